Source: an optimization exercise on an open RTL-to-GDS flow (aim: small area and a short achievable clock period). Production flows keep margins and buffers that such runs may drop. At most, simulation tests tie the RTL to the original design; equivalence was not proved. The runs stand in the order in which they began. Some may have run side by side, so a run need not build on the results above it, and the first need not be the original design. Not every run is shown, and edits may drop behaviour that the tests do not exercise. No functional check of the RTL was part of run 2.

[design/flow/run.sh]
#!/bin/bash
# synth_recipe.tcl (not shown) runs the flow's synth.tcl, then flattens the netlist and writes it again
# the make line also repeats each setting of config.mk as NAME=value (left out here)
make -C /OpenROAD-flow-scripts/flow DESIGN_CONFIG=/design/flow/config.mk WORK_HOME=/design/flow/orfs CLKGATE_MAP_FILE= SYNTH_SCRIPT=/design/flow/synth_recipe.tcl finish
[design/flow/config.mk]
export PLATFORM = sky130hd
export DESIGN_NAME = mcdf
export DESIGN_NICKNAME = mcdf
export VERILOG_FILES = /design/flow/design.v
export SDC_FILE = /design/flow/constraint.sdc
export NUM_CORES = 8
export LEC_CHECK = 0
export CAP_MARGIN = 20
export CORE_MARGIN = 2
export CORE_UTILIZATION = 40
export SLEW_MARGIN = 20
[design/flow/constraint.sdc]
create_clock -name core_clock -period 8.0 [get_ports {clk_i}]
set_input_delay 1.6000 -clock core_clock [delete_from_list [all_inputs] [get_ports {clk_i}]]
set_output_delay 1.6000 -clock core_clock [all_outputs]
set_load 0.01 [all_outputs]
[design/flow/design.v]
   module ctrl_regs(	clk_i,
						rstn_i,
						cmd_i,
						cmd_addr_i,
						cmd_data_i,
						cmd_data_o,
			      slv0_pkglen_o,
						slv1_pkglen_o,
						slv2_pkglen_o,
			      slv0_prio_o,
						slv1_prio_o,
						slv2_prio_o,		
						slv0_margin_i,
						slv1_margin_i,
						slv2_margin_i,
					 	slv0_en_o,
						slv1_en_o,
						slv2_en_o);
input clk_i;
input rstn_i;
input [1:0] cmd_i;
input [8-1:0]  cmd_addr_i; 
input [32-1:0]  cmd_data_i;
input [8-1:0] slv0_margin_i;
input [8-1:0] slv1_margin_i;
input [8-1:0] slv2_margin_i;
reg [32-1:0] mem_slv0_rw;
reg [32-1:0] mem_slv1_rw;
reg [32-1:0] mem_slv2_rw;
reg [32-1:0] mem_slv0_r;
reg [32-1:0] mem_slv1_r;
reg [32-1:0] mem_slv2_r;
reg [32-1:0] cmd_data_reg;
output  [32-1:0] cmd_data_o;
output  [3-1:0]  slv0_pkglen_o;
output  [3-1:0]  slv1_pkglen_o;
output  [3-1:0]  slv2_pkglen_o;
output  [2-1:0]  slv0_prio_o;
output  [2-1:0]  slv1_prio_o;
output  [2-1:0]  slv2_prio_o;
output   slv0_en_o;
output   slv1_en_o;
output   slv2_en_o;
always @ (posedge clk_i or negedge rstn_i)  
begin 
  if (!rstn_i)
    begin
      mem_slv0_r <= 32'h00000020;    
      mem_slv1_r <= 32'h00000020;
      mem_slv2_r <= 32'h00000020;
    end
    else 
    begin
      mem_slv0_r <= {24'b0,slv0_margin_i};
      mem_slv1_r <= {24'b0,slv1_margin_i};
      mem_slv2_r <= {24'b0,slv2_margin_i};
    end
end
always @ (posedge clk_i or negedge rstn_i)  
begin
	if (!rstn_i)
  begin 
    mem_slv0_rw <= 32'h00000007;
    mem_slv1_rw <= 32'h00000007;
    mem_slv2_rw <= 32'h00000007;
  end
 else if (cmd_i== 2'b10) begin
				case(cmd_addr_i)
				8'h00: mem_slv0_rw<= {26'b0,cmd_data_i[5:0]};				
				8'h04: mem_slv1_rw<= {26'b0,cmd_data_i[5:0]};			
				8'h08: mem_slv2_rw<= {26'b0,cmd_data_i[5:0]};   
				endcase 
			end	
end 
always@ (posedge clk_i or negedge rstn_i)  
  if(!rstn_i)
  	  cmd_data_reg <= 32'b0;
		else if(cmd_i == 2'b01)
      begin       
				case(cmd_addr_i)
				8'h00:		cmd_data_reg  <= mem_slv0_rw;
				8'h04:		cmd_data_reg  <= mem_slv1_rw;
				8'h08:	  cmd_data_reg  <= mem_slv2_rw;					
				8'h10: 		cmd_data_reg  <= mem_slv0_r;
				8'h14: 		cmd_data_reg  <= mem_slv1_r;
				8'h18: 		cmd_data_reg  <= mem_slv2_r;
				endcase
     end
assign  cmd_data_o  = cmd_data_reg;
assign  slv0_pkglen_o  = mem_slv0_rw[5:3];
assign  slv1_pkglen_o  = mem_slv1_rw[5:3];
assign  slv2_pkglen_o  = mem_slv2_rw[5:3];
assign  slv0_prio_o  = mem_slv0_rw[2:1];
assign  slv1_prio_o  = mem_slv1_rw[2:1];
assign  slv2_prio_o  = mem_slv2_rw[2:1];
assign  slv0_en_o = mem_slv0_rw[0];
assign  slv1_en_o = mem_slv1_rw[0];
assign  slv2_en_o = mem_slv2_rw[0];
endmodule
module slave_fifo (
input                       clk_i,                   
input                       rstn_i,                  
input [31:0]                chx_data_i,              
input                       a2sx_ack_i,              
input                       slvx_en_i,               
input                       chx_valid_i,             
output reg [31:0]           slvx_data_o,             
output [5:0]                margin_o,                
output reg                  chx_ready_o,             
output reg                  slvx_val_o,              
output reg                  slvx_req_o 
);     
reg [5:0] wr_pointer_r;
reg [5:0] rd_pointer_r;
reg [31:0] mem [0:31];  
wire full_s, empty_s, rd_en_s ;
wire [5:0] data_cnt_s;
assign full_s = ({~wr_pointer_r[5],wr_pointer_r[4:0]}==rd_pointer_r);
assign empty_s = (wr_pointer_r == rd_pointer_r);
assign data_cnt_s = (6'd32 - (wr_pointer_r - rd_pointer_r));
assign margin_o = data_cnt_s;
assign rd_en_s = a2sx_ack_i;
always @ (*)  
begin
if (!full_s && slvx_en_i) chx_ready_o = 1'b1; 
else chx_ready_o = 1'b0;
end
always @ (*)  
begin 
  if (!rstn_i) slvx_req_o = 1'b0;
  else if (!empty_s) slvx_req_o = 1'b1;
  else slvx_req_o = 1'b0;
end 
always @ (posedge clk_i or negedge rstn_i)
begin : WRITE_POINTER
  if (!rstn_i) begin
    wr_pointer_r <= 6'b0000;
  end else 
  if (chx_valid_i && chx_ready_o) begin
    wr_pointer_r <= wr_pointer_r + 6'b0001;
  end
end
always @ (posedge clk_i or negedge rstn_i)
begin : READ_POINTER
  if (!rstn_i) begin
    rd_pointer_r <= 6'b0000;
  end else 
  if (rd_en_s && (!empty_s)) begin
    rd_pointer_r <= rd_pointer_r + 6'b0001;
  end
end
always @ (posedge clk_i or negedge rstn_i)
begin
  if (!rstn_i) slvx_val_o <= 1'b0;
  else if (rd_en_s && (!empty_s))
    slvx_val_o <= 1'b1;
    else slvx_val_o <= 1'b0;
end 
always  @ (posedge clk_i )
begin : READ_DATA 
  if (rstn_i && rd_en_s && (!empty_s)) begin
    slvx_data_o <= mem[rd_pointer_r[4:0]];
  end
end
always @ (posedge clk_i)
begin : MEM_WRITE
	if (rstn_i && chx_valid_i && chx_ready_o && slvx_en_i) begin
	  mem[wr_pointer_r[4:0]] <= chx_data_i;
	 end
end
endmodule 
module arbiter(
input                    clk_i,
input                    rstn_i,
input  [1:0]             slv0_prio_i,
input  [1:0]             slv1_prio_i,
input  [1:0]             slv2_prio_i,
input [2:0] 				 slv0_pkglen_i,
input [2:0]					 slv1_pkglen_i,
input [2:0]					 slv2_pkglen_i,
input  [31:0]            slv0_data_i,
input  [31:0]            slv1_data_i,
input  [31:0]            slv2_data_i,
input                    slv0_req_i,
input                    slv1_req_i,
input                    slv2_req_i,
input                    slv0_val_i,
input                    slv1_val_i,
input                    slv2_val_i,
output                   a2s0_ack_o,
output                   a2s1_ack_o,
output                   a2s2_ack_o,
input                    f2a_id_req_i,
input                    f2a_ack_i,
output                   a2f_val_o,
output [1:0]             a2f_id_o,
output [31:0]            a2f_data_o,
output [2:0] 				 a2f_pkglen_sel_o
);
reg                   a2f_val_r;
reg [1:0]             a2f_id_r;
reg [31:0]            a2f_data_r;
reg [1:0]             id_sel_r;
reg [2:0] 				 a2f_pkglen_sel_r;
always @ (posedge clk_i or negedge rstn_i)
begin : CHANEL_SELECT
  if (!rstn_i) begin
    id_sel_r  <= 2'b11;
    a2f_pkglen_sel_r <= 3'b111;    
  end
  else if (f2a_id_req_i)
         case ({slv2_req_i,slv1_req_i,slv0_req_i})  
				3'b001: 	begin 
							id_sel_r <= 2'b00;
							a2f_pkglen_sel_r <= slv0_pkglen_i;
							end 
				3'b010: 	begin
							id_sel_r <= 2'b01;
							a2f_pkglen_sel_r <= slv1_pkglen_i;
							end 
				3'b011: 	begin
							if(slv1_prio_i >= slv0_prio_i) 
								begin
									id_sel_r <= 2'b00;
									a2f_pkglen_sel_r <= slv0_pkglen_i;
								end 
							else 
								begin
									id_sel_r <= 2'b01;
									a2f_pkglen_sel_r <= slv1_pkglen_i;
								end 
							end 
				3'b100: 	begin
								id_sel_r <= 2'b10;
								a2f_pkglen_sel_r <= slv2_pkglen_i;
							end 
				3'b101: 	begin
							if(slv2_prio_i >= slv0_prio_i) 
								begin
									id_sel_r <= 2'b00;
									a2f_pkglen_sel_r <= slv0_pkglen_i;
								end 
							else 
								begin
									id_sel_r <= 2'b10;
									a2f_pkglen_sel_r <= slv2_pkglen_i;
								end 
							end
		     3'b110: 	begin
							if(slv2_prio_i >= slv1_prio_i) 
								begin
									id_sel_r <= 2'b01;
									a2f_pkglen_sel_r <= slv1_pkglen_i;
								end 
							else 
								begin
									id_sel_r <= 2'b10;
									a2f_pkglen_sel_r <= slv2_pkglen_i;
								end 
							end
		     3'b111: 	begin
							      if(slv2_prio_i >= slv0_prio_i && slv1_prio_i >= slv0_prio_i)  
										begin 
											id_sel_r <= 2'b00;
											a2f_pkglen_sel_r <= slv0_pkglen_i;
										end  																														 
							      if(slv2_prio_i >= slv0_prio_i && slv1_prio_i < slv0_prio_i)   
										begin
											id_sel_r <= 2'b01;              																				 
											a2f_pkglen_sel_r <= slv1_pkglen_i;
										end 
							      if(slv2_prio_i < slv0_prio_i && slv2_prio_i >= slv1_prio_i)   
										begin
											id_sel_r <= 2'b01; 																								 
											a2f_pkglen_sel_r <= slv1_pkglen_i;
										end 	
							      if(slv2_prio_i < slv0_prio_i && slv2_prio_i < slv1_prio_i)    
										begin 
											id_sel_r <= 2'b10; 																								 
											a2f_pkglen_sel_r <= slv2_pkglen_i;
										end 
							    end
		     default: 	begin 
								id_sel_r <= 2'b11;
								a2f_pkglen_sel_r <= 3'b111;
							end 
		     endcase 
       else 
			begin
				id_sel_r <= id_sel_r;
				a2f_pkglen_sel_r <= a2f_pkglen_sel_r;
			end 
end 
always@( id_sel_r or slv0_data_i or slv1_data_i or slv2_data_i or
        slv0_val_i or slv1_val_i or slv2_val_i) begin
  case ( id_sel_r)
    2'b00: begin
      a2f_id_r = 2'b00;
      a2f_data_r = slv0_data_i;
      a2f_val_r = slv0_val_i;
    end
    2'b01: begin
      a2f_id_r = 2'b01;
      a2f_data_r = slv1_data_i;
      a2f_val_r = slv1_val_i;
    end
    2'b10: begin
      a2f_id_r = 2'b10;
      a2f_data_r = slv2_data_i;
      a2f_val_r = slv2_val_i;
    end
    default :begin
      a2f_id_r = 2'b11;               
      a2f_data_r = 32'hffff_ffff; 
      a2f_val_r = 1'b0;
    end
  endcase
end
assign a2s0_ack_o = ( id_sel_r == 2'b00)?f2a_ack_i:1'b0;
assign a2s1_ack_o = ( id_sel_r == 2'b01)?f2a_ack_i:1'b0;
assign a2s2_ack_o = ( id_sel_r == 2'b10)?f2a_ack_i:1'b0;
assign  a2f_val_o = a2f_val_r;
assign  a2f_id_o = a2f_id_r;
assign  a2f_data_o = a2f_data_r;
assign  a2f_pkglen_sel_o = a2f_pkglen_sel_r;
endmodule
module formater(
                 input                      clk_i,
                 input                      rstn_i,
				         output                     f2a_ack_o,
                 output                     fmt_id_req_o,
                 input                      a2f_val_i,
                 input    [1:0]             a2f_id_i,
                 input    [31:0]            a2f_data_i,
					       input 	  [2:0] 				  pkglen_sel_i,
				        input                      fmt_grant_i,
                output   [1:0]             fmt_chid_o,                  
                output   [5:0]             fmt_length_o,                  
                output                     fmt_req_o,
                output   [31:0]            fmt_data_o,
                output                     fmt_start_o,
                output                     fmt_end_o
               );
reg [5:0]     length_r;
reg [31:0]    fmt_fifo [0:31];
reg [5:0]     cnt_rec_r;
reg [5:0]     cnt_sen_r;
reg [31:0]    slv0_buffer_r;
reg [31:0]    slv1_buffer_r;
reg [31:0]    slv2_buffer_r;
reg [31:0]    fmt_data_r;
reg [2:0]     c_state, n_state;
reg buffer0_val_r;
reg buffer1_val_r;
reg buffer2_val_r;
reg fmt_end_r;
reg fmt_start_r;
reg fmt_req_r;
reg fmt_ack_r;
reg fmt_send_r;
reg fmt_id_req_r;
always @ (*)   						
begin
  if (!rstn_i) length_r = 6'd32;
  else 
  case (pkglen_sel_i) 
    3'd0 : length_r = 6'd4;
    3'd1 : length_r = 6'd8;
    3'd2 : length_r = 6'd16;
    3'd3 : length_r = 6'd32;
    default : length_r = 6'd32;
  endcase
end 
always @ (posedge clk_i or negedge rstn_i)
begin
  if (!rstn_i) cnt_rec_r <= 1'b0;
  else if (fmt_id_req_r) cnt_rec_r <= 1'b0;
  else 
  case (a2f_id_i)
    2'b00 : if ((a2f_val_i | buffer0_val_r) && fmt_ack_r) cnt_rec_r <= cnt_rec_r + 1'b1;
    2'b01 : if ((a2f_val_i | buffer1_val_r) && fmt_ack_r) cnt_rec_r <= cnt_rec_r + 1'b1;
    2'b10 : if ((a2f_val_i | buffer2_val_r) && fmt_ack_r) cnt_rec_r <= cnt_rec_r + 1'b1;
    default : cnt_rec_r <= cnt_rec_r;
  endcase 
end 
always @ (posedge clk_i)
begin
  if (rstn_i && fmt_ack_r)
        case (a2f_id_i)
              2'b00 : if (buffer0_val_r) fmt_fifo[cnt_rec_r] <= slv0_buffer_r;
              else if (a2f_val_i) fmt_fifo[cnt_rec_r] <= a2f_data_i;
              2'b01 : if (buffer1_val_r) fmt_fifo[cnt_rec_r] <= slv1_buffer_r;
              else if (a2f_val_i) fmt_fifo[cnt_rec_r] <= a2f_data_i;
              2'b10 : if (buffer2_val_r) fmt_fifo[cnt_rec_r] <= slv2_buffer_r;
              else if (a2f_val_i) fmt_fifo[cnt_rec_r] <= a2f_data_i;
              default : ;
        endcase
end
always @ (posedge clk_i or negedge rstn_i)
begin
  if (!rstn_i) begin
                      slv0_buffer_r <= 32'hffff_ffff; 
					            buffer0_val_r <= 1'b0;
                      slv1_buffer_r <= 32'hffff_ffff;
					            buffer1_val_r <= 1'b0;
                      slv2_buffer_r <= 32'hffff_ffff;
					            buffer2_val_r <= 1'b0;
                end 
  else if (fmt_ack_r) 
        case (a2f_id_i)
              2'b00 : if (buffer0_val_r) buffer0_val_r <= 1'b0;
              2'b01 : if (buffer1_val_r) buffer1_val_r <= 1'b0;
              2'b10 : if (buffer2_val_r) buffer2_val_r <= 1'b0;
              default : ;
        endcase
    else 
      case (a2f_id_i)
            2'b00 : if (a2f_val_i) begin slv0_buffer_r <= a2f_data_i; buffer0_val_r <= 1'b1; end
            2'b01 : if (a2f_val_i) begin slv1_buffer_r <= a2f_data_i; buffer1_val_r <= 1'b1; end
            2'b10 : if (a2f_val_i) begin slv2_buffer_r <= a2f_data_i; buffer2_val_r <= 1'b1; end 
            default : ;
      endcase 
end 
always @ (posedge clk_i or negedge rstn_i)
begin 
  if (!rstn_i) cnt_sen_r <= 1'b0;
  else if (fmt_id_req_r) cnt_sen_r <= 1'b0;
  else if (fmt_send_r) cnt_sen_r <= cnt_sen_r + 1'b1;
end 
always @ (*)
begin
	if (!rstn_i) fmt_data_r <= 32'hffff_ffff;
	else if (fmt_send_r) fmt_data_r <= fmt_fifo[cnt_sen_r];
	else fmt_data_r <= 32'hffff_ffff;
end 
parameter FMT_REQ = 3'b000;
parameter FMT_WAIT_GRANT = 3'b001;
parameter FMT_START = 3'b011;
parameter FMT_SEND = 3'b010;
parameter FMT_END = 3'b110;
parameter FMT_IDLE = 3'b111;
always @ (posedge clk_i or negedge rstn_i)
if (!rstn_i) c_state <= FMT_IDLE;
else c_state <= n_state;
always @ (*)                       
begin
	if (!rstn_i) 
	n_state = FMT_IDLE;
	else case (c_state)
	FMT_IDLE : 	begin
						if (cnt_rec_r == length_r - 2'd1)  
							n_state = FMT_REQ;       
						else 
							n_state = FMT_IDLE;
					end 
	FMT_REQ : if(cnt_rec_r >= length_r)	n_state = FMT_WAIT_GRANT;
            else n_state = FMT_REQ;
	FMT_WAIT_GRANT : 	begin
								if(fmt_grant_i) n_state = FMT_START;
								else n_state = FMT_WAIT_GRANT;
							end 
	FMT_START :  n_state = FMT_SEND ;
	FMT_SEND  : 	begin
							if (cnt_sen_r == length_r - 2'd2) n_state = FMT_END;
							else n_state = FMT_SEND;
						end 
	FMT_END : n_state = FMT_IDLE;	
	default : n_state = FMT_IDLE;
	endcase 
end 
always @ (*)
begin
  if (!rstn_i)begin
                fmt_end_r = 1'b0;
                fmt_start_r = 1'b0;
                fmt_req_r = 1'b0;
                fmt_ack_r = 1'b0;
                fmt_send_r = 1'b0;
                fmt_id_req_r = 1'b1;
              end
  else case (c_state)
    FMT_IDLE : begin
      if (a2f_id_i != 2'b11) fmt_ack_r = 1'b1;
      else fmt_ack_r = 1'b0;
      if (a2f_id_i == 2'b11) fmt_id_req_r = 1'b1;
      else fmt_id_req_r = 1'b0;
      fmt_end_r = 1'b0;
      fmt_start_r = 1'b0;
      fmt_req_r = 1'b0;
      fmt_send_r = 1'b0;
    end 
    FMT_REQ : begin
      if (cnt_rec_r >= length_r)  fmt_ack_r = 1'b0;
      else fmt_ack_r = 1'b1;
      fmt_req_r = 1'b1;
      fmt_end_r = 1'b0;
      fmt_start_r = 1'b0;
      fmt_send_r = 1'b0;
      fmt_id_req_r = 1'b0;
    end
    FMT_WAIT_GRANT : begin
      fmt_req_r = 1'b1;
      fmt_ack_r = 1'b0;
      fmt_start_r = 1'b0;
      fmt_end_r = 1'b0;
      fmt_send_r = 1'b0;
      fmt_id_req_r = 1'b0;
    end
    FMT_START : begin
      fmt_req_r = 1'b0;
      fmt_ack_r = 1'b0;
      fmt_start_r = 1'b1;
      fmt_end_r = 1'b0;
      fmt_send_r = 1'b1;
      fmt_id_req_r = 1'b0;
    end
    FMT_SEND : begin
      fmt_req_r = 1'b0;
      fmt_ack_r = 1'b0;
      fmt_start_r = 1'b0;
      fmt_end_r = 1'b0;
      fmt_send_r = 1'b1;
      fmt_id_req_r = 1'b0;
    end
    FMT_END : begin 
      fmt_req_r = 1'b0;
      fmt_ack_r = 1'b0;
      fmt_start_r = 1'b0;
      fmt_end_r = 1'b1;
      fmt_send_r = 1'b1;
      fmt_id_req_r = 1'b1;
    end
    default : begin   
      fmt_req_r = 1'b0;
      fmt_ack_r = 1'b0;
      fmt_start_r = 1'b0;
      fmt_end_r = 1'b0;
      fmt_send_r = 1'b0;
      fmt_id_req_r = 1'b0;
    end
  endcase 
end  
assign fmt_id_req_o = fmt_id_req_r;
assign fmt_chid_o = a2f_id_i;
assign fmt_length_o = length_r;
assign fmt_req_o = fmt_req_r;
assign fmt_start_o = fmt_start_r;
assign fmt_end_o = fmt_end_r; 
assign f2a_ack_o = fmt_ack_r;
assign fmt_data_o = fmt_data_r;
endmodule 
module mcdf(
  input clk_i,
  input rstn_i,
  input [1:0]  cmd_i,
  input [8-1:0] cmd_addr_i,
  input [32-1:0] cmd_data_i,
  output[32-1:0] cmd_data_o,
  input [31:0] ch0_data_i,
  input  ch0_vld_i,
  input [31:0] ch1_data_i,
  input  ch1_vld_i,
  input [31:0] ch2_data_i,
  input  ch2_vld_i,
  output  ch0_ready_o,
  output  ch1_ready_o,
  output  ch2_ready_o,
  input  fmt_grant_i,
  output [1:0] fmt_chid_o,
  output fmt_req_o,
  output [5:0]  fmt_length_o,
  output [31:0] fmt_data_o,
  output fmt_start_o,
  output fmt_end_o );
wire  slv0_en_s;
wire  slv1_en_s;
wire  slv2_en_s;
wire [5:0] slv0_margin_s;
wire [5:0] slv1_margin_s;
wire [5:0] slv2_margin_s;
wire [2-1:0] slv0_prio_s;
wire [2-1:0] slv1_prio_s;
wire [2-1:0] slv2_prio_s;
wire  [3-1:0]  slv0_pkglen_s;
wire  [3-1:0]  slv1_pkglen_s;
wire  [3-1:0]  slv2_pkglen_s;
wire [31:0]  slv0_data_s;
wire [31:0]  slv1_data_s;
wire [31:0]  slv2_data_s;
wire slv0_req_s;
wire slv1_req_s;
wire slv2_req_s;
wire slv0_val_s;
wire slv1_val_s;
wire slv2_val_s;
wire a2s0_ack_s;
wire a2s1_ack_s;
wire a2s2_ack_s;
wire   			f2a_ack_s;
wire    			a2f_val_s;
wire    			f2a_id_req_s;
wire[31:0] 		a2f_data_s;
wire[1:0]   	a2f_id_s;
wire[2:0] 		pkglen_sel_s;
ctrl_regs ctrl_regs_inst(
	.clk_i(clk_i),   
	.rstn_i(rstn_i),
	.cmd_i(cmd_i),
	.cmd_addr_i(cmd_addr_i),
	.cmd_data_i(cmd_data_i),
	.cmd_data_o(cmd_data_o),
	.slv0_pkglen_o(slv0_pkglen_s),
	.slv1_pkglen_o(slv1_pkglen_s),
	.slv2_pkglen_o(slv2_pkglen_s),
	.slv0_prio_o(slv0_prio_s),
	.slv1_prio_o(slv1_prio_s),
	.slv2_prio_o(slv2_prio_s),		
	.slv0_margin_i({2'b0, slv0_margin_s}),
	.slv1_margin_i({2'b0, slv1_margin_s}),
	.slv2_margin_i({2'b0, slv2_margin_s}),
	.slv0_en_o(slv0_en_s),
	.slv1_en_o(slv1_en_s),
	.slv2_en_o(slv2_en_s));
 slave_fifo slv0_inst(
         .clk_i(clk_i),
         .rstn_i(rstn_i),
         .chx_data_i(ch0_data_i),
         .chx_valid_i(ch0_vld_i),
         .chx_ready_o(ch0_ready_o),
         .slvx_en_i(slv0_en_s),
         .margin_o(slv0_margin_s),
         .a2sx_ack_i(a2s0_ack_s),
         .slvx_req_o(slv0_req_s),
         .slvx_val_o(slv0_val_s),
         .slvx_data_o(slv0_data_s)
          );
 slave_fifo slv1_inst(
         .clk_i(clk_i),
         .rstn_i(rstn_i),
         .chx_data_i(ch1_data_i),
         .chx_valid_i(ch1_vld_i),
         .chx_ready_o(ch1_ready_o),
         .slvx_en_i(slv1_en_s),
         .margin_o(slv1_margin_s),
         .slvx_req_o(slv1_req_s),
         .a2sx_ack_i(a2s1_ack_s),
         .slvx_val_o(slv1_val_s),
         .slvx_data_o(slv1_data_s)
          );
 slave_fifo slv2_inst(
         .clk_i(clk_i),
         .rstn_i(rstn_i),
         .chx_data_i(ch2_data_i),
         .chx_valid_i(ch2_vld_i),
         .chx_ready_o(ch2_ready_o),
         .slvx_en_i(slv2_en_s),
         .margin_o(slv2_margin_s),
         .slvx_req_o(slv2_req_s),
         .a2sx_ack_i(a2s2_ack_s),
         .slvx_val_o(slv2_val_s),
         .slvx_data_o(slv2_data_s)
          );
arbiter arbiter_inst(
  .clk_i(clk_i),
  .rstn_i(rstn_i),
  .slv0_prio_i(slv0_prio_s),
  .slv1_prio_i(slv1_prio_s),
  .slv2_prio_i(slv2_prio_s),
  .slv0_data_i(slv0_data_s),
  .slv1_data_i(slv1_data_s),
  .slv2_data_i(slv2_data_s),
  .slv0_req_i(slv0_req_s),
  .slv1_req_i(slv1_req_s),
  .slv2_req_i(slv2_req_s),
  .slv0_val_i(slv0_val_s),
  .slv1_val_i(slv1_val_s),
  .slv2_val_i(slv2_val_s),
  .slv0_pkglen_i(slv0_pkglen_s),
  .slv1_pkglen_i(slv1_pkglen_s),
  .slv2_pkglen_i(slv2_pkglen_s),  
  .a2s0_ack_o(a2s0_ack_s),
  .a2s1_ack_o(a2s1_ack_s),
  .a2s2_ack_o(a2s2_ack_s),
  .a2f_pkglen_sel_o(pkglen_sel_s),
  .f2a_ack_i(f2a_ack_s),
  .f2a_id_req_i(f2a_id_req_s),
  .a2f_val_o(a2f_val_s),
  .a2f_id_o(a2f_id_s),
  .a2f_data_o(a2f_data_s)
);
formater formater_inst(
                 .clk_i(clk_i),
                 .rstn_i(rstn_i),
                 .a2f_val_i(a2f_val_s),
					       .pkglen_sel_i(pkglen_sel_s),
                 .a2f_id_i(a2f_id_s),
                 .a2f_data_i(a2f_data_s),                          
                 .f2a_ack_o(f2a_ack_s),
                 .fmt_id_req_o(f2a_id_req_s),
                 .fmt_chid_o(fmt_chid_o),                  
                 .fmt_length_o(fmt_length_o),                  
                 .fmt_req_o(fmt_req_o),
                 .fmt_grant_i(fmt_grant_i),
                 .fmt_data_o(fmt_data_o),
                 .fmt_start_o(fmt_start_o),
                 .fmt_end_o(fmt_end_o)
                  );
endmodule
==> impl_metrics.json, run 1 <==
{
  "setup_viol": 0,
  "synth_warnings": 4,
  "track_usage_pct": 19.1,
  "cts_hold_buf": 0,
  "overflow": 0,
  "final_common_cell": "edfxtp_1",
  "nFillCells": 34800,
  "hold_viol_final": 0,
  "worst_setup_path_end_kind": "output pin",
  "synth_top_area_share_pct": 74.1,
  "vias": 78200,
  "status": "no timing/DRC/antenna violations",
  "die_y_um": 656,
  "cp_data_arrival_time_ps": 4970,
  "wl_per_cell_um": 30.3,
  "pin_count": 222,
  "syn_area_sq_um": 170000,
  "cp.required_ps": 6400,
  "crit_type": "reg2out",
  "post-dp-hpwl_um": 234000,
  "htree_levels": 5,
  "antenna_found_initial": 62,
  "yosys_register_bits": 4392,
  "worst_pin_slew_ps": 1110,
  "avgSynthCellArea_sq_um": 23.3,
  "drt_iter0_markers": 8784,
  "post_cts_buffers": 0,
  "nets": 7947,
  "critPathMaxFanout": 70,
  "crit_top_cell": "mux4_2",
  "first_pass_iters": 25,
  "fin_crit_sh_pct": 82.1,
  "gp_congestion": 0.846,
  "hold_class": "reg2reg",
  "remaining_drc_errors": 0,
  "slew_headroom_pct": 25.7,
  "crit_chain": "buf_12 > mux4_2 > mux4_2 > mux2i_1 > nand2_1 > clkdlybuf4s50_1",
  "drive_above_1_share_pct": 31.7,
  "max_stage_delay_ps": 1000,
  "slowest_stage": "dfrtp_4",
  "grt_pass1_wl_um": 596000,
  "synth_edf_count": 4192,
  "top_layer": "met5",
  "grt_max_degree": 144,
  "clockBufferDepth": 4,
  "layout_min_cycle_time_ps": 6570,
  "async_reset_ff_share_pct": 4.55,
  "cts_root_buf": "clkbuf_16",
  "yosysSeqAreaShare_pct": 77.1,
  "wirelength_um": 418000,
  "synthToLayoutAreaGrowth_pct": 13.9,
  "timing.critical_path.max_delay_family": "multiplexers",
  "cts_num_sinks": 4392,
  "fin_worst_skew_ps": 48.4,
  "critical_path_buf_inv_count": 2,
  "met1Wirelength_um": 171000,
  "rsz0062_at_grt": "false",
  "grt_pass1_vias": 80300,
  "clkTransAtPathRegs_ps": 60,
  "postRouteAntennaNets": 0,
  "die_area_sq_um": 430000,
  "synthCells": 7303,
  "maxSlewViolCount": 0,
  "die_x_um": 656,
  "setup_tns_ps": 0,
  "met3_length_um": 26000,
  "port_buffers": 167,
  "start_util_pct": 40.1,
  "clock_latency_ps": 990,
  "core_sq_um": 423000,
  "routed-wl-met2_um": 207000,
  "rows": 239,
  "fmax_ghz": 0.152,
  "yosysTopAreaCell": "edfxtp_1",
  "cts_tree": "built",
  "synthFlopType": "edfxtp_1",
  "cts_resized": 0,
  "cts_buffers": 439,
  "startpoint_type": "flip-flop",
  "ys_types": 79,
  "synthTopCellsByArea": "edfxtp_1 74%, mux4_2 17%, dfstp_2 1.8%",
  "maxCapViolCount": 0,
  "viasPerCell": 5.67,
  "layout_common_cells": "4,192 x edfxtp_1, 1,280 x mux4_2, 443 x clkbuf_16"
}
-- worst min-delay path, cell delays in order (launching register included) --
cell,delay (ps)
dfstp_2,360
nand2_1,40
o21ai_0,60
-- layout make-up --
| class | instances | area, sq um | area share, % |
|---|---|---|---|
| Sequential cell | 4392 | 131000 | 67.7 |
| Multi-Input combinational cell | 2465 | 37900 | 19.5 |
| Clock buffer | 539 | 11500 | 5.93 |
| Tap cell | 5663 | 7090 | 3.66 |
| Timing Repair Buffer | 377 | 3460 | 1.79 |
| Clock inverter | 279 | 2390 | 1.24 |
| Inverter | 60 | 225 | 0.116 |
| Antenna cell | 17 | 42.5 | 0.0220 |
-- final timing paths --
kind	start	cells after the start	end	slack, ps
worst max-delay path	formater_inst.cnt_sen_r[0]$_DFFE_PN0P_	6	fmt_data_o[9]	1430
worst min-delay path	formater_inst.slv2_buffer_r[19]$_DFFE_PN1P_	2	formater_inst.slv2_buffer_r[19]$_DFFE_PN1P_	480
min in group asynchronous	rstn_i	1	ctrl_regs_inst.mem_slv1_r[2]$_DFF_PN0_	540
worst min register to register	formater_inst.slv2_buffer_r[19]$_DFFE_PN1P_	2	formater_inst.slv2_buffer_r[19]$_DFFE_PN1P_	480
worst max register to register	arbiter_inst.id_sel_r[0]$_DFFE_PN1P_	9	formater_inst.fmt_fifo[23][19]$_DFFE_PP_	2270
max in group asynchronous	rstn_i	3	formater_inst.cnt_sen_r[2]$_DFFE_PN0P_	5690
-- Yosys cell counts (9+ instances only) --
cell	count
a211oi_1	33
a21o_1	10
a21oi_1	99
a221o_1	24
a221oi_1	9
a22o_1	31
buf_1	38
buf_2	59
buf_4	94
buf_6	14
clkbuf_1	207
dfrtp_1	84
dfstp_2	116
edfxtp_1	4192
ha_1	65
inv_1	59
mux2_2	109
mux2i_1	39
mux4_2	1280
nand2_1	151
nand2b_1	9
nand3_1	47
nand4_1	17
nor2_1	229
nor3_1	12
o21ai_0	65
o2bb2ai_1	25
or3_1	9
xnor2_1	46
xor2_1	11
-- stage by stage --
stage	cell area, sq um	hold WS, ps	setup slack [ps]	utilization, %	instances
after CTS	194000	465	1240	45.7	13800
after floorplan	170000	461	1990	-	7330
after detailed placement	180000	472	1230	42.5	13000
after global placement	180000	467	1200	42.4	12900
final	194000	479	1430	45.7	13800
after global routing	194000	496	1150	45.7	13800
-- layer usage --
layer,GRT usage (%),vias to the layer above
li1,-,31900
met4,6.11,18
met5,0,-
met1,26.2,42800
met3,2.91,654
met2,31.5,2791
-- cells by family (layout without fill, tap and decap cells) --
kind of cell / Yosys count / after routing / share of synthesized area [%]
other cells: 1 / 45 / 0.00221
mux: 1432 / 1432 / 17.9
compound gates: 357 / 357 / 1.44
fa+ha+maj: 68 / 68 / 0.514
buf+inv: 473 / 1255 / 1.36
flops: 4392 / 4392 / 77.1
xor+xnor: 57 / 57 / 0.294
simple gates: 523 / 523 / 1.37
Power of run 1 is not shown: the default activity estimate is doubtful for this run.
==> inputs of run 2 (changes only) <==
==> design/flow/design.v (replaced) <==
module mcdf_chan (
  input             clk_i,
  input             rstn_i,
  input      [31:0] data_i,
  input             vld_i,
  input             en_next_i,    
  input             pop_req_i,    
  output reg        ready_o,
  output     [5:0]  free_o,       
  output            empty_o,
  output reg        val_o,        
  output     [31:0] rdata_o       
);
reg [31:0] mem [0:31];
reg [4:0]  wr_r;       
reg [4:0]  lp_r;       
reg [5:0]  free_r;     
wire push = vld_i & ready_o;
wire pop  = pop_req_i & ~free_r[5];
reg [5:0] free_nx;
always @(*) begin
  case ({push, pop})
    2'b10:   free_nx = free_r - 6'd1;
    2'b01:   free_nx = free_r + 6'd1;
    default: free_nx = free_r;
  endcase
end
always @(posedge clk_i or negedge rstn_i) begin
  if (!rstn_i) begin
    wr_r    <= 5'd0;
    lp_r    <= 5'd31;
    free_r  <= 6'd32;
    ready_o <= 1'b1;
    val_o   <= 1'b0;
  end else begin
    if (push) wr_r <= wr_r + 5'd1;
    if (pop)  lp_r <= lp_r + 5'd1;
    free_r  <= free_nx;
    ready_o <= en_next_i & (free_nx != 6'd0);
    val_o   <= pop;
  end
end
always @(posedge clk_i) begin
  if (ready_o) mem[wr_r] <= data_i;
end
assign rdata_o = mem[lp_r];
assign free_o  = free_r;
assign empty_o = free_r[5];
endmodule
module mcdf(
  input clk_i,
  input rstn_i,
  input [1:0]  cmd_i,
  input [8-1:0] cmd_addr_i,
  input [32-1:0] cmd_data_i,
  output[32-1:0] cmd_data_o,
  input [31:0] ch0_data_i,
  input  ch0_vld_i,
  input [31:0] ch1_data_i,
  input  ch1_vld_i,
  input [31:0] ch2_data_i,
  input  ch2_vld_i,
  output  ch0_ready_o,
  output  ch1_ready_o,
  output  ch2_ready_o,
  input  fmt_grant_i,
  output [1:0] fmt_chid_o,
  output fmt_req_o,
  output [5:0]  fmt_length_o,
  output [31:0] fmt_data_o,
  output fmt_start_o,
  output fmt_end_o );
reg [5:0] cfg0_r, cfg1_r, cfg2_r;      
reg [5:0] mar0_r, mar1_r, mar2_r;      
reg [5:0] rdata_r;                     
wire wr_cmd = (cmd_i == 2'b10);
wire rd_cmd = (cmd_i == 2'b01);
wire wr0 = wr_cmd & (cmd_addr_i == 8'h00);
wire wr1 = wr_cmd & (cmd_addr_i == 8'h04);
wire wr2 = wr_cmd & (cmd_addr_i == 8'h08);
wire [5:0] cfg0_nx = wr0 ? cmd_data_i[5:0] : cfg0_r;
wire [5:0] cfg1_nx = wr1 ? cmd_data_i[5:0] : cfg1_r;
wire [5:0] cfg2_nx = wr2 ? cmd_data_i[5:0] : cfg2_r;
wire [5:0] free0, free1, free2;
always @(posedge clk_i or negedge rstn_i) begin
  if (!rstn_i) begin
    cfg0_r <= 6'h07; cfg1_r <= 6'h07; cfg2_r <= 6'h07;
    mar0_r <= 6'd32; mar1_r <= 6'd32; mar2_r <= 6'd32;
    rdata_r <= 6'd0;
  end else begin
    cfg0_r <= cfg0_nx; cfg1_r <= cfg1_nx; cfg2_r <= cfg2_nx;
    mar0_r <= free0; mar1_r <= free1; mar2_r <= free2;
    if (rd_cmd)
      case (cmd_addr_i)
        8'h00: rdata_r <= cfg0_r;
        8'h04: rdata_r <= cfg1_r;
        8'h08: rdata_r <= cfg2_r;
        8'h10:  rdata_r <= mar0_r;
        8'h14:  rdata_r <= mar1_r;
        8'h18:  rdata_r <= mar2_r;
        default: ;
      endcase
  end
end
assign cmd_data_o = {26'b0, rdata_r};
reg  [1:0] id_r;                  
reg  [3:0] len_r;                 
reg  s_idle, s_req, s_wait, s_start, s_send, s_end;
reg  [5:0] cnt_rec_r, cnt_sen_r;
reg  [2:0] bval_r;
reg  [31:0] buf0_r, buf1_r, buf2_r;
wire id_none = (id_r == 2'b11);
wire id_req  = (s_idle & id_none) | s_end;
wire ge_len  = len_r[0] ? (cnt_rec_r >= 6'd4)  :
               len_r[1] ? (cnt_rec_r >= 6'd8)  :
               len_r[2] ? (cnt_rec_r >= 6'd16) : (cnt_rec_r >= 6'd32);
wire ack     = (s_idle & ~id_none) | (s_req & ~ge_len);
wire send    = s_start | s_send | s_end;
wire empty0, empty1, empty2;
wire val0, val1, val2;
wire [31:0] rd0, rd1, rd2;
mcdf_chan chan0 (.clk_i(clk_i), .rstn_i(rstn_i), .data_i(ch0_data_i), .vld_i(ch0_vld_i),
  .en_next_i(cfg0_nx[0]), .pop_req_i(ack & (id_r == 2'b00)), .ready_o(ch0_ready_o),
  .free_o(free0), .empty_o(empty0), .val_o(val0), .rdata_o(rd0));
mcdf_chan chan1 (.clk_i(clk_i), .rstn_i(rstn_i), .data_i(ch1_data_i), .vld_i(ch1_vld_i),
  .en_next_i(cfg1_nx[0]), .pop_req_i(ack & (id_r == 2'b01)), .ready_o(ch1_ready_o),
  .free_o(free1), .empty_o(empty1), .val_o(val1), .rdata_o(rd1));
mcdf_chan chan2 (.clk_i(clk_i), .rstn_i(rstn_i), .data_i(ch2_data_i), .vld_i(ch2_vld_i),
  .en_next_i(cfg2_nx[0]), .pop_req_i(ack & (id_r == 2'b10)), .ready_o(ch2_ready_o),
  .free_o(free2), .empty_o(empty2), .val_o(val2), .rdata_o(rd2));
wire [1:0] p0 = cfg0_r[2:1], p1 = cfg1_r[2:1], p2 = cfg2_r[2:1];
reg  [1:0] id_nx;
always @(*) begin
  case ({~empty2, ~empty1, ~empty0})
    3'b001:  id_nx = 2'b00;
    3'b010:  id_nx = 2'b01;
    3'b011:  id_nx = (p1 >= p0) ? 2'b00 : 2'b01;
    3'b100:  id_nx = 2'b10;
    3'b101:  id_nx = (p2 >= p0) ? 2'b00 : 2'b10;
    3'b110:  id_nx = (p2 >= p1) ? 2'b01 : 2'b10;
    3'b111:  id_nx = (p2 >= p0 && p1 >= p0) ? 2'b00 :
                     (p2 >= p1 || p1 < p0 && p2 >= p0) ? 2'b01 : 2'b10;
    default: id_nx = 2'b11;
  endcase
end
function [3:0] len_dec(input [2:0] code);
  case (code)
    3'd0:    len_dec = 4'b0001;
    3'd1:    len_dec = 4'b0010;
    3'd2:    len_dec = 4'b0100;
    default: len_dec = 4'b1000;
  endcase
endfunction
reg [3:0] len_nx;
always @(*) begin
  case (id_nx)
    2'b00:   len_nx = len_dec(cfg0_r[5:3]);
    2'b01:   len_nx = len_dec(cfg1_r[5:3]);
    2'b10:   len_nx = len_dec(cfg2_r[5:3]);
    default: len_nx = 4'b1000;
  endcase
end
reg        a2f_val;
reg        bval_sel;
reg [31:0] a2f_data;
reg [31:0] buf_sel;
always @(*) begin
  case (id_r)
    2'b00:   begin a2f_val = val0; a2f_data = rd0; bval_sel = bval_r[0]; buf_sel = buf0_r; end
    2'b01:   begin a2f_val = val1; a2f_data = rd1; bval_sel = bval_r[1]; buf_sel = buf1_r; end
    2'b10:   begin a2f_val = val2; a2f_data = rd2; bval_sel = bval_r[2]; buf_sel = buf2_r; end
    default: begin a2f_val = 1'b0; a2f_data = 32'hffff_ffff; bval_sel = 1'b0; buf_sel = 32'hffff_ffff; end
  endcase
end
wire        take   = ack & (a2f_val | bval_sel);    
wire [31:0] din    = bval_sel ? buf_sel : a2f_data;
wire eq_last = len_r[0] ? (cnt_rec_r == 6'd3)  :
               len_r[1] ? (cnt_rec_r == 6'd7)  :
               len_r[2] ? (cnt_rec_r == 6'd15) : (cnt_rec_r == 6'd31);
wire eq_send = len_r[0] ? (cnt_sen_r == 6'd2)  :
               len_r[1] ? (cnt_sen_r == 6'd6)  :
               len_r[2] ? (cnt_sen_r == 6'd14) : (cnt_sen_r == 6'd30);
always @(posedge clk_i or negedge rstn_i) begin
  if (!rstn_i) begin
    id_r <= 2'b11;
    len_r <= 4'b1000;
    s_idle <= 1'b1; s_req <= 1'b0; s_wait <= 1'b0;
    s_start <= 1'b0; s_send <= 1'b0; s_end <= 1'b0;
    cnt_rec_r <= 6'd0;
    cnt_sen_r <= 6'd0;
    bval_r <= 3'b000;
  end else begin
    if (id_req) begin
      id_r  <= id_nx;
      len_r <= len_nx;
    end
    s_idle  <= (s_idle & ~eq_last) | s_end;
    s_req   <= (s_idle & eq_last) | (s_req & ~ge_len);
    s_wait  <= (s_req & ge_len) | (s_wait & ~fmt_grant_i);
    s_start <= s_wait & fmt_grant_i;
    s_send  <= s_start | (s_send & ~eq_send);
    s_end   <= s_send & eq_send;
    if (id_req)    cnt_rec_r <= 6'd0;
    else if (take) cnt_rec_r <= cnt_rec_r + 6'd1;
    if (id_req)    cnt_sen_r <= 6'd0;
    else if (send) cnt_sen_r <= cnt_sen_r + 6'd1;
    if (ack) begin
      if (id_r == 2'b00 && bval_r[0]) bval_r[0] <= 1'b0;
      if (id_r == 2'b01 && bval_r[1]) bval_r[1] <= 1'b0;
      if (id_r == 2'b10 && bval_r[2]) bval_r[2] <= 1'b0;
    end else begin
      if (id_r == 2'b00 && val0) bval_r[0] <= 1'b1;
      if (id_r == 2'b01 && val1) bval_r[1] <= 1'b1;
      if (id_r == 2'b10 && val2) bval_r[2] <= 1'b1;
    end
  end
end
always @(posedge clk_i) begin
  if (!ack && id_r == 2'b00 && val0) buf0_r <= rd0;
  if (!ack && id_r == 2'b01 && val1) buf1_r <= rd1;
  if (!ack && id_r == 2'b10 && val2) buf2_r <= rd2;
end
reg [31:0] pk [0:31];
wire shift = take | send;
integer i;
always @(posedge clk_i) begin
  if (shift) begin
    for (i = 0; i < 31; i = i + 1)
      pk[i] <= pk[i+1];
    pk[31] <= din;
    if (len_r[0]) pk[3]  <= din;
    if (len_r[1]) pk[7]  <= din;
    if (len_r[2]) pk[15] <= din;
  end
end
assign fmt_data_o   = send ? pk[0] : 32'hffff_ffff;
assign fmt_chid_o   = id_r;
assign fmt_length_o = {len_r, 2'b00};
assign fmt_req_o    = s_req | s_wait;
assign fmt_start_o  = s_start;
assign fmt_end_o    = s_end;
endmodule
==> run 2 against run 1 <==
Synthesized area down 5.3%. Worst hold slack worse by 120 ps. Die area down 5.2%. Clock skew up 56 ps. Count of clock-buffer cells in the layout down 1. Global-route usage down 1.1 points. Routed wire length down 11%. Still clean on timing, DRC and antenna. Highest routed layer unchanged.
==> impl_metrics.json, run 2 <==
{
  "crit_type": "reg2reg",
  "cts_num_sinks": 4315,
  "fin_crit_sh_pct": 66.7,
  "track_usage_pct": 18.0,
  "yosys_register_bits": 4315,
  "nets": 8343,
  "maxCapViolCount": 0,
  "antenna_found_initial": 30,
  "cp_data_arrival_time_ps": 5870,
  "crit_chain": "inv_2 > buf_4 > nor2_4 > buf_4 > a21oi_1 > a21o_1 > nand2_8 > buf_4 > buf_12",
  "avgSynthCellArea_sq_um": 20.8,
  "fmax_ghz": 0.187,
  "worst_setup_path_end_kind": "flip-flop",
  "layout_min_cycle_time_ps": 5330,
  "synthCells": 7723,
  "cts_hold_buf": 0,
  "cts_tree": "built",
  "place_area_sq_um": 170000,
  "hold_viol_final": 0,
  "die_area_sq_um": 408000,
  "setup_tns_ps": 0,
  "rows": 232,
  "rsz0062_at_grt": "false",
  "postRouteAntennaNets": 0,
  "grt_pass1_wl_um": 537000,
  "clkTransAtPathRegs_ps": 60,
  "worst_slack_ps": 2670,
  "die_x_um": 638,
  "final_cell_area_sq_um": 184000,
  "overflow": 0,
  "yosysSeqAreaShare_pct": 80.1,
  "clock_latency_ps": 1000,
  "grt_pass1_vias": 77000,
  "final_common_cell": "edfxtp_1",
  "ys_types": 71,
  "cts_root_buf": "clkbuf_16",
  "remaining_drc_errors": 0,
  "clockBufferDepth": 4,
  "synth_top_area_share_pct": 78.2,
  "drive_above_1_share_pct": 21.9,
  "gp_congestion": 0.803,
  "multi_input_area_sq_um": 30900,
  "startpoint_type": "flip-flop",
  "die_y_um": 638,
  "yosysTopAreaCell": "edfxtp_1",
  "syn_area_sq_um": 161000,
  "synthToLayoutAreaGrowth_pct": 14.1,
  "max_stage_delay_ps": 730,
  "maxSlewViolCount": 0,
  "fin_worst_skew_ps": 105,
  "cp.required_ps": 8530,
  "cts_buffers": 425,
  "post_cts_buffers": 0,
  "grt_max_degree": 199,
  "async_reset_ff_share_pct": 2.85,
  "wl_per_cell_um": 27.1,
  "htree_levels": 5,
  "reg2reg_slack_ps": 2670,
  "worst_pin_slew_ps": 1240,
  "port_buffers": 167,
  "layout_common_cells": "4,192 x edfxtp_1, 556 x mux4_2, 447 x mux2i_1",
  "wirelength_um": 373000,
  "place_inst": 13000,
  "synth_common_cells": "4,192 x edfxtp_1, 556 x mux4_2, 447 x mux2i_1, 282 x nor2_1, 227 x nand2_1",
  "post-dp-hpwl_um": 209000,
  "core_sq_um": 400000,
  "crit_top_cell": "buf_4",
  "drt_iter0_markers": 8228,
  "slew_headroom_pct": 16.8,
  "layout.cells.non_filler": 13800,
  "pin_count": 222,
  "synth_warnings": 3,
  "synthFlopType": "edfxtp_1",
  "nFillCells": 33000,
  "pre_cts_ws_ps": 2820,
  "regArea_sq_um": 129000,
  "yosysMostFrequentCell": "edfxtp_1",
  "start_util_pct": 40.3,
  "first_pass_iters": 6,
  "hold_class": "reg2reg",
  "status": "no timing/DRC/antenna violations",
  "synth_edf_count": 4192,
  "viasPerCell": 5.55,
  "setup_viol": 0,
  "critPathMaxFanout": 198,
  "vias": 76500,
  "synthTopCellsByArea": "edfxtp_1 78%, mux4_2 7.8%, mux2i_1 2.8%",
  "cts_resized": 0,
  "slowest_stage": "dfstp_2"
}
==> run 2: worst paths after layout <==
| check | startpoint | end | depth (start not counted) |
|---|---|---|---|
| worst max-delay path | id_r[1]$_DFFE_PN1N_ | pk[26][18]$_DFFE_PP_ | 9 |
| worst min-delay path | pk[7][7]$_DFFE_PP_ | pk[6][7]$_DFFE_PP_ | 0 |
| worst max register to register | id_r[1]$_DFFE_PN1N_ | pk[26][18]$_DFFE_PP_ | 9 |
| worst min register to register | pk[7][7]$_DFFE_PP_ | pk[6][7]$_DFFE_PP_ | 0 |
| max in group asynchronous | rstn_i | len_r[2]$_DFFE_PN0N_ | 3 |
| min in group asynchronous | rstn_i | chan2.free_r[4]$_DFF_PN0_ | 1 |
==> run 2: kinds of logic after synthesis <==
family	share of synthesized area, %
muxes	12.0
AOI/OAI and AO/OA	3.98
DFF	80.1
and+or+nand+nor	1.89
other	0.00233
xor gates and xnor gates	0.277
adders and majority gates	0.348
buffers and inverters	1.38
==> run 2: critical path, delay by kind of cell, from the launching register on <==
| kind | cells | cell delay, ps |
|---|---|---|
| compound gates | 2 | 520 |
| simple gates | 2 | 750 |
| flops | 1 | 730 |
| buf+inv | 5 | 2530 |
==> run 2: per-layer routing <==
layer | up-vias | global-route usage (%) | part of all wire [%]
met2 | 2646 | 29.2 | 48
met3 | 561 | 2.98 | 7.0
met5 | - | 0 | 0.021
li1 | 32500 | - | -
met4 | 12 | 5.13 | 2.8
met1 | 40700 | 25.0 | 42
==> run 2: per-stage QoR <==
stage / hold WS, ps / util (%)
after floorplan: 353 / -
after global placement: 397 / 42.6
after detailed placement: 396 / 42.6
after CTS: 360 / 46.0
after global routing: 367 / 45.9
final: 363 / 45.9
==> run 2: area by class of cell <==
type | instances | area share, %
antenna | 12 | 0.0163
clock buffer | 538 | 6.08
clock inverter | 241 | 1.35
inverter | 79 | 0.161
multi-input combinational | 2939 | 16.8
sequential | 4315 | 70.3
tap | 5265 | 3.59
timing repair buffer | 396 | 1.72
Power of run 2 is not shown: the default activity estimate is doubtful for this run.
==> inputs of run 3 (changes only) <==
--- a/design/flow/design.v
+++ b/design/flow/design.v
@@ -5,6 +5,7 @@
   input             vld_i,
   input             en_next_i,    
   input             pop_req_i,    
+  input             sel_i,        
   output reg        ready_o,
   output     [5:0]  free_o,       
   output            empty_o,
@@ -17,14 +18,12 @@
 reg [5:0]  free_r;     
 wire push = vld_i & ready_o;
 wire pop  = pop_req_i & ~free_r[5];
-reg [5:0] free_nx;
-always @(*) begin
-  case ({push, pop})
-    2'b10:   free_nx = free_r - 6'd1;
-    2'b01:   free_nx = free_r + 6'd1;
-    default: free_nx = free_r;
-  endcase
-end
+wire       f0 = (free_r == 6'd0);
+wire       f1 = (free_r == 6'd1);
+wire       full_nx = ~pop & (f0 | (push & f1));
+wire [5:0] free_m1 = free_r - 6'd1;
+wire [5:0] free_p1 = free_r + 6'd1;
+wire [5:0] free_nx = (push & ~pop) ? free_m1 : (pop & ~push) ? free_p1 : free_r;
 always @(posedge clk_i or negedge rstn_i) begin
   if (!rstn_i) begin
     wr_r    <= 5'd0;
@@ -36,14 +35,22 @@
     if (push) wr_r <= wr_r + 5'd1;
     if (pop)  lp_r <= lp_r + 5'd1;
     free_r  <= free_nx;
-    ready_o <= en_next_i & (free_nx != 6'd0);
+    ready_o <= en_next_i & ~full_nx;
     val_o   <= pop;
   end
 end
 always @(posedge clk_i) begin
   if (ready_o) mem[wr_r] <= data_i;
 end
-assign rdata_o = mem[lp_r];
+wire [31:0] rsel = sel_i ? (32'd1 << lp_r) : 32'd0;
+reg  [31:0] rd;
+integer k;
+always @(*) begin
+  rd = 32'd0;
+  for (k = 0; k < 32; k = k + 1)
+    rd = rd | (mem[k] & {32{rsel[k]}});
+end
+assign rdata_o = rd;
 assign free_o  = free_r;
 assign empty_o = free_r[5];
 endmodule
@@ -115,18 +122,20 @@
                len_r[1] ? (cnt_rec_r >= 6'd8)  :
                len_r[2] ? (cnt_rec_r >= 6'd16) : (cnt_rec_r >= 6'd32);
 wire ack     = (s_idle & ~id_none) | (s_req & ~ge_len);
-wire send    = s_start | s_send | s_end;
+reg  send_r;                      
+reg  req_r;                       
+wire send    = send_r;
 wire empty0, empty1, empty2;
 wire val0, val1, val2;
 wire [31:0] rd0, rd1, rd2;
 mcdf_chan chan0 (.clk_i(clk_i), .rstn_i(rstn_i), .data_i(ch0_data_i), .vld_i(ch0_vld_i),
-  .en_next_i(cfg0_nx[0]), .pop_req_i(ack & (id_r == 2'b00)), .ready_o(ch0_ready_o),
+  .en_next_i(cfg0_nx[0]), .pop_req_i(ack & (id_r == 2'b00)), .sel_i(id_r == 2'b00), .ready_o(ch0_ready_o),
   .free_o(free0), .empty_o(empty0), .val_o(val0), .rdata_o(rd0));
 mcdf_chan chan1 (.clk_i(clk_i), .rstn_i(rstn_i), .data_i(ch1_data_i), .vld_i(ch1_vld_i),
-  .en_next_i(cfg1_nx[0]), .pop_req_i(ack & (id_r == 2'b01)), .ready_o(ch1_ready_o),
+  .en_next_i(cfg1_nx[0]), .pop_req_i(ack & (id_r == 2'b01)), .sel_i(id_r == 2'b01), .ready_o(ch1_ready_o),
   .free_o(free1), .empty_o(empty1), .val_o(val1), .rdata_o(rd1));
 mcdf_chan chan2 (.clk_i(clk_i), .rstn_i(rstn_i), .data_i(ch2_data_i), .vld_i(ch2_vld_i),
-  .en_next_i(cfg2_nx[0]), .pop_req_i(ack & (id_r == 2'b10)), .ready_o(ch2_ready_o),
+  .en_next_i(cfg2_nx[0]), .pop_req_i(ack & (id_r == 2'b10)), .sel_i(id_r == 2'b10), .ready_o(ch2_ready_o),
   .free_o(free2), .empty_o(empty2), .val_o(val2), .rdata_o(rd2));
 wire [1:0] p0 = cfg0_r[2:1], p1 = cfg1_r[2:1], p2 = cfg2_r[2:1];
 reg  [1:0] id_nx;
@@ -165,11 +174,12 @@
 reg [31:0] a2f_data;
 reg [31:0] buf_sel;
 always @(*) begin
+  a2f_data = rd0 | rd1 | rd2;    
   case (id_r)
-    2'b00:   begin a2f_val = val0; a2f_data = rd0; bval_sel = bval_r[0]; buf_sel = buf0_r; end
-    2'b01:   begin a2f_val = val1; a2f_data = rd1; bval_sel = bval_r[1]; buf_sel = buf1_r; end
-    2'b10:   begin a2f_val = val2; a2f_data = rd2; bval_sel = bval_r[2]; buf_sel = buf2_r; end
-    default: begin a2f_val = 1'b0; a2f_data = 32'hffff_ffff; bval_sel = 1'b0; buf_sel = 32'hffff_ffff; end
+    2'b00:   begin a2f_val = val0; bval_sel = bval_r[0]; buf_sel = buf0_r; end
+    2'b01:   begin a2f_val = val1; bval_sel = bval_r[1]; buf_sel = buf1_r; end
+    2'b10:   begin a2f_val = val2; bval_sel = bval_r[2]; buf_sel = buf2_r; end
+    default: begin a2f_val = 1'b0; bval_sel = 1'b0; buf_sel = 32'hffff_ffff; end
   endcase
 end
 wire        take   = ack & (a2f_val | bval_sel);    
@@ -189,7 +199,11 @@
     cnt_rec_r <= 6'd0;
     cnt_sen_r <= 6'd0;
     bval_r <= 3'b000;
+    send_r <= 1'b0;
+    req_r <= 1'b0;
   end else begin
+    send_r  <= (s_wait & fmt_grant_i) | s_start | s_send;
+    req_r   <= (s_idle & eq_last) | s_req | (s_wait & ~fmt_grant_i);
     if (id_req) begin
       id_r  <= id_nx;
       len_r <= len_nx;
@@ -216,27 +230,34 @@
   end
 end
 always @(posedge clk_i) begin
-  if (!ack && id_r == 2'b00 && val0) buf0_r <= rd0;
-  if (!ack && id_r == 2'b01 && val1) buf1_r <= rd1;
-  if (!ack && id_r == 2'b10 && val2) buf2_r <= rd2;
+  if (!ack && id_r == 2'b00 && val0) buf0_r <= a2f_data;
+  if (!ack && id_r == 2'b01 && val1) buf1_r <= a2f_data;
+  if (!ack && id_r == 2'b10 && val2) buf2_r <= a2f_data;
 end
 reg [31:0] pk [0:31];
-wire shift = take | send;
+reg [31:0] pk_in_r;
+reg        pk_we_r;
+always @(posedge clk_i or negedge rstn_i) begin
+  if (!rstn_i) pk_we_r <= 1'b0;
+  else         pk_we_r <= take;
+end
+always @(posedge clk_i) pk_in_r <= din;
+wire shift = pk_we_r | send_r;
 integer i;
 always @(posedge clk_i) begin
   if (shift) begin
     for (i = 0; i < 31; i = i + 1)
       pk[i] <= pk[i+1];
-    pk[31] <= din;
-    if (len_r[0]) pk[3]  <= din;
-    if (len_r[1]) pk[7]  <= din;
-    if (len_r[2]) pk[15] <= din;
+    pk[31] <= pk_in_r;
+    if (len_r[0]) pk[3]  <= pk_in_r;
+    if (len_r[1]) pk[7]  <= pk_in_r;
+    if (len_r[2]) pk[15] <= pk_in_r;
   end
 end
 assign fmt_data_o   = send ? pk[0] : 32'hffff_ffff;
 assign fmt_chid_o   = id_r;
 assign fmt_length_o = {len_r, 2'b00};
-assign fmt_req_o    = s_req | s_wait;
+assign fmt_req_o    = req_r;
 assign fmt_start_o  = s_start;
 assign fmt_end_o    = s_end;
 endmodule
==> run 3 against run 2 <==
Still clean on timing, DRC and antenna. Fmax shrank 17%. Flip-flop and latch count grew 35. Setup slack lost 1100 ps. Synthesized area shrank 3.0%. Count of clock-buffer cells in the layout shrank 21. Synthesized cell count grew 8.3%. Sequential share of layout area grew 1.7 points. Utilization grew 0.46 points. Critical endpoint is now pk_in_r[2]$_DFF_P_.
==> impl_metrics.json, run 3 <==
{
  "status": "no timing/DRC/antenna violations",
  "gp_congestion": 0.938,
  "worst_setup_path_end_kind": "flip-flop",
  "drive_above_1_share_pct": 15.6,
  "wl_per_cell_um": 42.1,
  "start_util_pct": 40.2,
  "cts_hold_buf": 0,
  "first_pass_iters": 8,
  "die_y_um": 629,
  "cp.required_ps": 8800,
  "grt_pass1_vias": 88900,
  "core_sq_um": 389000,
  "vias": 97900,
  "cts_num_sinks": 4350,
  "regToRegEndpoint": "pk_in_r[2]$_DFF_P_",
  "post-dp-hpwl_um": 343000,
  "setup_viol": 0,
  "hold_viol_final": 0,
  "yosysMostFrequentCell": "edfxtp_1",
  "yosysTopAreaCell": "edfxtp_1",
  "clkTransAtPathRegs_ps": 60,
  "cts_root_buf": "clkbuf_16",
  "fin_crit_sh_pct": 80.4,
  "fin_util_pct": 46.4,
  "layout_min_cycle_time_ps": 6430,
  "cts_resized": 0,
  "nFillCells": 32400,
  "avgSynthCellArea_sq_um": 18.7,
  "synth_warnings": 3,
  "use_met1_pct": 37.4,
  "startpoint_type": "flip-flop",
  "worst_pin_slew_ps": 1350,
  "track_usage_pct": 30.1,
  "nets": 9152,
  "fin_worst_skew_ps": 97.2,
  "clock_latency_ps": 980,
  "grt_pass1_wl_um": 801000,
  "wirelength_um": 613000,
  "pre_cts_ws_ps": 2220,
  "rows": 229,
  "busiest_layer": "met2",
  "ys_types": 80,
  "worstRegToRegCells": 8,
  "pin_count": 222,
  "fmax_ghz": 0.155,
  "synth_top_area_share_pct": 80.6,
  "whs_endpoint": "pk[18][28]$_DFFE_PP_",
  "final_common_cell": "edfxtp_1",
  "synth-simple-area-share_pct": 6.26,
  "cts_tree": "built",
  "crit_type": "reg2reg",
  "synthAdderAreaFrac_pct": 0.441,
  "post_cts_buffers": 0,
  "grt.met3_usage_pct": 12.2,
  "drt_iter0_markers": 20200,
  "cp_data_arrival_time_ps": 7230,
  "antenna_found_initial": 76,
  "maxCapViolCount": 0,
  "min_from": "pk[19][28]$_DFFE_PP_",
  "syn_area_sq_um": 156000,
  "hold_class": "reg2reg",
  "hold_depth": 0,
  "reg2reg_slack_ps": 1570,
  "clockBufferDepth": 4,
  "rsz0062_at_grt": "false",
  "yosys_register_bits": 4350,
  "die_x_um": 629,
  "postRouteAntennaNets": 0,
  "r2r_start": "id_r[1]$_DFFE_PN1N_",
  "cts_buffers": 410,
  "synth_compound_area_share_pct": 7.16,
  "critPathMaxFanout": 51,
  "layout_common_cells": "4,192 x edfxtp_1, 878 x a22oi_1, 439 x and3_1",
  "synth_top_family_by_area": "compound AO/OA/AOI/OAI gates",
  "synth-xor-area-share_pct": 0.280,
  "synthFlopType": "edfxtp_1",
  "slew_headroom_pct": 9.53,
  "synth_common_cells": "4,192 x edfxtp_1, 878 x a22oi_1, 442 x and3_1, 335 x clkbuf_1, 274 x nand2_1",
  "synthToLayoutAreaGrowth_pct": 15.4,
  "synthMuxAreaShare_pct": 1.43,
  "synthCells": 8367,
  "yosysSeqAreaShare_pct": 83.0,
  "overflow": 0,
  "port_buffers": 167,
  "async_reset_ff_share_pct": 2.90,
  "remaining_drc_errors": 0,
  "use_met2_pct": 41.7,
  "setup_tns_ps": 0,
  "synthTopCellsByArea": "edfxtp_1 81%, a22oi_1 4.2%, and3_1 1.8%",
  "worst_slack_ps": 1570,
  "viasPerCell": 6.72,
  "maxSlewViolCount": 0,
  "die_area_sq_um": 396000,
  "grt_max_degree": 199,
  "synth_edf_count": 4192,
  "htree_levels": 5,
  "whs_ps": 401
}
[run 3: layer usage]
| metal | up-vias | routed length (um) |
|---|---|---|
| met5 | - | 701 |
| met4 | 26 | 59700 |
| met3 | 2719 | 106000 |
| met2 | 10500 | 248000 |
| met1 | 49200 | 199000 |
| li1 | 35500 | - |
[run 3: final cells by class]
| class | count | area, sq um | area share, % |
|---|---|---|---|
| Timing Repair Buffer | 606 | 5010 | 2.78 |
| Clock inverter | 232 | 2090 | 1.16 |
| Clock buffer | 517 | 10800 | 5.99 |
| Multi-Input combinational cell | 3539 | 25800 | 14.3 |
| Sequential cell | 4350 | 130000 | 71.9 |
| Tap cell | 5197 | 6500 | 3.61 |
| Antenna cell | 82 | 205 | 0.114 |
| Inverter | 46 | 173 | 0.0958 |
[run 3: cells by family after synthesis]
kind of cell | after synthesis
compound gates | 1446
xor+xnor | 50
fa+ha+maj | 55
buf+inv | 505
flops | 4350
mux | 203
other cells | 1
simple gates | 1757
[run 3: metrics by stage]
step	instance area, sq um	instances
after detailed placement	167000	13700
after floorplan	156000	8394
after global placement	167000	13700
final	180000	14600
after CTS	180000	14500
after global routing	180000	14500
[run 3: how the worst max path moves through the flow]
stage	from	to	slack, ps	cells past startpoint
floorplan	send_r$_DFF_PN0_	pk[0][0]$_DFFE_PP_	-530	3
finish	id_r[1]$_DFFE_PN1N_	pk_in_r[2]$_DFF_P_	1570	8
global route	id_r[1]$_DFFE_PN1N_	pk_in_r[2]$_DFF_P_	1840	8
global placement	id_r[1]$_DFFE_PN1N_	pk_in_r[2]$_DFF_P_	2140	8
CTS	id_r[1]$_DFFE_PN1N_	pk_in_r[29]$_DFF_P_	2220	9
detailed placement	id_r[1]$_DFFE_PN1N_	pk_in_r[29]$_DFF_P_	2220	9
[run 3: worst max-delay path: stages (launching register included)]
cell and delay (ps):
dfstp_4 1130, or3_1 850, nor2_4 270, buf_4 410, a222oi_1 1090, nand3_1 140, nor4_1 910, nand3_1 890
mux2_2 560
Power of run 3 is not shown: the default activity estimate is doubtful for this run.
==> inputs of run 4 (changes only) <==
==> design/flow/design.v (replaced) <==
module mcdf_chan (
  input             clk_i,
  input             rstn_i,
  input      [31:0] data_i,
  input             vld_i,
  input             en_next_i,    
  input             pop_req_i,    
  input             sel_next_i,   
  output reg        ready_o,
  output     [5:0]  free_o,       
  output            empty_o,
  output reg        val_o,        
  output reg [31:0] rdata_o       
);
reg [31:0] mem [0:31];
reg [3:0]  wlo_r;      
reg [7:0]  whi_r;
reg [3:0]  rlo_r;      
reg [7:0]  rhi_r;
reg [7:0]  rhs_r;      
reg [5:0]  lag_r;      
reg        push_r;     
reg        pop_r;
reg        full_r;
reg        empty_r;
wire push = vld_i & ready_o;
wire pop  = pop_req_i & ~empty_r;
wire [5:0] free = lag_r - {5'd0, push_r} + {5'd0, pop_r};
wire       f1 = (free == 6'd1);
wire       e1 = (free == 6'd31);
wire       full_nx  = ~pop & (full_r | (push & f1));
wire       empty_nx = ~push & (empty_r | (pop & e1));
wire [3:0] rlo_nx = pop ? {rlo_r[2:0], rlo_r[3]} : rlo_r;
wire [7:0] rhi_nx = (pop & rlo_r[3]) ? {rhi_r[6:0], rhi_r[7]} : rhi_r;
always @(posedge clk_i or negedge rstn_i) begin
  if (!rstn_i) begin
    wlo_r   <= 4'b0001;
    whi_r   <= 8'b0000_0001;
    rlo_r   <= 4'b0001;
    rhi_r   <= 8'b0000_0001;
    rhs_r   <= 8'b0000_0000;
    lag_r   <= 6'd32;
    push_r  <= 1'b0;
    pop_r   <= 1'b0;
    full_r  <= 1'b0;
    empty_r <= 1'b1;
    ready_o <= 1'b1;
    val_o   <= 1'b0;
  end else begin
    if (push) begin
      wlo_r <= {wlo_r[2:0], wlo_r[3]};
      if (wlo_r[3]) whi_r <= {whi_r[6:0], whi_r[7]};
    end
    rlo_r   <= rlo_nx;
    rhi_r   <= rhi_nx;
    rhs_r   <= rhi_nx & {8{sel_next_i}};
    lag_r   <= free;
    push_r  <= push;
    pop_r   <= pop;
    full_r  <= full_nx;
    empty_r <= empty_nx;
    ready_o <= en_next_i & ~full_nx;
    val_o   <= pop;
  end
end
integer k;
always @(posedge clk_i) begin
  for (k = 0; k < 32; k = k + 1)
    if (~full_r & wlo_r[k % 4] & whi_r[k / 4]) mem[k] <= data_i;
end
reg [31:0] rd;
always @(*) begin
  rd = 32'd0;
  for (k = 0; k < 32; k = k + 1)
    rd = rd | (mem[k] & {32{rlo_r[k % 4] & rhs_r[k / 4]}});
end
always @(posedge clk_i) rdata_o <= rd;
assign free_o  = free;
assign empty_o = empty_r;
endmodule
module mcdf(
  input clk_i,
  input rstn_i,
  input [1:0]  cmd_i,
  input [8-1:0] cmd_addr_i,
  input [32-1:0] cmd_data_i,
  output[32-1:0] cmd_data_o,
  input [31:0] ch0_data_i,
  input  ch0_vld_i,
  input [31:0] ch1_data_i,
  input  ch1_vld_i,
  input [31:0] ch2_data_i,
  input  ch2_vld_i,
  output  ch0_ready_o,
  output  ch1_ready_o,
  output  ch2_ready_o,
  input  fmt_grant_i,
  output [1:0] fmt_chid_o,
  output fmt_req_o,
  output [5:0]  fmt_length_o,
  output [31:0] fmt_data_o,
  output fmt_start_o,
  output fmt_end_o );
reg [5:0] cfg0_r, cfg1_r, cfg2_r;      
reg [5:0] mar0_r, mar1_r, mar2_r;      
reg [5:0] rdata_r;                     
wire wr_cmd = (cmd_i == 2'b10);
wire rd_cmd = (cmd_i == 2'b01);
wire wr0 = wr_cmd & (cmd_addr_i == 8'h00);
wire wr1 = wr_cmd & (cmd_addr_i == 8'h04);
wire wr2 = wr_cmd & (cmd_addr_i == 8'h08);
wire [5:0] cfg0_nx = wr0 ? cmd_data_i[5:0] : cfg0_r;
wire [5:0] cfg1_nx = wr1 ? cmd_data_i[5:0] : cfg1_r;
wire [5:0] cfg2_nx = wr2 ? cmd_data_i[5:0] : cfg2_r;
wire [5:0] free0, free1, free2;
always @(posedge clk_i or negedge rstn_i) begin
  if (!rstn_i) begin
    cfg0_r <= 6'h07; cfg1_r <= 6'h07; cfg2_r <= 6'h07;
    mar0_r <= 6'd32; mar1_r <= 6'd32; mar2_r <= 6'd32;
    rdata_r <= 6'd0;
  end else begin
    cfg0_r <= cfg0_nx; cfg1_r <= cfg1_nx; cfg2_r <= cfg2_nx;
    mar0_r <= free0; mar1_r <= free1; mar2_r <= free2;
    if (rd_cmd)
      case (cmd_addr_i)
        8'h00: rdata_r <= cfg0_r;
        8'h04: rdata_r <= cfg1_r;
        8'h08: rdata_r <= cfg2_r;
        8'h10:  rdata_r <= mar0_r;
        8'h14:  rdata_r <= mar1_r;
        8'h18:  rdata_r <= mar2_r;
        default: ;
      endcase
  end
end
assign cmd_data_o = {26'b0, rdata_r};
reg  [1:0] id_r;                  
reg  [2:0] sel_r;                 
reg  [3:0] len_r;                 
reg  s_idle, s_req, s_wait, s_start, s_send, s_end;
reg  send_r;                      
reg  req_r;                       
reg  [5:0] cnt_rec_r, cnt_sen_r;
reg  ge_len_r;                    
reg  eq_last_r;                   
reg  [2:0] bval_r;
reg  [31:0] buf0_r, buf1_r, buf2_r;
wire any_sel = |sel_r;
wire id_req  = (s_idle & ~any_sel) | s_end;
wire ack     = (s_idle & any_sel) | (s_req & ~ge_len_r);
wire [1:0] id_nx;
wire [2:0] sel_nx = id_req ? {id_nx == 2'b10, id_nx == 2'b01, id_nx == 2'b00} : sel_r;
wire empty0, empty1, empty2;
wire val0, val1, val2;
wire [31:0] rd0, rd1, rd2;
mcdf_chan chan0 (.clk_i(clk_i), .rstn_i(rstn_i), .data_i(ch0_data_i), .vld_i(ch0_vld_i),
  .en_next_i(cfg0_nx[0]), .pop_req_i(ack & sel_r[0]), .sel_next_i(sel_nx[0]), .ready_o(ch0_ready_o),
  .free_o(free0), .empty_o(empty0), .val_o(val0), .rdata_o(rd0));
mcdf_chan chan1 (.clk_i(clk_i), .rstn_i(rstn_i), .data_i(ch1_data_i), .vld_i(ch1_vld_i),
  .en_next_i(cfg1_nx[0]), .pop_req_i(ack & sel_r[1]), .sel_next_i(sel_nx[1]), .ready_o(ch1_ready_o),
  .free_o(free1), .empty_o(empty1), .val_o(val1), .rdata_o(rd1));
mcdf_chan chan2 (.clk_i(clk_i), .rstn_i(rstn_i), .data_i(ch2_data_i), .vld_i(ch2_vld_i),
  .en_next_i(cfg2_nx[0]), .pop_req_i(ack & sel_r[2]), .sel_next_i(sel_nx[2]), .ready_o(ch2_ready_o),
  .free_o(free2), .empty_o(empty2), .val_o(val2), .rdata_o(rd2));
wire [1:0] p0 = cfg0_r[2:1], p1 = cfg1_r[2:1], p2 = cfg2_r[2:1];
reg  [1:0] id_sel;
assign id_nx = id_sel;
always @(*) begin
  case ({~empty2, ~empty1, ~empty0})
    3'b001:  id_sel = 2'b00;
    3'b010:  id_sel = 2'b01;
    3'b011:  id_sel = (p1 >= p0) ? 2'b00 : 2'b01;
    3'b100:  id_sel = 2'b10;
    3'b101:  id_sel = (p2 >= p0) ? 2'b00 : 2'b10;
    3'b110:  id_sel = (p2 >= p1) ? 2'b01 : 2'b10;
    3'b111:  id_sel = (p2 >= p0 && p1 >= p0) ? 2'b00 :
                     (p2 >= p1 || p1 < p0 && p2 >= p0) ? 2'b01 : 2'b10;
    default: id_sel = 2'b11;
  endcase
end
function [3:0] len_dec(input [2:0] code);
  case (code)
    3'd0:    len_dec = 4'b0001;
    3'd1:    len_dec = 4'b0010;
    3'd2:    len_dec = 4'b0100;
    default: len_dec = 4'b1000;
  endcase
endfunction
reg [3:0] len_nx;
always @(*) begin
  case (id_nx)
    2'b00:   len_nx = len_dec(cfg0_r[5:3]);
    2'b01:   len_nx = len_dec(cfg1_r[5:3]);
    2'b10:   len_nx = len_dec(cfg2_r[5:3]);
    default: len_nx = 4'b1000;
  endcase
end
wire        a2f_val  = |(sel_r & {val2, val1, val0});
wire        bval_sel = |(sel_r & bval_r);
wire [31:0] a2f_data = rd0 | rd1 | rd2;    
wire [31:0] buf_sel  = (buf0_r & {32{sel_r[0]}}) | (buf1_r & {32{sel_r[1]}}) |
                       (buf2_r & {32{sel_r[2]}});
wire        take = ack & (a2f_val | bval_sel);    
wire [31:0] din  = bval_sel ? buf_sel : a2f_data;
wire eq_m2   = len_r[0] ? (cnt_rec_r == 6'd2)  :
               len_r[1] ? (cnt_rec_r == 6'd6)  :
               len_r[2] ? (cnt_rec_r == 6'd14) : (cnt_rec_r == 6'd30);
wire eq_send = len_r[0] ? (cnt_sen_r == 6'd2)  :
               len_r[1] ? (cnt_sen_r == 6'd6)  :
               len_r[2] ? (cnt_sen_r == 6'd14) : (cnt_sen_r == 6'd30);
always @(posedge clk_i or negedge rstn_i) begin
  if (!rstn_i) begin
    id_r <= 2'b11;
    sel_r <= 3'b000;
    len_r <= 4'b1000;
    s_idle <= 1'b1; s_req <= 1'b0; s_wait <= 1'b0;
    s_start <= 1'b0; s_send <= 1'b0; s_end <= 1'b0;
    send_r <= 1'b0;
    req_r <= 1'b0;
    cnt_rec_r <= 6'd0;
    cnt_sen_r <= 6'd0;
    ge_len_r <= 1'b0;
    eq_last_r <= 1'b0;
    bval_r <= 3'b000;
  end else begin
    sel_r <= sel_nx;
    if (id_req) begin
      id_r  <= id_nx;
      len_r <= len_nx;
    end
    s_idle  <= (s_idle & ~eq_last_r) | s_end;
    s_req   <= (s_idle & eq_last_r) | (s_req & ~ge_len_r);
    s_wait  <= (s_req & ge_len_r) | (s_wait & ~fmt_grant_i);
    s_start <= s_wait & fmt_grant_i;
    s_send  <= s_start | (s_send & ~eq_send);
    s_end   <= s_send & eq_send;
    send_r  <= (s_wait & fmt_grant_i) | s_start | s_send;
    req_r   <= (s_idle & eq_last_r) | s_req | (s_wait & ~fmt_grant_i);
    if (id_req) begin
      cnt_rec_r <= 6'd0;
      ge_len_r  <= 1'b0;
      eq_last_r <= 1'b0;
    end else if (take) begin
      cnt_rec_r <= cnt_rec_r + 6'd1;
      ge_len_r  <= ge_len_r | eq_last_r;
      eq_last_r <= eq_m2;
    end
    if (id_req)      cnt_sen_r <= 6'd0;
    else if (send_r) cnt_sen_r <= cnt_sen_r + 6'd1;
    if (ack) bval_r <= bval_r & ~sel_r;
    else     bval_r <= bval_r | (sel_r & {val2, val1, val0});
  end
end
always @(posedge clk_i) begin
  if (!ack && sel_r[0] && val0) buf0_r <= a2f_data;
  if (!ack && sel_r[1] && val1) buf1_r <= a2f_data;
  if (!ack && sel_r[2] && val2) buf2_r <= a2f_data;
end
reg [31:0] pk [0:31];
reg [31:0] pk_in_r;
reg        pk_we_r;
reg  [2:0] pk_ld_r;               
always @(posedge clk_i or negedge rstn_i) begin
  if (!rstn_i) begin
    pk_we_r <= 1'b0;
    pk_ld_r <= 3'b000;
  end else begin
    pk_we_r <= take;
    pk_ld_r <= {3{take}} & len_r[2:0];
  end
end
always @(posedge clk_i) pk_in_r <= din;
wire shift = pk_we_r | send_r;
integer i;
always @(posedge clk_i) begin
  if (shift) begin
    for (i = 0; i < 31; i = i + 1)
      pk[i] <= pk[i+1];
    pk[31] <= pk_in_r;
    if (pk_ld_r[0]) pk[3]  <= pk_in_r;
    if (pk_ld_r[1]) pk[7]  <= pk_in_r;
    if (pk_ld_r[2]) pk[15] <= pk_in_r;
  end
end
wire send_nx = (s_wait & fmt_grant_i) | s_start | s_send;
reg [31:0] dout_r;
always @(posedge clk_i or negedge rstn_i) begin
  if (!rstn_i) dout_r <= 32'hffff_ffff;
  else         dout_r <= send_nx ? (send_r ? pk[1] : pk[0]) : 32'hffff_ffff;
end
assign fmt_data_o   = dout_r;
assign fmt_chid_o   = id_r;
assign fmt_length_o = {len_r, 2'b00};
assign fmt_req_o    = req_r;
assign fmt_start_o  = s_start;
assign fmt_end_o    = s_end;
endmodule
--- a/design/flow/config.mk
+++ b/design/flow/config.mk
@@ -8,4 +8,7 @@
 export CAP_MARGIN = 20
 export CORE_MARGIN = 2
 export CORE_UTILIZATION = 40
+export CTS_CLUSTER_DIAMETER = 100
+export CTS_CLUSTER_SIZE = 20
+export SETUP_SLACK_MARGIN = 4.8
 export SLEW_MARGIN = 20
==> run 4 against run 3 <==
Die area rose by 2.2%. Critical path depth fell by 7. Critical path type is now reg2out. Synthesized area rose by 2.2%. Global-route usage fell by 8.6 points. Non-clock buffer count fell by 248. Register-to-register slack improved by 3200 ps.
==> impl_metrics.json, run 4 <==
{
  "htree_levels": 5,
  "core_sq_um": 397000,
  "synth-xor-area-share_pct": 0.148,
  "status": "no timing/DRC/antenna violations",
  "die_x_um": 636,
  "hold_viol_final": 0,
  "pin_count": 222,
  "ys_types": 86,
  "port_buffers": 167,
  "synth_common_cells": "4,192 x edfxtp_1, 678 x a22oi_1, 338 x a222oi_1, 331 x clkbuf_1, 258 x a22o_1",
  "critPathMaxFanout": 2,
  "drt_iter0_markers": 14800,
  "startpoint_type": "flip-flop",
  "clock_latency_ps": 930,
  "postRouteAntennaNets": 0,
  "crit_chain": "buf_6",
  "yosysSeqAreaShare_pct": 84.0,
  "hold_class": "reg2reg",
  "antenna_found_initial": 78,
  "start_util_pct": 40.2,
  "cts_buffers": 267,
  "grt_pass1_vias": 81300,
  "remaining_drc_errors": 0,
  "timing.critical_path.max_delay_family": "flip-flops",
  "max_stage_delay_ps": 760,
  "cts_num_sinks": 4543,
  "async_reset_ff_share_pct": 4.91,
  "synthCells": 8289,
  "final_common_cell": "edfxtp_1",
  "viasPerCell": 6.16,
  "grt_max_degree": 206,
  "synth_top_family_by_area": "compound AO/OA/AOI/OAI gates",
  "rsz0062_at_grt": "true",
  "layout_min_cycle_time_ps": 3450,
  "track_usage_pct": 21.5,
  "synthAdderAreaFrac_pct": 0.257,
  "overflow": 0,
  "die_area_sq_um": 404000,
  "synth_top_area_share_pct": 78.9,
  "grt_pass1_wl_um": 624000,
  "clockBufferDepth": 4,
  "wl_per_cell_um": 32.6,
  "synthMuxAreaShare_pct": 1.28,
  "first_pass_iters": 7,
  "fin_crit_sh_pct": 43.1,
  "maxSlewViolCount": 0,
  "yosysMostFrequentCell": "edfxtp_1",
  "post-dp-hpwl_um": 233000,
  "vias": 85500,
  "yosysTopAreaCell": "edfxtp_1",
  "synth_compound_area_share_pct": 9.76,
  "gp_congestion": 0.805,
  "rows": 231,
  "worst_setup_path_end_kind": "output pin",
  "drive_above_1_share_pct": 10.8,
  "clkTransAtPathRegs_ps": 80,
  "maxCapViolCount": 0,
  "synthToLayoutAreaGrowth_pct": 10.1,
  "die_y_um": 636,
  "layout_common_cells": "4,192 x edfxtp_1, 678 x a22oi_1, 338 x a222oi_1",
  "synthTopCellsByArea": "edfxtp_1 79%, a22oi_1 3.2%, dfrtp_1 2.5%",
  "avgSynthCellArea_sq_um": 19.3,
  "cts_root_buf": "clkbuf_16",
  "fmax_ghz": 0.290,
  "synth_warnings": 4,
  "worst_pin_slew_ps": 1170,
  "synth_edf_count": 4192,
  "nets": 8625,
  "synth-simple-area-share_pct": 3.08,
  "slew_headroom_pct": 21.6,
  "cts_tree": "built",
  "crit_type": "reg2out",
  "synthFlopType": "edfxtp_1",
  "fin_worst_skew_ps": 66.1,
  "setup_viol": 0,
  "whs_ps": 377,
  "syn_area_sq_um": 160000,
  "cp.required_ps": 6400,
  "slowest_stage": "dfstp_4",
  "nFillCells": 33500,
  "cp_data_arrival_time_ps": 1850,
  "critical_path_buf_inv_count": 1,
  "yosys_register_bits": 4543,
  "wirelength_um": 453000
}
## run 4: cell count changes in the layout (fill, tap and decap cells not counted), moves of 115 or more
| cell | change |
|---|---|
| a21oi_1 | +178 |
| a222oi_1 | +305 |
| a22o_1 | +150 |
| a22oi_1 | -200 |
| and3_1 | -430 |
| buf_4 | -260 |
| clkbuf_16 | -142 |
| nand3_1 | -115 |
| nand4_1 | -149 |
| nor2_4 | -120 |
## run 4: kinds of logic (layout without fill, tap and decap cells)
logic type,count (synthesis),in the layout
DFF,4543,4543
adders and majority gates,31,31
AOI/OAI and AO/OA,1986,1986
and+or+nand+nor,942,942
xor gates and xnor gates,27,27
other,1,63
muxes,185,185
buffers and inverters,574,869
## run 4: through the flow
stage / setup slack, ps / setup TNS [ps] / cell area (sq um) / instances / util [%]
finish: 4550 / 0 / 176000 / 13900 / 44.3
global placement: 3670 / 0 / 168000 / 13400 / 42.3
global route: 4520 / 0 / 176000 / 13900 / 44.3
detailed placement: 3640 / 0 / 168000 / 13400 / 42.3
floorplan: -570 / -583360 / 160000 / 8316 / -
CTS: 4480 / 0 / 176000 / 13800 / 44.3
## run 4: area by class of cell
class	count	area, sq um	share of cell area [%]
clock inverter	27	452	0.257
timing repair buffer	358	3310	1.88
multi-input combinational	3199	23600	13.4
clock buffer	403	7300	4.15
antenna	35	87.6	0.0498
inverter	81	312	0.177
tap	5242	6560	3.73
sequential	4543	134000	76.4
## run 4: worst paths after layout
| path | start | to | slack [ps] | depth (start not counted) |
|---|---|---|---|---|
| setup / recovery | chan2.ready_o$_DFF_PN1_ | ch2_ready_o | 4550 | 1 |
| hold / removal | pk[2][10]$_DFFE_PP_ | pk[1][10]$_DFFE_PP_ | 380 | 0 |
| setup reg to reg | chan0.rhs_r[5]$_DFF_PN0_ | chan0.rdata_o[15]$_DFF_P_ | 4760 | 6 |
| hold reg to reg | pk[2][10]$_DFFE_PP_ | pk[1][10]$_DFFE_PP_ | 380 | 0 |
| max in group asynchronous | rstn_i | chan2.rhs_r[1]$_DFF_PN0_ | 5730 | 2 |
| min in group asynchronous | rstn_i | send_r$_DFF_PN0_ | 650 | 1 |
## run 4: repair_timing
action | in CTS | in global routing
pin swaps | 0 | 1
setup buffers | 8 | 4
endpoints found under the setup margin | 258 | 35
gates resized for setup | 264 | 8
hold buffers | 0 | 0
## run 4: layer usage
metal  routed length, um  global-route usage, %
met5                 245                      0
met1              177000                   30.4
met4               18300                   8.02
met3               50500                   3.71
met2              207000                   33.6
## run 4: worst register-to-register path, cell delays in order (launching register included)
cell and delay, ps:
dfrtp_2 650, buf_4 470, buf_4 420, a22o_1 320
a221oi_1 390, nand4_1 160, or4_1 610
Power of run 4 is not shown: the default activity estimate is doubtful for this run.
==> inputs of run 5 (changes only) <==
==> design/flow/design.v: back to that of run 3 <==
--- a/design/flow/config.mk
+++ b/design/flow/config.mk
@@ -8,7 +8,5 @@
 export CAP_MARGIN = 20
 export CORE_MARGIN = 2
 export CORE_UTILIZATION = 40
-export CTS_CLUSTER_DIAMETER = 100
-export CTS_CLUSTER_SIZE = 20
-export SETUP_SLACK_MARGIN = 4.8
+export SETUP_SLACK_MARGIN = 4.5
 export SLEW_MARGIN = 20
==> run 5 against run 4 <==
Still clean. Via count rose by 20%. Utilization rose by 5.0 points. Register-to-register slack got worse by 1100 ps. Routed wire length rose by 45%. Largest cell class unchanged. Highest routed layer unchanged.
==> impl_metrics.json, run 5 <==
{
  "cp.required_ps": 8770,
  "htree_levels": 5,
  "rsz0062_at_grt": "true",
  "layout_common_cells": "4,192 x edfxtp_1, 807 x a22oi_1, 537 x buf_4",
  "max_stage_delay_ps": 1070,
  "layout_min_cycle_time_ps": 4360,
  "worst_slack_ps": 3640,
  "die_x_um": 629,
  "slew_headroom_pct": 14.1,
  "postRouteAntennaNets": 0,
  "wirelength_um": 658000,
  "setup_tns_ps": 0,
  "yosysSeqAreaShare_pct": 83.0,
  "clock_latency_ps": 980,
  "vias": 103000,
  "maxCapViolCount": 0,
  "viasPerCell": 6.83,
  "place_inst": 13700,
  "clockBufferDepth": 4,
  "hold_depth": 0,
  "fin_util_pct": 49.3,
  "fin_worst_skew_ps": 105,
  "pin_count": 222,
  "grt_pass1_wl_um": 848000,
  "startpoint_type": "flip-flop",
  "nFillCells": 31200,
  "grt_max_degree": 180,
  "syn_area_sq_um": 156000,
  "maxSlewViolCount": 0,
  "crit_top_cell": "buf_12",
  "synth_warnings": 3,
  "gp_congestion": 0.950,
  "drt_iter0_markers": 21900,
  "status": "no timing/DRC/antenna violations",
  "synthTopCellsByArea": "edfxtp_1 81%, a22oi_1 4.2%, and3_1 1.8%",
  "yosysMostFrequentCell": "edfxtp_1",
  "clkTransAtPathRegs_ps": 70,
  "nets": 9635,
  "synthFlopType": "edfxtp_1",
  "yosysTopAreaCell": "edfxtp_1",
  "synthCells": 8367,
  "track_usage_pct": 32.0,
  "overflow": 0,
  "crit_chain": "buf_12 > buf_12 > nand4bb_4 > buf_4 > nor2_2 > buf_6 > a222oi_1 > nand4_1 > nor4_4 > nand3_4 > buf_12 > mux2_4",
  "avgSynthCellArea_sq_um": 18.7,
  "cts_buffers": 414,
  "yosys_register_bits": 4350,
  "setup_viol": 0,
  "core_sq_um": 389000,
  "drive_above_1_share_pct": 24.7,
  "die_y_um": 629,
  "slowest_stage": "a222oi_1",
  "worst_setup_path_end_kind": "flip-flop",
  "critPathMaxFanout": 16,
  "ys_types": 80,
  "antenna_found_initial": 80,
  "grt_pass1_vias": 93000,
  "worst_pin_slew_ps": 1290,
  "pre_cts_ws_ps": 2240,
  "wl_per_cell_um": 43.6,
  "worstRegToRegCells": 12,
  "die_area_sq_um": 396000,
  "hold_class": "reg2reg",
  "start_util_pct": 40.2,
  "synth_common_cells": "4,192 x edfxtp_1, 878 x a22oi_1, 442 x and3_1, 335 x clkbuf_1, 274 x nand2_1",
  "synth_edf_count": 4192,
  "remaining_drc_errors": 0,
  "layout.cells.non_filler": 15100,
  "synthToLayoutAreaGrowth_pct": 22.7,
  "cts_root_buf": "clkbuf_16",
  "fmax_ghz": 0.229,
  "hold_viol_final": 0,
  "rows": 229,
  "crit_type": "reg2reg",
  "fin_crit_sh_pct": 54.5,
  "post-dp-hpwl_um": 344000,
  "port_buffers": 167,
  "cts_tree": "built",
  "first_pass_iters": 8,
  "final_common_cell": "edfxtp_1",
  "synth_top_area_share_pct": 80.6,
  "cp_data_arrival_time_ps": 5130,
  "async_reset_ff_share_pct": 2.90,
  "cts_hold_buf": 0,
  "cts_num_sinks": 4350
}
## run 5: cell types whose count changed after synthesis, moves of 96 or more
cell       before  now
a222oi_1      338   33
a22oi_1       678  878
dfxtp_1       128   32
a21oi_1       234   56
nand4_1        68  217
and2_1        170   55
nand3_1       107  222
a22o_1        258  108
a2111oi_0      10  133
and3_1          9  442
## run 5: worst paths after layout
check,start,to,slack (ps)
worst max-delay path,id_r[1]$_DFFE_PN1N_,pk_in_r[2]$_DFF_P_,3640
worst max register to register,id_r[1]$_DFFE_PN1N_,pk_in_r[2]$_DFF_P_,3640
min in group asynchronous,rstn_i,req_r$_DFF_PN0_,690
max in group asynchronous,rstn_i,chan0.wr_r[2]$_DFFE_PN0P_,5880
worst min-delay path,pk[26][29]$_DFFE_PP_,pk[25][29]$_DFFE_PP_,380
worst min register to register,pk[26][29]$_DFFE_PP_,pk[25][29]$_DFFE_PP_,380
## run 5: worst max-delay path: cells and delay by family, from the launching register on
| kind | cells | cell delay [ps] |
|---|---|---|
| buffers and inverters | 5 | 830 |
| AND/OR/NAND/NOR | 5 | 1330 |
| flip-flops | 1 | 640 |
| multiplexers | 1 | 260 |
| AO/OA/AOI/OAI | 1 | 1070 |
## run 5: cell type report
| class | instances | area [sq um] | share of cell area (%) |
|---|---|---|---|
| repair buffers | 1081 | 12200 | 6.34 |
| diodes | 98 | 245 | 0.128 |
| flip-flops and latches | 4350 | 130000 | 67.7 |
| well taps | 5197 | 6500 | 3.39 |
| multi-input cells | 3543 | 29500 | 15.4 |
| clock inverters | 230 | 2350 | 1.23 |
| clock buffers | 526 | 11000 | 5.73 |
| inverters | 46 | 176 | 0.0920 |
## run 5: per-layer routing
layer,global-route usage [%],vias up,share of wire [%]
met1,38.1,51100,31
met2,43.7,11800,40
li1,-,36500,-
met5,0.254,-,0.16
met3,15.8,3433,18
met4,25.9,20,11
## run 5: kinds of logic after synthesis
logic type,count (synthesis),synth area share (%)
multiplexers,203,1.43
AO/OA/AOI/OAI,1446,7.16
adder cells (fa/ha/maj),55,0.441
AND/OR/NAND/NOR,1757,6.26
other,1,0.00240
flip-flops,4350,83.0
XOR/XNOR,50,0.280
buffers and inverters,505,1.38
## run 5: stage by stage
stage               hold slack [ps]  instance area, sq um
finish                          381                192000
global route                    403                191000
CTS                             391                189000
detailed placement              405                167000
global placement                401                167000
floorplan                       353                156000
## run 5: timing repair
item / CTS / global route
setup buffers: 321 / 97
setup endpoints to repair: 524 / 384
hold endpoints to repair: 0 / 0
pin swaps: 206 / 166
resized for setup: 1151 / 287
cloned: 45 / 9
Power of run 5 is not shown: the default activity estimate is doubtful for this run.
==> inputs of run 6 (changes only) <==
==> design/flow/design.v (replaced) <==
module mcdf_chan (
  input             clk_i,
  input             rstn_i,
  input      [31:0] data_i,
  input             vld_i,
  input             en_next_i,    
  input             pop_req_i,    
  input             sel_next_i,   
  output            ready_o,
  output     [5:0]  free_o,       
  output            empty_o,
  output reg        val_o,        
  output reg [31:0] rdata_o       
);
reg [31:0] mem [0:31];
reg [3:0]  wlo_r;      
reg [7:0]  whi_r;
reg [3:0]  rlo_r;      
reg [7:0]  rhi_r;
reg [7:0]  rhs_r;      
reg [5:0]  lag_r;      
reg        push_r;     
reg        pop_r;
reg        full_r;
reg        empty_r;
reg  nrdy_r;           
assign ready_o = ~nrdy_r;
wire push = vld_i & ~nrdy_r;
wire pop  = pop_req_i & ~empty_r;
wire [5:0] free = lag_r - {5'd0, push_r} + {5'd0, pop_r};
wire       f1 = (free == 6'd1);
wire       e1 = (free == 6'd31);
wire       full_nx  = ~pop & (full_r | (push & f1));
wire       empty_nx = ~push & (empty_r | (pop & e1));
wire [3:0] rlo_nx = pop ? {rlo_r[2:0], rlo_r[3]} : rlo_r;
wire [7:0] rhi_nx = (pop & rlo_r[3]) ? {rhi_r[6:0], rhi_r[7]} : rhi_r;
always @(posedge clk_i or negedge rstn_i) begin
  if (!rstn_i) begin
    wlo_r   <= 4'b0001;
    whi_r   <= 8'b0000_0001;
    rlo_r   <= 4'b0001;
    rhi_r   <= 8'b0000_0001;
    rhs_r   <= 8'b0000_0000;
    lag_r   <= 6'd32;
    push_r  <= 1'b0;
    pop_r   <= 1'b0;
    full_r  <= 1'b0;
    empty_r <= 1'b1;
    nrdy_r  <= 1'b0;
    val_o   <= 1'b0;
  end else begin
    if (push) begin
      wlo_r <= {wlo_r[2:0], wlo_r[3]};
      if (wlo_r[3]) whi_r <= {whi_r[6:0], whi_r[7]};
    end
    rlo_r   <= rlo_nx;
    rhi_r   <= rhi_nx;
    rhs_r   <= rhi_nx & {8{sel_next_i}};
    lag_r   <= free;
    push_r  <= push;
    pop_r   <= pop;
    full_r  <= full_nx;
    empty_r <= empty_nx;
    nrdy_r  <= ~en_next_i | full_nx;
    val_o   <= pop;
  end
end
integer k;
always @(posedge clk_i) begin
  for (k = 0; k < 32; k = k + 1)
    if (~full_r & wlo_r[k % 4] & whi_r[k / 4]) mem[k] <= data_i;
end
reg [31:0] rd;
always @(*) begin
  rd = 32'd0;
  for (k = 0; k < 32; k = k + 1)
    rd = rd | (mem[k] & {32{rlo_r[k % 4] & rhs_r[k / 4]}});
end
always @(posedge clk_i) rdata_o <= rd;
assign free_o  = free;
assign empty_o = empty_r;
endmodule
module mcdf(
  input clk_i,
  input rstn_i,
  input [1:0]  cmd_i,
  input [8-1:0] cmd_addr_i,
  input [32-1:0] cmd_data_i,
  output[32-1:0] cmd_data_o,
  input [31:0] ch0_data_i,
  input  ch0_vld_i,
  input [31:0] ch1_data_i,
  input  ch1_vld_i,
  input [31:0] ch2_data_i,
  input  ch2_vld_i,
  output  ch0_ready_o,
  output  ch1_ready_o,
  output  ch2_ready_o,
  input  fmt_grant_i,
  output [1:0] fmt_chid_o,
  output fmt_req_o,
  output [5:0]  fmt_length_o,
  output [31:0] fmt_data_o,
  output fmt_start_o,
  output fmt_end_o );
reg [5:0] cfg0_r, cfg1_r, cfg2_r;      
reg [5:0] mar0_r, mar1_r, mar2_r;      
reg [5:0] rdata_r;                     
wire wr_cmd = (cmd_i == 2'b10);
wire rd_cmd = (cmd_i == 2'b01);
wire wr0 = wr_cmd & (cmd_addr_i == 8'h00);
wire wr1 = wr_cmd & (cmd_addr_i == 8'h04);
wire wr2 = wr_cmd & (cmd_addr_i == 8'h08);
wire [5:0] cfg0_nx = wr0 ? cmd_data_i[5:0] : cfg0_r;
wire [5:0] cfg1_nx = wr1 ? cmd_data_i[5:0] : cfg1_r;
wire [5:0] cfg2_nx = wr2 ? cmd_data_i[5:0] : cfg2_r;
wire [5:0] free0, free1, free2;
always @(posedge clk_i or negedge rstn_i) begin
  if (!rstn_i) begin
    cfg0_r <= 6'h07; cfg1_r <= 6'h07; cfg2_r <= 6'h07;
    mar0_r <= 6'd32; mar1_r <= 6'd32; mar2_r <= 6'd32;
    rdata_r <= 6'd0;
  end else begin
    cfg0_r <= cfg0_nx; cfg1_r <= cfg1_nx; cfg2_r <= cfg2_nx;
    mar0_r <= free0; mar1_r <= free1; mar2_r <= free2;
    if (rd_cmd)
      case (cmd_addr_i)
        8'h00: rdata_r <= cfg0_r;
        8'h04: rdata_r <= cfg1_r;
        8'h08: rdata_r <= cfg2_r;
        8'h10:  rdata_r <= mar0_r;
        8'h14:  rdata_r <= mar1_r;
        8'h18:  rdata_r <= mar2_r;
        default: ;
      endcase
  end
end
assign cmd_data_o = {26'b0, rdata_r};
reg  [1:0] nid_r;                 
reg  [2:0] sel_r;                 
reg  [2:0] len_r;                 
reg        nlen32_r;              
reg  s_idle, s_req, s_wait, s_start, s_send, s_end;
reg  send_r;                      
reg  req_r;                       
reg  [5:0] cnt_rec_r, cnt_sen_r;
reg  ge_len_r;                    
reg  eq_last_r;                   
reg  [2:0] bval_r;
reg  [31:0] buf0_r, buf1_r, buf2_r;
wire any_sel = |sel_r;
wire id_req  = (s_idle & ~any_sel) | s_end;
wire ack     = (s_idle & any_sel) | (s_req & ~ge_len_r);
wire [1:0] id_nx;
wire [2:0] sel_nx = id_req ? {id_nx == 2'b10, id_nx == 2'b01, id_nx == 2'b00} : sel_r;
wire empty0, empty1, empty2;
wire val0, val1, val2;
wire [31:0] rd0, rd1, rd2;
mcdf_chan chan0 (.clk_i(clk_i), .rstn_i(rstn_i), .data_i(ch0_data_i), .vld_i(ch0_vld_i),
  .en_next_i(cfg0_nx[0]), .pop_req_i(ack & sel_r[0]), .sel_next_i(sel_nx[0]), .ready_o(ch0_ready_o),
  .free_o(free0), .empty_o(empty0), .val_o(val0), .rdata_o(rd0));
mcdf_chan chan1 (.clk_i(clk_i), .rstn_i(rstn_i), .data_i(ch1_data_i), .vld_i(ch1_vld_i),
  .en_next_i(cfg1_nx[0]), .pop_req_i(ack & sel_r[1]), .sel_next_i(sel_nx[1]), .ready_o(ch1_ready_o),
  .free_o(free1), .empty_o(empty1), .val_o(val1), .rdata_o(rd1));
mcdf_chan chan2 (.clk_i(clk_i), .rstn_i(rstn_i), .data_i(ch2_data_i), .vld_i(ch2_vld_i),
  .en_next_i(cfg2_nx[0]), .pop_req_i(ack & sel_r[2]), .sel_next_i(sel_nx[2]), .ready_o(ch2_ready_o),
  .free_o(free2), .empty_o(empty2), .val_o(val2), .rdata_o(rd2));
wire [1:0] p0 = cfg0_r[2:1], p1 = cfg1_r[2:1], p2 = cfg2_r[2:1];
reg  [1:0] id_sel;
assign id_nx = id_sel;
always @(*) begin
  case ({~empty2, ~empty1, ~empty0})
    3'b001:  id_sel = 2'b00;
    3'b010:  id_sel = 2'b01;
    3'b011:  id_sel = (p1 >= p0) ? 2'b00 : 2'b01;
    3'b100:  id_sel = 2'b10;
    3'b101:  id_sel = (p2 >= p0) ? 2'b00 : 2'b10;
    3'b110:  id_sel = (p2 >= p1) ? 2'b01 : 2'b10;
    3'b111:  id_sel = (p2 >= p0 && p1 >= p0) ? 2'b00 :
                     (p2 >= p1 || p1 < p0 && p2 >= p0) ? 2'b01 : 2'b10;
    default: id_sel = 2'b11;
  endcase
end
function [3:0] len_dec(input [2:0] code);
  case (code)
    3'd0:    len_dec = 4'b0001;
    3'd1:    len_dec = 4'b0010;
    3'd2:    len_dec = 4'b0100;
    default: len_dec = 4'b1000;
  endcase
endfunction
reg [3:0] len_nx;
always @(*) begin
  case (id_nx)
    2'b00:   len_nx = len_dec(cfg0_r[5:3]);
    2'b01:   len_nx = len_dec(cfg1_r[5:3]);
    2'b10:   len_nx = len_dec(cfg2_r[5:3]);
    default: len_nx = 4'b1000;
  endcase
end
wire        a2f_val  = |(sel_r & {val2, val1, val0});
wire        bval_sel = |(sel_r & bval_r);
wire [31:0] a2f_data = rd0 | rd1 | rd2;    
wire [31:0] buf_sel  = (buf0_r & {32{sel_r[0]}}) | (buf1_r & {32{sel_r[1]}}) |
                       (buf2_r & {32{sel_r[2]}});
wire        take = ack & (a2f_val | bval_sel);    
wire [31:0] din  = bval_sel ? buf_sel : a2f_data;
wire eq_m2   = len_r[0] ? (cnt_rec_r == 6'd2)  :
               len_r[1] ? (cnt_rec_r == 6'd6)  :
               len_r[2] ? (cnt_rec_r == 6'd14) : (cnt_rec_r == 6'd30);
wire eq_send = len_r[0] ? (cnt_sen_r == 6'd2)  :
               len_r[1] ? (cnt_sen_r == 6'd6)  :
               len_r[2] ? (cnt_sen_r == 6'd14) : (cnt_sen_r == 6'd30);
always @(posedge clk_i or negedge rstn_i) begin
  if (!rstn_i) begin
    nid_r <= 2'b00;
    sel_r <= 3'b000;
    len_r <= 3'b000;
    nlen32_r <= 1'b0;
    s_idle <= 1'b1; s_req <= 1'b0; s_wait <= 1'b0;
    s_start <= 1'b0; s_send <= 1'b0; s_end <= 1'b0;
    send_r <= 1'b0;
    req_r <= 1'b0;
    cnt_rec_r <= 6'd0;
    cnt_sen_r <= 6'd0;
    ge_len_r <= 1'b0;
    eq_last_r <= 1'b0;
    bval_r <= 3'b000;
  end else begin
    sel_r <= sel_nx;
    if (id_req) begin
      nid_r <= ~id_nx;
      len_r <= len_nx[2:0];
      nlen32_r <= ~len_nx[3];
    end
    s_idle  <= (s_idle & ~eq_last_r) | s_end;
    s_req   <= (s_idle & eq_last_r) | (s_req & ~ge_len_r);
    s_wait  <= (s_req & ge_len_r) | (s_wait & ~fmt_grant_i);
    s_start <= s_wait & fmt_grant_i;
    s_send  <= s_start | (s_send & ~eq_send);
    s_end   <= s_send & eq_send;
    send_r  <= (s_wait & fmt_grant_i) | s_start | s_send;
    req_r   <= (s_idle & eq_last_r) | s_req | (s_wait & ~fmt_grant_i);
    if (id_req) begin
      cnt_rec_r <= 6'd0;
      ge_len_r  <= 1'b0;
      eq_last_r <= 1'b0;
    end else if (take) begin
      cnt_rec_r <= cnt_rec_r + 6'd1;
      ge_len_r  <= ge_len_r | eq_last_r;
      eq_last_r <= eq_m2;
    end
    if (id_req)      cnt_sen_r <= 6'd0;
    else if (send_r) cnt_sen_r <= cnt_sen_r + 6'd1;
    if (ack) bval_r <= bval_r & ~sel_r;
    else     bval_r <= bval_r | (sel_r & {val2, val1, val0});
  end
end
always @(posedge clk_i) begin
  if (!ack && sel_r[0] && val0) buf0_r <= a2f_data;
  if (!ack && sel_r[1] && val1) buf1_r <= a2f_data;
  if (!ack && sel_r[2] && val2) buf2_r <= a2f_data;
end
reg [31:0] pk [0:31];
wire shift = take | send_r;
integer i;
always @(posedge clk_i) begin
  if (shift) begin
    for (i = 0; i < 31; i = i + 1)
      pk[i] <= pk[i+1];
    pk[31] <= din;
    if (len_r[0]) pk[3]  <= din;
    if (len_r[1]) pk[7]  <= din;
    if (len_r[2]) pk[15] <= din;
  end
end
wire send_nx = (s_wait & fmt_grant_i) | s_start | s_send;
reg [31:0] ndout_r;               
always @(posedge clk_i or negedge rstn_i) begin
  if (!rstn_i) ndout_r <= 32'd0;
  else         ndout_r <= send_nx ? ~(send_r ? pk[1] : pk[0]) : 32'd0;
end
assign fmt_data_o   = ~ndout_r;
assign fmt_chid_o   = ~nid_r;
assign fmt_length_o = {~nlen32_r, len_r, 2'b00};
assign fmt_req_o    = req_r;
assign fmt_start_o  = s_start;
assign fmt_end_o    = s_end;
endmodule
--- a/design/flow/config.mk
+++ b/design/flow/config.mk
@@ -8,5 +8,7 @@
 export CAP_MARGIN = 20
 export CORE_MARGIN = 2
 export CORE_UTILIZATION = 40
-export SETUP_SLACK_MARGIN = 4.5
+export CTS_CLUSTER_DIAMETER = 100
+export CTS_CLUSTER_SIZE = 20
+export SETUP_SLACK_MARGIN = 4.8
 export SLEW_MARGIN = 20
==> run 6 against run 5 <==
Synthesized area grew 2.0%. Design area shrank 8.6%. Worst hold slack gained 11 ps. Utilization shrank 5.1 points. Register-to-register slack gained 1100 ps. Routed wire length shrank 32%.
==> impl_metrics.json, run 6 <==
{
  "syn_area_sq_um": 159000,
  "cts_hold_buf": 0,
  "clockBufferDepth": 4,
  "nets": 8618,
  "status": "no timing/DRC/antenna violations",
  "first_pass_iters": 10,
  "maxCapViolCount": 0,
  "fin_worst_skew_ps": 53.0,
  "cts_root_buf": "clkbuf_16",
  "cts_num_sinks": 4507,
  "startpoint_type": "flip-flop",
  "fmax_ghz": 0.295,
  "synth_common_cells": "4,192 x edfxtp_1, 704 x a22oi_1, 345 x a222oi_1, 307 x clkbuf_1, 250 x a22o_1",
  "synth_warnings": 4,
  "cts_buffers": 264,
  "grt_max_degree": 148,
  "yosys_register_bits": 4507,
  "cp_data_arrival_time_ps": 1780,
  "drt_iter0_markers": 14200,
  "synthCells": 8327,
  "vias": 84700,
  "hold_viol_final": 0,
  "rsz0062_at_grt": "true",
  "worst_pin_slew_ps": 1200,
  "pin_count": 222,
  "clock_latency_ps": 940,
  "fin_crit_sh_pct": 42.3,
  "die_area_sq_um": 403000,
  "clkTransAtPathRegs_ps": 90,
  "rows": 231,
  "gp_congestion": 0.826,
  "avgSynthCellArea_sq_um": 19.1,
  "viasPerCell": 6.10,
  "cp.required_ps": 6400,
  "drive_above_1_share_pct": 10.7,
  "hold_depth": 0,
  "setup_tns_ps": 0,
  "wl_per_cell_um": 32.0,
  "yosysTopAreaCell": "edfxtp_1",
  "hold_class": "reg2reg",
  "start_util_pct": 40.2,
  "final_common_cell": "edfxtp_1",
  "post-dp-hpwl_um": 229000,
  "remaining_drc_errors": 0,
  "synth_top_area_share_pct": 79.0,
  "slew_headroom_pct": 19.7,
  "die_x_um": 635,
  "async_reset_ff_share_pct": 4.86,
  "yosysMostFrequentCell": "edfxtp_1",
  "layout_min_cycle_time_ps": 3380,
  "synthFlopType": "edfxtp_1",
  "cts_tree": "built",
  "grt_pass1_wl_um": 616000,
  "wirelength_um": 444000,
  "crit_type": "reg2out",
  "postRouteAntennaNets": 0,
  "worstRegToRegCells": 7,
  "overflow": 0,
  "yosysSeqAreaShare_pct": 83.7,
  "maxSlewViolCount": 0,
  "port_buffers": 167,
  "core_sq_um": 396000,
  "grt_pass1_vias": 82100,
  "htree_levels": 5,
  "synth_edf_count": 4192,
  "worst_setup_path_end_kind": "output pin",
  "setup_viol": 0,
  "track_usage_pct": 21.2,
  "critPathMaxFanout": 2,
  "antenna_found_initial": 84,
  "ys_types": 82,
  "die_y_um": 635,
  "synthToLayoutAreaGrowth_pct": 10.0,
  "layout_common_cells": "4,192 x edfxtp_1, 704 x a22oi_1, 345 x a222oi_1",
  "synthTopCellsByArea": "edfxtp_1 79%, a22oi_1 3.3%, dfrtp_1 3.0%",
  "fin_util_pct": 44.2,
  "nFillCells": 33500
}
==> run 6: changes by cell type after synthesis, sizes merged, moves of 102 or more <==
| cell | previous run | this run |
|---|---|---|
| a2111oi | 139 | 10 |
| a21oi | 56 | 223 |
| a222oi | 33 | 345 |
| a22o | 108 | 250 |
| a22oi | 878 | 704 |
| and3 | 442 | 12 |
| dfrtp | 89 | 191 |
| nand4 | 217 | 58 |
==> run 6: final timing paths <==
check,endpoint,start,slack (ps)
worst max-delay path,fmt_chid_o[1],nid_r[1]$_DFFE_PN0N_,4620
worst min-delay path,pk[8][26]$_DFFE_PP_,pk[9][26]$_DFFE_PP_,390
worst max register to register,chan0.rdata_o[4]$_DFF_P_,chan0.rlo_r[3]$_DFFE_PN0P_,4730
worst min register to register,pk[8][26]$_DFFE_PP_,pk[9][26]$_DFFE_PP_,390
max in group asynchronous,chan2.rhs_r[6]$_DFF_PN0_,rstn_i,5920
min in group asynchronous,ndout_r[0]$_DFF_PN0_,rstn_i,620
==> run 6: repair_timing <==
item | 4_1_cts | 5_1_grt
cloned | 3 | 0
buffers inserted | 7 | 3
endpoints found under the hold margin | 0 | 0
pin swaps | 2 | 1
resized for setup | 265 | 25
endpoints found under the setup margin | 1159 | 461
==> run 6: cell type report <==
type | instances | area (sq um) | share of cell area, %
Sequential cell | 4507 | 133000 | 76.2
Multi-Input combinational cell | 3200 | 23800 | 13.6
Clock buffer | 378 | 7080 | 4.04
Tap cell | 5242 | 6560 | 3.74
Timing Repair Buffer | 340 | 3110 | 1.77
Clock inverter | 29 | 574 | 0.328
Inverter | 130 | 505 | 0.289
Antenna cell | 64 | 160 | 0.0914
==> run 6: critical path, cell delays in order, from the launching register on <==
cell	delay, ps
dfrtp_1	380
clkinvlp_4	250
buf_6	210
==> run 6: per-stage QoR <==
stage / setup slack, ps / std cells / instance area, sq um / hold slack (ps)
2_1_floorplan: -913 / 8354 / 159000 / 400
3_3_place_gp: 3710 / 13400 / 167000 / 400
3_5_place_dp: 3700 / 13400 / 167000 / 405
4_1_cts: 4540 / 13800 / 175000 / 382
5_1_grt: 4610 / 13900 / 175000 / 390
6_report: 4620 / 13900 / 175000 / 392
==> run 6: per-layer routing <==
metal  wire [um]  share of wire, %  GRT usage (%)  vias up
li1            -                 -              -    34600
met1      173000                39           29.0    44200
met5         191             0.043              0        -
met3       45700                10           3.85      825
met2      205000                46           33.2     5083
met4       20400               4.6           9.32       30
==> run 6: logic make-up after synthesis <==
family / share of synthesized area [%]
and+or+nand+nor: 2.96
other: 0.00235
adders and majority gates: 0.258
DFF: 83.7
xor gates and xnor gates: 0.143
AOI/OAI and AO/OA: 10.1
buffers and inverters: 1.64
muxes: 1.24
Power of run 6 is not shown: the default activity estimate is doubtful for this run.
==> inputs of run 7 (changes only) <==
--- a/design/flow/config.mk
+++ b/design/flow/config.mk
@@ -8,7 +8,8 @@
 export CAP_MARGIN = 20
 export CORE_MARGIN = 2
 export CORE_UTILIZATION = 40
+export CTS_BUF_LIST = sky130_fd_sc_hd__clkbuf_8
 export CTS_CLUSTER_DIAMETER = 100
-export CTS_CLUSTER_SIZE = 20
+export CTS_CLUSTER_SIZE = 16
 export SETUP_SLACK_MARGIN = 4.8
 export SLEW_MARGIN = 20
==> run 7 against run 6 <==
Still clean on timing, DRC and antenna. Design area shrank 1.2%. Synthesized cell count is the same. Flip-flop and latch count is the same. Via count grew 0.14%. Cell count grew 0.71%. Setup slack lost 180 ps. Non-clock buffer count is the same. Synthesized area is the same. First-iteration DRC count shrank 0.14%. Sequential share of layout area grew 0.95 points. Routed wire length grew 0.15%. Highest routed layer unchanged.
==> impl_metrics.json, run 7 <==
{
  "critPathMaxFanout": 2,
  "avgSynthCellArea_sq_um": 19.1,
  "viasPerCell": 6.06,
  "synth_edf_count": 4192,
  "worst_setup_path_end_kind": "output pin",
  "cts_hold_buf": 0,
  "hold_viol_final": 0,
  "nets": 8675,
  "grt_pass1_vias": 82600,
  "first_pass_iters": 9,
  "cp.required_ps": 6400,
  "fin_worst_skew_ps": 97.0,
  "cts_tree": "built",
  "final_common_cell": "edfxtp_1",
  "die_y_um": 635,
  "fin_crit_sh_pct": 44.6,
  "cp_data_arrival_time_ps": 1970,
  "crit_chain": "clkinvlp_4 > buf_6",
  "drt_iter0_markers": 14100,
  "vias": 84800,
  "max_stage_delay_ps": 390,
  "die_x_um": 635,
  "synthFlopType": "edfxtp_1",
  "hold_class": "reg2reg",
  "clock_latency_ps": 1160,
  "post-dp-hpwl_um": 229000,
  "die_area_sq_um": 403000,
  "cts_root_buf": "clkbuf_8",
  "slowest_stage": "dfrtp_1",
  "track_usage_pct": 21.2,
  "crit_start": "nid_r[1]$_DFFE_PN0N_",
  "slew_headroom_pct": 20.3,
  "async_reset_ff_share_pct": 4.86,
  "regArea_sq_um": 133000,
  "crit_type": "reg2out",
  "yosysMostFrequentCell": "edfxtp_1",
  "pin_count": 222,
  "multi_input_area_sq_um": 23800,
  "core_sq_um": 396000,
  "port_buffers": 167,
  "overflow": 0,
  "start_util_pct": 40.2,
  "rsz0062_at_grt": "true",
  "ys_types": 82,
  "reg2reg_slack_ps": 4700,
  "setup_viol": 0,
  "clkTransAtPathRegs_ps": 110,
  "remaining_drc_errors": 0,
  "grt_pass1_wl_um": 617000,
  "wl_per_cell_um": 31.8,
  "rows": 231,
  "status": "no timing/DRC/antenna violations",
  "r2r_start": "chan2.rlo_r[2]$_DFFE_PN0P_",
  "synthTopCellsByArea": "edfxtp_1 79%, a22oi_1 3.3%, dfrtp_1 3.0%",
  "layout_min_cycle_time_ps": 3570,
  "startpoint_type": "flip-flop",
  "fin_util_pct": 43.7,
  "clockBufferDepth": 4,
  "yosys_register_bits": 4507,
  "worst_pin_slew_ps": 1190,
  "final_cell_area_sq_um": 173000,
  "grt_max_degree": 170,
  "syn_area_sq_um": 159000,
  "synthToLayoutAreaGrowth_pct": 8.65,
  "timing.critical_path.max_delay_family": "buffers and inverters",
  "cts_buffers": 321,
  "critical_path_buf_inv_count": 2,
  "yosysSeqAreaShare_pct": 83.7,
  "synth_common_cells": "4,192 x edfxtp_1, 704 x a22oi_1, 345 x a222oi_1, 307 x clkbuf_1, 250 x a22o_1",
  "fmax_ghz": 0.280,
  "maxSlewViolCount": 0,
  "synthCells": 8327,
  "nFillCells": 33800,
  "wirelength_um": 445000,
  "place_area_sq_um": 167000,
  "drive_above_1_share_pct": 11.2,
  "synth_top_area_share_pct": 79.0,
  "min_from": "pk[11][29]$_DFFE_PP_",
  "synth_warnings": 4,
  "layout_common_cells": "4,192 x edfxtp_1, 704 x a22oi_1, 345 x a222oi_1",
  "gp_congestion": 0.826,
  "cts_num_sinks": 4507,
  "htree_levels": 5,
  "yosysTopAreaCell": "edfxtp_1",
  "maxCapViolCount": 0,
  "antenna_found_initial": 81,
  "postRouteAntennaNets": 0
}
run 7: worst paths after layout:
kind,end,depth (start not counted)
setup reg to reg,chan2.rdata_o[3]$_DFF_P_,6
hold / removal,pk[10][29]$_DFFE_PP_,0
setup / recovery,fmt_chid_o[1],2
hold reg to reg,pk[10][29]$_DFFE_PP_,0
max in group asynchronous,chan2.rhs_r[7]$_DFF_PN0_,2
min in group asynchronous,ndout_r[3]$_DFF_PN0_,1
run 7: worst reg2reg max path, stage by stage (launching register included):
cell and delay, ps:
dfrtp_2 640, buf_4 470, inv_4 410, buf_4 480, a31oi_1 140, nor3_1 390, o211ai_1 460
run 7: area by class of cell:
cell class | count | share of cell area [%]
flip-flops and latches | 4507 | 77.1
well taps | 5242 | 3.79
diodes | 67 | 0.0969
clock buffers | 322 | 2.56
clock inverters | 180 | 0.600
multi-input cells | 3200 | 13.7
repair buffers | 340 | 1.81
inverters | 130 | 0.292
run 7: stage by stage:
step                worst slack, ps  cells  TNS, ps  hold slack [ps]
floorplan                      -913   8354  -934810              400
global route                   4380  14000        0              376
CTS                            4310  13900        0              367
global placement               3710  13400        0              400
detailed placement             3700  13400        0              405
finish                         4430  14000        0              388
run 7: repair_timing:
action,CTS,global route
resized for setup,263,31
buffers inserted,8,2
pin swaps,2,2
cloned,2,1
setup endpoints to repair,1152,576
run 7: cells by family (layout without fill, tap and decap cells):
| logic type | count (synthesis) | count (layout) | share of synthesized area [%] |
|---|---|---|---|
| other cells | 1 | 95 | 0.00235 |
| flops | 4507 | 4507 | 83.7 |
| simple gates | 891 | 892 | 2.96 |
| fa+ha+maj | 31 | 31 | 0.258 |
| mux | 177 | 177 | 1.24 |
| buf+inv | 648 | 972 | 1.64 |
| compound gates | 2046 | 2046 | 10.1 |
| xor+xnor | 26 | 26 | 0.143 |
run 7: per-layer routing:
layer / track usage (%) / wire [um]
met1: 29.0 / 173000
met2: 33.3 / 206000
met3: 3.82 / 46000
met4: 9.38 / 20000
met5: 0 / 155
Power of run 7 is not shown: the default activity estimate is doubtful for this run.
==> inputs of run 8 (changes only) <==
--- a/design/flow/config.mk
+++ b/design/flow/config.mk
@@ -7,9 +7,8 @@
 export LEC_CHECK = 0
 export CAP_MARGIN = 20
 export CORE_MARGIN = 2
-export CORE_UTILIZATION = 40
-export CTS_BUF_LIST = sky130_fd_sc_hd__clkbuf_8
+export CORE_UTILIZATION = 50
 export CTS_CLUSTER_DIAMETER = 100
-export CTS_CLUSTER_SIZE = 16
+export CTS_CLUSTER_SIZE = 20
 export SETUP_SLACK_MARGIN = 4.8
 export SLEW_MARGIN = 20
==> run 8 against run 7 <==
Cell count is 8.3% lower. Still clean. Via count is 0.66% lower. Setup slack better by 230 ps.
==> impl_metrics.json, run 8 <==
{
  "status": "no timing/DRC/antenna violations",
  "ys_types": 82,
  "yosysSeqAreaShare_pct": 83.7,
  "crit_chain": "clkinvlp_4 > buf_6",
  "postRouteAntennaNets": 0,
  "multi_input_area_sq_um": 23700,
  "fin_worst_skew_ps": 53.3,
  "layout_common_cells": "4,192 x edfxtp_1, 704 x a22oi_1, 345 x a222oi_1",
  "fin_util_pct": 54.8,
  "yosysTopAreaCell": "edfxtp_1",
  "track_usage_pct": 26.6,
  "regArea_sq_um": 133000,
  "max_stage_delay_ps": 380,
  "clockBufferDepth": 4,
  "wirelength_um": 441000,
  "synthTopCellsByArea": "edfxtp_1 79%, a22oi_1 3.3%, dfrtp_1 3.0%",
  "maxCapViolCount": 0,
  "yosys_register_bits": 4507,
  "grt_pass1_wl_um": 611000,
  "grt_max_degree": 210,
  "slew_headroom_pct": 21.7,
  "layout_min_cycle_time_ps": 3340,
  "synthFlopType": "edfxtp_1",
  "htree_levels": 5,
  "synth_edf_count": 4192,
  "die_x_um": 568,
  "setup_viol": 0,
  "cts_num_sinks": 4507,
  "clkTransAtPathRegs_ps": 90,
  "cts_buffers": 265,
  "drt_iter0_markers": 13500,
  "start_util_pct": 50.2,
  "first_pass_iters": 10,
  "remaining_drc_errors": 0,
  "critPathMaxFanout": 2,
  "die_area_sq_um": 323000,
  "synthCells": 8327,
  "clock_latency_ps": 930,
  "final_common_cell": "edfxtp_1",
  "overflow": 0,
  "rsz0062_at_grt": "true",
  "viasPerCell": 6.57,
  "yosysMostFrequentCell": "edfxtp_1",
  "place_area_sq_um": 166000,
  "wl_per_cell_um": 34.4,
  "post-dp-hpwl_um": 224000,
  "final_cell_area_sq_um": 174000,
  "hold_viol_final": 0,
  "nets": 8624,
  "async_reset_ff_share_pct": 4.86,
  "synth_warnings": 4,
  "cts_root_buf": "clkbuf_16",
  "synth_common_cells": "4,192 x edfxtp_1, 704 x a22oi_1, 345 x a222oi_1, 307 x clkbuf_1, 250 x a22o_1",
  "core_sq_um": 318000,
  "timing.critical_path.max_delay_family": "buffers and inverters",
  "hold_class": "reg2reg",
  "fin_crit_sh_pct": 41.7,
  "worst_setup_path_end_kind": "output pin",
  "whs_ps": 403,
  "drive_above_1_share_pct": 10.5,
  "cts_tree": "built",
  "grt_pass1_vias": 80700,
  "vias": 84200,
  "pin_count": 222,
  "cp.required_ps": 6400,
  "critical_path_buf_inv_count": 2,
  "syn_area_sq_um": 159000,
  "synth_top_area_share_pct": 79.0,
  "nFillCells": 24300,
  "synthToLayoutAreaGrowth_pct": 9.16,
  "avgSynthCellArea_sq_um": 19.1,
  "die_y_um": 568,
  "port_buffers": 167,
  "fmax_ghz": 0.300,
  "crit_type": "reg2out",
  "maxSlewViolCount": 0,
  "antenna_found_initial": 73,
  "gp_congestion": 0.806,
  "cp_data_arrival_time_ps": 1740,
  "startpoint_type": "flip-flop",
  "cts_hold_buf": 0,
  "slowest_stage": "dfrtp_1",
  "worst_pin_slew_ps": 1170,
  "rows": 207
}
run 8: cell counts after synthesis:
Identical to the previous run, type by type.
run 8: path summary, 6_finish.rpt:
check | startpoint | end | slack, ps | cells past startpoint
worst min register to register | pk[24][22]$_DFFE_PP_ | pk[23][22]$_DFFE_PP_ | 400 | 0
worst max register to register | chan0.rlo_r[1]$_DFFE_PN0P_ | chan0.rdata_o[5]$_DFF_P_ | 4760 | 5
max in group asynchronous | rstn_i | chan2.rhs_r[0]$_DFF_PN0_ | 5880 | 2
worst max-delay path | nlen32_r$_DFFE_PN0N_ | fmt_length_o[5] | 4660 | 2
worst min-delay path | pk[24][22]$_DFFE_PP_ | pk[23][22]$_DFFE_PP_ | 400 | 0
min in group asynchronous | rstn_i | ndout_r[4]$_DFF_PN0_ | 600 | 1
run 8: final cells by class:
class | count | area share [%]
sequential | 4507 | 76.7
timing repair buffer | 343 | 1.85
clock buffer | 398 | 4.20
tap | 4180 | 3.01
antenna | 47 | 0.0676
clock inverter | 23 | 0.181
multi-input combinational | 3202 | 13.7
inverter | 130 | 0.287
run 8: cells by family after synthesis:
kind of cell             after synthesis  synth area share (%)
adder cells (fa/ha/maj)               31                 0.258
buffers and inverters                648                  1.64
AND/OR/NAND/NOR                      891                  2.96
AO/OA/AOI/OAI                       2046                  10.1
multiplexers                         177                  1.24
XOR/XNOR                              26                 0.143
flip-flops                          4507                  83.7
other                                  1               0.00235
run 8: timing repair:
item | in CTS | in global routing
endpoints found under the hold margin | 0 | 0
cloned | 4 | 3
endpoints found under the setup margin | 1031 | 542
resized for setup | 230 | 22
buffers inserted | 6 | 5
pin swaps | 2 | 4
run 8: stage by stage:
stage / worst slack (ps) / setup TNS, ps / std cells
6_report: 4660 / 0 / 12800
5_1_grt: 4620 / 0 / 12800
4_1_cts: 4600 / 0 / 12800
3_5_place_dp: 3830 / 0 / 12300
3_3_place_gp: 3910 / 0 / 12300
2_1_floorplan: -913 / -934810 / 8354
run 8: layer usage:
layer	part of all wire [%]	global-route usage (%)	routed length [um]	up-vias
met1	39	37.5	173000	44000
li1	-	-	-	34600
met2	47	41.6	205000	4905
met3	10	4.98	45200	768
met4	3.9	9.80	17200	44
met5	0.063	0	276	-
run 8: worst reg2reg max path, stage by stage (launching register included):
cell	delay (ps)
dfrtp_2	640
inv_1	420
buf_4	660
a31oi_1	120
nor3_1	400
nand3_1	630
Power of run 8 is not shown: the default activity estimate is doubtful for this run.
==> inputs of run 9 (changes only) <==
--- a/design/flow/config.mk
+++ b/design/flow/config.mk
@@ -7,8 +7,8 @@
 export LEC_CHECK = 0
 export CAP_MARGIN = 20
 export CORE_MARGIN = 2
-export CORE_UTILIZATION = 50
+export CORE_UTILIZATION = 40
 export CTS_CLUSTER_DIAMETER = 100
 export CTS_CLUSTER_SIZE = 20
-export SETUP_SLACK_MARGIN = 4.8
+export SETUP_SLACK_MARGIN = 5.0
 export SLEW_MARGIN = 20
==> run 9 against run 8 <==
Critical path depth unchanged. Routed wire length is 1.3% higher. Highest routed layer unchanged. Setup slack lost 69 ps. Clock skew rose by 7.6 ps. Cell count is 8.5% higher. Still clean on timing, DRC and antenna. Die area increased by 25%. Critical endpoint is now fmt_chid_o[0]. Worst hold slack worse by 2.9 ps. Synthesized area unchanged. Critical path type unchanged. Flip-flop and latch count did not move.
==> impl_metrics.json, run 9 <==
{
  "worst_pin_slew_ps": 1180,
  "gp_congestion": 0.818,
  "synthFlopType": "edfxtp_1",
  "cts_tree": "built",
  "critPathMaxFanout": 2,
  "slew_headroom_pct": 21.3,
  "remaining_drc_errors": 0,
  "startpoint_type": "flip-flop",
  "rsz0062_at_grt": "true",
  "cts_root_buf": "clkbuf_16",
  "wl_per_cell_um": 32.1,
  "die_area_sq_um": 403000,
  "slowest_stage": "dfrtp_1",
  "synth_edf_count": 4192,
  "post-dp-hpwl_um": 227000,
  "layout_common_cells": "4,192 x edfxtp_1, 704 x a22oi_1, 345 x a222oi_1",
  "antenna_found_initial": 89,
  "start_util_pct": 40.2,
  "synth_common_cells": "4,192 x edfxtp_1, 704 x a22oi_1, 345 x a222oi_1, 307 x clkbuf_1, 250 x a22o_1",
  "pin_count": 222,
  "grt_pass1_wl_um": 617000,
  "nets": 8625,
  "grt.met3_usage_pct": 3.67,
  "avgSynthCellArea_sq_um": 19.1,
  "wirelength_um": 447000,
  "drive_above_1_share_pct": 11.3,
  "die_y_um": 635,
  "busiest_layer": "met2",
  "cp.required_ps": 6400,
  "worst_slack_ps": 4590,
  "hold_class": "reg2reg",
  "max_stage_delay_ps": 410,
  "port_buffers": 167,
  "first_pass_iters": 12,
  "clkTransAtPathRegs_ps": 80,
  "htree_levels": 5,
  "synthTopCellsByArea": "edfxtp_1 79%, a22oi_1 3.3%, dfrtp_1 3.0%",
  "cts_num_sinks": 4507,
  "grt_pass1_vias": 81400,
  "drt_iter0_markers": 13700,
  "cp_data_arrival_time_ps": 1810,
  "clockBufferDepth": 4,
  "yosysSeqAreaShare_pct": 83.7,
  "synthToLayoutAreaGrowth_pct": 10.2,
  "die_x_um": 635,
  "cts_buffers": 265,
  "use_met1_pct": 28.7,
  "syn_area_sq_um": 159000,
  "crit_chain": "clkinvlp_4 > buf_6",
  "grt_max_degree": 216,
  "layout.cells.non_filler": 13900,
  "synth_top_area_share_pct": 79.0,
  "hold_viol_final": 0,
  "setup_viol": 0,
  "synthCells": 8327,
  "yosys_register_bits": 4507,
  "fin_worst_skew_ps": 60.8,
  "place_inst": 13400,
  "status": "no timing/DRC/antenna violations",
  "fin_crit_sh_pct": 42.6,
  "fmax_ghz": 0.293,
  "fin_util_pct": 44.3,
  "pre_cts_ws_ps": 3610,
  "layout_min_cycle_time_ps": 3410,
  "postRouteAntennaNets": 0,
  "use_met2_pct": 33.7,
  "synth_warnings": 4,
  "rows": 231,
  "worst_setup_path_end_kind": "output pin",
  "maxCapViolCount": 0,
  "core_sq_um": 396000,
  "overflow": 0,
  "clock_latency_ps": 930,
  "yosysTopAreaCell": "edfxtp_1",
  "ys_types": 82,
  "crit_type": "reg2out",
  "yosysMostFrequentCell": "edfxtp_1",
  "maxSlewViolCount": 0,
  "final_common_cell": "edfxtp_1",
  "track_usage_pct": 21.2,
  "whs_ps": 400,
  "vias": 84900,
  "viasPerCell": 6.10,
  "async_reset_ff_share_pct": 4.86
}
-- run 9: cell types whose count changed in the layout (fill, tap and decap cells not counted), moves of 14 or more --
cell      delta
diode_2     +36
buf_6       +27
a21oi_1     -22
a21oi_2     +22
buf_4       -14
clkbuf_1    -14
-- run 9: worst paths after layout --
| path | start | endpoint | slack (ps) | cells past startpoint |
|---|---|---|---|---|
| min in group asynchronous | rstn_i | ndout_r[11]$_DFF_PN0_ | 630 | 1 |
| worst min register to register | pk[9][24]$_DFFE_PP_ | pk[8][24]$_DFFE_PP_ | 400 | 0 |
| worst max-delay path | nid_r[0]$_DFFE_PN0N_ | fmt_chid_o[0] | 4590 | 2 |
| worst min-delay path | pk[9][24]$_DFFE_PP_ | pk[8][24]$_DFFE_PP_ | 400 | 0 |
| max in group asynchronous | rstn_i | chan0.rhs_r[4]$_DFF_PN0_ | 5910 | 2 |
| worst max register to register | chan1.rlo_r[2]$_DFFE_PN0P_ | chan1.rdata_o[19]$_DFF_P_ | 4910 | 7 |
-- run 9: area by class of cell --
cell class,count,area [sq um]
diodes,83,208
clock buffers,376,7050
clock inverters,32,636
fillers,33500,221000
inverters,130,517
multi-input cells,3199,23900
flip-flops and latches,4507,133000
well taps,5242,6560
repair buffers,347,3250
-- run 9: logic make-up (layout without fill, tap and decap cells) --
| kind of cell | count (synthesis) | count (layout) | synth area share (%) |
|---|---|---|---|
| multiplexers | 177 | 177 | 1.24 |
| other | 1 | 111 | 0.00235 |
| AO/OA/AOI/OAI | 2046 | 2046 | 10.1 |
| XOR/XNOR | 26 | 26 | 0.143 |
| adder cells (fa/ha/maj) | 31 | 31 | 0.258 |
| buffers and inverters | 648 | 885 | 1.64 |
| flip-flops | 4507 | 4507 | 83.7 |
| AND/OR/NAND/NOR | 891 | 891 | 2.96 |
-- run 9: repair_timing --
| item | CTS | global route |
|---|---|---|
| pin swaps | 8 | 5 |
| endpoints found under the hold margin | 0 | 0 |
| gates cloned | 0 | 2 |
| endpoints found under the setup margin | 930 | 774 |
| hold buffers | 0 | 0 |
| resized for setup | 322 | 44 |
| buffers inserted | 9 | 13 |
-- run 9: critical path, delay by kind of cell (launching register included) --
kind / cells / cell delay, ps
flops: 1 / 410
buf+inv: 2 / 480
-- run 9: per-layer routing --
layer | wire [um] | part of all wire [%]
met2 | 208000 | 47
met5 | 208 | 0.047
met4 | 20000 | 4.5
met3 | 47000 | 11
met1 | 171000 | 38
-- run 9: stage by stage --
stage / setup TNS (ps) / instance area [sq um]
2_1_floorplan: -934810 / 159000
3_3_place_gp: 0 / 167000
3_5_place_dp: 0 / 167000
4_1_cts: 0 / 175000
5_1_grt: 0 / 176000
6_report: 0 / 176000
Power of run 9 is not shown: the default activity estimate is doubtful for this run.
==> inputs of run 10 (changes only) <==
--- a/design/flow/design.v
+++ b/design/flow/design.v
@@ -17,7 +17,7 @@
 reg [7:0]  whi_r;
 reg [3:0]  rlo_r;      
 reg [7:0]  rhi_r;
-reg [7:0]  rhs_r;      
+reg [31:0] rs_r;       
 reg [5:0]  lag_r;      
 reg        push_r;     
 reg        pop_r;
@@ -26,6 +26,7 @@
 reg  nrdy_r;           
 assign ready_o = ~nrdy_r;
 wire push = vld_i & ~nrdy_r;
+integer k;
 wire pop  = pop_req_i & ~empty_r;
 wire [5:0] free = lag_r - {5'd0, push_r} + {5'd0, pop_r};
 wire       f1 = (free == 6'd1);
@@ -40,7 +41,7 @@
     whi_r   <= 8'b0000_0001;
     rlo_r   <= 4'b0001;
     rhi_r   <= 8'b0000_0001;
-    rhs_r   <= 8'b0000_0000;
+    rs_r    <= 32'd0;
     lag_r   <= 6'd32;
     push_r  <= 1'b0;
     pop_r   <= 1'b0;
@@ -55,7 +56,8 @@
     end
     rlo_r   <= rlo_nx;
     rhi_r   <= rhi_nx;
-    rhs_r   <= rhi_nx & {8{sel_next_i}};
+    for (k = 0; k < 32; k = k + 1)
+      rs_r[k] <= sel_next_i & rlo_nx[k % 4] & rhi_nx[k / 4];
     lag_r   <= free;
     push_r  <= push;
     pop_r   <= pop;
@@ -65,7 +67,6 @@
     val_o   <= pop;
   end
 end
-integer k;
 always @(posedge clk_i) begin
   for (k = 0; k < 32; k = k + 1)
     if (~full_r & wlo_r[k % 4] & whi_r[k / 4]) mem[k] <= data_i;
@@ -74,7 +75,7 @@
 always @(*) begin
   rd = 32'd0;
   for (k = 0; k < 32; k = k + 1)
-    rd = rd | (mem[k] & {32{rlo_r[k % 4] & rhs_r[k / 4]}});
+    rd = rd | (mem[k] & {32{rs_r[k]}});
 end
 always @(posedge clk_i) rdata_o <= rd;
 assign free_o  = free;
--- a/design/flow/config.mk
+++ b/design/flow/config.mk
@@ -7,8 +7,8 @@
 export LEC_CHECK = 0
 export CAP_MARGIN = 20
 export CORE_MARGIN = 2
-export CORE_UTILIZATION = 40
+export CORE_UTILIZATION = 50
 export CTS_CLUSTER_DIAMETER = 100
 export CTS_CLUSTER_SIZE = 20
-export SETUP_SLACK_MARGIN = 5.0
+export SETUP_SLACK_MARGIN = 4.8
 export SLEW_MARGIN = 20
==> run 10 against run 9 <==
Worst hold slack improved by 5.8 ps. Register-to-register slack about the same. Routed wire length increased by 3.1%. Via count decreased by 1.3%. Setup slack improved by 170 ps. Cell count decreased by 9.3%. Sequential share of layout area increased by 1.9 points. Clock skew decreased by 17 ps. First-iteration DRC count increased by 0.21%. Synthesized area decreased by 0.42%. Die area decreased by 20%. Critical path type unchanged.
==> impl_metrics.json, run 10 <==
{
  "status": "no timing/DRC/antenna violations",
  "gp_congestion": 0.809,
  "worst_setup_path_end_kind": "output pin",
  "wirelength_um": 461000,
  "drive_above_1_share_pct": 11.2,
  "core_sq_um": 315000,
  "final_common_cell": "edfxtp_1",
  "port_buffers": 167,
  "clockBufferDepth": 4,
  "overflow": 0,
  "whs_ps": 406,
  "remaining_drc_errors": 0,
  "met1Wirelength_um": 179000,
  "clock_latency_ps": 950,
  "post-dp-hpwl_um": 217000,
  "yosysSeqAreaShare_pct": 85.2,
  "synthCells": 8022,
  "grt_pass1_wl_um": 627000,
  "startpoint_type": "flip-flop",
  "synthTopCellsByArea": "edfxtp_1 79%, a22oi_1 5.5%, dfrtp_1 4.1%",
  "fin_crit_sh_pct": 40.4,
  "grt_max_degree": 159,
  "met3_length_um": 53600,
  "die_area_sq_um": 322000,
  "maxCapViolCount": 0,
  "pin_count": 222,
  "track_usage_pct": 28.0,
  "synth_top_area_share_pct": 79.4,
  "fin_worst_skew_ps": 43.9,
  "setup_viol": 0,
  "cts_root_buf": "clkbuf_16",
  "htree_levels": 5,
  "postRouteAntennaNets": 0,
  "critPathMaxFanout": 2,
  "synthFlopType": "edfxtp_1",
  "top_layer": "met5",
  "fin_util_pct": 55.1,
  "crit_type": "reg2out",
  "fmax_ghz": 0.309,
  "avgSynthCellArea_sq_um": 19.8,
  "slew_headroom_pct": 24.9,
  "hold_viol_final": 0,
  "maxSlewViolCount": 0,
  "rows": 206,
  "worst_pin_slew_ps": 1120,
  "yosys_register_bits": 4579,
  "hold_class": "reg2reg",
  "cts_tree": "built",
  "cp_data_arrival_time_ps": 1630,
  "routed-wl-met2_um": 208000,
  "nets": 8452,
  "synthToLayoutAreaGrowth_pct": 9.52,
  "reg2reg_slack_ps": 4900,
  "async_reset_ff_share_pct": 6.36,
  "pre_cts_ws_ps": 3790,
  "wl_per_cell_um": 36.5,
  "ys_types": 69,
  "layout_common_cells": "4,192 x edfxtp_1, 1,157 x a22oi_1, 279 x clkbuf_16",
  "final_cell_area_sq_um": 174000,
  "place_area_sq_um": 166000,
  "worst_slack_ps": 4770,
  "synth_edf_count": 4192,
  "rsz0062_at_grt": "true",
  "cts_num_sinks": 4579,
  "start_util_pct": 50.3,
  "antenna_found_initial": 64,
  "yosysTopAreaCell": "edfxtp_1",
  "drt_iter0_markers": 13800,
  "vias": 83900,
  "cts_buffers": 269,
  "grt_pass1_vias": 78600,
  "die_y_um": 567,
  "layout_min_cycle_time_ps": 3230,
  "syn_area_sq_um": 159000,
  "cp.required_ps": 6400,
  "first_pass_iters": 6,
  "synth_warnings": 4,
  "viasPerCell": 6.65,
  "yosysMostFrequentCell": "edfxtp_1",
  "clkTransAtPathRegs_ps": 90,
  "synth_common_cells": "4,192 x edfxtp_1, 1,157 x a22oi_1, 296 x clkbuf_1, 263 x dfrtp_1, 200 x nand4_1",
  "die_x_um": 567
}
## run 10: final timing paths
kind	from	end	depth (start not counted)
worst max register to register	sel_r[1]$_DFF_PN0_	pk[7][23]$_DFFE_PP_	7
max in group asynchronous	rstn_i	chan0.nrdy_r$_DFF_PN0_	2
worst min register to register	pk[18][25]$_DFFE_PP_	pk[17][25]$_DFFE_PP_	0
min in group asynchronous	rstn_i	ndout_r[7]$_DFF_PN0_	1
worst min-delay path	pk[18][25]$_DFFE_PP_	pk[17][25]$_DFFE_PP_	0
worst max-delay path	chan2.nrdy_r$_DFF_PN0_	ch2_ready_o	2
## run 10: metal layers
| layer | track usage, % | vias up |
|---|---|---|
| met5 | 0 | - |
| met4 | 10.6 | 50 |
| met3 | 5.89 | 957 |
| met2 | 42.6 | 5385 |
| met1 | 40.0 | 44100 |
| li1 | - | 33400 |
## run 10: kinds of logic after synthesis
family	after synthesis	synth area share, %
compound gates	1754	8.53
xor+xnor	26	0.144
fa+ha+maj	31	0.259
buf+inv	490	1.23
flops	4579	85.2
mux	185	1.29
other cells	1	0.00236
simple gates	956	3.36
## run 10: final cells by class
cell class | instances | area [sq um]
diodes | 34 | 85.1
clock buffers | 395 | 7400
clock inverters | 22 | 293
fillers | 23800 | 142000
inverters | 120 | 450
multi-input cells | 2983 | 22100
flip-flops and latches | 4579 | 135000
well taps | 4160 | 5200
repair buffers | 324 | 2930
## run 10: worst max-delay path: stages (launching register included)
cell	delay, ps
dfrtp_2	530
inv_2	60
buf_6	120
## run 10: timing repair
action / CTS / global route
pin swaps: 0 / 1
gates cloned: 6 / 1
setup buffers: 9 / 4
resized for setup: 225 / 16
hold buffers: 0 / 0
setup endpoints to repair: 1118 / 549
## run 10: through the flow
step,setup TNS [ps],instances
2_1_floorplan,-979140,8049
3_3_place_gp,0,12100
3_5_place_dp,0,12100
4_1_cts,0,12600
5_1_grt,0,12600
6_report,0,12600
Power of run 10 is not shown: the default activity estimate is doubtful for this run.
==> inputs of run 11 (changes only) <==
--- a/design/flow/design.v
+++ b/design/flow/design.v
@@ -10,7 +10,7 @@
   output     [5:0]  free_o,       
   output            empty_o,
   output reg        val_o,        
-  output reg [31:0] rdata_o       
+  output     [31:0] rdata_o       
 );
 reg [31:0] mem [0:31];
 reg [3:0]  wlo_r;      
@@ -77,7 +77,7 @@
   for (k = 0; k < 32; k = k + 1)
     rd = rd | (mem[k] & {32{rs_r[k]}});
 end
-always @(posedge clk_i) rdata_o <= rd;
+assign rdata_o = rd;
 assign free_o  = free;
 assign empty_o = empty_r;
 endmodule
@@ -201,7 +201,8 @@
 end
 wire        a2f_val  = |(sel_r & {val2, val1, val0});
 wire        bval_sel = |(sel_r & bval_r);
-wire [31:0] a2f_data = rd0 | rd1 | rd2;    
+reg  [31:0] a2f_data;
+always @(posedge clk_i) a2f_data <= rd0 | rd1 | rd2;    
 wire [31:0] buf_sel  = (buf0_r & {32{sel_r[0]}}) | (buf1_r & {32{sel_r[1]}}) |
                        (buf2_r & {32{sel_r[2]}});
 wire        take = ack & (a2f_val | bval_sel);    
==> run 11 against run 10 <==
Clock skew increased by 47 ps. Sequential share of layout area decreased by 0.50 points. Global-route usage increased by 11 points. First-iteration DRC count increased by 68%. Still clean. Cell count increased by 0.99%. Design area decreased by 0.31%. Routed wire length increased by 38%. Count of clock-buffer cells in the layout decreased by 51. Die area decreased by 0.75%. Non-clock buffer count increased by 177. Via count increased by 16%.
==> impl_metrics.json, run 11 <==
{
  "status": "no timing/DRC/antenna violations",
  "cp_data_arrival_time_ps": 4100,
  "synthCells": 7946,
  "die_area_sq_um": 319000,
  "max_stage_delay_ps": 710,
  "timing.critical_path.max_delay_family": "simple AND/OR/NAND/NOR gates",
  "setup_tns_ps": 0,
  "track_usage_pct": 39.3,
  "clkTransAtPathRegs_ps": 80,
  "gp_congestion": 0.947,
  "synth_warnings": 4,
  "synth-xor-area-share_pct": 0.156,
  "antenna_found_initial": 96,
  "nets": 8537,
  "layout.cells.non_filler": 12700,
  "rows": 206,
  "synthToLayoutAreaGrowth_pct": 10.0,
  "fmax_ghz": 0.287,
  "crit_top_cell": "buf_4",
  "start_util_pct": 50.1,
  "core_sq_um": 314000,
  "postRouteAntennaNets": 0,
  "viasPerCell": 7.65,
  "final_common_cell": "edfxtp_1",
  "first_pass_iters": 8,
  "cts_buffers": 264,
  "vias": 97400,
  "synth-simple-area-share_pct": 3.19,
  "worst_pin_slew_ps": 1350,
  "whs_ps": 402,
  "syn_area_sq_um": 157000,
  "crit_type": "reg2reg",
  "synth_top_family_by_area": "compound AO/OA/AOI/OAI gates",
  "post-dp-hpwl_um": 340000,
  "maxCapViolCount": 0,
  "worst_setup_path_end_kind": "flip-flop",
  "yosys_register_bits": 4515,
  "die_y_um": 565,
  "crit_chain": "buf_4 > buf_4 > a221oi_1 > nand3_1 > nor4_2 > nand3_2",
  "cts_tree": "built",
  "grt_pass1_vias": 85700,
  "overflow": 0,
  "slew_headroom_pct": 10.1,
  "yosysSeqAreaShare_pct": 85.0,
  "port_buffers": 167,
  "ys_types": 75,
  "grt_pass1_wl_um": 817000,
  "cts_root_buf": "clkbuf_16",
  "synth_common_cells": "4,192 x edfxtp_1, 1,146 x a22oi_1, 314 x clkbuf_1, 285 x nand4_1, 263 x dfrtp_1",
  "layout_min_cycle_time_ps": 3480,
  "wirelength_um": 636000,
  "slowest_stage": "dfrtp_2",
  "synth_edf_count": 4192,
  "synthTopCellsByArea": "edfxtp_1 80%, a22oi_1 5.5%, dfrtp_1 4.2%",
  "maxSlewViolCount": 0,
  "worst_slack_ps": 4520,
  "htree_levels": 5,
  "clockBufferDepth": 4,
  "nFillCells": 23900,
  "critPathMaxFanout": 13,
  "cts_hold_buf": 0,
  "clock_latency_ps": 1000,
  "drt_iter0_markers": 23100,
  "async_reset_ff_share_pct": 6.45,
  "setup_viol": 0,
  "fin_crit_sh_pct": 43.5,
  "cts_num_sinks": 4515,
  "grt_max_degree": 182,
  "pin_count": 222,
  "layout_common_cells": "4,192 x edfxtp_1, 1,146 x a22oi_1, 314 x buf_4",
  "synth_compound_area_share_pct": 8.78,
  "synthMuxAreaShare_pct": 1.28,
  "die_x_um": 565,
  "remaining_drc_errors": 0,
  "hold_class": "reg2reg",
  "drive_above_1_share_pct": 14.2,
  "hold_viol_final": 0,
  "startpoint_type": "flip-flop",
  "synthFlopType": "edfxtp_1",
  "yosysMostFrequentCell": "edfxtp_1",
  "fin_worst_skew_ps": 91.0,
  "critical_path_buf_inv_count": 2,
  "place_inst": 12200,
  "synth_top_area_share_pct": 80.0,
  "wl_per_cell_um": 49.9,
  "pre_cts_ws_ps": 3800,
  "synthAdderAreaFrac_pct": 0.261,
  "cp.required_ps": 8620,
  "yosysTopAreaCell": "edfxtp_1",
  "rsz0062_at_grt": "true",
  "avgSynthCellArea_sq_um": 19.8
}
-- run 11: kinds of logic (layout without fill, tap and decap cells) --
kind of cell	count (synthesis)	after routing
compound gates	1784	1784
xor+xnor	28	28
fa+ha+maj	31	31
buf+inv	509	998
flops	4515	4515
mux	182	182
other cells	1	146
simple gates	896	898
-- run 11: repair_timing --
item / 4_1_cts / 5_1_grt
setup buffers: 8 / 2
resized for setup: 201 / 38
pin swaps: 2 / 4
cloned: 4 / 0
setup endpoints to repair: 1093 / 89
-- run 11: worst paths after layout --
check                                               from                       end  slack (ps)  depth (start not counted)
worst max-delay path            chan0.rs_r[14]$_DFF_PN0_      a2f_data[17]$_DFF_P_        4520                          6
worst min-delay path                pk[26][21]$_DFFE_PP_      pk[25][21]$_DFFE_PP_         400                          0
worst max register to register  chan0.rs_r[14]$_DFF_PN0_      a2f_data[17]$_DFF_P_        4520                          6
worst min register to register      pk[26][21]$_DFFE_PP_      pk[25][21]$_DFFE_PP_         400                          0
max in group asynchronous                         rstn_i  chan1.rs_r[29]$_DFF_PN0_        5590                          3
min in group asynchronous                         rstn_i      ndout_r[7]$_DFF_PN0_         720                          1
-- run 11: per-layer routing --
| layer | GRT usage (%) | wire length (um) | vias up |
|---|---|---|---|
| met4 | 27.5 | 55700 | 46 |
| met2 | 52.6 | 255000 | 11800 |
| met3 | 20.9 | 122000 | 3094 |
| met5 | 0.878 | 521 | - |
| met1 | 48.6 | 203000 | 48800 |
| li1 | - | - | 33700 |
-- run 11: layout make-up --
type / count / area, sq um / share of cell area (%)
antenna: 118 / 295 / 0.171
clock buffer: 344 / 7020 / 4.06
clock inverter: 24 / 303 / 0.175
inverter: 129 / 484 / 0.280
multi-input combinational: 2951 / 22100 / 12.8
sequential: 4515 / 134000 / 77.4
tap: 4160 / 5200 / 3.01
timing repair buffer: 501 / 3780 / 2.18
-- run 11: stage by stage --
stage	area [sq um]	util (%)
finish	173000	55.1
global route	173000	55.0
CTS	173000	55.1
detailed placement	166000	52.7
global placement	166000	52.7
floorplan	158000	-
Power of run 11 is not shown: the default activity estimate is doubtful for this run.
==> inputs of run 12 (changes only) <==
--- a/design/flow/design.v
+++ b/design/flow/design.v
@@ -10,7 +10,7 @@
   output     [5:0]  free_o,       
   output            empty_o,
   output reg        val_o,        
-  output     [31:0] rdata_o       
+  output reg [31:0] rdata_o       
 );
 reg [31:0] mem [0:31];
 reg [3:0]  wlo_r;      
@@ -77,7 +77,7 @@
   for (k = 0; k < 32; k = k + 1)
     rd = rd | (mem[k] & {32{rs_r[k]}});
 end
-assign rdata_o = rd;
+always @(posedge clk_i) rdata_o <= rd;
 assign free_o  = free;
 assign empty_o = empty_r;
 endmodule
@@ -201,8 +201,7 @@
 end
 wire        a2f_val  = |(sel_r & {val2, val1, val0});
 wire        bval_sel = |(sel_r & bval_r);
-reg  [31:0] a2f_data;
-always @(posedge clk_i) a2f_data <= rd0 | rd1 | rd2;    
+wire [31:0] a2f_data = rd0 | rd1 | rd2;    
 wire [31:0] buf_sel  = (buf0_r & {32{sel_r[0]}}) | (buf1_r & {32{sel_r[1]}}) |
                        (buf2_r & {32{sel_r[2]}});
 wire        take = ack & (a2f_val | bval_sel);    
--- a/design/flow/config.mk
+++ b/design/flow/config.mk
@@ -9,6 +9,6 @@
 export CORE_MARGIN = 2
 export CORE_UTILIZATION = 50
 export CTS_CLUSTER_DIAMETER = 100
-export CTS_CLUSTER_SIZE = 20
+export CTS_CLUSTER_SIZE = 24
 export SETUP_SLACK_MARGIN = 4.8
 export SLEW_MARGIN = 20
==> run 12 against run 11 <==
Global-route usage shrank 11 points. Critical path depth shrank 4. Design area fell by 0.57%. Clock skew down 34 ps. Routed wire length decreased by 28%. Cell count decreased by 1.5%. Flip-flop and latch count up 64. Highest routed layer unchanged.
==> impl_metrics.json, run 12 <==
{
  "status": "no timing/DRC/antenna violations",
  "clock_latency_ps": 960,
  "die_y_um": 567,
  "pin_count": 222,
  "nets": 8397,
  "critical_path_buf_inv_count": 2,
  "crit_type": "reg2out",
  "slowest_stage": "dfrtp_2",
  "gp_congestion": 0.809,
  "hold_viol_final": 0,
  "synth_compound_area_share_pct": 8.53,
  "rows": 206,
  "clockBufferDepth": 4,
  "hold_class": "reg2reg",
  "rsz0062_at_grt": "true",
  "synthToLayoutAreaGrowth_pct": 8.56,
  "layout_min_cycle_time_ps": 3210,
  "worst_setup_path_end_kind": "output pin",
  "yosysMostFrequentCell": "edfxtp_1",
  "fin_worst_skew_ps": 56.8,
  "cts_num_sinks": 4579,
  "synth_common_cells": "4,192 x edfxtp_1, 1,157 x a22oi_1, 296 x clkbuf_1, 263 x dfrtp_1, 200 x nand4_1",
  "die_area_sq_um": 322000,
  "grt_max_degree": 159,
  "vias": 83400,
  "fin_crit_sh_pct": 40.2,
  "nFillCells": 23900,
  "layout_common_cells": "4,192 x edfxtp_1, 1,157 x a22oi_1, 221 x clkbuf_16",
  "cp_data_arrival_time_ps": 1610,
  "crit_chain": "inv_2 > buf_6",
  "post-dp-hpwl_um": 217000,
  "cts_hold_buf": 0,
  "die_x_um": 567,
  "port_buffers": 167,
  "cts_buffers": 215,
  "synth_top_family_by_area": "compound AO/OA/AOI/OAI gates",
  "maxSlewViolCount": 0,
  "grt_pass1_vias": 78000,
  "cts_root_buf": "clkbuf_16",
  "ys_types": 69,
  "track_usage_pct": 27.8,
  "maxCapViolCount": 0,
  "fin_util_pct": 54.6,
  "synth-xor-area-share_pct": 0.144,
  "antenna_found_initial": 67,
  "core_sq_um": 315000,
  "synth_top_area_share_pct": 79.4,
  "max_stage_delay_ps": 530,
  "setup_viol": 0,
  "synthAdderAreaFrac_pct": 0.259,
  "first_pass_iters": 6,
  "grt_pass1_wl_um": 623000,
  "synthCells": 8022,
  "slew_headroom_pct": 23.2,
  "avgSynthCellArea_sq_um": 19.8,
  "async_reset_ff_share_pct": 6.36,
  "viasPerCell": 6.64,
  "synthTopCellsByArea": "edfxtp_1 79%, a22oi_1 5.5%, dfrtp_1 4.1%",
  "final_common_cell": "edfxtp_1",
  "synth-simple-area-share_pct": 3.36,
  "wirelength_um": 458000,
  "cts_tree": "built",
  "postRouteAntennaNets": 0,
  "synth_edf_count": 4192,
  "yosys_register_bits": 4579,
  "yosysTopAreaCell": "edfxtp_1",
  "htree_levels": 4,
  "drive_above_1_share_pct": 10.5,
  "cp.required_ps": 6400,
  "syn_area_sq_um": 159000,
  "overflow": 0,
  "synthFlopType": "edfxtp_1",
  "fmax_ghz": 0.311,
  "startpoint_type": "flip-flop",
  "start_util_pct": 50.3,
  "yosysSeqAreaShare_pct": 85.2,
  "wl_per_cell_um": 36.5,
  "synth_warnings": 4,
  "clkTransAtPathRegs_ps": 100,
  "worst_pin_slew_ps": 1150,
  "remaining_drc_errors": 0,
  "timing.critical_path.max_delay_family": "flip-flops",
  "synthMuxAreaShare_pct": 1.29,
  "drt_iter0_markers": 13700,
  "critPathMaxFanout": 2
}
-- run 12: changes by cell type after synthesis, moves of 65 or more --
cell     delta
or4_1      +97
nor4_1     -65
nor3_1     -68
nand3_1    +85
nor2_1     +68
nand4_1    -85
-- run 12: cell families (layout without fill, tap and decap cells) --
family	count (synthesis)	count (layout)
DFF	4579	4579
AOI/OAI and AO/OA	1754	1754
and+or+nand+nor	956	959
buffers and inverters	490	796
muxes	185	185
adders and majority gates	31	31
xor gates and xnor gates	26	26
other	1	63
-- run 12: worst paths after layout --
kind,end,cells past startpoint,startpoint,slack (ps)
hold / removal,pk[27][17]$_DFFE_PP_,0,pk[28][17]$_DFFE_PP_,390
max in group asynchronous,chan0.nrdy_r$_DFF_PN0_,2,rstn_i,5840
min in group asynchronous,ndout_r[6]$_DFF_PN0_,1,rstn_i,650
hold reg to reg,pk[27][17]$_DFFE_PP_,0,pk[28][17]$_DFFE_PP_,390
setup reg to reg,pk[7][9]$_DFFE_PP_,7,sel_r[1]$_DFF_PN0_,4850
setup / recovery,ch2_ready_o,2,chan2.nrdy_r$_DFF_PN0_,4790
-- run 12: per-layer routing --
layer  track usage, %  wire, um  vias to the layer above
met4             10.3     18900                       40
met3             5.88     53100                      928
met5                0       256                        -
met2             42.3    207000                     5238
met1             40.0    179000                    43900
li1                 -         -                    33300
-- run 12: through the flow --
stage               setup TNS (ps)  hold slack [ps]  setup WS, ps  std cells  area (sq um)
floorplan                  -979140              400          -956       8049        159000
global placement                 0              400          3890      12100        166000
detailed placement               0              405          3790      12100        166000
CTS                              0              391          4710      12500        172000
global route                     0              397          4730      12500        172000
finish                           0              393          4790      12600        172000
-- run 12: timing repair --
action | 4_1_cts | 5_1_grt
pin swaps | 0 | 1
gates resized for setup | 235 | 13
setup endpoints to repair | 1112 | 408
cloned | 6 | 0
buffers inserted | 9 | 4
-- run 12: area by class of cell --
cell class	count	area [sq um]	area share, %
diodes	35	87.6	0.0509
clock buffers	341	5990	3.48
clock inverters	12	185	0.108
inverters	120	450	0.262
multi-input cells	2983	22100	12.8
flip-flops and latches	4579	135000	78.6
well taps	4160	5200	3.02
repair buffers	323	2920	1.70
Power of run 12 is not shown: the default activity estimate is doubtful for this run.
==> inputs of run 13 (changes only) <==
--- a/design/flow/config.mk
+++ b/design/flow/config.mk
@@ -7,8 +7,9 @@
 export LEC_CHECK = 0
 export CAP_MARGIN = 20
 export CORE_MARGIN = 2
-export CORE_UTILIZATION = 50
+export CORE_UTILIZATION = 55
 export CTS_CLUSTER_DIAMETER = 100
-export CTS_CLUSTER_SIZE = 24
+export CTS_CLUSTER_SIZE = 20
+export PLACE_DENSITY = 0.65
 export SETUP_SLACK_MARGIN = 4.8
 export SLEW_MARGIN = 20
==> run 13 against run 12 <==
Still clean on timing, DRC and antenna. Die area down 9.0%. First-iteration DRC count up 7.8%. Cell count down 2.3%. Clock skew down 7.0 ps. Flip-flop and latch count unchanged. Fmax up 1.2%. Critical path depth unchanged. Setup slack better by 38 ps. Critical path type unchanged.
==> impl_metrics.json, run 13 <==
{
  "syn_area_sq_um": 159000,
  "vias": 84300,
  "cts_num_sinks": 4579,
  "setup_tns_ps": 0,
  "worst_pin_slew_ps": 1170,
  "synth_edf_count": 4192,
  "clockBufferDepth": 4,
  "async_reset_ff_share_pct": 6.36,
  "maxSlewViolCount": 0,
  "rsz0062_at_grt": "true",
  "yosys_register_bits": 4579,
  "synthToLayoutAreaGrowth_pct": 9.25,
  "status": "no timing/DRC/antenna violations",
  "grt_pass1_wl_um": 612000,
  "drive_above_1_share_pct": 11.1,
  "clkTransAtPathRegs_ps": 80,
  "yosysSeqAreaShare_pct": 85.2,
  "die_x_um": 541,
  "wl_per_cell_um": 36.6,
  "fmax_ghz": 0.315,
  "drt_iter0_markers": 14700,
  "die_area_sq_um": 293000,
  "slew_headroom_pct": 21.9,
  "synthTopCellsByArea": "edfxtp_1 79%, a22oi_1 5.5%, dfrtp_1 4.1%",
  "wirelength_um": 449000,
  "fin_util_pct": 60.3,
  "pin_count": 222,
  "synthCells": 8022,
  "ys_types": 69,
  "grt_pass1_vias": 78500,
  "postRouteAntennaNets": 0,
  "cts_hold_buf": 0,
  "rows": 197,
  "post-dp-hpwl_um": 213000,
  "yosysTopAreaCell": "edfxtp_1",
  "core_sq_um": 287000,
  "synth_warnings": 4,
  "critPathMaxFanout": 2,
  "start_util_pct": 55.2,
  "avgSynthCellArea_sq_um": 19.8,
  "nets": 8466,
  "synthFlopType": "edfxtp_1",
  "overflow": 0,
  "yosysMostFrequentCell": "edfxtp_1",
  "setup_viol": 0,
  "hold_viol_final": 0,
  "htree_levels": 5,
  "first_pass_iters": 6,
  "startpoint_type": "flip-flop",
  "final_common_cell": "edfxtp_1",
  "cp.required_ps": 6400,
  "remaining_drc_errors": 0,
  "viasPerCell": 6.87,
  "cts_tree": "built",
  "fin_worst_skew_ps": 49.8,
  "synth_top_area_share_pct": 79.4,
  "antenna_found_initial": 67,
  "cts_root_buf": "clkbuf_16",
  "grt_max_degree": 205,
  "layout_common_cells": "4,192 x edfxtp_1, 1,157 x a22oi_1, 275 x clkbuf_16",
  "gp_congestion": 0.811,
  "cp_data_arrival_time_ps": 1580,
  "maxCapViolCount": 0,
  "crit_type": "reg2out",
  "worst_setup_path_end_kind": "output pin",
  "clock_latency_ps": 930,
  "fin_crit_sh_pct": 39.7,
  "die_y_um": 541,
  "layout_min_cycle_time_ps": 3180,
  "track_usage_pct": 30.1,
  "port_buffers": 167,
  "cts_buffers": 268,
  "synth_common_cells": "4,192 x edfxtp_1, 1,157 x a22oi_1, 296 x clkbuf_1, 263 x dfrtp_1, 200 x nand4_1",
  "hold_class": "reg2reg"
}
## run 13: what timing repair did
action,4_1_cts,5_1_grt
buffers inserted,7,5
endpoints found under the setup margin,1037,619
cloned,4,1
gates resized for setup,212,15
pin swaps,1,1
## run 13: area by class of cell
| class | instances | area, sq um |
|---|---|---|
| Clock buffer | 406 | 7350 |
| Sequential cell | 4579 | 135000 |
| Timing Repair Buffer | 340 | 3100 |
| Multi-Input combinational cell | 2982 | 22000 |
| Fill cell | 20200 | 114000 |
| Clock inverter | 23 | 309 |
| Inverter | 120 | 450 |
| Antenna cell | 38 | 95.1 |
| Tap cell | 3781 | 4730 |
## run 13: through the flow
stage	instance area [sq um]	instances	setup WS [ps]	hold slack (ps)
finish	173000	12300	4820	407
global route	173000	12200	4760	410
CTS	173000	12200	4760	395
detailed placement	165000	11800	3660	405
global placement	165000	11800	3750	400
floorplan	159000	8049	-956	400
## run 13: kinds of logic (layout without fill, tap and decap cells)
logic type | after synthesis | after routing | share of synthesized area (%)
xor gates and xnor gates | 26 | 26 | 0.144
and+or+nand+nor | 956 | 958 | 3.36
adders and majority gates | 31 | 31 | 0.259
AOI/OAI and AO/OA | 1754 | 1754 | 8.53
muxes | 185 | 185 | 1.29
DFF | 4579 | 4579 | 85.2
other | 1 | 66 | 0.00236
buffers and inverters | 490 | 889 | 1.23
## run 13: layer usage
| layer | wire (um) | share of wire [%] | global-route usage, % | up-vias |
|---|---|---|---|---|
| met5 | 347 | 0.077 | 0 | - |
| met1 | 166000 | 37 | 42.9 | 43400 |
| met3 | 60300 | 13 | 7.28 | 1084 |
| met4 | 20100 | 4.5 | 11.3 | 54 |
| met2 | 202000 | 45 | 45.4 | 6213 |
| li1 | - | - | - | 33500 |
## run 13: critical path, stage by stage (launching register included)
cell and delay (ps):
dfrtp_2 490, inv_2 90, buf_6 90
## run 13: path summary, 6_finish.rpt
check | depth (start not counted) | end | start | slack [ps]
setup / recovery | 2 | ch2_ready_o | chan2.nrdy_r$_DFF_PN0_ | 4820
hold / removal | 0 | pk[27][21]$_DFFE_PP_ | pk[28][21]$_DFFE_PP_ | 410
setup reg to reg | 7 | pk[3][25]$_DFFE_PP_ | sel_r[1]$_DFF_PN0_ | 4890
hold reg to reg | 0 | pk[27][21]$_DFFE_PP_ | pk[28][21]$_DFFE_PP_ | 410
max in group asynchronous | 3 | chan2.rs_r[21]$_DFF_PN0_ | rstn_i | 5480
min in group asynchronous | 1 | ndout_r[6]$_DFF_PN0_ | rstn_i | 690
Power of run 13 is not shown: the default activity estimate is doubtful for this run.
==> inputs of run 14 (changes only) <==
--- a/design/flow/config.mk
+++ b/design/flow/config.mk
@@ -7,9 +7,8 @@
 export LEC_CHECK = 0
 export CAP_MARGIN = 20
 export CORE_MARGIN = 2
-export CORE_UTILIZATION = 55
+export CORE_UTILIZATION = 50
 export CTS_CLUSTER_DIAMETER = 100
 export CTS_CLUSTER_SIZE = 20
-export PLACE_DENSITY = 0.65
-export SETUP_SLACK_MARGIN = 4.8
+export SETUP_SLACK_MARGIN = 4.3
 export SLEW_MARGIN = 20
==> run 14 against run 13 <==
Non-clock buffer count shrank 29. Worst hold slack improved by 1.7 ps. Clock skew decreased by 3.6 ps. Design area rose by 0.19%. Utilization fell by 5.2 points. Global-route usage fell by 2.2 points. First-iteration DRC count fell by 10%. Critical endpoint is now ch0_ready_o.
==> impl_metrics.json, run 14 <==
{
  "rsz0062_at_grt": "false",
  "routed-wl-met2_um": 209000,
  "min_from": "pk[7][22]$_DFFE_PP_",
  "maxCapViolCount": 0,
  "crit_type": "reg2out",
  "viasPerCell": 6.64,
  "grt_pass1_vias": 78800,
  "maxSlewViolCount": 0,
  "fin_crit_sh_pct": 45.4,
  "regArea_sq_um": 135000,
  "slew_headroom_pct": 24.9,
  "yosysSeqAreaShare_pct": 85.2,
  "ys_types": 69,
  "drive_above_1_share_pct": 10.1,
  "synthCells": 8022,
  "die_x_um": 567,
  "worst_setup_path_end_kind": "output pin",
  "slowest_stage": "clkdlybuf4s50_1",
  "setup_viol": 0,
  "wirelength_um": 459000,
  "yosysMostFrequentCell": "edfxtp_1",
  "critPathMaxFanout": 2,
  "final_common_cell": "edfxtp_1",
  "yosys_register_bits": 4579,
  "core_sq_um": 315000,
  "met1Wirelength_um": 179000,
  "grt_max_degree": 192,
  "htree_levels": 5,
  "final_cell_area_sq_um": 174000,
  "port_buffers": 167,
  "vias": 83700,
  "post-dp-hpwl_um": 217000,
  "layout_min_cycle_time_ps": 3630,
  "async_reset_ff_share_pct": 6.36,
  "track_usage_pct": 27.8,
  "clock_latency_ps": 920,
  "regToRegEndpoint": "pk[29][23]$_DFFE_PP_",
  "worst_pin_slew_ps": 1120,
  "whs_endpoint": "pk[6][22]$_DFFE_PP_",
  "cts_hold_buf": 0,
  "avgSynthCellArea_sq_um": 19.8,
  "synth_warnings": 4,
  "multi_input_area_sq_um": 22000,
  "layout_common_cells": "4,192 x edfxtp_1, 1,157 x a22oi_1, 279 x clkbuf_16",
  "synth_common_cells": "4,192 x edfxtp_1, 1,157 x a22oi_1, 296 x clkbuf_1, 263 x dfrtp_1, 200 x nand4_1",
  "whs_ps": 409,
  "drt_iter0_markers": 13200,
  "clockBufferDepth": 4,
  "antenna_found_initial": 76,
  "cts_root_buf": "clkbuf_16",
  "cts_num_sinks": 4579,
  "rows": 206,
  "path_depth": 2,
  "yosysTopAreaCell": "edfxtp_1",
  "place_area_sq_um": 166000,
  "wl_per_cell_um": 36.4,
  "timing.critical_path.max_delay_family": "buffers and inverters",
  "synthTopCellsByArea": "edfxtp_1 79%, a22oi_1 5.5%, dfrtp_1 4.1%",
  "grt_pass1_wl_um": 625000,
  "nFillCells": 23900,
  "overflow": 0,
  "first_pass_iters": 6,
  "die_area_sq_um": 322000,
  "clkTransAtPathRegs_ps": 80,
  "hold_viol_final": 0,
  "gp_congestion": 0.794,
  "synth_edf_count": 4192,
  "fin_util_pct": 55.1,
  "fin_worst_skew_ps": 46.2,
  "crit_chain": "inv_1 > clkdlybuf4s50_1",
  "synth_top_area_share_pct": 79.4,
  "synthToLayoutAreaGrowth_pct": 9.46,
  "die_y_um": 567,
  "worstRegToRegCells": 6,
  "max_stage_delay_ps": 560,
  "status": "no timing/DRC/antenna violations",
  "cts_tree": "built",
  "cp.required_ps": 6400,
  "hold_depth": 0,
  "syn_area_sq_um": 159000,
  "synthFlopType": "edfxtp_1",
  "met3_length_um": 51800,
  "fmax_ghz": 0.275,
  "r2r_start": "sel_r[1]$_DFF_PN0_",
  "critical_path_buf_inv_count": 2,
  "reg2reg_slack_ps": 4550,
  "hold_class": "reg2reg",
  "postRouteAntennaNets": 0,
  "top_layer": "met5",
  "pin_count": 222,
  "start_util_pct": 50.3,
  "cp_data_arrival_time_ps": 2030,
  "cts_buffers": 268,
  "nets": 8437,
  "startpoint_type": "flip-flop",
  "remaining_drc_errors": 0
}
-- run 14: worst max-delay path by stage --
stage,startpoint,endpoint,slack [ps]
floorplan,s_idle$_DFF_PN1_,pk[0][0]$_DFFE_PP_,-960
global placement,cmd_addr_i[0],chan2.nrdy_r$_DFF_PN0_,3700
detailed placement,cmd_addr_i[0],chan2.nrdy_r$_DFF_PN0_,3720
CTS,nid_r[0]$_DFFE_PN0N_,fmt_chid_o[0],4300
global route,nid_r[0]$_DFFE_PN0N_,fmt_chid_o[0],4310
finish,chan0.nrdy_r$_DFF_PN0_,ch0_ready_o,4370
-- run 14: worst reg2reg max path: cells and delay by family (launching register included) --
family / cells / cell delay (ps)
AOI/OAI and AO/OA: 2 / 880
DFF: 1 / 340
buffers and inverters: 3 / 1420
and+or+nand+nor: 1 / 480
-- run 14: stage by stage --
stage / setup WS [ps] / instances / setup TNS [ps]
CTS: 4300 / 12600 / 0
detailed placement: 3720 / 12100 / 0
floorplan: -956 / 8049 / -979140
global placement: 3700 / 12100 / 0
global route: 4310 / 12600 / 0
finish: 4370 / 12600 / 0
-- run 14: final cells by class --
class                      instances  share of cell area (%)
inverter                         120                   0.259
multi-input combinational       2982                    12.7
antenna                           40                  0.0577
timing repair buffer             311                    1.70
tap                             4160                    3.00
sequential                      4579                    77.9
clock buffer                     395                    4.25
clock inverter                    22                   0.177
-- run 14: cells by family after synthesis --
group,share of synthesized area [%]
fa+ha+maj,0.259
flops,85.2
other cells,0.00236
xor+xnor,0.144
simple gates,3.36
compound gates,8.53
buf+inv,1.23
mux,1.29
-- run 14: per-layer routing --
layer,vias up,GRT usage (%)
li1,33400,-
met1,43800,39.5
met2,5481,42.7
met3,1013,5.74
met4,54,10.7
met5,-,0
-- run 14: what timing repair did --
| action | 4_1_cts | 5_1_grt |
|---|---|---|
| resized for setup | 10 | 2 |
| setup endpoints to repair | 718 | 232 |
| setup buffers | 1 | 0 |
| cloned | 1 | 3 |
Power of run 14 is not shown: the default activity estimate is doubtful for this run.
==> inputs of run 15 (changes only) <==
--- a/design/flow/config.mk
+++ b/design/flow/config.mk
@@ -8,7 +8,7 @@
 export CAP_MARGIN = 20
 export CORE_MARGIN = 2
 export CORE_UTILIZATION = 50
-export CTS_CLUSTER_DIAMETER = 100
+export CTS_CLUSTER_DIAMETER = 50
 export CTS_CLUSTER_SIZE = 20
-export SETUP_SLACK_MARGIN = 4.3
+export SETUP_SLACK_MARGIN = 4.8
 export SLEW_MARGIN = 20
==> run 15 against run 14 <==
Routed wire length increased by 1.2%. Global-route usage increased by 0.40 points. Synthesized area did not move. Cell count grew 3.2%. Die area stayed put. Utilization up 2.4 points.
==> impl_metrics.json, run 15 <==
{
  "synth_top_area_share_pct": 79.4,
  "cts_num_sinks": 4579,
  "post-dp-hpwl_um": 217000,
  "maxSlewViolCount": 0,
  "overflow": 0,
  "rsz0062_at_grt": "true",
  "vias": 85500,
  "synth_edf_count": 4192,
  "synthFlopType": "edfxtp_1",
  "synth_warnings": 4,
  "fmax_ghz": 0.306,
  "layout_min_cycle_time_ps": 3270,
  "gp_congestion": 0.809,
  "die_y_um": 567,
  "crit_type": "reg2out",
  "fin_worst_skew_ps": 66.2,
  "first_pass_iters": 6,
  "core_sq_um": 315000,
  "hold_viol_final": 0,
  "wirelength_um": 464000,
  "worst_pin_slew_ps": 1150,
  "clkTransAtPathRegs_ps": 80,
  "postRouteAntennaNets": 0,
  "track_usage_pct": 28.2,
  "grt_pass1_wl_um": 634000,
  "grt_pass1_vias": 80200,
  "critPathMaxFanout": 2,
  "synthTopCellsByArea": "edfxtp_1 79%, a22oi_1 5.5%, dfrtp_1 4.1%",
  "cp.required_ps": 6400,
  "startpoint_type": "flip-flop",
  "worst_setup_path_end_kind": "output pin",
  "synth_common_cells": "4,192 x edfxtp_1, 1,157 x a22oi_1, 296 x clkbuf_1, 263 x dfrtp_1, 200 x nand4_1",
  "synthCells": 8022,
  "status": "no timing/DRC/antenna violations",
  "layout.cells.non_filler": 13000,
  "yosysSeqAreaShare_pct": 85.2,
  "drive_above_1_share_pct": 16.0,
  "cts_buffers": 425,
  "layout_common_cells": "4,192 x edfxtp_1, 1,157 x a22oi_1, 432 x clkbuf_16",
  "antenna_found_initial": 61,
  "async_reset_ff_share_pct": 6.36,
  "cts_tree": "built",
  "start_util_pct": 50.3,
  "place_inst": 12100,
  "syn_area_sq_um": 159000,
  "setup_viol": 0,
  "hold_class": "reg2reg",
  "yosys_register_bits": 4579,
  "htree_levels": 5,
  "yosysTopAreaCell": "edfxtp_1",
  "fin_crit_sh_pct": 40.9,
  "final_common_cell": "edfxtp_1",
  "synthToLayoutAreaGrowth_pct": 14.2,
  "cts_root_buf": "clkbuf_16",
  "pin_count": 222,
  "fin_util_pct": 57.4,
  "cts_hold_buf": 0,
  "viasPerCell": 6.57,
  "whs_ps": 403,
  "remaining_drc_errors": 0,
  "die_x_um": 567,
  "yosysMostFrequentCell": "edfxtp_1",
  "wl_per_cell_um": 35.7,
  "slew_headroom_pct": 22.9,
  "cp_data_arrival_time_ps": 1670,
  "nets": 8612,
  "maxCapViolCount": 0,
  "port_buffers": 167,
  "rows": 206,
  "drt_iter0_markers": 13600,
  "die_area_sq_um": 322000,
  "clockBufferDepth": 4,
  "avgSynthCellArea_sq_um": 19.8,
  "clock_latency_ps": 1020,
  "grt_max_degree": 159,
  "ys_types": 69
}
[run 15: cell counts after synthesis]
No cell type changed its count.
[run 15: cell families after synthesis]
family	Yosys count	share of synthesized area, %
other	1	0.00236
adder cells (fa/ha/maj)	31	0.259
AND/OR/NAND/NOR	956	3.36
flip-flops	4579	85.2
XOR/XNOR	26	0.144
multiplexers	185	1.29
buffers and inverters	490	1.23
AO/OA/AOI/OAI	1754	8.53
[run 15: cell type report]
class                           count  area, sq um
Fill cell                       23000       134000
Multi-Input combinational cell   2983        22100
Clock buffer                      466        11000
Inverter                          120          450
Tap cell                         4160         5200
Clock inverter                    339         3940
Timing Repair Buffer              328         3050
Sequential cell                  4579       135000
Antenna cell                       38         95.1
[run 15: timing repair]
item / CTS / global route
resized for setup: 246 / 18
setup endpoints to repair: 1110 / 406
pin swaps: 0 / 1
gates cloned: 6 / 1
setup buffers: 12 / 5
[run 15: final timing paths]
kind                                              from                       end  cells past startpoint  slack (ps)
worst max register to register      sel_r[0]$_DFF_PN0_  chan2.rs_r[11]$_DFF_PN0_                      5        4840
worst min register to register    pk[31][19]$_DFFE_PP_      pk[30][19]$_DFFE_PP_                      0         400
worst max-delay path            chan2.nrdy_r$_DFF_PN0_               ch2_ready_o                      2        4730
min in group asynchronous                       rstn_i      ndout_r[3]$_DFF_PN0_                      1         630
worst min-delay path              pk[31][19]$_DFFE_PP_      pk[30][19]$_DFFE_PP_                      0         400
max in group asynchronous                       rstn_i    chan0.nrdy_r$_DFF_PN0_                      2        5890
[run 15: per-stage QoR]
step,cell area [sq um],worst slack (ps),setup TNS [ps]
finish,181000,4730,0
global route,181000,4690,0
CTS,181000,4680,0
detailed placement,166000,3790,0
global placement,166000,3890,0
floorplan,159000,-956,-979140
[run 15: critical path: stages (launching register included)]
cell	delay [ps]
dfrtp_2	520
inv_2	60
buf_6	120
[run 15: layer usage]
metal	part of all wire [%]	routed length, um	global-route usage, %	vias to the layer above
li1	-	-	-	34100
met1	39	180000	40.3	44700
met2	45	210000	43.0	5724
met3	12	55000	6.08	967
met4	4.1	19000	10.6	42
met5	0.062	290	0	-
Power of run 15 is not shown: the default activity estimate is doubtful for this run.

## what the ideal ports hide
In the flow no input, the clock included, has a driving cell. The finished layouts below were timed again as built, in two steps. Step 1 (the two cells are an assumption about what drives the block):
set clk [get_ports {clk_i}]
set_driving_cell -lib_cell sky130_fd_sc_hd__clkbuf_16 $clk
set_driving_cell -lib_cell sky130_fd_sc_hd__buf_2 [delete_from_list [all_inputs] $clk]
Step 2, shift: input delay + t, output delay - t, t = (earliest + latest rising clock arrival at the registers) / 2. This alone moves slack from input paths to output paths. Slacks: ideal ports / drivers / drivers and shift; pairs: ideal ports / drivers.
| run | t, ns | setup WS [ns] | worst hold slack (ns) | worst setup path at the end |
|---|---|---|---|---|
| run 1 | 1.078 | 1.432 / 1.321 / 0.921 | 0.479 / 0.479 / 0.479 | input to register |
| run 2 | 1.061 | 2.666 / 2.666 / 2.666 | 0.363 / 0.363 / 0.363 | register to register |
| run 3 | 1.051 | 1.569 / 1.569 / 1.569 | 0.401 / 0.401 / 0.401 | register to register |
| run 4 | 1.016 | 4.554 / 4.445 / 3.882 | 0.377 / 0.377 / 0.377 | input to register |
| run 5 | 1.044 | 3.641 / 3.641 / 3.641 | 0.381 / 0.381 / 0.381 | register to register |
| run 6 | 1.048 | 4.616 / 4.493 / 3.818 | 0.392 / 0.392 / 0.392 | input to register |
| run 7 | 1.231 | 4.432 / 4.319 / 3.808 | 0.388 / 0.384 / 0.388 | input to register |
| run 8 | 1.019 | 4.662 / 4.549 / 3.840 | 0.403 / 0.403 / 0.403 | input to register |
| run 9 | 1.006 | 4.592 / 4.483 / 4.023 | 0.400 / 0.400 / 0.400 | input to register |
| run 10 | 1.032 | 4.767 / 4.655 / 3.782 | 0.406 / 0.406 / 0.406 | input to register |
| run 11 | 1.065 | 4.520 / 4.520 / 3.954 | 0.402 / 0.402 / 0.402 | input to register |
| run 12 | 1.044 | 4.786 / 4.671 / 3.811 | 0.393 / 0.393 / 0.393 | input to register |
| run 13 | 1.017 | 4.824 / 4.719 / 3.888 | 0.407 / 0.407 / 0.407 | input to register |
| run 14 | 1.014 | 4.369 / 4.266 / 3.605 | 0.409 / 0.409 / 0.409 | input to register |
| run 15 | 1.101 | 4.731 / 4.609 / 3.827 | 0.403 / 0.403 / 0.403 | input to register |
After both steps every run listed still meets setup and hold. For run 10, which loses most, drivers alone change the setup slack by -0.112 ns; drivers and shift together by -0.985 ns.
